Context: an optimization exercise on an open-source flow, tuned for small area. The choices shown serve that exercise and are no tape-out recipe.
At most, simulation tests tie the RTL to the original design; equivalence was not proved.
Runs are listed by start time; runs that overlapped did not see each other's results, and the first one shown may already differ from the original design.
Some runs may be left out. An edit can pass the tests and still lose a function that they never use.
The RTL of runs 8 to 10, 14 and 19 was laid out without a check of its function.

[config.mk]
export PLATFORM = sky130hd
export DESIGN_NAME = FIR
export DESIGN_NICKNAME = FIR
export VERILOG_FILES = /design/flow/design.v
export SDC_FILE = /design/flow/constraint.sdc
export NUM_CORES = 4
export LEC_CHECK = 0
export CAP_MARGIN = 20
export CORE_MARGIN = 2
export CORE_UTILIZATION = 40
export SLEW_MARGIN = 20
[design.v]
`timescale 1ns / 10ps
module FIR(
    input rst,
    input clk,
    input en,
    input signed [16-1:0] din,
    output  reg signed [16-1:0] dout
    );
    integer  i;
    parameter signed tap0 =16'hFF9F;
    parameter signed tap1 =16'h00A4 ;
    parameter signed tap2 =16'h02A5 ;
    parameter signed tap3 =16'h0338 ;
    parameter signed tap4 =16'h004C ;
    parameter signed tap5 =16'hFCB3 ;
    parameter signed tap6 =16'hFDF5 ;
    parameter signed tap7 =16'h03BD ;
    parameter signed tap8 =16'h056C ;
    parameter signed tap9 =16'hFD6A ;
    parameter signed tap10=16'hF50B ;
    parameter signed tap11=16'hFD47 ;
    parameter signed tap12=16'h188F ;
    parameter signed tap13=16'h3218 ;
    reg enable_id;
    reg [4:0] index ;
    reg signed [16-1:0]tap_coef[0:28-1];
    reg signed [16-1:0] buffer;    
    reg signed [16-1:0] d_input[0:28-1];
    reg signed [(2*16)-1:0] temp_output; 
    reg [20:0] counter_r;   
    reg signed  [(2*16)-1:0] D_in;
    always @(posedge clk or posedge rst) begin
       if(rst)begin
             buffer <= 0;
             enable_id<= 0;
       end
       else begin
          if(en)begin
             buffer <= din;
             enable_id<=1'd1;
          end
          else begin
             buffer <= buffer ;
             enable_id<=1'd0;
          end
       end
    end 
    always @(posedge clk or posedge rst ) begin
       if(rst)begin
	        counter_r <= 0;
	  end
	  else begin
            if(en && counter_r!=21'd2)begin   
              counter_r <=  counter_r+1;
	    end
            else begin
		counter_r<=counter_r;
	    end
	  end	
    end
    always @(posedge clk or posedge rst) begin
       if(rst)begin
		tap_coef[0]<=tap0;
          tap_coef[1]<=tap1;
          tap_coef[2]<=tap2;
          tap_coef[3]<=tap3;
          tap_coef[4]<=tap4;
          tap_coef[5]<=tap5;
          tap_coef[6]<=tap6;
          tap_coef[7]<=tap7;
          tap_coef[8]<=tap8;
          tap_coef[9]<=tap9;
          tap_coef[10]<=tap10;
          tap_coef[11]<=tap11;
          tap_coef[12]<=tap12;
          tap_coef[13]<=tap13;     
          tap_coef[14]<=tap13;
          tap_coef[15]<=tap12;
          tap_coef[16]<=tap11;
          tap_coef[17]<=tap10;
          tap_coef[18]<=tap9;
          tap_coef[19]<=tap8;
          tap_coef[20]<=tap7;
          tap_coef[21]<=tap6;
          tap_coef[22]<=tap5;
          tap_coef[23]<=tap4;
          tap_coef[24]<=tap3;
          tap_coef[25]<=tap2;
          tap_coef[26]<=tap1;
          tap_coef[27]<=tap0;
       end
       else begin
          tap_coef[0]<=tap_coef[0];
          tap_coef[1]<=tap_coef[1];
          tap_coef[2]<=tap_coef[2];
          tap_coef[3]<=tap_coef[3];
          tap_coef[4]<=tap_coef[4];
          tap_coef[5]<=tap_coef[5];
          tap_coef[6]<=tap_coef[6];
          tap_coef[7]<=tap_coef[7];
          tap_coef[8]<=tap_coef[8];
          tap_coef[9]<=tap_coef[9];
          tap_coef[10]<=tap_coef[10];
          tap_coef[11]<=tap_coef[11];
          tap_coef[12]<=tap_coef[12];
          tap_coef[13]<=tap_coef[13];     
          tap_coef[14]<=tap_coef[14];
          tap_coef[15]<=tap_coef[15];
          tap_coef[16]<=tap_coef[16];
          tap_coef[17]<=tap_coef[17];
          tap_coef[18]<=tap_coef[18];
          tap_coef[19]<=tap_coef[19];
          tap_coef[20]<=tap_coef[20];
          tap_coef[21]<=tap_coef[21];
          tap_coef[22]<=tap_coef[22];
          tap_coef[23]<=tap_coef[23];
          tap_coef[24]<=tap_coef[24];
          tap_coef[25]<=tap_coef[25];
          tap_coef[26]<=tap_coef[26];
          tap_coef[27]<=tap_coef[27];  
       end
    end
    always@(posedge clk or posedge rst)begin
        if(rst)begin
            for(i=0;i<28;i=i+1)
            begin
                d_input[i]<=16'h0000;
            end
        end
        else begin
	  if(counter_r==1 || index==5'd28)begin
		    d_input[0]<=buffer;
		    d_input[1]<=d_input[0];
		    d_input[2]<=d_input[1];
		    d_input[3]<=d_input[2];
		    d_input[4]<=d_input[3];
		    d_input[5]<=d_input[4];
		    d_input[6]<=d_input[5];
		    d_input[7]<=d_input[6];
		    d_input[8]<=d_input[7];
		    d_input[9]<=d_input[8];
		    d_input[10]<=d_input[9];
		    d_input[11]<=d_input[10];
		    d_input[12]<=d_input[11];
		    d_input[13]<=d_input[12];
		    d_input[14]<=d_input[13];
		    d_input[15]<=d_input[14];
		    d_input[16]<=d_input[15];
		    d_input[17]<=d_input[16];
		    d_input[18]<=d_input[17];
		    d_input[19]<=d_input[18];
		    d_input[20]<=d_input[19];
		    d_input[21]<=d_input[20];
		    d_input[22]<=d_input[21];
		    d_input[23]<=d_input[22];
		    d_input[24]<=d_input[23];
		    d_input[25]<=d_input[24];
		    d_input[26]<=d_input[25];
		    d_input[27]<=d_input[26];
	   end
	   else begin
		    d_input[0]<=d_input[0];
		    d_input[1]<=d_input[1];
		    d_input[2]<=d_input[2];
		    d_input[3]<=d_input[3];
		    d_input[4]<=d_input[4];
		    d_input[5]<=d_input[5];
		    d_input[6]<=d_input[6];
		    d_input[7]<=d_input[7];
		    d_input[8]<=d_input[8];
		    d_input[9]<=d_input[9];
		    d_input[10]<=d_input[10];
		    d_input[11]<=d_input[11];
		    d_input[12]<=d_input[12];
		    d_input[13]<=d_input[13];
		    d_input[14]<=d_input[14];
		    d_input[15]<=d_input[15];
		    d_input[16]<=d_input[16];
		    d_input[17]<=d_input[17];
		    d_input[18]<=d_input[18];
		    d_input[19]<=d_input[19];
		    d_input[20]<=d_input[20];
		    d_input[21]<=d_input[21];
		    d_input[22]<=d_input[22];
		    d_input[23]<=d_input[23];
		    d_input[24]<=d_input[24];
		    d_input[25]<=d_input[25];
		    d_input[26]<=d_input[26];
		    d_input[27]<=d_input[27];
           end
        end
    end
   always@(posedge clk or posedge rst)begin
        if(rst)begin
            index<=5'd0;          
        end
        else begin
           if(index==5'd28)begin
               index<=0;
           end
           else if (enable_id)begin
               index<=index+1;
           end
           else begin
               index<=5'd0;
           end
        end
    end
    always@(posedge clk or posedge rst)begin
        if(rst)begin
            temp_output<=32'd0;
        end
        else begin
           if(index==5'd0)begin
               temp_output<=32'd0;
           end
           else if (enable_id )begin
			if( index!=32'd28)begin
			   temp_output<=temp_output+ D_in;
			end
			else begin
                  temp_output<=temp_output+ D_in;
			end
           end
           else begin
               temp_output<=32'd0;
           end
        end
    end
    always@(posedge clk)begin
        if(!rst && index==5'd0)begin
            dout<={temp_output[31],temp_output[29:15]};
        end
    end
	always@(posedge clk or posedge rst)begin
        if(rst)begin
	       D_in<=32'd0;
        end
        else begin
            if (enable_id && index!=32'd28 )begin
	           D_in<=d_input[index]*tap_coef[index];
           end
           else begin
                D_in<=32'd0;
           end
        end
    end
endmodule
[run.sh]
#!/bin/bash
# synth_recipe.tcl (not shown) runs the flow's synth.tcl, then flattens the netlist and writes it again
# the make line also repeats each setting of config.mk as NAME=value (left out here)
make -C /OpenROAD-flow-scripts/flow DESIGN_CONFIG=/design/flow/config.mk WORK_HOME=/design/flow/orfs CLKGATE_MAP_FILE= SYNTH_SCRIPT=/design/flow/synth_recipe.tcl finish
[constraint.sdc]
create_clock -name core_clock -period 12.0 [get_ports {clk}]
set_input_delay 2.4000 -clock core_clock [delete_from_list [all_inputs] [get_ports {clk}]]
set_output_delay 2.4000 -clock core_clock [all_outputs]
set_load 0.01 [all_outputs]
==> notes.md, run 1 <==
clk latency of the worst-skew pair=approximately 0.64 ns; Yosys top cell area share=roughly two fifths; CTS buffer count=slightly above 60; Slew Limit Fails=0; min-delay worst type=reg2reg; top_reg_cell synth=dfrtp_1; Post CTS Setup Buffer Count=0; FF-to-FF Start=index[4]$_DFF_PP0_; hold buffer count at cts=0; Worst setup SP type=register; Worst setup EP type=register; Worst Hold Endpoint=dout[13]$_DFFE_PP_; Clock Tree Buf Depth=3; clock root cell=clkbuf_16; die height=301.9 µm; Syn Area/Cell=11.86 µm²; RSZ-0062 raised after global routing=no; Max H-tree Level=2; clock tree sinks=around 570; # port buffers=34; Fin. Hold Viols=0; Crit Path Category=reg2reg; post-synthesis mux area share=14.77%; DRT iter0 DRCs=between 1500 and 2000; vias=~23000; die area=slightly above 90000 µm²; final setup violation count=0; num rows=between 100 and 150; HPWL after detailed placement=59.26 mm; Synth async-reset ratio=97.20%; layout cells sized above 1=between 20% and 30%; FF-to-FF path depth=25; Synth Warn #=3; final WL=between 80 and 90 mm; Routed Antenna Nets=0; drt first pass iters=8; Mapped Nets=around 3400; gr ovfl total=0; Chip Width=301.9 µm; Yosys cell types=between 80 and 90; antenna violations before repair=0; core footprint=approximately 88000 µm²; relative slew slack=between 10 and 15%; Area growth syn-to-layout=10.62%; Synth area leader=dfrtp_1; required time of the critical path=12.49 ns; fin crit period=10.27 ns; Reg2Reg Capture Point=D_in[31]$_DFF_PP0_; largest family of logic cells by synthesized area=adder cells; measured slew at the worst slew-check pin=between 1 and 1.5 ns; Synth Area in Adders=about a fifth; number of flops mapped to enable cells by yosys=16; status=complete, no violations; Synth Area in Compound Gates=roughly 9.0%; Post-Synth XOR/XNOR Area=under 10%; sequential share of the synthesized area=40.47%; global-route wire length before repair=between 100 and 150 mm; number of synthesized register bits=between 500 and 600; Initial Util=between 40% and 50%; clk_skew=about 0.024 ns; Mapped Cells=approximately 3000; Area contributors post-synth=dfrtp_1 (39%), fa_1 (15%), mux2_2 (15%), ha_1 (4.2%), inv_1 (3.3%); # IOs=35; Max Cap Viol=0; worst hold start=temp_output[28]$_DFF_PP0_; reg-to-reg slack, setup=approximately 1.7 ns; Final nets=between 3000 and 4000; clock slew at reported path FFs=0.07 ns; total track usage=20.13%; number of global-route vias before repair=between 20000 and 25000; area of the mapped netlist=approximately 36000 µm²; worst-path fanout max=35; residual DRC count=0; CTS tree=done; gpl congestion=0.8143; WL/cell=21.37 µm; simple-gate share of the synthesized area=under 10%; worst hold stages=0; crit share post-route=around 86%; Max Freq=between 90 and 100 MHz; Sum Neg Setup Slack=0 ns; CP arrival=~11 ns; CTS resizes=0; largest net degree at the start of global routing=between 150 and 200; Via-to-Cell Ratio=around 5.5
[routing by layer]
layer	GRT usage [%]	up-vias	routed length, µm
met5	0	-	0
met4	4.455	0	2001
met3	2.456	128	5192
met2	32.49	667	41650
met1	29.16	11900	40760
li1	-	10310	-
[synth_stat cells (10+ instances only)]
cell type	number
xnor2_1	44
nand2_1	110
a21o_1	22
nor3_1	28
inv_1	311
mux2_2	464
o21a_1	19
edfxtp_1	16
fa_1	263
nand2b_1	42
buf_6	13
a222oi_1	15
and2_1	55
xor2_1	28
clkbuf_1	61
nor2_1	169
o21ai_0	34
nand4_1	39
a22oi_1	88
dfrtp_1	555
a22o_1	51
buf_4	11
a21oi_1	51
nand3_1	28
a211oi_1	10
nor4_1	15
ha_1	120
and3_1	22
a221oi_1	55
buf_2	67
nor2b_1	48
[layout by cell type (no fill, tap or decap), types with 39 or more instances in the layout]
cell type,Yosys,final
dfrtp_1,555,553
mux2_2,464,464
inv_1,311,310
fa_1,263,263
nor2_1,169,166
ha_1,120,120
nand2_1,110,110
a22oi_1,88,88
clkbuf_16,0,62
a221oi_1,55,55
and2_1,55,55
a22o_1,51,51
a21oi_1,51,50
nor2b_1,48,45
xnor2_1,44,44
nand2b_1,42,42
nand4_1,39,39
buf_4,11,39
[how the worst max path moves through the flow]
stage / depth (start not counted) / startpoint / slack, ns / endpoint
2_1_floorplan: 1 / rst / 2.05 / D_in[0]$_DFF_PP0_
3_3_place_gp: 25 / index[4]$_DFF_PP0_ / 2.11 / D_in[31]$_DFF_PP0_
3_5_place_dp: 25 / index[4]$_DFF_PP0_ / 1.82 / D_in[31]$_DFF_PP0_
4_1_cts: 25 / index[4]$_DFF_PP0_ / 1.78 / D_in[31]$_DFF_PP0_
5_1_grt: 25 / index[4]$_DFF_PP0_ / 1.08 / D_in[31]$_DFF_PP0_
6_report: 25 / index[4]$_DFF_PP0_ / 1.73 / D_in[31]$_DFF_PP0_
[flip-flops by register name (all words and copies together), names as in the netlist]
register and cells:
d_input 448, counter_r 21, buffer 16, temp_output 32, dout 16, index 5
enable_id 1, D_in 32
[metrics by stage]
step / hold slack (ns) / util, % / worst slack (ns) / std cells / cell area, µm²
4_1_cts: 0.4497 / 44.57 / 1.775 / 4191 / 39270
3_3_place_gp: 0.4410 / 42.05 / 2.112 / 4078 / 37050
6_report: 0.4514 / 44.58 / 1.727 / 4192 / 39270
3_5_place_dp: 0.4411 / 42.05 / 1.824 / 4078 / 37050
2_1_floorplan: 0.4314 / - / 2.046 / 2994 / 35510
5_1_grt: 0.4526 / 44.57 / 1.075 / 4191 / 39270
[kinds of logic (layout without fill, tap and decap cells)]
family | Yosys count | after routing
and+or+nand+nor | 620 | 620
DFF | 571 | 571
buffers and inverters | 469 | 501
muxes | 466 | 466
AOI/OAI and AO/OA | 412 | 412
adders and majority gates | 383 | 383
xor gates and xnor gates | 73 | 73
other | 0 | 1
[cell type report]
type                    count  area [µm²]
repair buffers             77       713.2
well taps                1165        1458
inverters                 311        1171
flip-flops and latches    571       14370
multi-input cells        1954       19330
clock inverters            33       503.0
clock buffers              80        1719
fillers                  8273       48830
diodes                      1       2.502
[worst max-delay path: stages, from the launching register on]
cell	delay, ns
dfrtp_2	0.97
inv_1	0.22
ha_1	0.31
nor4_4	0.35
o2111ai_1	0.19
or3b_2	0.88
a31oi_4	0.69
o21ai_0	0.42
fa_1	0.62
inv_1	0.07
fa_1	0.80
fa_1	0.53
fa_1	0.51
fa_1	0.49
inv_1	0.05
fa_1	0.48
inv_1	0.04
ha_1	0.33
a21oi_1	0.21
o21ai_0	0.14
a2111oi_0	0.47
o221ai_1	0.42
a221oi_1	0.45
o21ai_0	0.16
xnor3_1	0.24
nor2_1	0.04
Power of run 1 is not shown: default switching activity piles up to over one toggle a cycle in this logic, so the estimate is an artifact.
==> run 2: changes to the inputs <==
==> design.v (replaced) <==
module FIR(
    input rst,
    input clk,
    input en,
    input signed [15:0] din,
    output reg signed [15:0] dout
    );
    reg        enable_id;
    reg [1:0]  counter_r;    
    reg [4:0]  index;        
    reg [4:0]  ptap;         
    reg [4:0]  live;         
    reg        pend;         
    reg [15:0] buffer;
    reg [15:0] ring [0:27];
    reg [31:0] acc;
    wire shift = (counter_r == 2'd1) || (index == 5'd28);
    wire wr    = (shift && ptap == 5'd27) || (pend && ptap == 5'd0);
    wire [15:0] dp = wr ? buffer : ring[1];
    wire signed [15:0] x  = (ptap < live) ? dp : 16'd0;
    wire [4:0] cidx = (ptap > 5'd13) ? (5'd27 - ptap) : ptap;
    reg signed [15:0] coef;
    always @(*) begin
        case (cidx)
            5'd0:  coef = 16'hFF9F;
            5'd1:  coef = 16'h00A4;
            5'd2:  coef = 16'h02A5;
            5'd3:  coef = 16'h0338;
            5'd4:  coef = 16'h004C;
            5'd5:  coef = 16'hFCB3;
            5'd6:  coef = 16'hFDF5;
            5'd7:  coef = 16'h03BD;
            5'd8:  coef = 16'h056C;
            5'd9:  coef = 16'hFD6A;
            5'd10: coef = 16'hF50B;
            5'd11: coef = 16'hFD47;
            5'd12: coef = 16'h188F;
            default: coef = 16'h3218;
        endcase
    end
    wire signed [31:0] prod = x * coef;
    integer i;
    always @(posedge clk) begin
        ring[0] <= dp;
        for (i = 1; i < 27; i = i + 1)
            ring[i] <= ring[i+1];
        ring[27] <= ring[0];
        if (en && (wr || (!pend && !shift)))
            buffer <= din;
    end
    always @(posedge clk or posedge rst) begin
        if (rst) begin
            enable_id <= 1'b0;
            counter_r <= 2'd0;
            index     <= 5'd0;
            ptap      <= 5'd27;
            live      <= 5'd0;
            pend      <= 1'b0;
            acc       <= 32'd0;
        end else begin
            enable_id <= en;
            if (en && counter_r != 2'd2)
                counter_r <= counter_r + 2'd1;
            if (index == 5'd28)
                index <= 5'd0;
            else if (enable_id)
                index <= index + 5'd1;
            else
                index <= 5'd0;
            if (counter_r == 2'd0)
                ptap <= 5'd27;
            else if (!shift)
                ptap <= (ptap == 5'd0) ? 5'd27 : ptap - 5'd1;
            if (shift && live != 5'd28)
                live <= live + 5'd1;
            if (shift)
                pend <= !wr;
            else if (wr)
                pend <= 1'b0;
            if (!enable_id)
                acc <= 32'd0;
            else if (index == 5'd0)
                acc <= prod;
            else if (index != 5'd28)
                acc <= acc + prod;
        end
    end
    always @(posedge clk) begin
        if (!rst && index == 5'd0)
            dout <= {acc[31], acc[29:15]};
    end
endmodule
==> notes.md, run 2 <==
Routed Antenna Nets=0 (unchanged); Fillers=5556 (was 8273); clock slew at reported path FFs=0.06 ns (was 0.07 ns); vias=14910 (was 23000); CTS resizes=0 (unchanged); WL/cell=16.65 µm (was 21.37 µm); Yosys top cell area share=36.61% (was 39.12%); Diodes inserted=0 (was 1); DRT iter0 DRCs=737 (was 1905); top cells by count, synth=dfxtp_1 (448), inv_1 (326), fa_1 (264) (was dfrtp_1 (555), mux2_2 (464), inv_1 (311)); CP arrival=11.65 ns (was 10.76 ns); FF-to-FF Start=ptap[2]$_DFFE_PP0P_ (was index[4]$_DFF_PP0_); Area contributors post-synth=dfxtp_1 (37%), fa_1 (22%), ha_1 (6.7%), inv_1 (5.0%), dfrtp_1 (4.8%) (was dfrtp_1 (39%), fa_1 (15%), mux2_2 (15%), ha_1 (4.2%), inv_1 (3.3%)); Reg2Reg Capture Point=acc[31]$_DFFE_PP0P_ (was D_in[31]$_DFF_PP0_); clock root cell=clkbuf_16 (unchanged); die area=63250 µm² (was 91150 µm²); Mapped Nets=2628 (was 3396); Slew Limit Fails=0 (unchanged); required time of the critical path=12.48 ns (was 12.49 ns); Synth area leader=dfxtp_1 (was dfrtp_1); final setup violation count=0 (unchanged); dpl cells=2999 (was 4078); layout cells sized above 1=6.548% (was 22.17%); number of synthesized register bits=531 (was 571); fin crit period=11.16 ns (was 10.27 ns); crit share post-route=93.04% (was 85.61%); number of global-route vias before repair=15960 (was 23860); most frequent CP cell=fa_1 (unchanged); min-delay worst type=reg2reg (unchanged); number of flops mapped to enable cells by yosys=32 (was 16); # port buffers=34 (unchanged); Area growth syn-to-layout=12.14% (was 10.62%); # IOs=35 (unchanged); worst setup margin=0.8353 ns (was 1.727 ns); global-route wire length before repair=85.33 mm (was 142.3 mm); Crit-path slowest cell=dfrtp_1 (was dfrtp_2); relative slew slack=31.43% (was 13.98%); Biggest register=ring (was d_input); area of the multi-input gates=11820 µm² (was 19330 µm²); Crit Path Category=reg2reg (unchanged); Mapped Cells=2214 (was 2994); clock tree sinks=531 (was 571); worst-path fanout max=31 (was 35); CTS buffer count=49 (was 61); Worst path max stage delay=0.95 ns (was 0.97 ns); area of the mapped netlist=24500 µm² (was 35500 µm²); Max Freq=89.57 MHz (was 97.35 MHz); pre-CTS WS=1.006 ns (was 1.824 ns); Worst setup EP type=register (unchanged); HPWL after detailed placement=38.99 mm (was 59.26 mm); largest net degree at the start of global routing=52 (was 192); drt first pass iters=6 (was 8); biggest regs=ring x448, acc x32 (was d_input x448, D_in x32, temp_output x32); core footprint=60470 µm² (was 88100 µm²); commonest non-fill, non-tap cell in the layout=dfxtp_1 (was dfrtp_1); reg-to-reg slack, setup=0.84 ns (was 1.73 ns); top_reg_cell synth=dfxtp_1 (was dfrtp_1); hold buffer count at cts=0 (unchanged); FF-to-FF path depth=42 (was 25); fin cells=3088 (was 4192); Worst setup SP type=register (unchanged); Fin. Hold Viols=0 (unchanged); Max H-tree Level=2 (unchanged); gpl congestion=0.9260 (was 0.8143); Sum Neg Setup Slack=0 ns (unchanged); CP endpoint=acc[31]$_DFFE_PP0P_ (was D_in[31]$_DFF_PP0_); die height=251.5 µm (was 301.9 µm); Post CTS Setup Buffer Count=0 (unchanged); fin util=45.44% (was 44.58%); Max Cap Viol=0 (unchanged); total track usage=17.08% (was 20.13%); Synth Warn #=2 (was 3); gr ovfl total=0 (unchanged); status=complete, no violations (unchanged); most frequent cells in the layout=dfxtp_1 (448), inv_1 (325), fa_1 (264) (was dfrtp_1 (553), mux2_2 (464), inv_1 (310)); num rows=90 (was 109); CTS tree=done (unchanged); Final nets=2682 (was 3378); Via-to-Cell Ratio=4.829 (was 5.487); residual DRC count=0 (unchanged); Synth async-reset ratio=9.605% (was 97.20%); cell with the most instances after synthesis=dfxtp_1 (was dfrtp_1); Seq. cell area=11210 µm² (was 14370 µm²); Initial Util=40.52% (was 40.30%); Clock Tree Buf Depth=3 (unchanged); clk_skew=0.04405 ns (was 0.02394 ns); Chip Width=251.5 µm (was 301.9 µm); clk latency of the worst-skew pair=0.60 ns (was 0.64 ns); Syn Area/Cell=11.07 µm² (was 11.86 µm²); sequential share of the synthesized area=45.76% (was 40.47%); Yosys cell types=80 (was 86); final WL=51.41 mm (was 89.60 mm); max FFs per register=448 (unchanged); Critical Path Source=ptap[2]$_DFFE_PP0P_ (was index[4]$_DFF_PP0_); antenna violations before repair=1 (was 0); RSZ-0062 raised after global routing=no (unchanged); measured slew at the worst slew-check pin=1.022 ns (was 1.290 ns)
[run 2: area by class of cell]
type | instances | share of cell area [%]
multi-input cells | 1296 | 43.03
flip-flops and latches | 531 | 40.80
clock buffers | 58 | 5.046
inverters | 328 | 4.481
well taps | 782 | 3.561
repair buffers | 62 | 2.004
clock inverters | 31 | 1.079
[run 2: logic make-up (layout without fill, tap and decap cells)]
kind of cell    after synthesis  count (layout)  synth area share, %
simple gates                560             560                9.687
flops                       531             531                45.76
fa+ha+maj                   395             395                28.26
buf+inv                     387             479                6.062
compound gates              253             253                6.976
xor+xnor                     67              67                2.395
mux                          21              21               0.8630
[run 2: layer usage]
layer / vias to the layer above / global-route usage (%) / routed length (µm)
li1: 7088 / - / -
met1: 7399 / 23.76 / 23860
met2: 363 / 27.23 / 23390
met3: 63 / 3.198 / 2981
met4: 0 / 5.034 / 1180
met5: - / 0 / 0
[run 2: worst max-delay path, delay by kind of cell (launching register included)]
| family | cells | cell delay, ns |
|---|---|---|
| simple gates | 7 | 1.22 |
| xor+xnor | 1 | 0.14 |
| compound gates | 18 | 3.80 |
| mux | 1 | 0.24 |
| fa+ha+maj | 9 | 3.92 |
| buf+inv | 6 | 0.80 |
| flops | 1 | 0.95 |
[run 2: metrics by stage]
stage               hold WS, ns  cell area (µm²)
global route             0.2869            27480
CTS                      0.2787            27480
finish                   0.2859            27480
floorplan                0.3096            24500
global placement         0.3099            25790
detailed placement       0.3121            25790
[run 2: worst min-delay path by stage]
stage / startpoint / endpoint / slack [ns] / cells after the start
after floorplan: ring[11][0]$_DFF_P_ / ring[10][0]$_DFF_P_ / 0.31 / 0
after global placement: ring[20][13]$_DFF_P_ / ring[19][13]$_DFF_P_ / 0.31 / 0
after detailed placement: ring[12][0]$_DFF_P_ / ring[11][0]$_DFF_P_ / 0.31 / 0
after CTS: ring[9][8]$_DFF_P_ / ring[8][8]$_DFF_P_ / 0.28 / 0
after global routing: ring[7][7]$_DFF_P_ / ring[6][7]$_DFF_P_ / 0.29 / 0
final: ring[9][8]$_DFF_P_ / ring[8][8]$_DFF_P_ / 0.29 / 0
Power of run 2 is not shown: the default activity estimate is doubtful for this run.
==> run 3: changes to the inputs <==
--- a/design.v
+++ b/design.v
@@ -18,26 +18,48 @@
     wire wr    = (shift && ptap == 5'd27) || (pend && ptap == 5'd0);
     wire [15:0] dp = wr ? buffer : ring[1];
-    wire signed [15:0] x  = (ptap < live) ? dp : 16'd0;
+    wire        use_p  = enable_id && index != 5'd28 && ptap < live;
+    wire [15:0] x      = use_p ? dp : 16'd0;
+    wire [31:0] acc_in = (enable_id && index != 5'd0) ? acc : 32'd0;
     wire [4:0] cidx = (ptap > 5'd13) ? (5'd27 - ptap) : ptap;
-    reg signed [15:0] coef;
+    reg [24:0] bc;
     always @(*) begin
         case (cidx)
-            5'd0:  coef = 16'hFF9F;
-            5'd1:  coef = 16'h00A4;
-            5'd2:  coef = 16'h02A5;
-            5'd3:  coef = 16'h0338;
-            5'd4:  coef = 16'h004C;
-            5'd5:  coef = 16'hFCB3;
-            5'd6:  coef = 16'hFDF5;
-            5'd7:  coef = 16'h03BD;
-            5'd8:  coef = 16'h056C;
-            5'd9:  coef = 16'hFD6A;
-            5'd10: coef = 16'hF50B;
-            5'd11: coef = 16'hFD47;
-            5'd12: coef = 16'h188F;
-            default: coef = 16'h3218;
+            5'd0: bc = 25'h0004911;
+            5'd1: bc = 25'h0000908;
+            5'd2: bc = 25'h0009294;
+            5'd3: bc = 25'h0015220;
+            5'd4: bc = 25'h0000428;
+            5'd5: bc = 25'h0091244;
+            5'd6: bc = 25'h0088234;
+            5'd7: bc = 25'h0014414;
+            5'd8: bc = 25'h0024a88;
+            5'd9: bc = 25'h008ca82;
+            5'd10: bc = 25'h1112024;
+            5'd11: bc = 25'h008d031;
+            5'd12: bc = 25'h0140851;
+            default: bc = 25'h0408080;
         endcase
     end
-    wire signed [31:0] prod = x * coef;
+    wire [18:0] x1 = {{3{x[15]}}, x};
+    wire [18:0] x2 = {{2{x[15]}}, x, 1'b0};
+    wire [18:0] x3 = x1 + x2;
+    wire [18:0] x4 = {x[15], x, 2'b0};
+    reg [31:0] sum;
+    reg [31:0] k;
+    reg [18:0] pp;
+    integer j;
+    always @(*) begin
+        sum = acc_in;
+        k = 32'd0;
+        for (j = 0; j < 5; j = j + 1) begin
+            pp = (bc[5*j] ? x1 : 19'd0) | (bc[5*j+1] ? x2 : 19'd0)
+               | (bc[5*j+2] ? x3 : 19'd0) | (bc[5*j+3] ? x4 : 19'd0);
+            pp = pp ^ {19{bc[5*j+4]}};
+            sum = sum + ({13'd0, ~pp[18], pp[17:0]} << (3*j))
+                      + ({31'd0, bc[5*j+4]} << (3*j));
+            k = k - (32'd1 << (18 + 3*j));
+        end
+        sum = sum + k;
+    end
     integer i;
     always @(posedge clk) begin
@@ -48,4 +70,5 @@
         if (en && (wr || (!pend && !shift)))
             buffer <= din;
+        acc <= sum;
     end
     always @(posedge clk or posedge rst) begin
@@ -57,5 +80,4 @@
             live      <= 5'd0;
             pend      <= 1'b0;
-            acc       <= 32'd0;
         end else begin
             enable_id <= en;
@@ -78,10 +100,4 @@
             else if (wr)
                 pend <= 1'b0;
-            if (!enable_id)
-                acc <= 32'd0;
-            else if (index == 5'd0)
-                acc <= prod;
-            else if (index != 5'd28)
-                acc <= acc + prod;
         end
     end
==> notes.md, run 3 <==
measured slew at the worst slew-check pin=1.092 ns (was 1.022 ns); drt first pass iters=7 (was 6); fin crit period=9.800 ns (was 11.16 ns); clock tree sinks=531 (unchanged); Worst setup EP type=register (unchanged); Routed Antenna Nets=0 (unchanged); area of the multi-input gates=7971 µm² (was 11820 µm²); final WL=43.13 mm (was 51.41 mm); Initial Util=40.56% (was 40.52%); Via-to-Cell Ratio=4.964 (was 4.829); Post CTS Setup Buffer Count=0 (unchanged); Synth async-reset ratio=3.578% (was 9.605%); CP top delay family=compound AO/OA/AOI/OAI gates (was adder cells); CP Buf/Inv Count=4 (was 6); Diodes inserted=0 (unchanged); hold buffer count at cts=0 (unchanged); number of flops mapped to enable cells by yosys=32 (unchanged); Synth area leader=dfxtp_1 (unchanged); residual DRC count=0 (unchanged); vias=11980 (was 14910); commonest non-fill, non-tap cell in the layout=dfxtp_1 (unchanged); CTS tree=done (unchanged); clock root cell=clkbuf_16 (unchanged); sequential share of the synthesized area=55.66% (was 45.76%); most frequent cells in the layout=dfxtp_1 (480), ha_1 (131), inv_1 (129) (was dfxtp_1 (448), inv_1 (325), fa_1 (264)); total track usage=17.14% (was 17.08%); biggest regs=ring x448, acc x32 (unchanged); Fillers=4420 (was 5556); die height=226.8 µm (was 251.5 µm); clk_skew=0.02589 ns (was 0.04405 ns); Seq. cell area=11050 µm² (was 11210 µm²); Crit Path Category=reg2reg (unchanged); top_reg_cell synth=dfxtp_1 (unchanged); number of global-route vias before repair=12020 (was 15960); Max Freq=102.0 MHz (was 89.57 MHz); Max H-tree Level=2 (unchanged); DRT iter0 DRCs=791 (was 737); Worst path max stage delay=0.58 ns (was 0.95 ns); tightest hold margin=0.3047 ns (was 0.2859 ns); Biggest register=ring (unchanged); Worst setup SP type=register (unchanged); cell with the most instances after synthesis=dfxtp_1 (unchanged); Clock Tree Buf Depth=3 (unchanged); Crit-path slowest cell=a311oi_1 (was dfrtp_1); Yosys top cell area share=48.40% (was 36.61%); Yosys cell types=92 (was 80); num rows=81 (was 90); relative slew slack=26.65% (was 31.43%); RSZ-0062 raised after global routing=no (unchanged); CP arrival=10.32 ns (was 11.65 ns); Chip Width=226.8 µm (was 251.5 µm); final setup violation count=0 (unchanged); Final nets=1927 (was 2682); clk latency of the worst-skew pair=0.60 ns (about the same); Fin. Hold Viols=0 (unchanged); Syn Area/Cell=11.95 µm² (was 11.07 µm²); largest net degree at the start of global routing=33 (was 52); number of synthesized register bits=531 (unchanged); clock slew at reported path FFs=0.06 ns (about the same); Max Cap Viol=0 (unchanged); min-delay worst type=reg2reg (unchanged); Slew Limit Fails=0 (unchanged); Synth Warn #=2 (unchanged); global-route wire length before repair=68.30 mm (was 85.33 mm); Post-DP Area=20860 µm² (was 25790 µm²); required time of the critical path=12.52 ns (was 12.48 ns); Mapped Cells=1662 (was 2214); Area contributors post-synth=dfxtp_1 (48%), ha_1 (8.3%), fa_1 (7.1%), edfxtp_1 (4.8%), xnor2_1 (3.9%) (was dfxtp_1 (37%), fa_1 (22%), ha_1 (6.7%), inv_1 (5.0%), dfrtp_1 (4.8%)); CTS buffer count=51 (was 49); Mapped Nets=1882 (was 2628); antenna violations before repair=0 (was 1); crit share post-route=81.66% (was 93.04%); # IOs=35 (unchanged); worst-path fanout max=13 (was 31); Post-Layout Inst Area=22630 µm² (was 27480 µm²); CTS resizes=0 (unchanged); Sum Neg Setup Slack=0 ns (unchanged); gpl congestion=0.9269 (was 0.9260); max FFs per register=448 (unchanged); Area growth syn-to-layout=13.97% (was 12.14%); die area=51440 µm² (was 63250 µm²); status=complete, no violations (unchanged); core footprint=48950 µm² (was 60470 µm²); # port buffers=34 (unchanged); HPWL after detailed placement=30.56 mm (was 38.99 mm); top cells by count, synth=dfxtp_1 (480), ha_1 (131), inv_1 (129) (was dfxtp_1 (448), inv_1 (326), fa_1 (264)); area of the mapped netlist=19860 µm² (was 24500 µm²); gr ovfl total=0 (unchanged); layout cells sized above 1=9.086% (was 6.548%); WL/cell=17.87 µm (was 16.65 µm)
-- run 3: changes by cell type after synthesis, moves of 32 or more --
cell,delta
dfrtp_1,-32
fa_1,-194
inv_1,-197
nand2_1,-112
dfxtp_1,+32
nor2_1,-188
-- run 3: per-stage QoR --
step | worst slack, ns | cells | util (%)
finish | 2.200 | 2414 | 46.23
global route | 1.501 | 2414 | 46.23
CTS | 2.280 | 2414 | 46.23
detailed placement | 2.355 | 2318 | 42.61
global placement | 2.572 | 2318 | 42.61
floorplan | 3.758 | 1662 | -
-- run 3: worst register-to-register path, delay by kind of cell (launching register included) --
family,cells,cell delay (ns)
compound gates,13,3.43
fa+ha+maj,8,3.35
buf+inv,4,1.02
xor+xnor,3,0.81
simple gates,3,0.48
flops,1,0.38
mux,1,0.26
-- run 3: area by class of cell --
type | instances | area share, %
Inverter | 144 | 2.400
Tap cell | 664 | 3.671
Clock buffer | 73 | 6.497
Sequential cell | 531 | 48.83
Clock inverter | 23 | 1.338
Timing Repair Buffer | 50 | 2.035
Multi-Input combinational cell | 929 | 35.23
-- run 3: logic make-up after synthesis --
family	Yosys count	synth area share, %
buf+inv	202	4.430
mux	18	0.9137
flops	531	55.66
fa+ha+maj	201	15.31
xor+xnor	117	5.161
compound gates	334	12.00
simple gates	259	6.522
-- run 3: worst paths after layout --
path,start,to,slack (ns),cells after the start
hold reg to reg,ring[3][3]$_DFF_P_,ring[2][3]$_DFF_P_,0.30,0
setup / recovery,ptap[2]$_DFFE_PP0P_,acc[28]$_DFF_P_,2.20,32
hold / removal,ring[3][3]$_DFF_P_,ring[2][3]$_DFF_P_,0.30,0
min in group asynchronous,rst,enable_id$_DFF_PP0_,2.26,2
max in group asynchronous,rst,ptap[2]$_DFFE_PP0P_,9.25,2
setup reg to reg,ptap[2]$_DFFE_PP0P_,acc[28]$_DFF_P_,2.20,32
-- run 3: routing by layer --
layer / wire (µm) / share of wire (%) / track usage, %
met1: 21040 / 49 / 24.34
met2: 18490 / 43 / 26.09
met3: 2308 / 5.4 / 2.760
met4: 1299 / 3.0 / 6.706
met5: 0 / 0 / 0
Power of run 3 is left out: the tool's default activity adds up to more than one toggle a clock period on the data nets, which glitch-free logic cannot reach.
==> run 4: changes to the inputs <==
--- a/design.v
+++ b/design.v
@@ -21,21 +21,21 @@
     wire [15:0] x      = use_p ? dp : 16'd0;
     wire [31:0] acc_in = (enable_id && index != 5'd0) ? acc : 32'd0;
-    wire [4:0] cidx = (ptap > 5'd13) ? (5'd27 - ptap) : ptap;
+    wire [3:0] cidx = (ptap > 5'd13) ? (5'd27 - ptap) : ptap[3:0];
     reg [24:0] bc;
     always @(*) begin
         case (cidx)
-            5'd0: bc = 25'h0004911;
-            5'd1: bc = 25'h0000908;
-            5'd2: bc = 25'h0009294;
-            5'd3: bc = 25'h0015220;
-            5'd4: bc = 25'h0000428;
-            5'd5: bc = 25'h0091244;
-            5'd6: bc = 25'h0088234;
-            5'd7: bc = 25'h0014414;
-            5'd8: bc = 25'h0024a88;
-            5'd9: bc = 25'h008ca82;
-            5'd10: bc = 25'h1112024;
-            5'd11: bc = 25'h008d031;
-            5'd12: bc = 25'h0140851;
+            4'd0: bc = 25'h0004911;
+            4'd1: bc = 25'h0000908;
+            4'd2: bc = 25'h0009294;
+            4'd3: bc = 25'h0015220;
+            4'd4: bc = 25'h0000428;
+            4'd5: bc = 25'h0091244;
+            4'd6: bc = 25'h0088234;
+            4'd7: bc = 25'h0014414;
+            4'd8: bc = 25'h0024a88;
+            4'd9: bc = 25'h008ca82;
+            4'd10: bc = 25'h1112024;
+            4'd11: bc = 25'h008d031;
+            4'd12: bc = 25'h0140851;
             default: bc = 25'h0408080;
         endcase
@@ -45,21 +45,227 @@
     wire [18:0] x3 = x1 + x2;
     wire [18:0] x4 = {x[15], x, 2'b0};
-    reg [31:0] sum;
-    reg [31:0] k;
-    reg [18:0] pp;
-    integer j;
-    always @(*) begin
-        sum = acc_in;
-        k = 32'd0;
-        for (j = 0; j < 5; j = j + 1) begin
-            pp = (bc[5*j] ? x1 : 19'd0) | (bc[5*j+1] ? x2 : 19'd0)
-               | (bc[5*j+2] ? x3 : 19'd0) | (bc[5*j+3] ? x4 : 19'd0);
-            pp = pp ^ {19{bc[5*j+4]}};
-            sum = sum + ({13'd0, ~pp[18], pp[17:0]} << (3*j))
-                      + ({31'd0, bc[5*j+4]} << (3*j));
-            k = k - (32'd1 << (18 + 3*j));
-        end
-        sum = sum + k;
-    end
+    wire [18:0] pp0 = ((bc[0] ? x1 : 19'd0) | (bc[1] ? x2 : 19'd0)
+                      | (bc[2] ? x3 : 19'd0) | (bc[3] ? x4 : 19'd0)) ^ {19{bc[4]}};
+    wire [18:0] pp1 = ((bc[5] ? x1 : 19'd0) | (bc[6] ? x2 : 19'd0)
+                      | (bc[7] ? x3 : 19'd0) | (bc[8] ? x4 : 19'd0)) ^ {19{bc[9]}};
+    wire [18:0] pp2 = ((bc[10] ? x1 : 19'd0) | (bc[11] ? x2 : 19'd0)
+                      | (bc[12] ? x3 : 19'd0) | (bc[13] ? x4 : 19'd0)) ^ {19{bc[14]}};
+    wire [18:0] pp3 = ((bc[15] ? x1 : 19'd0) | (bc[16] ? x2 : 19'd0)
+                      | (bc[17] ? x3 : 19'd0) | (bc[18] ? x4 : 19'd0)) ^ {19{bc[19]}};
+    wire [18:0] pp4 = ((bc[20] ? x1 : 19'd0) | (bc[21] ? x2 : 19'd0)
+                      | (bc[22] ? x3 : 19'd0) | (bc[23] ? x4 : 19'd0)) ^ {19{bc[24]}};
+    wire [31:0] sum;
+    wire cs_1, cs_2, cs_3, cs_4, cs_5, cs_6, cs_7, cs_8, cs_9, cs_10, cs_11, cs_12, cs_13, cs_14, cs_15, cs_16, cs_17, cs_18, cs_19, cs_20, cs_21, cs_22, cs_23, cs_24, cs_25, cs_26, cs_27, cs_28, cs_29, cs_30, cs_31, cs_32, cs_33, cs_34, cs_35, cs_36, cs_37, cs_38, cs_39, cs_40, cs_41, cs_42, cs_43, cs_44, cs_45, cs_46, cs_47, cs_48, cs_49, cs_50, cs_51, cs_52, cs_53, cs_54, cs_55, cs_56, cs_57, cs_58, cs_59, cs_60, cs_61, cs_62, cs_63, cs_64, cs_65, cs_66, cs_67, cs_68, cs_69, cs_70, cs_71, cs_72, cs_73, cs_74, cs_75, cs_76, cs_77, cs_78, cs_79, cs_80, cs_81, cs_82, cs_83, cs_84, cs_85, cs_86, cs_87, cs_88, cs_89, cs_90, cs_91, cs_92, cs_93, cs_94, cs_95, cs_96, cs_97, cs_98, cs_99, cs_100, cs_101, cs_102, cs_103, cs_104, cs_105, cs_106, cs_107, cs_108, cs_109, cs_110, cs_111, cs_112, cs_113, cs_114, cs_115, cs_116, cs_117, cs_118, cs_119, cs_120, cs_121, cs_122, cs_123, cs_124, cs_125, cs_126, cs_127, cs_128, cs_129, cs_130, cs_131, cs_132, cs_133, cs_134, cs_135, cs_136, cs_137, cs_138, cs_139, cs_140, cs_141, cs_142, cs_143, cs_144, cs_145, cs_146, cs_147, cs_148, cs_149, cs_150, cs_151, cs_152, cs_153, cs_154, cs_155, cs_156, cs_157, cs_158, cs_159, cs_160, cs_161, cs_162, cs_163, cs_164, cs_165, cs_166, cs_167, cs_168, cs_169, cs_170, cs_171, cs_172, cs_173, cs_174, cs_175, cs_176, cs_177, cs_178, cs_179, cs_180, cs_181, cs_182, cs_183, cs_184, cs_185, cs_186, cs_187, cs_188, cs_189, cs_190, cs_191, cs_192, cs_193, cs_194, cs_195, cs_196, cs_197, cs_198, cs_199, cs_200, cs_201, cs_202, cs_203, cs_204, cs_205, cs_206, cs_207, cs_208;
+    assign cs_1 = acc_in[0] ^ pp0[0] ^ bc[4];
+    assign cs_2 = (acc_in[0] & pp0[0]) | (acc_in[0] & bc[4]) | (pp0[0] & bc[4]);
+    assign cs_3 = acc_in[3] ^ pp0[3] ^ pp1[0];
+    assign cs_4 = (acc_in[3] & pp0[3]) | (acc_in[3] & pp1[0]) | (pp0[3] & pp1[0]);
+    assign cs_5 = acc_in[4] ^ pp0[4] ^ pp1[1];
+    assign cs_6 = (acc_in[4] & pp0[4]) | (acc_in[4] & pp1[1]) | (pp0[4] & pp1[1]);
+    assign cs_7 = acc_in[5] ^ pp0[5] ^ pp1[2];
+    assign cs_8 = (acc_in[5] & pp0[5]) | (acc_in[5] & pp1[2]) | (pp0[5] & pp1[2]);
+    assign cs_9 = acc_in[6] ^ pp0[6] ^ pp1[3];
+    assign cs_10 = (acc_in[6] & pp0[6]) | (acc_in[6] & pp1[3]) | (pp0[6] & pp1[3]);
+    assign cs_11 = acc_in[7] ^ pp0[7] ^ pp1[4];
+    assign cs_12 = (acc_in[7] & pp0[7]) | (acc_in[7] & pp1[4]) | (pp0[7] & pp1[4]);
+    assign cs_13 = acc_in[8] ^ pp0[8] ^ pp1[5];
+    assign cs_14 = (acc_in[8] & pp0[8]) | (acc_in[8] & pp1[5]) | (pp0[8] & pp1[5]);
+    assign cs_15 = acc_in[9] ^ pp0[9] ^ pp1[6];
+    assign cs_16 = (acc_in[9] & pp0[9]) | (acc_in[9] & pp1[6]) | (pp0[9] & pp1[6]);
+    assign cs_17 = pp2[3] ^ pp3[0] ^ bc[19];
+    assign cs_18 = (pp2[3] & pp3[0]) | (pp2[3] & bc[19]) | (pp3[0] & bc[19]);
+    assign cs_19 = acc_in[10] ^ pp0[10] ^ pp1[7];
+    assign cs_20 = (acc_in[10] & pp0[10]) | (acc_in[10] & pp1[7]) | (pp0[10] & pp1[7]);
+    assign cs_21 = acc_in[11] ^ pp0[11] ^ pp1[8];
+    assign cs_22 = (acc_in[11] & pp0[11]) | (acc_in[11] & pp1[8]) | (pp0[11] & pp1[8]);
+    assign cs_23 = acc_in[12] ^ pp0[12] ^ pp1[9];
+    assign cs_24 = (acc_in[12] & pp0[12]) | (acc_in[12] & pp1[9]) | (pp0[12] & pp1[9]);
+    assign cs_25 = pp2[6] ^ pp3[3] ^ pp4[0];
+    assign cs_26 = (pp2[6] & pp3[3]) | (pp2[6] & pp4[0]) | (pp3[3] & pp4[0]);
+    assign cs_27 = acc_in[13] ^ pp0[13] ^ pp1[10];
+    assign cs_28 = (acc_in[13] & pp0[13]) | (acc_in[13] & pp1[10]) | (pp0[13] & pp1[10]);
+    assign cs_29 = pp2[7] ^ pp3[4] ^ pp4[1];
+    assign cs_30 = (pp2[7] & pp3[4]) | (pp2[7] & pp4[1]) | (pp3[4] & pp4[1]);
+    assign cs_31 = acc_in[14] ^ pp0[14] ^ pp1[11];
+    assign cs_32 = (acc_in[14] & pp0[14]) | (acc_in[14] & pp1[11]) | (pp0[14] & pp1[11]);
+    assign cs_33 = pp2[8] ^ pp3[5] ^ pp4[2];
+    assign cs_34 = (pp2[8] & pp3[5]) | (pp2[8] & pp4[2]) | (pp3[5] & pp4[2]);
+    assign cs_35 = acc_in[15] ^ pp0[15] ^ pp1[12];
+    assign cs_36 = (acc_in[15] & pp0[15]) | (acc_in[15] & pp1[12]) | (pp0[15] & pp1[12]);
+    assign cs_37 = pp2[9] ^ pp3[6] ^ pp4[3];
+    assign cs_38 = (pp2[9] & pp3[6]) | (pp2[9] & pp4[3]) | (pp3[6] & pp4[3]);
+    assign cs_39 = acc_in[16] ^ pp0[16] ^ pp1[13];
+    assign cs_40 = (acc_in[16] & pp0[16]) | (acc_in[16] & pp1[13]) | (pp0[16] & pp1[13]);
+    assign cs_41 = pp2[10] ^ pp3[7] ^ pp4[4];
+    assign cs_42 = (pp2[10] & pp3[7]) | (pp2[10] & pp4[4]) | (pp3[7] & pp4[4]);
+    assign cs_43 = acc_in[17] ^ pp0[17] ^ pp1[14];
+    assign cs_44 = (acc_in[17] & pp0[17]) | (acc_in[17] & pp1[14]) | (pp0[17] & pp1[14]);
+    assign cs_45 = pp2[11] ^ pp3[8] ^ pp4[5];
+    assign cs_46 = (pp2[11] & pp3[8]) | (pp2[11] & pp4[5]) | (pp3[8] & pp4[5]);
+    assign cs_47 = acc_in[18] ^ ~pp0[18] ^ pp1[15];
+    assign cs_48 = (acc_in[18] & ~pp0[18]) | (acc_in[18] & pp1[15]) | (~pp0[18] & pp1[15]);
+    assign cs_49 = pp2[12] ^ pp3[9] ^ pp4[6];
+    assign cs_50 = (pp2[12] & pp3[9]) | (pp2[12] & pp4[6]) | (pp3[9] & pp4[6]);
+    assign cs_51 = acc_in[19] ^ pp1[16] ^ pp2[13];
+    assign cs_52 = (acc_in[19] & pp1[16]) | (acc_in[19] & pp2[13]) | (pp1[16] & pp2[13]);
+    assign cs_53 = pp3[10] ^ pp4[7] ^ 1'b1;
+    assign cs_54 = (pp3[10] & pp4[7]) | (pp3[10] & 1'b1) | (pp4[7] & 1'b1);
+    assign cs_55 = acc_in[20] ^ pp1[17] ^ pp2[14];
+    assign cs_56 = (acc_in[20] & pp1[17]) | (acc_in[20] & pp2[14]) | (pp1[17] & pp2[14]);
+    assign cs_57 = pp3[11] ^ pp4[8] ^ 1'b1;
+    assign cs_58 = (pp3[11] & pp4[8]) | (pp3[11] & 1'b1) | (pp4[8] & 1'b1);
+    assign cs_59 = acc_in[21] ^ ~pp1[18] ^ pp2[15];
+    assign cs_60 = (acc_in[21] & ~pp1[18]) | (acc_in[21] & pp2[15]) | (~pp1[18] & pp2[15]);
+    assign cs_61 = acc_in[22] ^ pp2[16] ^ pp3[13];
+    assign cs_62 = (acc_in[22] & pp2[16]) | (acc_in[22] & pp3[13]) | (pp2[16] & pp3[13]);
+    assign cs_63 = acc_in[23] ^ pp2[17] ^ pp3[14];
+    assign cs_64 = (acc_in[23] & pp2[17]) | (acc_in[23] & pp3[14]) | (pp2[17] & pp3[14]);
+    assign cs_65 = acc_in[24] ^ ~pp2[18] ^ pp3[15];
+    assign cs_66 = (acc_in[24] & ~pp2[18]) | (acc_in[24] & pp3[15]) | (~pp2[18] & pp3[15]);
+    assign cs_67 = acc_in[25] ^ pp3[16] ^ pp4[13];
+    assign cs_68 = (acc_in[25] & pp3[16]) | (acc_in[25] & pp4[13]) | (pp3[16] & pp4[13]);
+    assign cs_69 = acc_in[26] ^ pp3[17] ^ pp4[14];
+    assign cs_70 = (acc_in[26] & pp3[17]) | (acc_in[26] & pp4[14]) | (pp3[17] & pp4[14]);
+    assign cs_71 = acc_in[27] ^ ~pp3[18] ^ pp4[15];
+    assign cs_72 = (acc_in[27] & ~pp3[18]) | (acc_in[27] & pp4[15]) | (~pp3[18] & pp4[15]);
+    assign cs_73 = acc_in[28] ^ pp4[16] ^ 1'b1;
+    assign cs_74 = (acc_in[28] & pp4[16]) | (acc_in[28] & 1'b1) | (pp4[16] & 1'b1);
+    assign cs_75 = acc_in[29] ^ pp4[17] ^ 1'b1;
+    assign cs_76 = (acc_in[29] & pp4[17]) | (acc_in[29] & 1'b1) | (pp4[17] & 1'b1);
+    assign cs_77 = cs_2 ^ acc_in[1] ^ pp0[1];
+    assign cs_78 = (cs_2 & acc_in[1]) | (cs_2 & pp0[1]) | (acc_in[1] & pp0[1]);
+    assign cs_79 = cs_8 ^ cs_9 ^ pp2[0];
+    assign cs_80 = (cs_8 & cs_9) | (cs_8 & pp2[0]) | (cs_9 & pp2[0]);
+    assign cs_81 = cs_10 ^ cs_11 ^ pp2[1];
+    assign cs_82 = (cs_10 & cs_11) | (cs_10 & pp2[1]) | (cs_11 & pp2[1]);
+    assign cs_83 = cs_12 ^ cs_13 ^ pp2[2];
+    assign cs_84 = (cs_12 & cs_13) | (cs_12 & pp2[2]) | (cs_13 & pp2[2]);
+    assign cs_85 = cs_14 ^ cs_15 ^ cs_17;
+    assign cs_86 = (cs_14 & cs_15) | (cs_14 & cs_17) | (cs_15 & cs_17);
+    assign cs_87 = cs_16 ^ cs_18 ^ cs_19;
+    assign cs_88 = (cs_16 & cs_18) | (cs_16 & cs_19) | (cs_18 & cs_19);
+    assign cs_89 = cs_20 ^ cs_21 ^ pp2[5];
+    assign cs_90 = (cs_20 & cs_21) | (cs_20 & pp2[5]) | (cs_21 & pp2[5]);
+    assign cs_91 = cs_22 ^ cs_23 ^ cs_25;
+    assign cs_92 = (cs_22 & cs_23) | (cs_22 & cs_25) | (cs_23 & cs_25);
+    assign cs_93 = cs_24 ^ cs_26 ^ cs_27;
+    assign cs_94 = (cs_24 & cs_26) | (cs_24 & cs_27) | (cs_26 & cs_27);
+    assign cs_95 = cs_28 ^ cs_30 ^ cs_31;
+    assign cs_96 = (cs_28 & cs_30) | (cs_28 & cs_31) | (cs_30 & cs_31);
+    assign cs_97 = cs_32 ^ cs_34 ^ cs_35;
+    assign cs_98 = (cs_32 & cs_34) | (cs_32 & cs_35) | (cs_34 & cs_35);
+    assign cs_99 = cs_36 ^ cs_38 ^ cs_39;
+    assign cs_100 = (cs_36 & cs_38) | (cs_36 & cs_39) | (cs_38 & cs_39);
+    assign cs_101 = cs_40 ^ cs_42 ^ cs_43;
+    assign cs_102 = (cs_40 & cs_42) | (cs_40 & cs_43) | (cs_42 & cs_43);
+    assign cs_103 = cs_44 ^ cs_46 ^ cs_47;
+    assign cs_104 = (cs_44 & cs_46) | (cs_44 & cs_47) | (cs_46 & cs_47);
+    assign cs_105 = cs_48 ^ cs_50 ^ cs_51;
+    assign cs_106 = (cs_48 & cs_50) | (cs_48 & cs_51) | (cs_50 & cs_51);
+    assign cs_107 = cs_52 ^ cs_54 ^ cs_55;
+    assign cs_108 = (cs_52 & cs_54) | (cs_52 & cs_55) | (cs_54 & cs_55);
+    assign cs_109 = cs_56 ^ cs_58 ^ cs_59;
+    assign cs_110 = (cs_56 & cs_58) | (cs_56 & cs_59) | (cs_58 & cs_59);
+    assign cs_111 = cs_60 ^ cs_61 ^ pp4[10];
+    assign cs_112 = (cs_60 & cs_61) | (cs_60 & pp4[10]) | (cs_61 & pp4[10]);
+    assign cs_113 = cs_62 ^ cs_63 ^ pp4[11];
+    assign cs_114 = (cs_62 & cs_63) | (cs_62 & pp4[11]) | (cs_63 & pp4[11]);
+    assign cs_115 = cs_64 ^ cs_65 ^ pp4[12];
+    assign cs_116 = (cs_64 & cs_65) | (cs_64 & pp4[12]) | (cs_65 & pp4[12]);
+    assign cs_117 = cs_66 ^ cs_67 ^ 1'b1;
+    assign cs_118 = (cs_66 & cs_67) | (cs_66 & 1'b1) | (cs_67 & 1'b1);
+    assign cs_119 = cs_68 ^ cs_69 ^ 1'b1;
+    assign cs_120 = (cs_68 & cs_69) | (cs_68 & 1'b1) | (cs_69 & 1'b1);
+    assign cs_121 = cs_76 ^ acc_in[30] ^ ~pp4[18];
+    assign cs_122 = (cs_76 & acc_in[30]) | (cs_76 & ~pp4[18]) | (acc_in[30] & ~pp4[18]);
+    assign cs_123 = cs_78 ^ acc_in[2] ^ pp0[2];
+    assign cs_124 = (cs_78 & acc_in[2]) | (cs_78 & pp0[2]) | (acc_in[2] & pp0[2]);
+    assign cs_125 = cs_86 ^ cs_87 ^ pp2[4];
+    assign cs_126 = (cs_86 & cs_87) | (cs_86 & pp2[4]) | (cs_87 & pp2[4]);
+    assign cs_127 = cs_88 ^ cs_89 ^ pp3[2];
+    assign cs_128 = (cs_88 & cs_89) | (cs_88 & pp3[2]) | (cs_89 & pp3[2]);
+    assign cs_129 = cs_90 ^ cs_91 ^ bc[24];
+    assign cs_130 = (cs_90 & cs_91) | (cs_90 & bc[24]) | (cs_91 & bc[24]);
+    assign cs_131 = cs_92 ^ cs_93 ^ cs_29;
+    assign cs_132 = (cs_92 & cs_93) | (cs_92 & cs_29) | (cs_93 & cs_29);
+    assign cs_133 = cs_94 ^ cs_95 ^ cs_33;
+    assign cs_134 = (cs_94 & cs_95) | (cs_94 & cs_33) | (cs_95 & cs_33);
+    assign cs_135 = cs_96 ^ cs_97 ^ cs_37;
+    assign cs_136 = (cs_96 & cs_97) | (cs_96 & cs_37) | (cs_97 & cs_37);
+    assign cs_137 = cs_98 ^ cs_99 ^ cs_41;
+    assign cs_138 = (cs_98 & cs_99) | (cs_98 & cs_41) | (cs_99 & cs_41);
+    assign cs_139 = cs_100 ^ cs_101 ^ cs_45;
+    assign cs_140 = (cs_100 & cs_101) | (cs_100 & cs_45) | (cs_101 & cs_45);
+    assign cs_141 = cs_102 ^ cs_103 ^ cs_49;
+    assign cs_142 = (cs_102 & cs_103) | (cs_102 & cs_49) | (cs_103 & cs_49);
+    assign cs_143 = cs_104 ^ cs_105 ^ cs_53;
+    assign cs_144 = (cs_104 & cs_105) | (cs_104 & cs_53) | (cs_105 & cs_53);
+    assign cs_145 = cs_106 ^ cs_107 ^ cs_57;
+    assign cs_146 = (cs_106 & cs_107) | (cs_106 & cs_57) | (cs_107 & cs_57);
+    assign cs_147 = cs_108 ^ cs_109 ^ pp3[12];
+    assign cs_148 = (cs_108 & cs_109) | (cs_108 & pp3[12]) | (cs_109 & pp3[12]);
+    assign cs_149 = cs_110 ^ cs_111 ^ 1'b1;
+    assign cs_150 = (cs_110 & cs_111) | (cs_110 & 1'b1) | (cs_111 & 1'b1);
+    assign cs_151 = cs_112 ^ cs_113 ^ 1'b1;
+    assign cs_152 = (cs_112 & cs_113) | (cs_112 & 1'b1) | (cs_113 & 1'b1);
+    assign cs_153 = cs_120 ^ cs_70 ^ cs_71;
+    assign cs_154 = (cs_120 & cs_70) | (cs_120 & cs_71) | (cs_70 & cs_71);
+    assign cs_155 = cs_122 ^ acc_in[31] ^ 1'b1;
+    assign cs_156 = (cs_122 & acc_in[31]) | (cs_122 & 1'b1) | (acc_in[31] & 1'b1);
+    assign cs_157 = cs_124 ^ cs_3 ^ bc[9];
+    assign cs_158 = (cs_124 & cs_3) | (cs_124 & bc[9]) | (cs_3 & bc[9]);
+    assign cs_159 = cs_140 ^ cs_141 ^ 1'b1;
+    assign cs_160 = (cs_140 & cs_141) | (cs_140 & 1'b1) | (cs_141 & 1'b1);
+    assign cs_161 = cs_146 ^ cs_147 ^ pp4[9];
+    assign cs_162 = (cs_146 & cs_147) | (cs_146 & pp4[9]) | (cs_147 & pp4[9]);
+    assign cs_163 = cs_152 ^ cs_114 ^ cs_115;
+    assign cs_164 = (cs_152 & cs_114) | (cs_152 & cs_115) | (cs_114 & cs_115);
+    assign cs_165 = cs_154 ^ cs_72 ^ cs_73;
+    assign cs_166 = (cs_154 & cs_72) | (cs_154 & cs_73) | (cs_72 & cs_73);
+    assign cs_167 = cs_158 ^ cs_4 ^ cs_5;
+    assign cs_168 = (cs_158 & cs_4) | (cs_158 & cs_5) | (cs_4 & cs_5);
+    assign cs_169 = cs_160 ^ cs_142 ^ cs_143;
+    assign cs_170 = (cs_160 & cs_142) | (cs_160 & cs_143) | (cs_142 & cs_143);
+    assign cs_171 = cs_162 ^ cs_148 ^ cs_149;
+    assign cs_172 = (cs_162 & cs_148) | (cs_162 & cs_149) | (cs_148 & cs_149);
+    assign cs_173 = cs_164 ^ cs_116 ^ cs_117;
+    assign cs_174 = (cs_164 & cs_116) | (cs_164 & cs_117) | (cs_116 & cs_117);
+    assign cs_175 = cs_166 ^ cs_74 ^ cs_75;
+    assign cs_176 = (cs_166 & cs_74) | (cs_166 & cs_75) | (cs_74 & cs_75);
+    assign cs_177 = cs_168 ^ cs_6 ^ cs_7;
+    assign cs_178 = (cs_168 & cs_6) | (cs_168 & cs_7) | (cs_6 & cs_7);
+    assign cs_179 = cs_170 ^ cs_144 ^ cs_145;
+    assign cs_180 = (cs_170 & cs_144) | (cs_170 & cs_145) | (cs_144 & cs_145);
+    assign cs_181 = cs_172 ^ cs_150 ^ cs_151;
+    assign cs_182 = (cs_172 & cs_150) | (cs_172 & cs_151) | (cs_150 & cs_151);
+    assign cs_183 = cs_174 ^ cs_118 ^ cs_119;
+    assign cs_184 = (cs_174 & cs_118) | (cs_174 & cs_119) | (cs_118 & cs_119);
+    assign cs_185 = cs_178 ^ cs_79 ^ bc[14];
+    assign cs_186 = (cs_178 & cs_79) | (cs_178 & bc[14]) | (cs_79 & bc[14]);
+    assign cs_187 = cs_186 ^ cs_80 ^ cs_81;
+    assign cs_188 = (cs_186 & cs_80) | (cs_186 & cs_81) | (cs_80 & cs_81);
+    assign cs_189 = cs_188 ^ cs_82 ^ cs_83;
+    assign cs_190 = (cs_188 & cs_82) | (cs_188 & cs_83) | (cs_82 & cs_83);
+    assign cs_191 = cs_190 ^ cs_84 ^ cs_85;
+    assign cs_192 = (cs_190 & cs_84) | (cs_190 & cs_85) | (cs_84 & cs_85);
+    assign cs_193 = cs_192 ^ cs_125 ^ pp3[1];
+    assign cs_194 = (cs_192 & cs_125) | (cs_192 & pp3[1]) | (cs_125 & pp3[1]);
+    assign cs_195 = cs_194 ^ cs_126 ^ cs_127;
+    assign cs_196 = (cs_194 & cs_126) | (cs_194 & cs_127) | (cs_126 & cs_127);
+    assign cs_197 = cs_196 ^ cs_128 ^ cs_129;
+    assign cs_198 = (cs_196 & cs_128) | (cs_196 & cs_129) | (cs_128 & cs_129);
+    assign cs_199 = cs_198 ^ cs_130 ^ cs_131;
+    assign cs_200 = (cs_198 & cs_130) | (cs_198 & cs_131) | (cs_130 & cs_131);
+    assign cs_201 = cs_200 ^ cs_132 ^ cs_133;
+    assign cs_202 = (cs_200 & cs_132) | (cs_200 & cs_133) | (cs_132 & cs_133);
+    assign cs_203 = cs_202 ^ cs_134 ^ cs_135;
+    assign cs_204 = (cs_202 & cs_134) | (cs_202 & cs_135) | (cs_134 & cs_135);
+    assign cs_205 = cs_204 ^ cs_136 ^ cs_137;
+    assign cs_206 = (cs_204 & cs_136) | (cs_204 & cs_137) | (cs_136 & cs_137);
+    assign cs_207 = cs_206 ^ cs_138 ^ cs_139;
+    assign cs_208 = (cs_206 & cs_138) | (cs_206 & cs_139) | (cs_138 & cs_139);
+    wire [31:0] csa_a = {cs_155, cs_176, cs_175, cs_165, cs_184, cs_183, cs_173, cs_182, cs_181, cs_171, cs_180, cs_179, cs_169, cs_208, cs_207, cs_205, cs_203, cs_201, cs_199, cs_197, cs_195, cs_193, cs_191, cs_189, cs_187, cs_185, cs_177, cs_167, cs_157, cs_123, cs_77, cs_1};
+    wire [31:0] csa_b = {1'b0, cs_121, 1'b0, 1'b0, cs_153, 1'b0, 1'b0, cs_163, 1'b0, 1'b0, cs_161, 1'b0, 1'b0, cs_159, 1'b0, 1'b0, 1'b0, 1'b0, 1'b0, 1'b0, 1'b0, 1'b0, 1'b0, 1'b0, 1'b0, 1'b0, 1'b0, 1'b0, 1'b0, 1'b0, 1'b0, 1'b0};
+    assign sum = csa_a + csa_b;
     integer i;
     always @(posedge clk) begin
--- a/config.mk
+++ b/config.mk
@@ -8,4 +8,9 @@
 export CAP_MARGIN = 20
 export CORE_MARGIN = 2
-export CORE_UTILIZATION = 40
+export CORE_UTILIZATION = 50
+export CTS_BUF_LIST = sky130_fd_sc_hd__clkbuf_4 sky130_fd_sc_hd__clkbuf_8
+export CTS_CLUSTER_DIAMETER = 60
+export CTS_CLUSTER_SIZE = 20
+export GPL_TIMING_DRIVEN = 0
+export HOLD_SLACK_MARGIN = 0
 export SLEW_MARGIN = 20
==> notes.md, run 4 <==
status=complete, no violations (unchanged); relative slew slack=31.03% (was 26.65%); Max H-tree Level=2 (unchanged); hold buffer count at cts=0 (unchanged); residual DRC count=0 (unchanged); CTS buffer count=36 (was 51); Routed Antenna Nets=0 (unchanged); FF-to-FF path depth=43 (was 32); Clock Tree Buf Depth=3 (unchanged); total track usage=21.57% (was 17.14%); Worst setup EP type=register (unchanged); final WL=39.82 mm (was 43.13 mm); gpl congestion=0.9532 (was 0.9269); Via-to-Cell Ratio=5.210 (was 4.964); Max Freq=86.44 MHz (was 102.0 MHz); commonest non-fill, non-tap cell in the layout=dfxtp_1 (unchanged); Area contributors post-synth=dfxtp_1 (52%), fa_1 (10%), edfxtp_1 (5.2%), ha_1 (3.8%), inv_1 (2.8%) (was dfxtp_1 (48%), ha_1 (8.3%), fa_1 (7.1%), edfxtp_1 (4.8%), xnor2_1 (3.9%)); area of the mapped netlist=18320 µm² (was 19860 µm²); Diodes inserted=0 (unchanged); Mapped Nets=1640 (was 1882); CP arrival=12.05 ns (was 10.32 ns); Sum Neg Setup Slack=0 ns (unchanged); fin util=56.34% (was 46.23%); Initial Util=50.41% (was 40.56%); # port buffers=34 (unchanged); Yosys top cell area share=52.44% (was 48.40%); Worst path max stage delay=0.47 ns (was 0.58 ns); Biggest register=ring (unchanged); most frequent cells in the layout=dfxtp_1 (480), inv_1 (137), nand2_1 (89) (was dfxtp_1 (480), ha_1 (131), inv_1 (129)); Final nets=1736 (was 1927); worst hold start=ring[6][7]$_DFF_P_ (was ring[3][3]$_DFF_P_); Synth Warn #=2 (unchanged); fin crit period=11.57 ns (was 9.800 ns); antenna violations before repair=0 (unchanged); Area growth syn-to-layout=11.77% (was 13.97%); die height=195.4 µm (was 226.8 µm); number of flops mapped to enable cells by yosys=32 (unchanged); Crit Path Category=reg2reg (unchanged); clock root cell=clkbuf_8 (was clkbuf_16); min-delay worst type=reg2reg (unchanged); WL/cell=19.37 µm (was 17.87 µm); core footprint=36350 µm² (was 48950 µm²); gr ovfl total=0 (unchanged); final setup violation count=0 (unchanged); FF-to-FF Start=ptap[2]$_DFFE_PP0P_ (unchanged); crit share post-route=96.41% (was 81.66%); top cells by count, synth=dfxtp_1 (480), inv_1 (138), fa_1 (92) (was dfxtp_1 (480), ha_1 (131), inv_1 (129)); number of global-route vias before repair=10810 (was 12020); worst-path fanout max=12 (was 13); Yosys cell types=63 (was 92); Slew Limit Fails=0 (unchanged); Worst Hold Endpoint=ring[5][7]$_DFF_P_ (was ring[2][3]$_DFF_P_); Syn Area/Cell=12.43 µm² (was 11.95 µm²); largest net degree at the start of global routing=22 (was 33); clock tree sinks=531 (unchanged); Synth area leader=dfxtp_1 (unchanged); CTS tree=done (unchanged); HPWL after detailed placement=28.81 mm (was 30.56 mm); max FFs per register=448 (unchanged); clk latency of the worst-skew pair=0.61 ns (was 0.60 ns); measured slew at the worst slew-check pin=1.025 ns (was 1.092 ns); number of synthesized register bits=531 (unchanged); required time of the critical path=12.48 ns (was 12.52 ns); Synth async-reset ratio=3.578% (unchanged); Worst setup SP type=register (unchanged); sequential share of the synthesized area=60.31% (was 55.66%); vias=10710 (was 11980); Reg2Reg Capture Point=acc[30]$_DFF_P_ (was acc[28]$_DFF_P_); biggest regs=ring x448, acc x32 (unchanged); Chip Width=195.4 µm (was 226.8 µm); DRT iter0 DRCs=1040 (was 791); layout cells sized above 1=11.78% (was 9.086%); drt first pass iters=6 (was 7); die area=38190 µm² (was 51440 µm²); most frequent CP cell=fa_2; cell with the most instances after synthesis=dfxtp_1 (unchanged); reg-to-reg slack, setup=0.43 ns (was 2.20 ns); clk_skew=0.03873 ns (was 0.02589 ns); Fin. Hold Viols=0 (unchanged); Mapped Cells=1474 (was 1662); clock slew at reported path FFs=0.11 ns (was 0.06 ns); num rows=70 (was 81); Crit-path slowest cell=fa_1 (was a311oi_1); global-route wire length before repair=62.33 mm (was 68.30 mm); worst hold stages=0 (unchanged); Max Cap Viol=0 (unchanged); # IOs=35 (unchanged); top_reg_cell synth=dfxtp_1 (unchanged)
-- run 4: per-stage QoR --
step                      hold WS, ns  instance area (µm²)  instances  setup WS, ns
final                          0.2958                20480       2056        0.4307
after global routing           0.3032                20480       2056      -0.01484
after global placement         0.3096                19260       1976        -2.139
after CTS                      0.3076                20300       2046       0.05724
after floorplan                0.3096                18330       1474       0.03006
after detailed placement       0.3121                19270       1977        -2.094
-- run 4: logic make-up (layout without fill, tap and decap cells) --
logic type / Yosys count / count (layout) / synth area share, %
mux: 22 / 22 / 1.215
simple gates: 223 / 223 / 5.511
buf+inv: 203 / 317 / 4.493
flops: 531 / 531 / 60.31
fa+ha+maj: 147 / 147 / 13.81
compound gates: 242 / 242 / 9.594
xor+xnor: 106 / 106 / 5.067
-- run 4: layer usage --
layer  routed length, µm  vias to the layer above  track usage (%)
met1               19250                     5217            31.41
met3                2497                       70            4.318
met5                   0                        -                0
met2               16910                      348            32.04
li1                    -                     5077                -
met4                1155                        0            7.775
-- run 4: worst max path at each step --
stage	end	slack, ns	startpoint
after floorplan	acc[30]$_DFF_P_	0.03	ptap[2]$_DFFE_PP0P_
after global placement	acc[30]$_DFF_P_	-2.14	ptap[2]$_DFFE_PP0P_
after detailed placement	acc[30]$_DFF_P_	-2.09	ptap[2]$_DFFE_PP0P_
after CTS	acc[31]$_DFF_P_	0.06	ptap[2]$_DFFE_PP0P_
after global routing	acc[30]$_DFF_P_	-0.01	ptap[2]$_DFFE_PP0P_
final	acc[30]$_DFF_P_	0.43	ptap[2]$_DFFE_PP0P_
-- run 4: area by class of cell --
class                      count  area [µm²]
buffer                        63       349.1
clock buffer                  48       598.1
clock inverter                 8       87.58
fill                        3120       15870
inverter                     139       521.8
multi-input combinational    740        6741
sequential                   531       11050
tap                          468       585.6
timing repair buffer          59       544.3
-- run 4: what timing repair did --
item	4_1_cts	5_1_grt
pin swaps	6	18
resized for setup	56	28
setup buffers	14	10
endpoints found under the setup margin	16	6
-- run 4: worst max-delay path: cells and delay by family (launching register included) --
kind,cells,cell delay [ns]
flops,1,0.45
simple gates,6,0.53
xor+xnor,3,0.55
buf+inv,7,0.85
fa+ha+maj,21,7.52
mux,1,0.25
compound gates,5,1.28
Power of run 4 is left out for the same reason.
==> run 5: changes to the inputs <==
--- a/config.mk
+++ b/config.mk
@@ -6,5 +6,5 @@
 export NUM_CORES = 4
 export LEC_CHECK = 0
-export CAP_MARGIN = 20
+export CAP_MARGIN = 0
 export CORE_MARGIN = 2
 export CORE_UTILIZATION = 50
@@ -14,3 +14,3 @@
 export GPL_TIMING_DRIVEN = 0
 export HOLD_SLACK_MARGIN = 0
-export SLEW_MARGIN = 20
+export SLEW_MARGIN = 0
==> notes.md, run 5 <==
Yosys cell types=63 (unchanged); Seq. cell area=11050 µm² (unchanged); Chip Width=195.4 µm (unchanged); largest net degree at the start of global routing=22 (unchanged); Mapped Cells=1474 (unchanged); most frequent CP cell=fa_2 (unchanged); Routed Antenna Nets=0 (unchanged); Synth Warn #=2 (unchanged); Max Cap Viol=0 (unchanged); clock tree sinks=531 (unchanged); WL/cell=19.43 µm (was 19.37 µm); Crit-path slowest cell=fa_1 (unchanged); number of global-route vias before repair=10740 (was 10810); fin util=56.35% (was 56.34%); number of flops mapped to enable cells by yosys=32 (unchanged); Final nets=1732 (was 1736); top_reg_cell synth=dfxtp_1 (unchanged); Worst setup EP type=register (unchanged); final WL=39.89 mm (was 39.82 mm); antenna violations before repair=0 (unchanged); Fin. Hold Viols=0 (unchanged); total track usage=21.54% (was 21.57%); vias=10650 (was 10710); Worst setup SP type=register (unchanged); pre-CTS WS=-2.072 ns (was -2.094 ns); clk latency of the worst-skew pair=0.61 ns (about the same); Clock Tree Buf Depth=3 (unchanged); sequential share of the synthesized area=60.31% (unchanged); Worst path max stage delay=0.49 ns (was 0.47 ns); Max H-tree Level=2 (unchanged); global-route wire length before repair=62.15 mm (was 62.33 mm); worst-path fanout max=12 (unchanged); fin crit period=11.53 ns (was 11.57 ns); layout cells sized above 1=11.80% (was 11.78%); gr ovfl total=0 (unchanged); num rows=70 (unchanged); hold buffer count at cts=0 (unchanged); Area contributors post-synth=dfxtp_1 (52%), fa_1 (10%), edfxtp_1 (5.2%), ha_1 (3.8%), inv_1 (2.8%) (unchanged); residual DRC count=0 (unchanged); commonest non-fill, non-tap cell in the layout=dfxtp_1 (unchanged); top cells by count, synth=dfxtp_1 (480), inv_1 (138), fa_1 (92) (unchanged); Initial Util=50.41% (unchanged); DRT iter0 DRCs=774 (was 1040); area of the multi-input gates=6749 µm² (was 6741 µm²); die height=195.4 µm (unchanged); final setup violation count=0 (unchanged); clock slew at reported path FFs=0.11 ns (about the same); tightest hold margin=0.3073 ns (was 0.2958 ns); clk_skew=0.02832 ns (was 0.03873 ns); max FFs per register=448 (unchanged); Crit Path Category=reg2reg (unchanged); biggest regs=ring x448, acc x32 (unchanged); CP arrival=12.02 ns (was 12.05 ns); Via-to-Cell Ratio=5.189 (was 5.210); Area growth syn-to-layout=11.79% (was 11.77%); drt first pass iters=6 (unchanged); worst setup margin=0.4699 ns (was 0.4307 ns); cell with the most instances after synthesis=dfxtp_1 (unchanged); area of the mapped netlist=18320 µm² (unchanged); fin cells=2053 (was 2056); Syn Area/Cell=12.43 µm² (unchanged); Max Freq=86.73 MHz (was 86.44 MHz); core footprint=36350 µm² (unchanged); relative slew slack=20.07% (was 31.03%); Synth async-reset ratio=3.578% (unchanged); CTS tree=done (unchanged); Diodes inserted=0 (unchanged); # IOs=35 (unchanged); number of synthesized register bits=531 (unchanged); CTS buffer count=36 (unchanged); Biggest register=ring (unchanged); required time of the critical path=12.49 ns (was 12.48 ns); most frequent cells in the layout=dfxtp_1 (480), inv_1 (137), nand2_1 (88) (was dfxtp_1 (480), inv_1 (137), nand2_1 (89)); # port buffers=34 (unchanged); Yosys top cell area share=52.44% (unchanged); clock root cell=clkbuf_8 (unchanged); Synth area leader=dfxtp_1 (unchanged); gpl congestion=0.9532 (unchanged); HPWL after detailed placement=28.87 mm (was 28.81 mm); Fillers=3121 (was 3120); Slew Limit Fails=0 (unchanged); min-delay worst type=reg2reg (unchanged); dpl cells=1977 (unchanged); die area=38190 µm² (unchanged); crit share post-route=96.08% (was 96.41%); measured slew at the worst slew-check pin=1.188 ns (was 1.025 ns); Mapped Nets=1640 (unchanged); status=complete, no violations (unchanged)
## run 5: metal layers
metal | GRT usage (%) | vias to the layer above | share of wire, %
li1 | - | 5071 | -
met1 | 31.61 | 5230 | 49
met2 | 31.77 | 294 | 42
met3 | 4.318 | 57 | 6.0
met4 | 7.634 | 0 | 2.7
met5 | 0 | - | 0
## run 5: final cells by class
| cell class | count | area share (%) |
|---|---|---|
| timing repair buffer | 55 | 2.468 |
| inverter | 139 | 2.547 |
| multi-input combinational | 740 | 32.95 |
| sequential | 531 | 53.96 |
| clock buffer | 49 | 2.926 |
| tap | 468 | 2.859 |
| clock inverter | 8 | 0.5315 |
| buffer | 63 | 1.759 |
## run 5: cell families after synthesis
logic type | Yosys count | synth area share [%]
flops | 531 | 60.31
compound gates | 242 | 9.594
mux | 22 | 1.215
simple gates | 223 | 5.511
xor+xnor | 106 | 5.067
buf+inv | 203 | 4.493
fa+ha+maj | 147 | 13.81
## run 5: per-stage QoR
| stage | cell area, µm² | TNS, ns |
|---|---|---|
| after floorplan | 18330 | 0 |
| after global placement | 19260 | -20.69 |
| after detailed placement | 19280 | -19.88 |
| after CTS | 20300 | 0 |
| after global routing | 20480 | -0.003408 |
| final | 20480 | 0 |
## run 5: path summary, 6_finish.rpt
path,cells past startpoint,endpoint,startpoint,slack [ns]
worst max-delay path,43,acc[30]$_DFF_P_,ptap[2]$_DFFE_PP0P_,0.47
worst min-delay path,0,ring[2][3]$_DFF_P_,ring[3][3]$_DFF_P_,0.31
worst max register to register,43,acc[30]$_DFF_P_,ptap[2]$_DFFE_PP0P_,0.47
worst min register to register,0,ring[2][3]$_DFF_P_,ring[3][3]$_DFF_P_,0.31
max in group asynchronous,2,ptap[2]$_DFFE_PP0P_,rst,9.24
min in group asynchronous,2,index[4]$_DFF_PP0_,rst,2.21
## run 5: repair_timing
item / in CTS / in global routing
pin swaps: 7 / 16
cloned: 0 / 0
endpoints found under the hold margin: 0 / 0
setup buffers: 15 / 5
gates resized for setup: 51 / 39
endpoints found under the setup margin: 16 / 6
## run 5: critical path, delay by kind of cell, from the launching register on
family / cells / cell delay [ns]
DFF: 1 / 0.46
xor gates and xnor gates: 3 / 0.50
muxes: 1 / 0.25
adders and majority gates: 21 / 7.50
buffers and inverters: 7 / 0.83
AOI/OAI and AO/OA: 5 / 1.26
and+or+nand+nor: 6 / 0.59
Power of run 5 is left out for the same reason.
==> run 6: changes to the inputs <==
--- a/config.mk
+++ b/config.mk
@@ -6,5 +6,5 @@
 export NUM_CORES = 4
 export LEC_CHECK = 0
-export CAP_MARGIN = 0
+export CAP_MARGIN = 20
 export CORE_MARGIN = 2
 export CORE_UTILIZATION = 50
@@ -12,5 +12,4 @@
 export CTS_CLUSTER_DIAMETER = 60
 export CTS_CLUSTER_SIZE = 20
-export GPL_TIMING_DRIVEN = 0
 export HOLD_SLACK_MARGIN = 0
-export SLEW_MARGIN = 0
+export SLEW_MARGIN = 20
==> notes.md, run 6 <==
Synth area leader=dfxtp_1 (unchanged); Synth Warn #=2 (unchanged); # port buffers=34 (unchanged); clock slew at reported path FFs=0.12 ns (was 0.11 ns); Fin. Hold Viols=0 (unchanged); worst setup margin=0.6054 ns (was 0.4699 ns); Area contributors post-synth=dfxtp_1 (52%), fa_1 (10%), edfxtp_1 (5.2%), ha_1 (3.8%), inv_1 (2.8%) (unchanged); Routed Antenna Nets=0 (unchanged); num rows=70 (unchanged); crit share post-route=94.96% (was 96.08%); Diodes inserted=0 (unchanged); reg-to-reg slack, setup=0.61 ns (was 0.47 ns); Max Cap Viol=0 (unchanged); Yosys cell types=63 (unchanged); Worst setup EP type=register (unchanged); Synth async-reset ratio=3.578% (unchanged); sequential share of the synthesized area=60.31% (unchanged); Area growth syn-to-layout=11.06% (was 11.79%); Crit Path Category=reg2reg (unchanged); top cells by count, synth=dfxtp_1 (480), inv_1 (138), fa_1 (92) (unchanged); max FFs per register=448 (unchanged); antenna violations before repair=0 (unchanged); dpl cells=1982 (was 1977); top_reg_cell synth=dfxtp_1 (unchanged); Reg2Reg Capture Point=acc[31]$_DFF_P_ (was acc[30]$_DFF_P_); measured slew at the worst slew-check pin=1.082 ns (was 1.188 ns); most frequent cells in the layout=dfxtp_1 (480), inv_1 (137), nand2_1 (90) (was dfxtp_1 (480), inv_1 (137), nand2_1 (88)); required time of the critical path=12.58 ns (was 12.49 ns); RSZ-0062 raised after global routing=no; Slew Limit Fails=0 (unchanged); FF-to-FF Start=ptap[4]$_DFFE_PP1P_ (was ptap[2]$_DFFE_PP0P_); worst-path fanout max=13 (was 12); Critical Path Source=ptap[4]$_DFFE_PP1P_ (was ptap[2]$_DFFE_PP0P_); FF-to-FF path depth=35 (was 43); clk_skew=0.07160 ns (was 0.02832 ns); die height=195.4 µm (unchanged); cell with the most instances after synthesis=dfxtp_1 (unchanged); Fillers=3036 (was 3121); clock tree sinks=531 (unchanged); status=complete, no violations (unchanged); Worst path max stage delay=0.70 ns (was 0.49 ns); number of flops mapped to enable cells by yosys=32 (unchanged); DRT iter0 DRCs=893 (was 774); Biggest register=ring (unchanged); CTS tree=done (unchanged); core footprint=36350 µm² (unchanged); Post-Layout Inst Area=20350 µm² (was 20480 µm²); residual DRC count=0 (unchanged); clock root cell=clkbuf_8 (unchanged); Mapped Cells=1474 (unchanged); final WL=34.94 mm (was 39.89 mm); most frequent CP cell=fa_2 (unchanged); Worst setup SP type=register (unchanged); worst hold start=ring[26][0]$_DFF_P_ (was ring[3][3]$_DFF_P_); relative slew slack=27.19% (was 20.07%); Clock Tree Buf Depth=3 (unchanged); fin crit period=11.39 ns (was 11.53 ns); Initial Util=50.41% (unchanged); pre-CTS WS=0.03696 ns (was -2.072 ns); # IOs=35 (unchanged); number of global-route vias before repair=10470 (was 10740); Yosys top cell area share=52.44% (unchanged); Max H-tree Level=2 (unchanged); fin cells=2044 (was 2053); CTS buffer count=37 (was 36); final setup violation count=0 (unchanged); gr ovfl total=0 (unchanged); Mapped Nets=1640 (unchanged); largest net degree at the start of global routing=32 (was 22); Sum Neg Setup Slack=0 ns (unchanged); HPWL after detailed placement=24.29 mm (was 28.87 mm); Final nets=1722 (was 1732); min-delay worst type=reg2reg (unchanged); CP arrival=11.97 ns (was 12.02 ns); Crit-path slowest cell=dfstp_2 (was fa_1); drt first pass iters=6 (unchanged); global-route wire length before repair=56.44 mm (was 62.15 mm); vias=10420 (was 10650); clk latency of the worst-skew pair=0.65 ns (was 0.61 ns); die area=38190 µm² (unchanged); biggest regs=ring x448, acc x32 (unchanged); CP endpoint=acc[31]$_DFF_P_ (was acc[30]$_DFF_P_); number of synthesized register bits=531 (unchanged); Max Freq=87.76 MHz (was 86.73 MHz); total track usage=18.87% (was 21.54%); area of the mapped netlist=18320 µm² (unchanged); commonest non-fill, non-tap cell in the layout=dfxtp_1 (unchanged); Syn Area/Cell=12.43 µm² (unchanged); Via-to-Cell Ratio=5.095 (was 5.189); Post-DP Area=19500 µm² (was 19280 µm²); layout cells sized above 1=11.04% (was 11.80%); Chip Width=195.4 µm (unchanged); WL/cell=17.09 µm (was 19.43 µm); gpl congestion=0.9157 (was 0.9532)
## run 6: final cells by class
| type | instances | area [µm²] | area share [%] |
|---|---|---|---|
| Inverter | 139 | 521.8 | 2.564 |
| Tap cell | 468 | 585.6 | 2.878 |
| Sequential cell | 531 | 11050 | 54.31 |
| Multi-Input combinational cell | 740 | 6549 | 32.18 |
| Timing Repair Buffer | 107 | 895.9 | 4.403 |
| Clock inverter | 12 | 153.9 | 0.7563 |
| Clock buffer | 47 | 590.6 | 2.902 |
## run 6: worst min-delay path by stage
stage,to,slack (ns),depth (start not counted)
after floorplan,ring[10][0]$_DFF_P_,0.31,0
after global placement,ring[2][10]$_DFF_P_,0.31,0
after detailed placement,ring[20][10]$_DFF_P_,0.31,0
after CTS,ring[25][0]$_DFF_P_,0.29,0
after global routing,ring[25][0]$_DFF_P_,0.31,0
final,ring[25][0]$_DFF_P_,0.29,0
## run 6: kinds of logic (layout without fill, tap and decap cells)
family | after synthesis | count (layout) | share of synthesized area [%]
AO/OA/AOI/OAI | 242 | 242 | 9.594
XOR/XNOR | 106 | 106 | 5.067
adder cells (fa/ha/maj) | 147 | 147 | 13.81
buffers and inverters | 203 | 305 | 4.493
flip-flops | 531 | 531 | 60.31
multiplexers | 22 | 22 | 1.215
AND/OR/NAND/NOR | 223 | 223 | 5.511
## run 6: repair_timing
action | in CTS | in global routing
endpoints found under the setup margin | 1 | 9
buffers inserted | 0 | 3
pin swaps | 0 | 2
hold buffers | 0 | 0
resized for setup | 1 | 21
## run 6: critical path: cells and delay by family (launching register included)
kind                     cells  cell delay (ns)
AO/OA/AOI/OAI                6             1.60
buffers and inverters        3             0.36
XOR/XNOR                     2             0.29
flip-flops                   1             0.70
adder cells (fa/ha/maj)     19             7.62
AND/OR/NAND/NOR              5             0.76
## run 6: routing by layer
metal	GRT usage (%)	vias to the layer above	share of wire [%]	routed length, µm
li1	-	5036	-	-
met1	26.75	5021	48	16870
met2	28.57	301	43	14950
met3	3.834	57	6.1	2145
met4	7.323	0	2.8	977
met5	0	-	0	0
## run 6: through the flow
| step | hold WS, ns | util, % |
|---|---|---|
| 3_5_place_dp | 0.3121 | 53.66 |
| 6_report | 0.2904 | 55.98 |
| 5_1_grt | 0.3075 | 55.98 |
| 2_1_floorplan | 0.3096 | - |
| 4_1_cts | 0.2927 | 55.73 |
| 3_3_place_gp | 0.3102 | 53.66 |
Power of run 6 is left out for the same reason.
==> run 7: changes to the inputs <==
--- a/config.mk
+++ b/config.mk
@@ -9,7 +9,7 @@
 export CORE_MARGIN = 2
 export CORE_UTILIZATION = 50
-export CTS_BUF_LIST = sky130_fd_sc_hd__clkbuf_4 sky130_fd_sc_hd__clkbuf_8
-export CTS_CLUSTER_DIAMETER = 60
-export CTS_CLUSTER_SIZE = 20
+export CTS_BUF_LIST = sky130_fd_sc_hd__clkbuf_4
+export CTS_CLUSTER_DIAMETER = 40
+export CTS_CLUSTER_SIZE = 12
 export HOLD_SLACK_MARGIN = 0
 export SLEW_MARGIN = 20
==> notes.md, run 7 <==
status=complete, no violations (unchanged); CTS tree=done (unchanged); commonest non-fill, non-tap cell in the layout=dfxtp_1 (unchanged); FF-to-FF Start=ptap[4]$_DFFE_PP1P_ (unchanged); num rows=70 (unchanged); top cells by count, synth=dfxtp_1 (480), inv_1 (138), fa_1 (92) (unchanged); max FFs per register=448 (unchanged); largest net degree at the start of global routing=32 (unchanged); clk latency of the worst-skew pair=0.84 ns (was 0.65 ns); Max H-tree Level=2 (unchanged); final WL=34.90 mm (was 34.94 mm); Crit Path Category=reg2reg (unchanged); gr ovfl total=0 (unchanged); Max Freq=88.19 MHz (was 87.76 MHz); Yosys top cell area share=52.44% (unchanged); clock root cell=clkbuf_4 (was clkbuf_8); Final nets=1741 (was 1722); Worst setup SP type=register (unchanged); antenna violations before repair=2 (was 0); vias=10570 (was 10420); Worst setup EP type=register (unchanged); Clock Tree Buf Depth=3 (unchanged); Synth Warn #=2 (unchanged); fin cells=2072 (was 2044); Yosys cell types=63 (unchanged); residual DRC count=0 (unchanged); required time of the critical path=12.78 ns (was 12.58 ns); most frequent CP cell=fa_2 (unchanged); number of flops mapped to enable cells by yosys=32 (unchanged); top_reg_cell synth=dfxtp_1 (unchanged); Biggest register=ring (unchanged); Reg2Reg Capture Point=acc[31]$_DFF_P_ (unchanged); number of synthesized register bits=531 (unchanged); Via-to-Cell Ratio=5.100 (was 5.095); reg-to-reg slack, setup=0.66 ns (was 0.61 ns); clock slew at reported path FFs=0.12 ns (about the same); FF-to-FF path depth=35 (unchanged); dpl cells=1982 (unchanged); CP top delay family=adder cells (unchanged); Area contributors post-synth=dfxtp_1 (52%), fa_1 (10%), edfxtp_1 (5.2%), ha_1 (3.8%), inv_1 (2.8%) (unchanged); gpl congestion=0.9157 (unchanged); area of the mapped netlist=18320 µm² (unchanged); Syn Area/Cell=12.43 µm² (unchanged); worst hold stages=0 (unchanged); core footprint=36350 µm² (unchanged); number of global-route vias before repair=10590 (was 10470); Routed Antenna Nets=0 (unchanged); layout cells sized above 1=12.36% (was 11.04%); clock tree sinks=531 (unchanged); hold buffer count at cts=0 (unchanged); crit share post-route=94.49% (was 94.96%); measured slew at the worst slew-check pin=1.055 ns (was 1.082 ns); # IOs=35 (unchanged); drt first pass iters=7 (was 6); Post-DP Area=19500 µm² (unchanged); Synth area leader=dfxtp_1 (unchanged); CP arrival=12.12 ns (was 11.97 ns); Post-Layout Inst Area=20300 µm² (was 20350 µm²); Area growth syn-to-layout=10.82% (was 11.06%); Crit-path slowest cell=dfstp_2 (unchanged); die height=195.4 µm (unchanged); die area=38190 µm² (unchanged); # port buffers=34 (unchanged); fin crit period=11.34 ns (was 11.39 ns); CP Buf/Inv Count=3 (unchanged); cell with the most instances after synthesis=dfxtp_1 (unchanged); RSZ-0062 raised after global routing=no (unchanged); final setup violation count=0 (unchanged); WL/cell=16.84 µm (was 17.09 µm); sequential share of the synthesized area=60.31% (unchanged); Synth async-reset ratio=3.578% (unchanged); CTS buffer count=56 (was 37); Initial Util=50.41% (unchanged); Slew Limit Fails=0 (unchanged); relative slew slack=29.02% (was 27.19%); global-route wire length before repair=56.62 mm (was 56.44 mm); Max Cap Viol=0 (unchanged); Fin. Hold Viols=0 (unchanged); min-delay worst type=reg2reg (unchanged); HPWL after detailed placement=24.29 mm (unchanged); total track usage=18.92% (was 18.87%); worst hold start=ring[7][0]$_DFF_P_ (was ring[26][0]$_DFF_P_); worst-path fanout max=13 (unchanged); Sum Neg Setup Slack=0 ns (unchanged); Worst path max stage delay=0.70 ns (about the same); Worst Hold Endpoint=ring[6][0]$_DFF_P_ (was ring[25][0]$_DFF_P_); biggest regs=ring x448, acc x32 (unchanged); DRT iter0 DRCs=938 (was 893); Chip Width=195.4 µm (unchanged); most frequent cells in the layout=dfxtp_1 (480), inv_1 (137), nand2_1 (90) (unchanged); clk_skew=0.1208 ns (was 0.07160 ns); Mapped Cells=1474 (unchanged); Mapped Nets=1640 (unchanged)
[run 7: cell type report]
cell class,instances,area (µm²)
Sequential cell,531,11050
Fill cell,3065,16040
Clock inverter,16,177.7
Multi-Input combinational cell,740,6549
Antenna cell,2,5.005
Inverter,139,521.8
Tap cell,468,585.6
Timing Repair Buffer,107,895.9
Clock buffer,69,518.0
[run 7: kinds of logic after synthesis]
kind of cell             after synthesis  synth area share, %
AND/OR/NAND/NOR                      223                5.511
flip-flops                           531                60.31
multiplexers                          22                1.215
XOR/XNOR                             106                5.067
buffers and inverters                203                4.493
AO/OA/AOI/OAI                        242                9.594
adder cells (fa/ha/maj)              147                13.81
[run 7: repair_timing]
item | 4_1_cts | 5_1_grt
setup endpoints to repair | 0 | 9
buffers inserted | 0 | 3
resized for setup | 0 | 22
[run 7: per-layer routing]
metal  vias up  track usage [%]  wire (µm)  share of wire (%)
met5         -                0          0                  0
met4         0            7.888        993                2.8
met3        57            4.128       2316                6.6
met2       345            28.49      15190                 44
met1      5058            26.56      16400                 47
li1       5108                -          -                  -
[run 7: worst max path at each step]
stage                                    from              end  slack [ns]  cells past startpoint
after floorplan           ptap[2]$_DFFE_PP0P_  acc[30]$_DFF_P_        0.03                     43
after global placement     index[0]$_DFF_PP0_  acc[31]$_DFF_P_        0.13                     38
after detailed placement  ptap[4]$_DFFE_PP1P_  acc[30]$_DFF_P_        0.04                     36
after CTS                  index[0]$_DFF_PP0_  acc[30]$_DFF_P_        0.02                     39
after global routing      ptap[2]$_DFFE_PP0P_  acc[30]$_DFF_P_        0.02                     44
final                     ptap[4]$_DFFE_PP1P_  acc[31]$_DFF_P_        0.66                     35
[run 7: per-stage QoR]
stage | utilization (%) | worst slack [ns] | hold slack [ns]
after floorplan | - | 0.03006 | 0.3096
after global placement | 53.66 | 0.1278 | 0.3102
after detailed placement | 53.66 | 0.03696 | 0.3121
after CTS | 55.57 | 0.01965 | 0.2953
after global routing | 55.86 | 0.02310 | 0.3202
final | 55.86 | 0.6610 | 0.2854
[run 7: worst reg2reg max path: cells and delay by family, from the launching register on]
| family | cells | cell delay (ns) |
|---|---|---|
| simple gates | 5 | 0.76 |
| flops | 1 | 0.70 |
| buf+inv | 3 | 0.37 |
| fa+ha+maj | 19 | 7.66 |
| compound gates | 6 | 1.60 |
| xor+xnor | 2 | 0.29 |
Power of run 7 is left out for the same reason.
==> run 8: changes to the inputs <==
==> design.v (replaced) <==
module FIR(
    input rst,
    input clk,
    input en,
    input signed [15:0] din,
    output reg signed [15:0] dout
    );
    reg        enable_id;
    reg [1:0]  counter_r;    
    reg [4:0]  index;        
    reg [4:0]  ptap;         
    reg [4:0]  live;         
    reg        pend;         
    reg [15:0] buffer;
    reg [15:0] ring [0:27];
    reg [31:0] acc;
    wire shift = (counter_r == 2'd1) || (index == 5'd28);
    wire wr    = (shift && ptap == 5'd27) || (pend && ptap == 5'd0);
    wire [15:0] dp = wr ? buffer : ring[1];
    wire        use_p  = enable_id && index != 5'd28 && ptap < live;
    wire [15:0] x      = use_p ? dp : 16'd0;
    wire [31:0] acc_in = (enable_id && index != 5'd0) ? acc : 32'd0;
    wire [3:0] cidx = (ptap > 5'd13) ? (5'd27 - ptap) : ptap[3:0];
    reg [24:0] bc;
    always @(*) begin
        case (cidx)
            4'd0: bc = 25'h0004911;
            4'd1: bc = 25'h0000908;
            4'd2: bc = 25'h0009294;
            4'd3: bc = 25'h0015220;
            4'd4: bc = 25'h0000428;
            4'd5: bc = 25'h0091244;
            4'd6: bc = 25'h0088234;
            4'd7: bc = 25'h0014414;
            4'd8: bc = 25'h0024a88;
            4'd9: bc = 25'h008ca82;
            4'd10: bc = 25'h1112024;
            4'd11: bc = 25'h008d031;
            4'd12: bc = 25'h0140851;
            default: bc = 25'h0408080;
        endcase
    end
    wire [17:0] x1 = {{2{x[15]}}, x};
    wire [17:0] x2 = {x[15], x, 1'b0};
    wire [17:0] x3 = x1 + x2;
    wire [17:0] x4 = {x, 2'b0};
    wire [17:0] pp0 = ((bc[0] ? x1 : 18'd0) | (bc[1] ? x2 : 18'd0)
                      | (bc[2] ? x3 : 18'd0) | (bc[3] ? x4 : 18'd0)) ^ {18{bc[4]}};
    wire [17:0] pp1 = ((bc[5] ? x1 : 18'd0) | (bc[6] ? x2 : 18'd0)
                      | (bc[7] ? x3 : 18'd0) | (bc[8] ? x4 : 18'd0)) ^ {18{bc[9]}};
    wire [17:0] pp2 = ((bc[10] ? x1 : 18'd0) | (bc[11] ? x2 : 18'd0)
                      | (bc[12] ? x3 : 18'd0) | (bc[13] ? x4 : 18'd0)) ^ {18{bc[14]}};
    wire [17:0] pp3 = ((bc[15] ? x1 : 18'd0) | (bc[16] ? x2 : 18'd0)
                      | (bc[17] ? x3 : 18'd0) | (bc[18] ? x4 : 18'd0)) ^ {18{bc[19]}};
    wire [17:0] pp4 = ((bc[20] ? x1 : 18'd0) | (bc[21] ? x2 : 18'd0)
                      | (bc[22] ? x3 : 18'd0) | (bc[23] ? x4 : 18'd0)) ^ {18{bc[24]}};
    wire [31:0] sum;
    wire cs_1, cs_2, cs_3, cs_4, cs_5, cs_6, cs_7, cs_8, cs_9, cs_10, cs_11, cs_12, cs_13, cs_14, cs_15, cs_16, cs_17, cs_18, cs_19, cs_20, cs_21, cs_22, cs_23, cs_24, cs_25, cs_26, cs_27, cs_28, cs_29, cs_30, cs_31, cs_32, cs_33, cs_34, cs_35, cs_36, cs_37, cs_38, cs_39, cs_40, cs_41, cs_42, cs_43, cs_44, cs_45, cs_46, cs_47, cs_48, cs_49, cs_50, cs_51, cs_52, cs_53, cs_54, cs_55, cs_56, cs_57, cs_58, cs_59, cs_60, cs_61, cs_62, cs_63, cs_64, cs_65, cs_66, cs_67, cs_68, cs_69, cs_70, cs_71, cs_72, cs_73, cs_74, cs_75, cs_76, cs_77, cs_78, cs_79, cs_80, cs_81, cs_82, cs_83, cs_84, cs_85, cs_86, cs_87, cs_88, cs_89, cs_90, cs_91, cs_92, cs_93, cs_94, cs_95, cs_96, cs_97, cs_98, cs_99, cs_100, cs_101, cs_102, cs_103, cs_104, cs_105, cs_106, cs_107, cs_108, cs_109, cs_110, cs_111, cs_112, cs_113, cs_114, cs_115, cs_116, cs_117, cs_118, cs_119, cs_120, cs_121, cs_122, cs_123, cs_124, cs_125, cs_126, cs_127, cs_128, cs_129, cs_130, cs_131, cs_132, cs_133, cs_134, cs_135, cs_136, cs_137, cs_138, cs_139, cs_140, cs_141, cs_142, cs_143, cs_144, cs_145, cs_146, cs_147, cs_148, cs_149, cs_150, cs_151, cs_152, cs_153, cs_154, cs_155, cs_156, cs_157, cs_158, cs_159, cs_160, cs_161, cs_162, cs_163, cs_164, cs_165, cs_166, cs_167, cs_168, cs_169, cs_170, cs_171, cs_172, cs_173, cs_174, cs_175, cs_176, cs_177, cs_178, cs_179, cs_180, cs_181, cs_182, cs_183, cs_184, cs_185, cs_186, cs_187, cs_188, cs_189, cs_190, cs_191, cs_192, cs_193, cs_194, cs_195, cs_196, cs_197, cs_198, cs_199, cs_200;
    assign cs_1 = acc_in[0] ^ pp0[0] ^ bc[4];
    assign cs_2 = (acc_in[0] & pp0[0]) | (acc_in[0] & bc[4]) | (pp0[0] & bc[4]);
    assign cs_3 = acc_in[3] ^ pp0[3] ^ pp1[0];
    assign cs_4 = (acc_in[3] & pp0[3]) | (acc_in[3] & pp1[0]) | (pp0[3] & pp1[0]);
    assign cs_5 = acc_in[4] ^ pp0[4] ^ pp1[1];
    assign cs_6 = (acc_in[4] & pp0[4]) | (acc_in[4] & pp1[1]) | (pp0[4] & pp1[1]);
    assign cs_7 = acc_in[5] ^ pp0[5] ^ pp1[2];
    assign cs_8 = (acc_in[5] & pp0[5]) | (acc_in[5] & pp1[2]) | (pp0[5] & pp1[2]);
    assign cs_9 = acc_in[6] ^ pp0[6] ^ pp1[3];
    assign cs_10 = (acc_in[6] & pp0[6]) | (acc_in[6] & pp1[3]) | (pp0[6] & pp1[3]);
    assign cs_11 = acc_in[7] ^ pp0[7] ^ pp1[4];
    assign cs_12 = (acc_in[7] & pp0[7]) | (acc_in[7] & pp1[4]) | (pp0[7] & pp1[4]);
    assign cs_13 = acc_in[8] ^ pp0[8] ^ pp1[5];
    assign cs_14 = (acc_in[8] & pp0[8]) | (acc_in[8] & pp1[5]) | (pp0[8] & pp1[5]);
    assign cs_15 = acc_in[9] ^ pp0[9] ^ pp1[6];
    assign cs_16 = (acc_in[9] & pp0[9]) | (acc_in[9] & pp1[6]) | (pp0[9] & pp1[6]);
    assign cs_17 = pp2[3] ^ pp3[0] ^ bc[19];
    assign cs_18 = (pp2[3] & pp3[0]) | (pp2[3] & bc[19]) | (pp3[0] & bc[19]);
    assign cs_19 = acc_in[10] ^ pp0[10] ^ pp1[7];
    assign cs_20 = (acc_in[10] & pp0[10]) | (acc_in[10] & pp1[7]) | (pp0[10] & pp1[7]);
    assign cs_21 = acc_in[11] ^ pp0[11] ^ pp1[8];
    assign cs_22 = (acc_in[11] & pp0[11]) | (acc_in[11] & pp1[8]) | (pp0[11] & pp1[8]);
    assign cs_23 = acc_in[12] ^ pp0[12] ^ pp1[9];
    assign cs_24 = (acc_in[12] & pp0[12]) | (acc_in[12] & pp1[9]) | (pp0[12] & pp1[9]);
    assign cs_25 = pp2[6] ^ pp3[3] ^ pp4[0];
    assign cs_26 = (pp2[6] & pp3[3]) | (pp2[6] & pp4[0]) | (pp3[3] & pp4[0]);
    assign cs_27 = acc_in[13] ^ pp0[13] ^ pp1[10];
    assign cs_28 = (acc_in[13] & pp0[13]) | (acc_in[13] & pp1[10]) | (pp0[13] & pp1[10]);
    assign cs_29 = pp2[7] ^ pp3[4] ^ pp4[1];
    assign cs_30 = (pp2[7] & pp3[4]) | (pp2[7] & pp4[1]) | (pp3[4] & pp4[1]);
    assign cs_31 = acc_in[14] ^ pp0[14] ^ pp1[11];
    assign cs_32 = (acc_in[14] & pp0[14]) | (acc_in[14] & pp1[11]) | (pp0[14] & pp1[11]);
    assign cs_33 = pp2[8] ^ pp3[5] ^ pp4[2];
    assign cs_34 = (pp2[8] & pp3[5]) | (pp2[8] & pp4[2]) | (pp3[5] & pp4[2]);
    assign cs_35 = acc_in[15] ^ pp0[15] ^ pp1[12];
    assign cs_36 = (acc_in[15] & pp0[15]) | (acc_in[15] & pp1[12]) | (pp0[15] & pp1[12]);
    assign cs_37 = pp2[9] ^ pp3[6] ^ pp4[3];
    assign cs_38 = (pp2[9] & pp3[6]) | (pp2[9] & pp4[3]) | (pp3[6] & pp4[3]);
    assign cs_39 = acc_in[16] ^ pp0[16] ^ pp1[13];
    assign cs_40 = (acc_in[16] & pp0[16]) | (acc_in[16] & pp1[13]) | (pp0[16] & pp1[13]);
    assign cs_41 = pp2[10] ^ pp3[7] ^ pp4[4];
    assign cs_42 = (pp2[10] & pp3[7]) | (pp2[10] & pp4[4]) | (pp3[7] & pp4[4]);
    assign cs_43 = acc_in[17] ^ ~pp0[17] ^ pp1[14];
    assign cs_44 = (acc_in[17] & ~pp0[17]) | (acc_in[17] & pp1[14]) | (~pp0[17] & pp1[14]);
    assign cs_45 = pp2[11] ^ pp3[8] ^ pp4[5];
    assign cs_46 = (pp2[11] & pp3[8]) | (pp2[11] & pp4[5]) | (pp3[8] & pp4[5]);
    assign cs_47 = acc_in[18] ^ pp1[15] ^ pp2[12];
    assign cs_48 = (acc_in[18] & pp1[15]) | (acc_in[18] & pp2[12]) | (pp1[15] & pp2[12]);
    assign cs_49 = pp3[9] ^ pp4[6] ^ 1'b1;
    assign cs_50 = (pp3[9] & pp4[6]) | (pp3[9] & 1'b1) | (pp4[6] & 1'b1);
    assign cs_51 = acc_in[19] ^ pp1[16] ^ pp2[13];
    assign cs_52 = (acc_in[19] & pp1[16]) | (acc_in[19] & pp2[13]) | (pp1[16] & pp2[13]);
    assign cs_53 = pp3[10] ^ pp4[7] ^ 1'b1;
    assign cs_54 = (pp3[10] & pp4[7]) | (pp3[10] & 1'b1) | (pp4[7] & 1'b1);
    assign cs_55 = acc_in[20] ^ ~pp1[17] ^ pp2[14];
    assign cs_56 = (acc_in[20] & ~pp1[17]) | (acc_in[20] & pp2[14]) | (~pp1[17] & pp2[14]);
    assign cs_57 = acc_in[21] ^ pp2[15] ^ pp3[12];
    assign cs_58 = (acc_in[21] & pp2[15]) | (acc_in[21] & pp3[12]) | (pp2[15] & pp3[12]);
    assign cs_59 = acc_in[22] ^ pp2[16] ^ pp3[13];
    assign cs_60 = (acc_in[22] & pp2[16]) | (acc_in[22] & pp3[13]) | (pp2[16] & pp3[13]);
    assign cs_61 = acc_in[23] ^ ~pp2[17] ^ pp3[14];
    assign cs_62 = (acc_in[23] & ~pp2[17]) | (acc_in[23] & pp3[14]) | (~pp2[17] & pp3[14]);
    assign cs_63 = acc_in[24] ^ pp3[15] ^ pp4[12];
    assign cs_64 = (acc_in[24] & pp3[15]) | (acc_in[24] & pp4[12]) | (pp3[15] & pp4[12]);
    assign cs_65 = acc_in[25] ^ pp3[16] ^ pp4[13];
    assign cs_66 = (acc_in[25] & pp3[16]) | (acc_in[25] & pp4[13]) | (pp3[16] & pp4[13]);
    assign cs_67 = acc_in[26] ^ ~pp3[17] ^ pp4[14];
    assign cs_68 = (acc_in[26] & ~pp3[17]) | (acc_in[26] & pp4[14]) | (~pp3[17] & pp4[14]);
    assign cs_69 = acc_in[27] ^ pp4[15] ^ 1'b1;
    assign cs_70 = (acc_in[27] & pp4[15]) | (acc_in[27] & 1'b1) | (pp4[15] & 1'b1);
    assign cs_71 = acc_in[28] ^ pp4[16] ^ 1'b1;
    assign cs_72 = (acc_in[28] & pp4[16]) | (acc_in[28] & 1'b1) | (pp4[16] & 1'b1);
    assign cs_73 = cs_2 ^ acc_in[1] ^ pp0[1];
    assign cs_74 = (cs_2 & acc_in[1]) | (cs_2 & pp0[1]) | (acc_in[1] & pp0[1]);
    assign cs_75 = cs_8 ^ cs_9 ^ pp2[0];
    assign cs_76 = (cs_8 & cs_9) | (cs_8 & pp2[0]) | (cs_9 & pp2[0]);
    assign cs_77 = cs_10 ^ cs_11 ^ pp2[1];
    assign cs_78 = (cs_10 & cs_11) | (cs_10 & pp2[1]) | (cs_11 & pp2[1]);
    assign cs_79 = cs_12 ^ cs_13 ^ pp2[2];
    assign cs_80 = (cs_12 & cs_13) | (cs_12 & pp2[2]) | (cs_13 & pp2[2]);
    assign cs_81 = cs_14 ^ cs_15 ^ cs_17;
    assign cs_82 = (cs_14 & cs_15) | (cs_14 & cs_17) | (cs_15 & cs_17);
    assign cs_83 = cs_16 ^ cs_18 ^ cs_19;
    assign cs_84 = (cs_16 & cs_18) | (cs_16 & cs_19) | (cs_18 & cs_19);
    assign cs_85 = cs_20 ^ cs_21 ^ pp2[5];
    assign cs_86 = (cs_20 & cs_21) | (cs_20 & pp2[5]) | (cs_21 & pp2[5]);
    assign cs_87 = cs_22 ^ cs_23 ^ cs_25;
    assign cs_88 = (cs_22 & cs_23) | (cs_22 & cs_25) | (cs_23 & cs_25);
    assign cs_89 = cs_24 ^ cs_26 ^ cs_27;
    assign cs_90 = (cs_24 & cs_26) | (cs_24 & cs_27) | (cs_26 & cs_27);
    assign cs_91 = cs_28 ^ cs_30 ^ cs_31;
    assign cs_92 = (cs_28 & cs_30) | (cs_28 & cs_31) | (cs_30 & cs_31);
    assign cs_93 = cs_32 ^ cs_34 ^ cs_35;
    assign cs_94 = (cs_32 & cs_34) | (cs_32 & cs_35) | (cs_34 & cs_35);
    assign cs_95 = cs_36 ^ cs_38 ^ cs_39;
    assign cs_96 = (cs_36 & cs_38) | (cs_36 & cs_39) | (cs_38 & cs_39);
    assign cs_97 = cs_40 ^ cs_42 ^ cs_43;
    assign cs_98 = (cs_40 & cs_42) | (cs_40 & cs_43) | (cs_42 & cs_43);
    assign cs_99 = cs_44 ^ cs_46 ^ cs_47;
    assign cs_100 = (cs_44 & cs_46) | (cs_44 & cs_47) | (cs_46 & cs_47);
    assign cs_101 = cs_48 ^ cs_50 ^ cs_51;
    assign cs_102 = (cs_48 & cs_50) | (cs_48 & cs_51) | (cs_50 & cs_51);
    assign cs_103 = cs_52 ^ cs_54 ^ cs_55;
    assign cs_104 = (cs_52 & cs_54) | (cs_52 & cs_55) | (cs_54 & cs_55);
    assign cs_105 = cs_56 ^ cs_57 ^ pp4[9];
    assign cs_106 = (cs_56 & cs_57) | (cs_56 & pp4[9]) | (cs_57 & pp4[9]);
    assign cs_107 = cs_58 ^ cs_59 ^ pp4[10];
    assign cs_108 = (cs_58 & cs_59) | (cs_58 & pp4[10]) | (cs_59 & pp4[10]);
    assign cs_109 = cs_60 ^ cs_61 ^ pp4[11];
    assign cs_110 = (cs_60 & cs_61) | (cs_60 & pp4[11]) | (cs_61 & pp4[11]);
    assign cs_111 = cs_62 ^ cs_63 ^ 1'b1;
    assign cs_112 = (cs_62 & cs_63) | (cs_62 & 1'b1) | (cs_63 & 1'b1);
    assign cs_113 = cs_64 ^ cs_65 ^ 1'b1;
    assign cs_114 = (cs_64 & cs_65) | (cs_64 & 1'b1) | (cs_65 & 1'b1);
    assign cs_115 = cs_72 ^ acc_in[29] ^ ~pp4[17];
    assign cs_116 = (cs_72 & acc_in[29]) | (cs_72 & ~pp4[17]) | (acc_in[29] & ~pp4[17]);
    assign cs_117 = cs_74 ^ acc_in[2] ^ pp0[2];
    assign cs_118 = (cs_74 & acc_in[2]) | (cs_74 & pp0[2]) | (acc_in[2] & pp0[2]);
    assign cs_119 = cs_82 ^ cs_83 ^ pp2[4];
    assign cs_120 = (cs_82 & cs_83) | (cs_82 & pp2[4]) | (cs_83 & pp2[4]);
    assign cs_121 = cs_84 ^ cs_85 ^ pp3[2];
    assign cs_122 = (cs_84 & cs_85) | (cs_84 & pp3[2]) | (cs_85 & pp3[2]);
    assign cs_123 = cs_86 ^ cs_87 ^ bc[24];
    assign cs_124 = (cs_86 & cs_87) | (cs_86 & bc[24]) | (cs_87 & bc[24]);
    assign cs_125 = cs_88 ^ cs_89 ^ cs_29;
    assign cs_126 = (cs_88 & cs_89) | (cs_88 & cs_29) | (cs_89 & cs_29);
    assign cs_127 = cs_90 ^ cs_91 ^ cs_33;
    assign cs_128 = (cs_90 & cs_91) | (cs_90 & cs_33) | (cs_91 & cs_33);
    assign cs_129 = cs_92 ^ cs_93 ^ cs_37;
    assign cs_130 = (cs_92 & cs_93) | (cs_92 & cs_37) | (cs_93 & cs_37);
    assign cs_131 = cs_94 ^ cs_95 ^ cs_41;
    assign cs_132 = (cs_94 & cs_95) | (cs_94 & cs_41) | (cs_95 & cs_41);
    assign cs_133 = cs_96 ^ cs_97 ^ cs_45;
    assign cs_134 = (cs_96 & cs_97) | (cs_96 & cs_45) | (cs_97 & cs_45);
    assign cs_135 = cs_98 ^ cs_99 ^ cs_49;
    assign cs_136 = (cs_98 & cs_99) | (cs_98 & cs_49) | (cs_99 & cs_49);
    assign cs_137 = cs_100 ^ cs_101 ^ cs_53;
    assign cs_138 = (cs_100 & cs_101) | (cs_100 & cs_53) | (cs_101 & cs_53);
    assign cs_139 = cs_102 ^ cs_103 ^ pp3[11];
    assign cs_140 = (cs_102 & cs_103) | (cs_102 & pp3[11]) | (cs_103 & pp3[11]);
    assign cs_141 = cs_104 ^ cs_105 ^ 1'b1;
    assign cs_142 = (cs_104 & cs_105) | (cs_104 & 1'b1) | (cs_105 & 1'b1);
    assign cs_143 = cs_106 ^ cs_107 ^ 1'b1;
    assign cs_144 = (cs_106 & cs_107) | (cs_106 & 1'b1) | (cs_107 & 1'b1);
    assign cs_145 = cs_114 ^ cs_66 ^ cs_67;
    assign cs_146 = (cs_114 & cs_66) | (cs_114 & cs_67) | (cs_66 & cs_67);
    assign cs_147 = cs_116 ^ acc_in[30] ^ 1'b1;
    assign cs_148 = (cs_116 & acc_in[30]) | (cs_116 & 1'b1) | (acc_in[30] & 1'b1);
    assign cs_149 = cs_118 ^ cs_3 ^ bc[9];
    assign cs_150 = (cs_118 & cs_3) | (cs_118 & bc[9]) | (cs_3 & bc[9]);
    assign cs_151 = cs_132 ^ cs_133 ^ 1'b1;
    assign cs_152 = (cs_132 & cs_133) | (cs_132 & 1'b1) | (cs_133 & 1'b1);
    assign cs_153 = cs_138 ^ cs_139 ^ pp4[8];
    assign cs_154 = (cs_138 & cs_139) | (cs_138 & pp4[8]) | (cs_139 & pp4[8]);
    assign cs_155 = cs_144 ^ cs_108 ^ cs_109;
    assign cs_156 = (cs_144 & cs_108) | (cs_144 & cs_109) | (cs_108 & cs_109);
    assign cs_157 = cs_146 ^ cs_68 ^ cs_69;
    assign cs_158 = (cs_146 & cs_68) | (cs_146 & cs_69) | (cs_68 & cs_69);
    assign cs_159 = cs_148 ^ acc_in[31] ^ 1'b1;
    assign cs_160 = (cs_148 & acc_in[31]) | (cs_148 & 1'b1) | (acc_in[31] & 1'b1);
    assign cs_161 = cs_150 ^ cs_4 ^ cs_5;
    assign cs_162 = (cs_150 & cs_4) | (cs_150 & cs_5) | (cs_4 & cs_5);
    assign cs_163 = cs_152 ^ cs_134 ^ cs_135;
    assign cs_164 = (cs_152 & cs_134) | (cs_152 & cs_135) | (cs_134 & cs_135);
    assign cs_165 = cs_154 ^ cs_140 ^ cs_141;
    assign cs_166 = (cs_154 & cs_140) | (cs_154 & cs_141) | (cs_140 & cs_141);
    assign cs_167 = cs_156 ^ cs_110 ^ cs_111;
    assign cs_168 = (cs_156 & cs_110) | (cs_156 & cs_111) | (cs_110 & cs_111);
    assign cs_169 = cs_158 ^ cs_70 ^ cs_71;
    assign cs_170 = (cs_158 & cs_70) | (cs_158 & cs_71) | (cs_70 & cs_71);
    assign cs_171 = cs_162 ^ cs_6 ^ cs_7;
    assign cs_172 = (cs_162 & cs_6) | (cs_162 & cs_7) | (cs_6 & cs_7);
    assign cs_173 = cs_164 ^ cs_136 ^ cs_137;
    assign cs_174 = (cs_164 & cs_136) | (cs_164 & cs_137) | (cs_136 & cs_137);
    assign cs_175 = cs_166 ^ cs_142 ^ cs_143;
    assign cs_176 = (cs_166 & cs_142) | (cs_166 & cs_143) | (cs_142 & cs_143);
    assign cs_177 = cs_168 ^ cs_112 ^ cs_113;
    assign cs_178 = (cs_168 & cs_112) | (cs_168 & cs_113) | (cs_112 & cs_113);
    assign cs_179 = cs_172 ^ cs_75 ^ bc[14];
    assign cs_180 = (cs_172 & cs_75) | (cs_172 & bc[14]) | (cs_75 & bc[14]);
    assign cs_181 = cs_180 ^ cs_76 ^ cs_77;
    assign cs_182 = (cs_180 & cs_76) | (cs_180 & cs_77) | (cs_76 & cs_77);
    assign cs_183 = cs_182 ^ cs_78 ^ cs_79;
    assign cs_184 = (cs_182 & cs_78) | (cs_182 & cs_79) | (cs_78 & cs_79);
    assign cs_185 = cs_184 ^ cs_80 ^ cs_81;
    assign cs_186 = (cs_184 & cs_80) | (cs_184 & cs_81) | (cs_80 & cs_81);
    assign cs_187 = cs_186 ^ cs_119 ^ pp3[1];
    assign cs_188 = (cs_186 & cs_119) | (cs_186 & pp3[1]) | (cs_119 & pp3[1]);
    assign cs_189 = cs_188 ^ cs_120 ^ cs_121;
    assign cs_190 = (cs_188 & cs_120) | (cs_188 & cs_121) | (cs_120 & cs_121);
    assign cs_191 = cs_190 ^ cs_122 ^ cs_123;
    assign cs_192 = (cs_190 & cs_122) | (cs_190 & cs_123) | (cs_122 & cs_123);
    assign cs_193 = cs_192 ^ cs_124 ^ cs_125;
    assign cs_194 = (cs_192 & cs_124) | (cs_192 & cs_125) | (cs_124 & cs_125);
    assign cs_195 = cs_194 ^ cs_126 ^ cs_127;
    assign cs_196 = (cs_194 & cs_126) | (cs_194 & cs_127) | (cs_126 & cs_127);
    assign cs_197 = cs_196 ^ cs_128 ^ cs_129;
    assign cs_198 = (cs_196 & cs_128) | (cs_196 & cs_129) | (cs_128 & cs_129);
    assign cs_199 = cs_198 ^ cs_130 ^ cs_131;
    assign cs_200 = (cs_198 & cs_130) | (cs_198 & cs_131) | (cs_130 & cs_131);
    wire [31:0] csa_a = {cs_159, cs_147, cs_170, cs_169, cs_157, cs_178, cs_177, cs_167, cs_176, cs_175, cs_165, cs_174, cs_173, cs_163, cs_200, cs_199, cs_197, cs_195, cs_193, cs_191, cs_189, cs_187, cs_185, cs_183, cs_181, cs_179, cs_171, cs_161, cs_149, cs_117, cs_73, cs_1};
    wire [31:0] csa_b = {1'b0, 1'b0, cs_115, 1'b0, 1'b0, cs_145, 1'b0, 1'b0, cs_155, 1'b0, 1'b0, cs_153, 1'b0, 1'b0, cs_151, 1'b0, 1'b0, 1'b0, 1'b0, 1'b0, 1'b0, 1'b0, 1'b0, 1'b0, 1'b0, 1'b0, 1'b0, 1'b0, 1'b0, 1'b0, 1'b0, 1'b0};
    assign sum = csa_a + csa_b;
    integer i;
    always @(posedge clk) begin
        ring[0] <= dp;
        for (i = 1; i < 27; i = i + 1)
            ring[i] <= ring[i+1];
        ring[27] <= ring[0];
        if (en && (wr || (!pend && !shift)))
            buffer <= din;
        acc <= sum;
    end
    always @(posedge clk or posedge rst) begin
        if (rst) begin
            enable_id <= 1'b0;
            counter_r <= 2'd0;
            index     <= 5'd0;
            ptap      <= 5'd27;
            live      <= 5'd0;
            pend      <= 1'b0;
        end else begin
            enable_id <= en;
            if (en && counter_r != 2'd2)
                counter_r <= counter_r + 2'd1;
            if (index == 5'd28)
                index <= 5'd0;
            else if (enable_id)
                index <= index + 5'd1;
            else
                index <= 5'd0;
            if (counter_r == 2'd0)
                ptap <= 5'd27;
            else if (!shift)
                ptap <= (ptap == 5'd0) ? 5'd27 : ptap - 5'd1;
            if (shift && live != 5'd28)
                live <= live + 5'd1;
            if (shift)
                pend <= !wr;
            else if (wr)
                pend <= 1'b0;
        end
    end
    always @(posedge clk) begin
        if (!rst && index == 5'd0)
            dout <= {acc[31], acc[29:15]};
    end
endmodule
--- a/config.mk
+++ b/config.mk
@@ -9,7 +9,7 @@
 export CORE_MARGIN = 2
 export CORE_UTILIZATION = 50
-export CTS_BUF_LIST = sky130_fd_sc_hd__clkbuf_4
-export CTS_CLUSTER_DIAMETER = 40
-export CTS_CLUSTER_SIZE = 12
+export CTS_BUF_LIST = sky130_fd_sc_hd__clkbuf_4 sky130_fd_sc_hd__clkbuf_8
+export CTS_CLUSTER_DIAMETER = 60
+export CTS_CLUSTER_SIZE = 20
 export HOLD_SLACK_MARGIN = 0
 export SLEW_MARGIN = 20
==> notes.md, run 8 <==
dpl cells=2036 (was 1982); die area=39090 µm² (was 38190 µm²); Slew Limit Fails=0 (unchanged); Syn Area/Cell=12.43 µm² (about the same); Synth Warn #=2 (unchanged); hold buffer count at cts=0 (unchanged); Max Freq=87.11 MHz (was 88.19 MHz); Worst setup EP type=register (unchanged); fin crit period=11.48 ns (was 11.34 ns); Fin. Hold Viols=0 (unchanged); area of the mapped netlist=18760 µm² (was 18320 µm²); status=complete, no violations (unchanged); Max H-tree Level=2 (unchanged); Yosys cell types=83 (was 63); FF-to-FF path depth=40 (was 35); Critical Path Stages=40 (was 35); CP top delay family=adder cells (unchanged); Mapped Cells=1510 (was 1474); Area growth syn-to-layout=11.37% (was 10.82%); number of global-route vias before repair=11430 (was 10590); Max Cap Viol=0 (unchanged); final WL=42.37 mm (was 34.90 mm); area of the multi-input gates=6994 µm² (was 6549 µm²); clock tree sinks=531 (unchanged); HPWL after detailed placement=31.02 mm (was 24.29 mm); # port buffers=34 (unchanged); Fillers=3100 (was 3065); Crit Path Category=reg2reg (unchanged); core footprint=36790 µm² (was 36350 µm²); gr ovfl total=0 (unchanged); most frequent CP cell=fa_1 (was fa_2); number of flops mapped to enable cells by yosys=32 (unchanged); max FFs per register=448 (unchanged); CTS buffer count=35 (was 56); commonest non-fill, non-tap cell in the layout=dfxtp_1 (unchanged); Critical Path Source=ptap[3]$_DFFE_PP1P_ (was ptap[4]$_DFFE_PP1P_); clk latency of the worst-skew pair=0.61 ns (was 0.84 ns); min-delay worst type=reg2reg (unchanged); CP endpoint=acc[31]$_DFF_P_ (unchanged); FF-to-FF Start=ptap[3]$_DFFE_PP1P_ (was ptap[4]$_DFFE_PP1P_); relative slew slack=39.50% (was 29.02%); clock slew at reported path FFs=0.11 ns (was 0.12 ns); Final nets=1770 (was 1741); # IOs=35 (unchanged); CTS tree=done (unchanged); Yosys top cell area share=51.21% (was 52.44%); CP arrival=11.98 ns (was 12.12 ns); fin cells=2097 (was 2072); num rows=70 (unchanged); Synth area leader=dfxtp_1 (unchanged); vias=11400 (was 10570); Worst setup SP type=register (unchanged); cell with the most instances after synthesis=dfxtp_1 (unchanged); biggest regs=ring x448, acc x32 (unchanged); Initial Util=51.01% (was 50.41%); top_reg_cell synth=dfxtp_1 (unchanged); Mapped Nets=1674 (was 1640); most frequent cells in the layout=dfxtp_1 (480), inv_1 (137), fa_1 (85) (was dfxtp_1 (480), inv_1 (137), nand2_1 (90)); crit share post-route=95.66% (was 94.49%); antenna violations before repair=0 (was 2); required time of the critical path=12.50 ns (was 12.78 ns); worst-path fanout max=9 (was 13); Routed Antenna Nets=0 (unchanged); final setup violation count=0 (unchanged); die height=197.7 µm (was 195.4 µm); layout cells sized above 1=12.16% (was 12.36%); number of synthesized register bits=531 (unchanged); Reg2Reg Capture Point=acc[31]$_DFF_P_ (unchanged); gpl congestion=0.9644 (was 0.9157); Clock Tree Buf Depth=3 (unchanged); DRT iter0 DRCs=1066 (was 938); WL/cell=20.21 µm (was 16.84 µm); measured slew at the worst slew-check pin=0.9006 ns (was 1.055 ns); sequential share of the synthesized area=58.89% (was 60.31%); Chip Width=197.7 µm (was 195.4 µm); Post-Layout Inst Area=20900 µm² (was 20300 µm²); reg-to-reg slack, setup=0.52 ns (was 0.66 ns); clk_skew=0.02489 ns (was 0.1208 ns); largest net degree at the start of global routing=37 (was 32); Synth async-reset ratio=3.578% (unchanged); total track usage=22.64% (was 18.92%); CP Buf/Inv Count=5 (was 3); Post-DP Area=20070 µm² (was 19500 µm²); Worst path max stage delay=0.49 ns (was 0.70 ns); top cells by count, synth=dfxtp_1 (480), inv_1 (137), fa_1 (88) (was dfxtp_1 (480), inv_1 (138), fa_1 (92)); Seq. cell area=11050 µm² (about the same); Area contributors post-synth=dfxtp_1 (51%), fa_1 (9.4%), edfxtp_1 (5.1%), ha_1 (3.8%), xnor2_1 (3.2%) (was dfxtp_1 (52%), fa_1 (10%), edfxtp_1 (5.2%), ha_1 (3.8%), inv_1 (2.8%)); clock root cell=clkbuf_8 (was clkbuf_4); Crit-path slowest cell=fa_1 (was dfstp_2); drt first pass iters=6 (was 7); Biggest register=ring (unchanged); global-route wire length before repair=66.48 mm (was 56.62 mm); residual DRC count=0 (unchanged); Via-to-Cell Ratio=5.435 (was 5.100)
==> run 8: cell types whose count changed in the layout (fill, tap and decap cells not counted), moves of 11 or more <==
cell      change
a22oi_1      -15
nand2_1      -23
mux2i_1      -12
xor2_1       -16
a22o_1       -11
a21oi_1      +11
clkbuf_8     +36
xnor2_1      +17
o22ai_1      +46
clkbuf_4     -58
==> run 8: cell families (layout without fill, tap and decap cells) <==
logic type	count (synthesis)	count (layout)	share of synthesized area, %
buffers and inverters	201	319	4.401
xor gates and xnor gates	108	108	5.041
DFF	531	531	58.89
and+or+nand+nor	214	214	5.395
muxes	25	25	1.994
AOI/OAI and AO/OA	286	286	11.09
adders and majority gates	145	145	13.19
other	0	1	0
==> run 8: stage by stage <==
step           setup slack (ns)  util [%]  hold WS [ns]  TNS (ns)
2_1_floorplan            0.3611         -        0.3096         0
3_3_place_gp             0.3367     54.56        0.3096         0
3_5_place_dp             0.2067     54.56        0.3121         0
4_1_cts                  0.1558     56.58        0.3195         0
5_1_grt                -0.01769     56.80        0.3240  -0.01769
6_report                 0.5208     56.81        0.3140         0
==> run 8: what timing repair did <==
action                     in CTS  in global routing
gates resized for setup         0                 15
setup endpoints to repair       0                  6
setup buffers                   0                  1
==> run 8: how the worst min path moves through the flow <==
stage | depth (start not counted) | from | to | slack [ns]
floorplan | 0 | ring[11][0]$_DFF_P_ | ring[10][0]$_DFF_P_ | 0.31
global placement | 0 | ring[10][14]$_DFF_P_ | ring[9][14]$_DFF_P_ | 0.31
detailed placement | 0 | ring[12][7]$_DFF_P_ | ring[11][7]$_DFF_P_ | 0.31
CTS | 0 | ring[6][14]$_DFF_P_ | ring[5][14]$_DFF_P_ | 0.32
global route | 0 | ring[27][7]$_DFF_P_ | ring[26][7]$_DFF_P_ | 0.32
finish | 0 | ring[0][4]$_DFF_P_ | ring[27][4]$_DFF_P_ | 0.31
==> run 8: cell type report <==
class	instances	area share, %
antenna	1	0.01197
timing repair buffer	115	4.658
inverter	145	2.604
multi-input combinational	778	33.47
clock inverter	12	0.7903
tap	468	2.802
sequential	531	52.90
clock buffer	47	2.766
==> run 8: layer usage <==
metal | vias to the layer above | wire (µm) | global-route usage [%]
met5 | - | 0 | 0
met2 | 398 | 18820 | 35.41
met4 | 0 | 1433 | 8.493
li1 | 5326 | - | -
met1 | 5585 | 19170 | 31.43
met3 | 89 | 2947 | 4.258
==> run 8: worst reg2reg max path: cells and delay by family (launching register included) <==
family	cells	cell delay [ns]
adders and majority gates	20	7.86
AOI/OAI and AO/OA	6	1.38
buffers and inverters	5	0.53
and+or+nand+nor	5	0.53
xor gates and xnor gates	3	0.45
DFF	1	0.43
muxes	1	0.22
Power of run 8 is left out for the same reason.
==> run 9: changes to the inputs <==
--- a/design.v
+++ b/design.v
@@ -15,10 +15,12 @@
     reg [15:0] ring [0:27];
     reg [31:0] acc;
+    reg        cy;
     wire shift = (counter_r == 2'd1) || (index == 5'd28);
     wire wr    = (shift && ptap == 5'd27) || (pend && ptap == 5'd0);
     wire [15:0] dp = wr ? buffer : ring[1];
     wire        use_p  = enable_id && index != 5'd28 && ptap < live;
-    wire [15:0] x      = use_p ? dp : 16'd0;
+    wire [15:0] x      = dp;
     wire [31:0] acc_in = (enable_id && index != 5'd0) ? acc : 32'd0;
+    wire        cy_in  = enable_id && index != 5'd0 && cy;
     wire [3:0] cidx = (ptap > 5'd13) ? (5'd27 - ptap) : ptap[3:0];
     reg [24:0] bc;
@@ -41,22 +43,24 @@
         endcase
     end
+    wire [24:0] bcu = use_p ? bc : 25'd0;
     wire [17:0] x1 = {{2{x[15]}}, x};
     wire [17:0] x2 = {x[15], x, 1'b0};
     wire [17:0] x3 = x1 + x2;
     wire [17:0] x4 = {x, 2'b0};
-    wire [17:0] pp0 = ((bc[0] ? x1 : 18'd0) | (bc[1] ? x2 : 18'd0)
-                      | (bc[2] ? x3 : 18'd0) | (bc[3] ? x4 : 18'd0)) ^ {18{bc[4]}};
-    wire [17:0] pp1 = ((bc[5] ? x1 : 18'd0) | (bc[6] ? x2 : 18'd0)
-                      | (bc[7] ? x3 : 18'd0) | (bc[8] ? x4 : 18'd0)) ^ {18{bc[9]}};
-    wire [17:0] pp2 = ((bc[10] ? x1 : 18'd0) | (bc[11] ? x2 : 18'd0)
-                      | (bc[12] ? x3 : 18'd0) | (bc[13] ? x4 : 18'd0)) ^ {18{bc[14]}};
-    wire [17:0] pp3 = ((bc[15] ? x1 : 18'd0) | (bc[16] ? x2 : 18'd0)
-                      | (bc[17] ? x3 : 18'd0) | (bc[18] ? x4 : 18'd0)) ^ {18{bc[19]}};
-    wire [17:0] pp4 = ((bc[20] ? x1 : 18'd0) | (bc[21] ? x2 : 18'd0)
-                      | (bc[22] ? x3 : 18'd0) | (bc[23] ? x4 : 18'd0)) ^ {18{bc[24]}};
+    wire [17:0] pp0 = ((bcu[0] ? x1 : 18'd0) | (bcu[1] ? x2 : 18'd0)
+                      | (bcu[2] ? x3 : 18'd0) | (bcu[3] ? x4 : 18'd0)) ^ {18{bcu[4]}};
+    wire [17:0] pp1 = ((bcu[5] ? x1 : 18'd0) | (bcu[6] ? x2 : 18'd0)
+                      | (bcu[7] ? x3 : 18'd0) | (bcu[8] ? x4 : 18'd0)) ^ {18{bcu[9]}};
+    wire [17:0] pp2 = ((bcu[10] ? x1 : 18'd0) | (bcu[11] ? x2 : 18'd0)
+                      | (bcu[12] ? x3 : 18'd0) | (bcu[13] ? x4 : 18'd0)) ^ {18{bcu[14]}};
+    wire [17:0] pp3 = ((bcu[15] ? x1 : 18'd0) | (bcu[16] ? x2 : 18'd0)
+                      | (bcu[17] ? x3 : 18'd0) | (bcu[18] ? x4 : 18'd0)) ^ {18{bcu[19]}};
+    wire [17:0] pp4 = ((bcu[20] ? x1 : 18'd0) | (bcu[21] ? x2 : 18'd0)
+                      | (bcu[22] ? x3 : 18'd0) | (bcu[23] ? x4 : 18'd0)) ^ {18{bcu[24]}};
     wire [31:0] sum;
+    wire        sum_c;
     wire cs_1, cs_2, cs_3, cs_4, cs_5, cs_6, cs_7, cs_8, cs_9, cs_10, cs_11, cs_12, cs_13, cs_14, cs_15, cs_16, cs_17, cs_18, cs_19, cs_20, cs_21, cs_22, cs_23, cs_24, cs_25, cs_26, cs_27, cs_28, cs_29, cs_30, cs_31, cs_32, cs_33, cs_34, cs_35, cs_36, cs_37, cs_38, cs_39, cs_40, cs_41, cs_42, cs_43, cs_44, cs_45, cs_46, cs_47, cs_48, cs_49, cs_50, cs_51, cs_52, cs_53, cs_54, cs_55, cs_56, cs_57, cs_58, cs_59, cs_60, cs_61, cs_62, cs_63, cs_64, cs_65, cs_66, cs_67, cs_68, cs_69, cs_70, cs_71, cs_72, cs_73, cs_74, cs_75, cs_76, cs_77, cs_78, cs_79, cs_80, cs_81, cs_82, cs_83, cs_84, cs_85, cs_86, cs_87, cs_88, cs_89, cs_90, cs_91, cs_92, cs_93, cs_94, cs_95, cs_96, cs_97, cs_98, cs_99, cs_100, cs_101, cs_102, cs_103, cs_104, cs_105, cs_106, cs_107, cs_108, cs_109, cs_110, cs_111, cs_112, cs_113, cs_114, cs_115, cs_116, cs_117, cs_118, cs_119, cs_120, cs_121, cs_122, cs_123, cs_124, cs_125, cs_126, cs_127, cs_128, cs_129, cs_130, cs_131, cs_132, cs_133, cs_134, cs_135, cs_136, cs_137, cs_138, cs_139, cs_140, cs_141, cs_142, cs_143, cs_144, cs_145, cs_146, cs_147, cs_148, cs_149, cs_150, cs_151, cs_152, cs_153, cs_154, cs_155, cs_156, cs_157, cs_158, cs_159, cs_160, cs_161, cs_162, cs_163, cs_164, cs_165, cs_166, cs_167, cs_168, cs_169, cs_170, cs_171, cs_172, cs_173, cs_174, cs_175, cs_176, cs_177, cs_178, cs_179, cs_180, cs_181, cs_182, cs_183, cs_184, cs_185, cs_186, cs_187, cs_188, cs_189, cs_190, cs_191, cs_192, cs_193, cs_194, cs_195, cs_196, cs_197, cs_198, cs_199, cs_200;
-    assign cs_1 = acc_in[0] ^ pp0[0] ^ bc[4];
-    assign cs_2 = (acc_in[0] & pp0[0]) | (acc_in[0] & bc[4]) | (pp0[0] & bc[4]);
+    assign cs_1 = acc_in[0] ^ pp0[0] ^ bcu[4];
+    assign cs_2 = (acc_in[0] & pp0[0]) | (acc_in[0] & bcu[4]) | (pp0[0] & bcu[4]);
     assign cs_3 = acc_in[3] ^ pp0[3] ^ pp1[0];
     assign cs_4 = (acc_in[3] & pp0[3]) | (acc_in[3] & pp1[0]) | (pp0[3] & pp1[0]);
@@ -73,6 +77,6 @@
     assign cs_15 = acc_in[9] ^ pp0[9] ^ pp1[6];
     assign cs_16 = (acc_in[9] & pp0[9]) | (acc_in[9] & pp1[6]) | (pp0[9] & pp1[6]);
-    assign cs_17 = pp2[3] ^ pp3[0] ^ bc[19];
-    assign cs_18 = (pp2[3] & pp3[0]) | (pp2[3] & bc[19]) | (pp3[0] & bc[19]);
+    assign cs_17 = pp2[3] ^ pp3[0] ^ bcu[19];
+    assign cs_18 = (pp2[3] & pp3[0]) | (pp2[3] & bcu[19]) | (pp3[0] & bcu[19]);
     assign cs_19 = acc_in[10] ^ pp0[10] ^ pp1[7];
     assign cs_20 = (acc_in[10] & pp0[10]) | (acc_in[10] & pp1[7]) | (pp0[10] & pp1[7]);
@@ -95,8 +99,8 @@
     assign cs_37 = pp2[9] ^ pp3[6] ^ pp4[3];
     assign cs_38 = (pp2[9] & pp3[6]) | (pp2[9] & pp4[3]) | (pp3[6] & pp4[3]);
-    assign cs_39 = acc_in[16] ^ pp0[16] ^ pp1[13];
-    assign cs_40 = (acc_in[16] & pp0[16]) | (acc_in[16] & pp1[13]) | (pp0[16] & pp1[13]);
-    assign cs_41 = pp2[10] ^ pp3[7] ^ pp4[4];
-    assign cs_42 = (pp2[10] & pp3[7]) | (pp2[10] & pp4[4]) | (pp3[7] & pp4[4]);
+    assign cs_39 = acc_in[16] ^ cy_in ^ pp0[16];
+    assign cs_40 = (acc_in[16] & cy_in) | (acc_in[16] & pp0[16]) | (cy_in & pp0[16]);
+    assign cs_41 = pp1[13] ^ pp2[10] ^ pp3[7];
+    assign cs_42 = (pp1[13] & pp2[10]) | (pp1[13] & pp3[7]) | (pp2[10] & pp3[7]);
     assign cs_43 = acc_in[17] ^ ~pp0[17] ^ pp1[14];
     assign cs_44 = (acc_in[17] & ~pp0[17]) | (acc_in[17] & pp1[14]) | (~pp0[17] & pp1[14]);
@@ -179,6 +183,6 @@
     assign cs_121 = cs_84 ^ cs_85 ^ pp3[2];
     assign cs_122 = (cs_84 & cs_85) | (cs_84 & pp3[2]) | (cs_85 & pp3[2]);
-    assign cs_123 = cs_86 ^ cs_87 ^ bc[24];
-    assign cs_124 = (cs_86 & cs_87) | (cs_86 & bc[24]) | (cs_87 & bc[24]);
+    assign cs_123 = cs_86 ^ cs_87 ^ bcu[24];
+    assign cs_124 = (cs_86 & cs_87) | (cs_86 & bcu[24]) | (cs_87 & bcu[24]);
     assign cs_125 = cs_88 ^ cs_89 ^ cs_29;
     assign cs_126 = (cs_88 & cs_89) | (cs_88 & cs_29) | (cs_89 & cs_29);
@@ -205,59 +209,61 @@
     assign cs_147 = cs_116 ^ acc_in[30] ^ 1'b1;
     assign cs_148 = (cs_116 & acc_in[30]) | (cs_116 & 1'b1) | (acc_in[30] & 1'b1);
-    assign cs_149 = cs_118 ^ cs_3 ^ bc[9];
-    assign cs_150 = (cs_118 & cs_3) | (cs_118 & bc[9]) | (cs_3 & bc[9]);
-    assign cs_151 = cs_132 ^ cs_133 ^ 1'b1;
-    assign cs_152 = (cs_132 & cs_133) | (cs_132 & 1'b1) | (cs_133 & 1'b1);
-    assign cs_153 = cs_138 ^ cs_139 ^ pp4[8];
-    assign cs_154 = (cs_138 & cs_139) | (cs_138 & pp4[8]) | (cs_139 & pp4[8]);
-    assign cs_155 = cs_144 ^ cs_108 ^ cs_109;
-    assign cs_156 = (cs_144 & cs_108) | (cs_144 & cs_109) | (cs_108 & cs_109);
-    assign cs_157 = cs_146 ^ cs_68 ^ cs_69;
-    assign cs_158 = (cs_146 & cs_68) | (cs_146 & cs_69) | (cs_68 & cs_69);
-    assign cs_159 = cs_148 ^ acc_in[31] ^ 1'b1;
-    assign cs_160 = (cs_148 & acc_in[31]) | (cs_148 & 1'b1) | (acc_in[31] & 1'b1);
-    assign cs_161 = cs_150 ^ cs_4 ^ cs_5;
-    assign cs_162 = (cs_150 & cs_4) | (cs_150 & cs_5) | (cs_4 & cs_5);
-    assign cs_163 = cs_152 ^ cs_134 ^ cs_135;
-    assign cs_164 = (cs_152 & cs_134) | (cs_152 & cs_135) | (cs_134 & cs_135);
-    assign cs_165 = cs_154 ^ cs_140 ^ cs_141;
-    assign cs_166 = (cs_154 & cs_140) | (cs_154 & cs_141) | (cs_140 & cs_141);
-    assign cs_167 = cs_156 ^ cs_110 ^ cs_111;
-    assign cs_168 = (cs_156 & cs_110) | (cs_156 & cs_111) | (cs_110 & cs_111);
-    assign cs_169 = cs_158 ^ cs_70 ^ cs_71;
-    assign cs_170 = (cs_158 & cs_70) | (cs_158 & cs_71) | (cs_70 & cs_71);
-    assign cs_171 = cs_162 ^ cs_6 ^ cs_7;
-    assign cs_172 = (cs_162 & cs_6) | (cs_162 & cs_7) | (cs_6 & cs_7);
-    assign cs_173 = cs_164 ^ cs_136 ^ cs_137;
-    assign cs_174 = (cs_164 & cs_136) | (cs_164 & cs_137) | (cs_136 & cs_137);
-    assign cs_175 = cs_166 ^ cs_142 ^ cs_143;
-    assign cs_176 = (cs_166 & cs_142) | (cs_166 & cs_143) | (cs_142 & cs_143);
-    assign cs_177 = cs_168 ^ cs_112 ^ cs_113;
-    assign cs_178 = (cs_168 & cs_112) | (cs_168 & cs_113) | (cs_112 & cs_113);
-    assign cs_179 = cs_172 ^ cs_75 ^ bc[14];
-    assign cs_180 = (cs_172 & cs_75) | (cs_172 & bc[14]) | (cs_75 & bc[14]);
-    assign cs_181 = cs_180 ^ cs_76 ^ cs_77;
-    assign cs_182 = (cs_180 & cs_76) | (cs_180 & cs_77) | (cs_76 & cs_77);
-    assign cs_183 = cs_182 ^ cs_78 ^ cs_79;
-    assign cs_184 = (cs_182 & cs_78) | (cs_182 & cs_79) | (cs_78 & cs_79);
-    assign cs_185 = cs_184 ^ cs_80 ^ cs_81;
-    assign cs_186 = (cs_184 & cs_80) | (cs_184 & cs_81) | (cs_80 & cs_81);
-    assign cs_187 = cs_186 ^ cs_119 ^ pp3[1];
-    assign cs_188 = (cs_186 & cs_119) | (cs_186 & pp3[1]) | (cs_119 & pp3[1]);
-    assign cs_189 = cs_188 ^ cs_120 ^ cs_121;
-    assign cs_190 = (cs_188 & cs_120) | (cs_188 & cs_121) | (cs_120 & cs_121);
-    assign cs_191 = cs_190 ^ cs_122 ^ cs_123;
-    assign cs_192 = (cs_190 & cs_122) | (cs_190 & cs_123) | (cs_122 & cs_123);
-    assign cs_193 = cs_192 ^ cs_124 ^ cs_125;
-    assign cs_194 = (cs_192 & cs_124) | (cs_192 & cs_125) | (cs_124 & cs_125);
-    assign cs_195 = cs_194 ^ cs_126 ^ cs_127;
-    assign cs_196 = (cs_194 & cs_126) | (cs_194 & cs_127) | (cs_126 & cs_127);
-    assign cs_197 = cs_196 ^ cs_128 ^ cs_129;
-    assign cs_198 = (cs_196 & cs_128) | (cs_196 & cs_129) | (cs_128 & cs_129);
-    assign cs_199 = cs_198 ^ cs_130 ^ cs_131;
-    assign cs_200 = (cs_198 & cs_130) | (cs_198 & cs_131) | (cs_130 & cs_131);
-    wire [31:0] csa_a = {cs_159, cs_147, cs_170, cs_169, cs_157, cs_178, cs_177, cs_167, cs_176, cs_175, cs_165, cs_174, cs_173, cs_163, cs_200, cs_199, cs_197, cs_195, cs_193, cs_191, cs_189, cs_187, cs_185, cs_183, cs_181, cs_179, cs_171, cs_161, cs_149, cs_117, cs_73, cs_1};
-    wire [31:0] csa_b = {1'b0, 1'b0, cs_115, 1'b0, 1'b0, cs_145, 1'b0, 1'b0, cs_155, 1'b0, 1'b0, cs_153, 1'b0, 1'b0, cs_151, 1'b0, 1'b0, 1'b0, 1'b0, 1'b0, 1'b0, 1'b0, 1'b0, 1'b0, 1'b0, 1'b0, 1'b0, 1'b0, 1'b0, 1'b0, 1'b0, 1'b0};
-    assign sum = csa_a + csa_b;
+    assign cs_149 = cs_118 ^ cs_3 ^ bcu[9];
+    assign cs_150 = (cs_118 & cs_3) | (cs_118 & bcu[9]) | (cs_3 & bcu[9]);
+    assign cs_151 = cs_130 ^ cs_131 ^ pp4[4];
+    assign cs_152 = (cs_130 & cs_131) | (cs_130 & pp4[4]) | (cs_131 & pp4[4]);
+    assign cs_153 = cs_132 ^ cs_133 ^ 1'b1;
+    assign cs_154 = (cs_132 & cs_133) | (cs_132 & 1'b1) | (cs_133 & 1'b1);
+    assign cs_155 = cs_138 ^ cs_139 ^ pp4[8];
+    assign cs_156 = (cs_138 & cs_139) | (cs_138 & pp4[8]) | (cs_139 & pp4[8]);
+    assign cs_157 = cs_144 ^ cs_108 ^ cs_109;
+    assign cs_158 = (cs_144 & cs_108) | (cs_144 & cs_109) | (cs_108 & cs_109);
+    assign cs_159 = cs_146 ^ cs_68 ^ cs_69;
+    assign cs_160 = (cs_146 & cs_68) | (cs_146 & cs_69) | (cs_68 & cs_69);
+    assign cs_161 = cs_148 ^ acc_in[31] ^ 1'b1;
+    assign cs_162 = (cs_148 & acc_in[31]) | (cs_148 & 1'b1) | (acc_in[31] & 1'b1);
+    assign cs_163 = cs_150 ^ cs_4 ^ cs_5;
+    assign cs_164 = (cs_150 & cs_4) | (cs_150 & cs_5) | (cs_4 & cs_5);
+    assign cs_165 = cs_154 ^ cs_134 ^ cs_135;
+    assign cs_166 = (cs_154 & cs_134) | (cs_154 & cs_135) | (cs_134 & cs_135);
+    assign cs_167 = cs_156 ^ cs_140 ^ cs_141;
+    assign cs_168 = (cs_156 & cs_140) | (cs_156 & cs_141) | (cs_140 & cs_141);
+    assign cs_169 = cs_158 ^ cs_110 ^ cs_111;
+    assign cs_170 = (cs_158 & cs_110) | (cs_158 & cs_111) | (cs_110 & cs_111);
+    assign cs_171 = cs_160 ^ cs_70 ^ cs_71;
+    assign cs_172 = (cs_160 & cs_70) | (cs_160 & cs_71) | (cs_70 & cs_71);
+    assign cs_173 = cs_164 ^ cs_6 ^ cs_7;
+    assign cs_174 = (cs_164 & cs_6) | (cs_164 & cs_7) | (cs_6 & cs_7);
+    assign cs_175 = cs_166 ^ cs_136 ^ cs_137;
+    assign cs_176 = (cs_166 & cs_136) | (cs_166 & cs_137) | (cs_136 & cs_137);
+    assign cs_177 = cs_168 ^ cs_142 ^ cs_143;
+    assign cs_178 = (cs_168 & cs_142) | (cs_168 & cs_143) | (cs_142 & cs_143);
+    assign cs_179 = cs_170 ^ cs_112 ^ cs_113;
+    assign cs_180 = (cs_170 & cs_112) | (cs_170 & cs_113) | (cs_112 & cs_113);
+    assign cs_181 = cs_174 ^ cs_75 ^ bcu[14];
+    assign cs_182 = (cs_174 & cs_75) | (cs_174 & bcu[14]) | (cs_75 & bcu[14]);
+    assign cs_183 = cs_182 ^ cs_76 ^ cs_77;
+    assign cs_184 = (cs_182 & cs_76) | (cs_182 & cs_77) | (cs_76 & cs_77);
+    assign cs_185 = cs_184 ^ cs_78 ^ cs_79;
+    assign cs_186 = (cs_184 & cs_78) | (cs_184 & cs_79) | (cs_78 & cs_79);
+    assign cs_187 = cs_186 ^ cs_80 ^ cs_81;
+    assign cs_188 = (cs_186 & cs_80) | (cs_186 & cs_81) | (cs_80 & cs_81);
+    assign cs_189 = cs_188 ^ cs_119 ^ pp3[1];
+    assign cs_190 = (cs_188 & cs_119) | (cs_188 & pp3[1]) | (cs_119 & pp3[1]);
+    assign cs_191 = cs_190 ^ cs_120 ^ cs_121;
+    assign cs_192 = (cs_190 & cs_120) | (cs_190 & cs_121) | (cs_120 & cs_121);
+    assign cs_193 = cs_192 ^ cs_122 ^ cs_123;
+    assign cs_194 = (cs_192 & cs_122) | (cs_192 & cs_123) | (cs_122 & cs_123);
+    assign cs_195 = cs_194 ^ cs_124 ^ cs_125;
+    assign cs_196 = (cs_194 & cs_124) | (cs_194 & cs_125) | (cs_124 & cs_125);
+    assign cs_197 = cs_196 ^ cs_126 ^ cs_127;
+    assign cs_198 = (cs_196 & cs_126) | (cs_196 & cs_127) | (cs_126 & cs_127);
+    assign cs_199 = cs_198 ^ cs_128 ^ cs_129;
+    assign cs_200 = (cs_198 & cs_128) | (cs_198 & cs_129) | (cs_128 & cs_129);
+    wire [31:0] csa_a = {cs_161, cs_147, cs_172, cs_171, cs_159, cs_180, cs_179, cs_169, cs_178, cs_177, cs_167, cs_176, cs_175, cs_165, cs_152, cs_200, cs_199, cs_197, cs_195, cs_193, cs_191, cs_189, cs_187, cs_185, cs_183, cs_181, cs_173, cs_163, cs_149, cs_117, cs_73, cs_1};
+    wire [31:0] csa_b = {1'b0, 1'b0, cs_115, 1'b0, 1'b0, cs_145, 1'b0, 1'b0, cs_157, 1'b0, 1'b0, cs_155, 1'b0, 1'b0, cs_153, cs_151, 1'b0, 1'b0, 1'b0, 1'b0, 1'b0, 1'b0, 1'b0, 1'b0, 1'b0, 1'b0, 1'b0, 1'b0, 1'b0, 1'b0, 1'b0, 1'b0};
+    wire [16:0] sum_lo = {1'b0, csa_a[15:0]} + {1'b0, csa_b[15:0]};
+    assign sum = {csa_a[31:16] + csa_b[31:16], sum_lo[15:0]};
+    assign sum_c = sum_lo[16];
     integer i;
     always @(posedge clk) begin
@@ -269,4 +275,5 @@
             buffer <= din;
         acc <= sum;
+        cy  <= sum_c;
     end
     always @(posedge clk or posedge rst) begin
==> notes.md, run 9 <==
status=complete, no violations (unchanged); crit share post-route=93.33% (was 95.66%); Biggest register=ring (unchanged); Slew Limit Fails=0 (unchanged); Worst path max stage delay=0.71 ns (was 0.49 ns); Via-to-Cell Ratio=5.367 (was 5.435); Max Freq=89.29 MHz (was 87.11 MHz); RSZ-0062 raised after global routing=no; min-delay worst type=reg2reg (unchanged); Synth area leader=dfxtp_1 (unchanged); core footprint=37580 µm² (was 36790 µm²); relative slew slack=30.38% (was 39.50%); Max Cap Viol=0 (unchanged); residual DRC count=0 (unchanged); final setup violation count=0 (unchanged); Diodes inserted=0 (was 1); Syn Area/Cell=12.43 µm² (about the same); number of flops mapped to enable cells by yosys=32 (unchanged); HPWL after detailed placement=30.73 mm (was 31.02 mm); gpl congestion=0.9618 (was 0.9644); CP Buf/Inv Count=7 (was 5); most frequent cells in the layout=dfxtp_1 (480), inv_1 (148), fa_1 (88) (was dfxtp_1 (480), inv_1 (137), fa_1 (85)); top_reg_cell synth=dfxtp_1 (unchanged); final WL=43.45 mm (was 42.37 mm); # port buffers=34 (unchanged); required time of the critical path=12.56 ns (was 12.50 ns); fin crit period=11.20 ns (was 11.48 ns); gr ovfl total=0 (unchanged); global-route wire length before repair=67.38 mm (was 66.48 mm); Area growth syn-to-layout=9.433% (was 11.37%); hold buffer count at cts=0 (unchanged); Synth Warn #=2 (unchanged); clk latency of the worst-skew pair=0.62 ns (was 0.61 ns); CP arrival=11.76 ns (was 11.98 ns); Initial Util=50.65% (was 51.01%); most frequent CP cell=fa_1 (unchanged); area of the mapped netlist=19030 µm² (was 18760 µm²); tightest hold margin=0.2948 ns (was 0.3140 ns); Clock Tree Buf Depth=3 (unchanged); worst-path fanout max=16 (was 9); layout cells sized above 1=11.10% (was 12.16%); Max H-tree Level=2 (unchanged); die area=39640 µm² (was 39090 µm²); Routed Antenna Nets=0 (unchanged); cell with the most instances after synthesis=dfxtp_1 (unchanged); Worst setup EP type=register (unchanged); total track usage=22.80% (was 22.64%); num rows=71 (was 70); largest net degree at the start of global routing=53 (was 37); drt first pass iters=7 (was 6); Final nets=1760 (was 1770); Area contributors post-synth=dfxtp_1 (50%), fa_1 (9.3%), edfxtp_1 (5.0%), ha_1 (3.7%), xnor2_1 (3.2%) (was dfxtp_1 (51%), fa_1 (9.4%), edfxtp_1 (5.1%), ha_1 (3.8%), xnor2_1 (3.2%)); Post-Layout Inst Area=20830 µm² (was 20900 µm²); clock tree sinks=531 (unchanged); clk_skew=0.04539 ns (was 0.02489 ns); die height=199.1 µm (was 197.7 µm); DRT iter0 DRCs=1105 (was 1066); Mapped Cells=1531 (was 1510); Crit-path slowest cell=dfstp_2 (was fa_1); top cells by count, synth=dfxtp_1 (480), inv_1 (148), fa_1 (88) (was dfxtp_1 (480), inv_1 (137), fa_1 (88)); clock root cell=clkbuf_8 (unchanged); CTS buffer count=35 (unchanged); number of global-route vias before repair=11500 (was 11430); Fin. Hold Viols=0 (unchanged); sequential share of the synthesized area=58.06% (was 58.89%); measured slew at the worst slew-check pin=1.044 ns (was 0.9006 ns); clock slew at reported path FFs=0.11 ns (about the same); Yosys top cell area share=50.49% (was 51.21%); number of synthesized register bits=531 (unchanged); CTS tree=done (unchanged); fin cells=2124 (was 2097); dpl cells=2063 (was 2036); Post-DP Area=20050 µm² (was 20070 µm²); # IOs=35 (unchanged); Mapped Nets=1695 (was 1674); Yosys cell types=95 (was 83); Crit Path Category=reg2reg (unchanged); Sum Neg Setup Slack=0 ns (unchanged); Worst setup SP type=register (unchanged); vias=11400 (about the same); biggest regs=ring x448, acc x32 (unchanged); Chip Width=199.1 µm (was 197.7 µm); commonest non-fill, non-tap cell in the layout=dfxtp_1 (unchanged); Synth async-reset ratio=3.578% (unchanged); max FFs per register=448 (unchanged); antenna violations before repair=1 (was 0); CP top delay family=adder cells (unchanged); WL/cell=20.46 µm (was 20.21 µm)
==> run 9: cell types whose count changed after synthesis, sizes merged, moves of 5 or more <==
cell,change
clkbuf,-12
o221ai,+17
o21bai,+6
nand2,-11
and3,+5
a222oi,-17
a41oi,+5
inv,+9
buf,+18
a21oi,-6
and2,-8
a211oi,+5
==> run 9: path summary, 6_finish.rpt <==
check	from	endpoint	slack (ns)	cells past startpoint
max	ptap[0]$_DFFE_PP1P_	acc[28]$_DFF_P_	0.80	38
min	ring[10][3]$_DFF_P_	ring[9][3]$_DFF_P_	0.29	0
max reg2reg	ptap[0]$_DFFE_PP1P_	acc[28]$_DFF_P_	0.80	38
min reg2reg	ring[10][3]$_DFF_P_	ring[9][3]$_DFF_P_	0.29	0
max in group asynchronous	rst	ptap[2]$_DFFE_PP0P_	9.23	2
min in group asynchronous	rst	index[3]$_DFF_PP0_	2.25	2
==> run 9: area by class of cell <==
class,instances,area (µm²)
Fill cell,3291,16750
Clock buffer,45,569.3
Clock inverter,9,122.6
Sequential cell,531,11050
Inverter,152,570.5
Tap cell,511,639.4
Timing Repair Buffer,90,773.2
Multi-Input combinational cell,786,7103
==> run 9: what timing repair did <==
item,4_1_cts,5_1_grt
setup buffers,0,7
setup endpoints to repair,0,8
gates resized for setup,0,5
==> run 9: logic make-up (layout without fill, tap and decap cells) <==
kind of cell    count (synthesis)  count (layout)  synth area share (%)
flops                         531             531                 58.06
fa+ha+maj                     145             145                 13.00
xor+xnor                      105             105                 4.832
compound gates                296             296                 11.89
buf+inv                       214             296                 4.911
simple gates                  218             218                 5.884
mux                            22              22                 1.420
==> run 9: layer usage <==
metal  routed length, µm  track usage [%]  up-vias
li1                    -                -     5321
met2               18880            34.56      409
met1               19680            31.16     5563
met4                1513            8.817        0
met5                   0           0.3831        -
met3                3381            6.143      107
==> run 9: worst reg2reg max path, delay by kind of cell, from the launching register on <==
family | cells | cell delay (ns)
buf+inv | 7 | 0.90
xor+xnor | 2 | 0.26
mux | 1 | 0.35
simple gates | 4 | 0.52
fa+ha+maj | 16 | 5.93
compound gates | 8 | 2.50
flops | 1 | 0.71
==> run 9: through the flow <==
| step | setup slack, ns | utilization, % |
|---|---|---|
| final | 0.8000 | 55.43 |
| after CTS | 0.3066 | 55.19 |
| after global routing | 0.1483 | 55.43 |
| after global placement | 0.5045 | 53.35 |
| after detailed placement | 0.3034 | 53.35 |
| after floorplan | 1.405 | - |
Power of run 9 is not shown: the default activity estimate is doubtful for this run.
==> run 10: changes to the inputs <==
--- a/design.v
+++ b/design.v
@@ -15,5 +15,4 @@
     reg [15:0] ring [0:27];
     reg [31:0] acc;
-    reg        cy;
     wire shift = (counter_r == 2'd1) || (index == 5'd28);
     wire wr    = (shift && ptap == 5'd27) || (pend && ptap == 5'd0);
@@ -22,5 +21,4 @@
     wire [15:0] x      = dp;
     wire [31:0] acc_in = (enable_id && index != 5'd0) ? acc : 32'd0;
-    wire        cy_in  = enable_id && index != 5'd0 && cy;
     wire [3:0] cidx = (ptap > 5'd13) ? (5'd27 - ptap) : ptap[3:0];
     reg [24:0] bc;
@@ -59,5 +57,4 @@
                       | (bcu[22] ? x3 : 18'd0) | (bcu[23] ? x4 : 18'd0)) ^ {18{bcu[24]}};
     wire [31:0] sum;
-    wire        sum_c;
     wire cs_1, cs_2, cs_3, cs_4, cs_5, cs_6, cs_7, cs_8, cs_9, cs_10, cs_11, cs_12, cs_13, cs_14, cs_15, cs_16, cs_17, cs_18, cs_19, cs_20, cs_21, cs_22, cs_23, cs_24, cs_25, cs_26, cs_27, cs_28, cs_29, cs_30, cs_31, cs_32, cs_33, cs_34, cs_35, cs_36, cs_37, cs_38, cs_39, cs_40, cs_41, cs_42, cs_43, cs_44, cs_45, cs_46, cs_47, cs_48, cs_49, cs_50, cs_51, cs_52, cs_53, cs_54, cs_55, cs_56, cs_57, cs_58, cs_59, cs_60, cs_61, cs_62, cs_63, cs_64, cs_65, cs_66, cs_67, cs_68, cs_69, cs_70, cs_71, cs_72, cs_73, cs_74, cs_75, cs_76, cs_77, cs_78, cs_79, cs_80, cs_81, cs_82, cs_83, cs_84, cs_85, cs_86, cs_87, cs_88, cs_89, cs_90, cs_91, cs_92, cs_93, cs_94, cs_95, cs_96, cs_97, cs_98, cs_99, cs_100, cs_101, cs_102, cs_103, cs_104, cs_105, cs_106, cs_107, cs_108, cs_109, cs_110, cs_111, cs_112, cs_113, cs_114, cs_115, cs_116, cs_117, cs_118, cs_119, cs_120, cs_121, cs_122, cs_123, cs_124, cs_125, cs_126, cs_127, cs_128, cs_129, cs_130, cs_131, cs_132, cs_133, cs_134, cs_135, cs_136, cs_137, cs_138, cs_139, cs_140, cs_141, cs_142, cs_143, cs_144, cs_145, cs_146, cs_147, cs_148, cs_149, cs_150, cs_151, cs_152, cs_153, cs_154, cs_155, cs_156, cs_157, cs_158, cs_159, cs_160, cs_161, cs_162, cs_163, cs_164, cs_165, cs_166, cs_167, cs_168, cs_169, cs_170, cs_171, cs_172, cs_173, cs_174, cs_175, cs_176, cs_177, cs_178, cs_179, cs_180, cs_181, cs_182, cs_183, cs_184, cs_185, cs_186, cs_187, cs_188, cs_189, cs_190, cs_191, cs_192, cs_193, cs_194, cs_195, cs_196, cs_197, cs_198, cs_199, cs_200;
     assign cs_1 = acc_in[0] ^ pp0[0] ^ bcu[4];
@@ -99,8 +96,8 @@
     assign cs_37 = pp2[9] ^ pp3[6] ^ pp4[3];
     assign cs_38 = (pp2[9] & pp3[6]) | (pp2[9] & pp4[3]) | (pp3[6] & pp4[3]);
-    assign cs_39 = acc_in[16] ^ cy_in ^ pp0[16];
-    assign cs_40 = (acc_in[16] & cy_in) | (acc_in[16] & pp0[16]) | (cy_in & pp0[16]);
-    assign cs_41 = pp1[13] ^ pp2[10] ^ pp3[7];
-    assign cs_42 = (pp1[13] & pp2[10]) | (pp1[13] & pp3[7]) | (pp2[10] & pp3[7]);
+    assign cs_39 = acc_in[16] ^ pp0[16] ^ pp1[13];
+    assign cs_40 = (acc_in[16] & pp0[16]) | (acc_in[16] & pp1[13]) | (pp0[16] & pp1[13]);
+    assign cs_41 = pp2[10] ^ pp3[7] ^ pp4[4];
+    assign cs_42 = (pp2[10] & pp3[7]) | (pp2[10] & pp4[4]) | (pp3[7] & pp4[4]);
     assign cs_43 = acc_in[17] ^ ~pp0[17] ^ pp1[14];
     assign cs_44 = (acc_in[17] & ~pp0[17]) | (acc_in[17] & pp1[14]) | (~pp0[17] & pp1[14]);
@@ -211,59 +208,57 @@
     assign cs_149 = cs_118 ^ cs_3 ^ bcu[9];
     assign cs_150 = (cs_118 & cs_3) | (cs_118 & bcu[9]) | (cs_3 & bcu[9]);
-    assign cs_151 = cs_130 ^ cs_131 ^ pp4[4];
-    assign cs_152 = (cs_130 & cs_131) | (cs_130 & pp4[4]) | (cs_131 & pp4[4]);
-    assign cs_153 = cs_132 ^ cs_133 ^ 1'b1;
-    assign cs_154 = (cs_132 & cs_133) | (cs_132 & 1'b1) | (cs_133 & 1'b1);
-    assign cs_155 = cs_138 ^ cs_139 ^ pp4[8];
-    assign cs_156 = (cs_138 & cs_139) | (cs_138 & pp4[8]) | (cs_139 & pp4[8]);
-    assign cs_157 = cs_144 ^ cs_108 ^ cs_109;
-    assign cs_158 = (cs_144 & cs_108) | (cs_144 & cs_109) | (cs_108 & cs_109);
-    assign cs_159 = cs_146 ^ cs_68 ^ cs_69;
-    assign cs_160 = (cs_146 & cs_68) | (cs_146 & cs_69) | (cs_68 & cs_69);
-    assign cs_161 = cs_148 ^ acc_in[31] ^ 1'b1;
-    assign cs_162 = (cs_148 & acc_in[31]) | (cs_148 & 1'b1) | (acc_in[31] & 1'b1);
-    assign cs_163 = cs_150 ^ cs_4 ^ cs_5;
-    assign cs_164 = (cs_150 & cs_4) | (cs_150 & cs_5) | (cs_4 & cs_5);
-    assign cs_165 = cs_154 ^ cs_134 ^ cs_135;
-    assign cs_166 = (cs_154 & cs_134) | (cs_154 & cs_135) | (cs_134 & cs_135);
-    assign cs_167 = cs_156 ^ cs_140 ^ cs_141;
-    assign cs_168 = (cs_156 & cs_140) | (cs_156 & cs_141) | (cs_140 & cs_141);
-    assign cs_169 = cs_158 ^ cs_110 ^ cs_111;
-    assign cs_170 = (cs_158 & cs_110) | (cs_158 & cs_111) | (cs_110 & cs_111);
-    assign cs_171 = cs_160 ^ cs_70 ^ cs_71;
-    assign cs_172 = (cs_160 & cs_70) | (cs_160 & cs_71) | (cs_70 & cs_71);
-    assign cs_173 = cs_164 ^ cs_6 ^ cs_7;
-    assign cs_174 = (cs_164 & cs_6) | (cs_164 & cs_7) | (cs_6 & cs_7);
-    assign cs_175 = cs_166 ^ cs_136 ^ cs_137;
-    assign cs_176 = (cs_166 & cs_136) | (cs_166 & cs_137) | (cs_136 & cs_137);
-    assign cs_177 = cs_168 ^ cs_142 ^ cs_143;
-    assign cs_178 = (cs_168 & cs_142) | (cs_168 & cs_143) | (cs_142 & cs_143);
-    assign cs_179 = cs_170 ^ cs_112 ^ cs_113;
-    assign cs_180 = (cs_170 & cs_112) | (cs_170 & cs_113) | (cs_112 & cs_113);
-    assign cs_181 = cs_174 ^ cs_75 ^ bcu[14];
-    assign cs_182 = (cs_174 & cs_75) | (cs_174 & bcu[14]) | (cs_75 & bcu[14]);
-    assign cs_183 = cs_182 ^ cs_76 ^ cs_77;
-    assign cs_184 = (cs_182 & cs_76) | (cs_182 & cs_77) | (cs_76 & cs_77);
-    assign cs_185 = cs_184 ^ cs_78 ^ cs_79;
-    assign cs_186 = (cs_184 & cs_78) | (cs_184 & cs_79) | (cs_78 & cs_79);
-    assign cs_187 = cs_186 ^ cs_80 ^ cs_81;
-    assign cs_188 = (cs_186 & cs_80) | (cs_186 & cs_81) | (cs_80 & cs_81);
-    assign cs_189 = cs_188 ^ cs_119 ^ pp3[1];
-    assign cs_190 = (cs_188 & cs_119) | (cs_188 & pp3[1]) | (cs_119 & pp3[1]);
-    assign cs_191 = cs_190 ^ cs_120 ^ cs_121;
-    assign cs_192 = (cs_190 & cs_120) | (cs_190 & cs_121) | (cs_120 & cs_121);
-    assign cs_193 = cs_192 ^ cs_122 ^ cs_123;
-    assign cs_194 = (cs_192 & cs_122) | (cs_192 & cs_123) | (cs_122 & cs_123);
-    assign cs_195 = cs_194 ^ cs_124 ^ cs_125;
-    assign cs_196 = (cs_194 & cs_124) | (cs_194 & cs_125) | (cs_124 & cs_125);
-    assign cs_197 = cs_196 ^ cs_126 ^ cs_127;
-    assign cs_198 = (cs_196 & cs_126) | (cs_196 & cs_127) | (cs_126 & cs_127);
-    assign cs_199 = cs_198 ^ cs_128 ^ cs_129;
-    assign cs_200 = (cs_198 & cs_128) | (cs_198 & cs_129) | (cs_128 & cs_129);
-    wire [31:0] csa_a = {cs_161, cs_147, cs_172, cs_171, cs_159, cs_180, cs_179, cs_169, cs_178, cs_177, cs_167, cs_176, cs_175, cs_165, cs_152, cs_200, cs_199, cs_197, cs_195, cs_193, cs_191, cs_189, cs_187, cs_185, cs_183, cs_181, cs_173, cs_163, cs_149, cs_117, cs_73, cs_1};
-    wire [31:0] csa_b = {1'b0, 1'b0, cs_115, 1'b0, 1'b0, cs_145, 1'b0, 1'b0, cs_157, 1'b0, 1'b0, cs_155, 1'b0, 1'b0, cs_153, cs_151, 1'b0, 1'b0, 1'b0, 1'b0, 1'b0, 1'b0, 1'b0, 1'b0, 1'b0, 1'b0, 1'b0, 1'b0, 1'b0, 1'b0, 1'b0, 1'b0};
-    wire [16:0] sum_lo = {1'b0, csa_a[15:0]} + {1'b0, csa_b[15:0]};
-    assign sum = {csa_a[31:16] + csa_b[31:16], sum_lo[15:0]};
-    assign sum_c = sum_lo[16];
+    assign cs_151 = cs_132 ^ cs_133 ^ 1'b1;
+    assign cs_152 = (cs_132 & cs_133) | (cs_132 & 1'b1) | (cs_133 & 1'b1);
+    assign cs_153 = cs_138 ^ cs_139 ^ pp4[8];
+    assign cs_154 = (cs_138 & cs_139) | (cs_138 & pp4[8]) | (cs_139 & pp4[8]);
+    assign cs_155 = cs_144 ^ cs_108 ^ cs_109;
+    assign cs_156 = (cs_144 & cs_108) | (cs_144 & cs_109) | (cs_108 & cs_109);
+    assign cs_157 = cs_146 ^ cs_68 ^ cs_69;
+    assign cs_158 = (cs_146 & cs_68) | (cs_146 & cs_69) | (cs_68 & cs_69);
+    assign cs_159 = cs_148 ^ acc_in[31] ^ 1'b1;
+    assign cs_160 = (cs_148 & acc_in[31]) | (cs_148 & 1'b1) | (acc_in[31] & 1'b1);
+    assign cs_161 = cs_150 ^ cs_4 ^ cs_5;
+    assign cs_162 = (cs_150 & cs_4) | (cs_150 & cs_5) | (cs_4 & cs_5);
+    assign cs_163 = cs_152 ^ cs_134 ^ cs_135;
+    assign cs_164 = (cs_152 & cs_134) | (cs_152 & cs_135) | (cs_134 & cs_135);
+    assign cs_165 = cs_154 ^ cs_140 ^ cs_141;
+    assign cs_166 = (cs_154 & cs_140) | (cs_154 & cs_141) | (cs_140 & cs_141);
+    assign cs_167 = cs_156 ^ cs_110 ^ cs_111;
+    assign cs_168 = (cs_156 & cs_110) | (cs_156 & cs_111) | (cs_110 & cs_111);
+    assign cs_169 = cs_158 ^ cs_70 ^ cs_71;
+    assign cs_170 = (cs_158 & cs_70) | (cs_158 & cs_71) | (cs_70 & cs_71);
+    assign cs_171 = cs_162 ^ cs_6 ^ cs_7;
+    assign cs_172 = (cs_162 & cs_6) | (cs_162 & cs_7) | (cs_6 & cs_7);
+    assign cs_173 = cs_164 ^ cs_136 ^ cs_137;
+    assign cs_174 = (cs_164 & cs_136) | (cs_164 & cs_137) | (cs_136 & cs_137);
+    assign cs_175 = cs_166 ^ cs_142 ^ cs_143;
+    assign cs_176 = (cs_166 & cs_142) | (cs_166 & cs_143) | (cs_142 & cs_143);
+    assign cs_177 = cs_168 ^ cs_112 ^ cs_113;
+    assign cs_178 = (cs_168 & cs_112) | (cs_168 & cs_113) | (cs_112 & cs_113);
+    assign cs_179 = cs_172 ^ cs_75 ^ bcu[14];
+    assign cs_180 = (cs_172 & cs_75) | (cs_172 & bcu[14]) | (cs_75 & bcu[14]);
+    assign cs_181 = cs_180 ^ cs_76 ^ cs_77;
+    assign cs_182 = (cs_180 & cs_76) | (cs_180 & cs_77) | (cs_76 & cs_77);
+    assign cs_183 = cs_182 ^ cs_78 ^ cs_79;
+    assign cs_184 = (cs_182 & cs_78) | (cs_182 & cs_79) | (cs_78 & cs_79);
+    assign cs_185 = cs_184 ^ cs_80 ^ cs_81;
+    assign cs_186 = (cs_184 & cs_80) | (cs_184 & cs_81) | (cs_80 & cs_81);
+    assign cs_187 = cs_186 ^ cs_119 ^ pp3[1];
+    assign cs_188 = (cs_186 & cs_119) | (cs_186 & pp3[1]) | (cs_119 & pp3[1]);
+    assign cs_189 = cs_188 ^ cs_120 ^ cs_121;
+    assign cs_190 = (cs_188 & cs_120) | (cs_188 & cs_121) | (cs_120 & cs_121);
+    assign cs_191 = cs_190 ^ cs_122 ^ cs_123;
+    assign cs_192 = (cs_190 & cs_122) | (cs_190 & cs_123) | (cs_122 & cs_123);
+    assign cs_193 = cs_192 ^ cs_124 ^ cs_125;
+    assign cs_194 = (cs_192 & cs_124) | (cs_192 & cs_125) | (cs_124 & cs_125);
+    assign cs_195 = cs_194 ^ cs_126 ^ cs_127;
+    assign cs_196 = (cs_194 & cs_126) | (cs_194 & cs_127) | (cs_126 & cs_127);
+    assign cs_197 = cs_196 ^ cs_128 ^ cs_129;
+    assign cs_198 = (cs_196 & cs_128) | (cs_196 & cs_129) | (cs_128 & cs_129);
+    assign cs_199 = cs_198 ^ cs_130 ^ cs_131;
+    assign cs_200 = (cs_198 & cs_130) | (cs_198 & cs_131) | (cs_130 & cs_131);
+    wire [31:0] csa_a = {cs_159, cs_147, cs_170, cs_169, cs_157, cs_178, cs_177, cs_167, cs_176, cs_175, cs_165, cs_174, cs_173, cs_163, cs_200, cs_199, cs_197, cs_195, cs_193, cs_191, cs_189, cs_187, cs_185, cs_183, cs_181, cs_179, cs_171, cs_161, cs_149, cs_117, cs_73, cs_1};
+    wire [31:0] csa_b = {1'b0, 1'b0, cs_115, 1'b0, 1'b0, cs_145, 1'b0, 1'b0, cs_155, 1'b0, 1'b0, cs_153, 1'b0, 1'b0, cs_151, 1'b0, 1'b0, 1'b0, 1'b0, 1'b0, 1'b0, 1'b0, 1'b0, 1'b0, 1'b0, 1'b0, 1'b0, 1'b0, 1'b0, 1'b0, 1'b0, 1'b0};
+    assign sum = csa_a + csa_b;
     integer i;
     always @(posedge clk) begin
@@ -275,5 +270,4 @@
             buffer <= din;
         acc <= sum;
-        cy  <= sum_c;
     end
     always @(posedge clk or posedge rst) begin
==> notes.md, run 10 <==
status=complete, no violations (unchanged); top_reg_cell synth=dfxtp_1 (unchanged); clk latency of the worst-skew pair=0.64 ns (was 0.62 ns); clk_skew=0.05409 ns (was 0.04539 ns); Synth Warn #=2 (unchanged); area of the mapped netlist=18670 µm² (was 19030 µm²); clock root cell=clkbuf_8 (unchanged); Initial Util=50.88% (was 50.65%); min-delay worst type=reg2reg (unchanged); die area=38910 µm² (was 39640 µm²); most frequent cells in the layout=dfxtp_1 (480), inv_1 (137), fa_1 (88) (was dfxtp_1 (480), inv_1 (148), fa_1 (88)); Clock Tree Buf Depth=3 (unchanged); layout cells sized above 1=11.96% (was 11.10%); # port buffers=34 (unchanged); drt first pass iters=7 (unchanged); Mapped Cells=1466 (was 1531); Yosys top cell area share=51.46% (was 50.49%); largest net degree at the start of global routing=33 (was 53); # IOs=35 (unchanged); most frequent CP cell=fa_1 (unchanged); CTS tree=done (unchanged); Worst setup EP type=register (unchanged); Syn Area/Cell=12.74 µm² (was 12.43 µm²); top routing layer in use=met5 (was met4); met1 WL=16.59 mm (was 19.68 mm); Via-to-Cell Ratio=5.263 (was 5.367); Max Cap Viol=0 (unchanged); worst hold stages=0 (unchanged); gpl congestion=0.9378 (was 0.9618); Sum Neg Setup Slack=0 ns (unchanged); Area growth syn-to-layout=9.328% (was 9.433%); max FFs per register=448 (unchanged); CTS buffer count=37 (was 35); required time of the critical path=12.53 ns (was 12.56 ns); tightest hold margin=0.2933 ns (was 0.2948 ns); Fin. Hold Viols=0 (unchanged); Synth area leader=dfxtp_1 (unchanged); Synth async-reset ratio=3.578% (unchanged); final WL=36.93 mm (was 43.45 mm); Crit Path Category=reg2reg (unchanged); crit share post-route=94.73% (was 93.33%); Max Freq=87.97 MHz (was 89.29 MHz); relative slew slack=30.38% (about the same); num rows=70 (was 71); core footprint=36700 µm² (was 37580 µm²); CP arrival=11.90 ns (was 11.76 ns); Worst path max stage delay=0.67 ns (was 0.71 ns); Routed Antenna Nets=0 (unchanged); Crit-path slowest cell=dfstp_4 (was dfstp_2); met3 routed WL=2.420 mm (was 3.381 mm); WL/cell=18.26 µm (was 20.46 µm); measured slew at the worst slew-check pin=1.044 ns (about the same); Mapped Nets=1630 (was 1695); Slew Limit Fails=0 (unchanged); HPWL after detailed placement=25.95 mm (was 30.73 mm); Yosys cell types=89 (was 95); WL met2=16.62 mm (was 18.88 mm); total track usage=19.79% (was 22.80%); number of flops mapped to enable cells by yosys=32 (unchanged); Biggest register=ring (unchanged); residual DRC count=0 (unchanged); antenna violations before repair=1 (unchanged); worst-path fanout max=11 (was 16); Area contributors post-synth=dfxtp_1 (51%), fa_1 (9.4%), edfxtp_1 (5.1%), ha_1 (3.8%), xnor2_1 (2.8%) (was dfxtp_1 (50%), fa_1 (9.3%), edfxtp_1 (5.0%), ha_1 (3.7%), xnor2_1 (3.2%)); Max H-tree Level=2 (unchanged); clock tree sinks=531 (unchanged); sequential share of the synthesized area=59.18% (was 58.06%); number of synthesized register bits=531 (unchanged); clock slew at reported path FFs=0.12 ns (was 0.11 ns); FF-to-FF path depth=43 (was 38); Worst setup SP type=register (unchanged); gr ovfl total=0 (unchanged); Diodes inserted=0 (unchanged); DRT iter0 DRCs=1020 (was 1105); final setup violation count=0 (unchanged); top cells by count, synth=dfxtp_1 (480), inv_1 (138), fa_1 (88) (was dfxtp_1 (480), inv_1 (148), fa_1 (88)); Final nets=1705 (was 1760); global-route wire length before repair=58.61 mm (was 67.38 mm); commonest non-fill, non-tap cell in the layout=dfxtp_1 (unchanged); Chip Width=197.2 µm (was 199.1 µm); vias=10650 (was 11400); die height=197.2 µm (was 199.1 µm); number of global-route vias before repair=10580 (was 11500); biggest regs=ring x448, acc x32 (unchanged); fin crit period=11.37 ns (was 11.20 ns); cell with the most instances after synthesis=dfxtp_1 (unchanged)
run 10: worst max-delay path, delay by kind of cell (launching register included):
kind	cells	cell delay, ns
compound gates	8	1.80
fa+ha+maj	17	6.39
simple gates	6	0.80
flops	1	0.67
xor+xnor	3	0.45
mux	1	0.27
buf+inv	8	0.92
run 10: final timing paths:
| path | startpoint | end | slack [ns] |
|---|---|---|---|
| max | ptap[1]$_DFFE_PP1P_ | acc[31]$_DFF_P_ | 0.63 |
| min reg2reg | ring[15][13]$_DFF_P_ | ring[14][13]$_DFF_P_ | 0.29 |
| min in group asynchronous | rst | live[0]$_DFFE_PP0P_ | 2.25 |
| max reg2reg | ptap[1]$_DFFE_PP1P_ | acc[31]$_DFF_P_ | 0.63 |
| min | ring[15][13]$_DFF_P_ | ring[14][13]$_DFF_P_ | 0.29 |
| max in group asynchronous | rst | enable_id$_DFF_PP0_ | 9.27 |
run 10: logic make-up (layout without fill, tap and decap cells):
logic type	after synthesis	count (layout)	synth area share, %
flops	531	531	59.18
compound gates	257	257	10.55
simple gates	209	209	5.683
buf+inv	197	286	4.604
fa+ha+maj	145	145	13.25
xor+xnor	106	106	4.972
mux	21	21	1.749
run 10: repair_timing:
action                                  in CTS  in global routing
endpoints found under the setup margin       0                  7
hold buffers                                 0                  0
resized for setup                            0                 11
setup buffers                                0                  9
run 10: final cells by class:
cell class / instances / area, µm²
inverters: 154 / 580.6
repair buffers: 79 / 678.2
fillers: 3126 / 16280
flip-flops and latches: 531 / 11060
clock buffers: 41 / 539.3
multi-input cells: 738 / 6822
clock inverters: 12 / 150.1
well taps: 468 / 585.6
run 10: layer usage:
layer / track usage, % / vias up
met5: 1.916 / -
met4: 8.187 / 2
met3: 3.910 / 84
met2: 30.93 / 359
met1: 26.90 / 5121
li1: - / 5082
run 10: metrics by stage:
stage | area, µm² | std cells | util, % | worst slack, ns
floorplan | 18670 | 1466 | - | 0.2825
global placement | 19600 | 1961 | 53.41 | 0.4049
detailed placement | 19600 | 1961 | 53.41 | 0.2111
CTS | 20290 | 2014 | 55.29 | 0.2305
global route | 20410 | 2023 | 55.63 | -0.01679
finish | 20410 | 2023 | 55.63 | 0.6324
Power of run 10 is not shown: the default activity estimate is doubtful for this run.
==> run 11: changes to the inputs <==
==> design.v: back to that of run 4 <==
==> flow/run.sh (new file) <==
#!/bin/bash
# Standard ORFS layout with two changes:
#  - after the standard synthesis, flow/polarity.py re-chooses the polarity of
#    the full adders to drop inverters (same function, same registers);
#  - ports are buffered with buf_1 cells.
set -euo pipefail
R=orfs/results/$FLOW_PLATFORM/FIR/base
bash standard.sh synth > synth.log 2>&1
python3 flow/polarity.py $R/1_2_yosys.v > polarity.log 2>&1
bash standard.sh BUFFER_PORTS_ARGS="-buffer_cell sky130_fd_sc_hd__buf_1" finish > layout.log 2>&1
==> flow/polarity.py (new file) <==
#!/usr/bin/env python3
"""Re-choose the polarity of full adders in a mapped netlist to remove inverters.

A full adder is self-dual: FA(~a, ~b, ~c) = ~FA(a, b, c) on both outputs.  The
synthesised netlist has inverters between full adders; this script removes every
inverter, picks for each sky130 fa cell whether it computes on true or on
complemented values, and adds back one inverter per signal that still has a load
needing the other polarity.  The function of the netlist is unchanged.
usage: polarity.py netlist.v  (rewritten in place)
"""
import re, sys, random

path = sys.argv[1]
text = open(path).read()
OUTS = {'X', 'Y', 'Q', 'Q_N', 'SUM', 'COUT', 'HI', 'LO'}
inst_re = re.compile(r'^(\s*)(sky130_fd_sc_hd__\w+)\s+(\S+)\s*\((.*?)\);\n', re.S | re.M)
pin_re = re.compile(r'\.(\w+)\(([^()]*)\)')

insts = []
for m in inst_re.finditer(text):
    pins = [(p, n.strip()) for p, n in pin_re.findall(m.group(4))]
    insts.append(dict(span=m.span(), indent=m.group(1), type=m.group(2), name=m.group(3), pins=pins))

def is_inv(t):
    return re.match(r'sky130_fd_sc_hd__(clk)?inv_\d+$', t) is not None
def is_fa(t):
    return re.match(r'sky130_fd_sc_hd__fa_\d+$', t) is not None
def is_const(n):
    return re.match(r"^\d+'[bh][01]$", n) is not None

driver = {}
for i, c in enumerate(insts):
    for p, n in c['pins']:
        if p in OUTS:
            driver[n] = (i, p)

# nets used outside instances (assigns, ports) keep their inverters
other = text
for c in reversed(insts):
    other = other[:c['span'][0]] + other[c['span'][1]:]
assign_nets = set()
for m in re.finditer(r'assign\s+(.*?);', other, re.S):
    for tok in re.findall(r'\\\S+|[A-Za-z_][\w$]*(?:\[\d+\])?', m.group(1)):
        assign_nets.add(tok)
outports = set()
for m in re.finditer(r'^\s*output\s+(?:\[(\d+):(\d+)\]\s*)?(\S+)\s*;', other, re.M):
    if m.group(1):
        for k in range(int(m.group(2)), int(m.group(1)) + 1):
            outports.add(f'{m.group(3)}[{k}]')
    else:
        outports.add(m.group(3))

# removable inverters: output net not an assign/port net
removable = set()
for i, c in enumerate(insts):
    if is_inv(c['type']):
        y = dict(c['pins'])['Y']
        if y not in assign_nets and y not in outports:
            removable.add(i)

def root(n):
    par = 0
    seen = 0
    while n in driver and driver[n][0] in removable:
        a = dict(insts[driver[n][0]]['pins'])['A']
        n = a; par ^= 1; seen += 1
        if seen > 100: raise SystemExit('inverter loop')
    return n, par

fa_ids = [i for i, c in enumerate(insts) if is_fa(c['type'])]
fa_index = {i: k for k, i in enumerate(fa_ids)}
# loads: (inst, pin, source, parity)
loads = {}
for i, c in enumerate(insts):
    if i in removable:
        continue
    for p, n in c['pins']:
        if p in OUTS or n == '':
            continue
        s, par = root(n)
        loads.setdefault(s, []).append((i, p, par))
src_fa = {}
for s in loads:
    if s in driver and driver[s][0] in fa_index:
        src_fa[s] = driver[s][0]

def need(s, L, pol):
    pd = pol.get(src_fa.get(s), 0)
    return L[2] ^ pol.get(L[0], 0) ^ pd

def cost_of(s, pol):
    if is_const(s):
        return 0
    return 1 if any(need(s, L, pol) for L in loads[s]) else 0

touch = {}
for s, Ls in loads.items():
    ids = set(L[0] for L in Ls if L[0] in fa_index)
    if s in src_fa:
        ids.add(src_fa[s])
    for i in ids:
        touch.setdefault(i, []).append(s)

def total(pol):
    return sum(cost_of(s, pol) for s in loads)

best = None
rng = random.Random(1)
for trial in range(20):
    pol = {i: (rng.random() < 0.5 if trial else 0) for i in fa_ids}
    improved = True
    while improved:
        improved = False
        order = fa_ids[:]
        rng.shuffle(order)
        for i in order:
            before = sum(cost_of(s, pol) for s in touch.get(i, []))
            pol[i] ^= 1
            after = sum(cost_of(s, pol) for s in touch.get(i, []))
            if after < before:
                improved = True
            else:
                pol[i] ^= 1
    t = total(pol)
    if best is None or t < best[0]:
        best = (t, dict(pol))
ninv_before = sum(1 for i in removable)
pol = best[1]

# rewrite
newpins = {}
new_insts = []
new_wires = []
invnet = {}
k = 0
for s, Ls in loads.items():
    for L in Ls:
        i, p, par = L
        if need(s, L, pol):
            if is_const(s):
                net = s[:-1] + ('0' if s[-1] == '1' else '1')
            else:
                if s not in invnet:
                    k += 1
                    invnet[s] = f'polinv_n{k}'
                    new_wires.append(invnet[s])
                    new_insts.append(f'  sky130_fd_sc_hd__inv_1 polinv_{k} (\n    .A({s}),\n    .Y({invnet[s]})\n  );\n')
                net = invnet[s]
        else:
            net = s
        newpins[(i, p)] = net

out = []
pos = 0
for i, c in enumerate(insts):
    a, b = c['span']
    out.append(text[pos:a])
    pos = b
    if i in removable:
        continue
    pins = []
    for p, n in c['pins']:
        n2 = newpins.get((i, p), n)
        pins.append(f'    .{p}({n2})')
    out.append(f"{c['indent']}{c['type']} {c['name']} (\n" + ',\n'.join(pins) + '\n  );\n')
tail = text[pos:]
m = tail.rfind('endmodule')
out.append(tail[:m] + ''.join(new_insts) + tail[m:])
res = ''.join(out)
decl = ''.join(f'  wire {w};\n' for w in new_wires)
res = re.sub(r'(\n\s*(?:wire|input|output)\b)', '\n' + decl.rstrip('\n') + r'\1', res, count=1) if decl else res
open(path, 'w').write(res)
print(f'polarity: inverters {ninv_before} removed, {k} added; fa flipped {sum(pol.values())} of {len(fa_ids)}')
==> standard.sh (new file) <==
#!/bin/bash
# synth_recipe.tcl (not shown) runs the flow's synth.tcl, then flattens the netlist and writes it again
# the make line also repeats each setting of config.mk as NAME=value (left out here)
make -C /OpenROAD-flow-scripts/flow DESIGN_CONFIG=/design/flow/config.mk WORK_HOME=/design/flow/orfs CLKGATE_MAP_FILE= SYNTH_SCRIPT=/design/flow/synth_recipe.tcl "${@:-finish}"
removed: run.sh
==> notes.md, run 11 <==
Err=[ERROR STA-0171] /design/flow/orfs/results/sky130hd/FIR/base/1_2_yosys.v line 1705, syntax error; status=aborted with a tool error (was complete, no violations); Exit stage=1_synth; Synth Warn #=2 (unchanged)
==> run 12: changes to the inputs <==
==> run.sh (new file) <==
#!/bin/bash
# synth_recipe.tcl (not shown) runs the flow's synth.tcl, then flattens the netlist and writes it again
# the make line also repeats each setting of config.mk as NAME=value (left out here)
make -C /OpenROAD-flow-scripts/flow DESIGN_CONFIG=/design/flow/config.mk WORK_HOME=/design/flow/orfs CLKGATE_MAP_FILE= SYNTH_SCRIPT=/design/flow/synth_recipe.tcl finish
--- a/config.mk
+++ b/config.mk
@@ -9,7 +9,7 @@
 export CORE_MARGIN = 2
 export CORE_UTILIZATION = 50
-export CTS_BUF_LIST = sky130_fd_sc_hd__clkbuf_4 sky130_fd_sc_hd__clkbuf_8
-export CTS_CLUSTER_DIAMETER = 60
-export CTS_CLUSTER_SIZE = 20
+export CTS_BUF_LIST = sky130_fd_sc_hd__clkbuf_8
+export CTS_CLUSTER_DIAMETER = 50
+export CTS_CLUSTER_SIZE = 24
 export HOLD_SLACK_MARGIN = 0
 export SLEW_MARGIN = 20
removed: flow/run.sh
removed: flow/polarity.py
removed: standard.sh
==> notes.md, run 12 <==
Mapped Cells=1474; Area contributors post-synth=dfxtp_1 (52%), fa_1 (10%), edfxtp_1 (5.2%), ha_1 (3.8%), inv_1 (2.8%); clock tree sinks=531; relative slew slack=around 24%; Synth async-reset ratio=under 10%; crit share post-route=between 90 and 100%; number of global-route vias before repair=10520; dpl cells=between 1500 and 2000; Worst path max stage delay=around 0.67 ns; Diodes inserted=0; Via-to-Cell Ratio=5.084; Chip Width=a little under 200 µm; post-synthesis mux area share=under 10%; Yosys top cell area share=52.44%; top cells by count, synth=dfxtp_1 (480), inv_1 (138), fa_1 (92); top_reg_cell synth=dfxtp_1; measured slew at the worst slew-check pin=between 1 and 1.5 ns; die height=~200 µm; Crit-path slowest cell=dfstp_2; largest family of logic cells by synthesized area=adder cells; biggest regs=ring x448, acc x32; Max Freq=87.80 MHz; clock root cell=clkbuf_8; clk_skew=between 0.06 and 0.07 ns; Biggest register=ring; Fin. Hold Viols=0; Worst setup SP type=register; most frequent CP cell=fa_2; num rows=70; final setup violation count=0; cell with the most instances after synthesis=dfxtp_1; Synth Area in Compound Gates=9.594%; Critical Path Source=ptap[4]$_DFFE_PP1P_; clk latency of the worst-skew pair=~0.65 ns; Max Cap Viol=0; largest net degree at the start of global routing=32; FF-to-FF Start=ptap[4]$_DFFE_PP1P_; Max H-tree Level=2; total track usage=between 10% and 20%; sequential share of the synthesized area=between 60% and 70%; most frequent cells in the layout=dfxtp_1 (480), inv_1 (141), nand2_1 (90); vias=around 11000; Slew Limit Fails=0; clock slew at reported path FFs=roughly 0.12 ns; fin crit period=approximately 11 ns; # IOs=35; Yosys cell types=63; worst hold start=ring[2][3]$_DFF_P_; CTS buffer count=40; status=complete, no violations (was aborted with a tool error); die area=roughly 38000 µm²; Clock Tree Buf Depth=3; antenna violations before repair=0; number of synthesized register bits=531; pre-CTS WS=~0.037 ns; required time of the critical path=around 12 ns; worst-path fanout max=13; core footprint=36350 µm²; gr ovfl total=0; CTS tree=done; Worst setup EP type=register; Synth area leader=dfxtp_1; Crit Path Category=reg2reg; # port buffers=34; number of flops mapped to enable cells by yosys=32; Post-Synth XOR/XNOR Area=under 10%; Syn Area/Cell=12.43 µm²; Synth Warn #=2 (unchanged); Final nets=1737; Fillers=between 3000 and 4000; gpl congestion=between 0.9 and 1; Routed Antenna Nets=0; worst setup margin=just over 0.6 ns; drt first pass iters=6; simple-gate share of the synthesized area=5.511%; Initial Util=50.41%; layout cells sized above 1=~13%; Seq. cell area=about 11000 µm²; HPWL after detailed placement=roughly 24 mm; DRT iter0 DRCs=~890; min-delay worst type=reg2reg; WL/cell=~17 µm; CP arrival=11.88 ns; Synth Area in Adders=between 10% and 20%; area of the mapped netlist=18320 µm²; commonest non-fill, non-tap cell in the layout=dfxtp_1; final WL=35.16 mm; Area growth syn-to-layout=12.82%; fin cells=between 2000 and 2500; area of the multi-input gates=roughly 6600 µm²; max FFs per register=448; fin util=approximately 57%; reg-to-reg slack, setup=about 0.6 ns; residual DRC count=0; Mapped Nets=between 1500 and 2000; global-route wire length before repair=~57 mm
run 12: metal layers:
| layer | vias to the layer above | wire length [µm] | GRT usage [%] |
|---|---|---|---|
| met5 | - | 0 | 0 |
| met4 | 0 | 1088 | 7.803 |
| met3 | 67 | 2112 | 3.765 |
| met2 | 311 | 15140 | 28.53 |
| met1 | 5061 | 16830 | 26.92 |
| li1 | 5085 | - | - |
run 12: worst max-delay path: cells and delay by family, from the launching register on:
family	cells	cell delay [ns]
flip-flops	1	0.67
XOR/XNOR	2	0.25
AND/OR/NAND/NOR	5	0.73
adder cells (fa/ha/maj)	19	7.60
AO/OA/AOI/OAI	6	1.59
buffers and inverters	3	0.36
run 12: path summary, 6_finish.rpt:
kind	end	cells after the start
setup / recovery	acc[31]$_DFF_P_	35
hold / removal	ring[1][3]$_DFF_P_	0
setup reg to reg	acc[31]$_DFF_P_	35
hold reg to reg	ring[1][3]$_DFF_P_	0
max in group asynchronous	ptap[2]$_DFFE_PP0P_	2
min in group asynchronous	index[0]$_DFF_PP0_	2
run 12: per-stage QoR:
step                      hold slack (ns)  TNS [ns]  cell area (µm²)
final                              0.3164         0            20670
after floorplan                    0.3096         0            18330
after global routing               0.3155  -0.05839            20670
after global placement             0.3102         0            19500
after detailed placement           0.3121         0            19500
after CTS                          0.2987         0            20510
run 12: timing repair:
item                                    4_1_cts  5_1_grt
hold buffers                                  0        0
buffers inserted                              5       10
gates resized for setup                       6       24
endpoints found under the setup margin        3        9
endpoints found under the hold margin         0        0
pin swaps                                     2        3
run 12: kinds of logic (layout without fill, tap and decap cells):
group                    after synthesis  count (layout)
multiplexers                          22              22
AND/OR/NAND/NOR                      223             223
adder cells (fa/ha/maj)              147             147
flip-flops                           531             531
AO/OA/AOI/OAI                        242             242
XOR/XNOR                             106             106
buffers and inverters                203             331
run 12: area by class of cell:
class / count / share of cell area (%)
multi-input cells: 740 / 31.82
inverters: 139 / 2.524
clock inverters: 31 / 1.792
flip-flops and latches: 531 / 53.46
well taps: 468 / 2.833
repair buffers: 119 / 4.769
clock buffers: 42 / 2.796
Power of run 12 is left out: the tool's default activity adds up to more than one toggle a clock period on the data nets, which glitch-free logic cannot reach.
==> run 13: changes to the inputs <==
==> flow/run.sh (new file) <==
#!/bin/bash
# Standard ORFS layout with two changes:
#  - after the standard synthesis, flow/polarity.py re-chooses the polarity of
#    the full adders to drop inverters (same function, same registers);
#  - ports are buffered with buf_1 cells.
set -euo pipefail
R=orfs/results/$FLOW_PLATFORM/FIR/base
bash standard.sh synth > synth.log 2>&1
python3 flow/polarity.py $R/1_2_yosys.v > polarity.log 2>&1
bash standard.sh BUFFER_PORTS_ARGS="-buffer_cell sky130_fd_sc_hd__buf_1" finish > layout.log 2>&1
==> flow/polarity.py (new file) <==
#!/usr/bin/env python3
"""Re-choose the polarity of full adders in a mapped netlist to remove inverters.

A full adder is self-dual: FA(~a, ~b, ~c) = ~FA(a, b, c) on both outputs.  The
synthesised netlist has inverters between full adders; this script removes every
inverter, picks for each sky130 fa cell whether it computes on true or on
complemented values, and adds back one inverter per signal that still has a load
needing the other polarity.  The function of the netlist is unchanged.
usage: polarity.py netlist.v  (rewritten in place)
"""
import re, sys, random

path = sys.argv[1]
text = open(path).read()
OUTS = {'X', 'Y', 'Q', 'Q_N', 'SUM', 'COUT', 'HI', 'LO'}
inst_re = re.compile(r'^(\s*)(sky130_fd_sc_hd__\w+)\s+(\S+)\s*\((.*?)\);\n', re.S | re.M)
pin_re = re.compile(r'\.(\w+)\(([^()]*)\)')

insts = []
for m in inst_re.finditer(text):
    pins = [(p, n.strip()) for p, n in pin_re.findall(m.group(4))]
    insts.append(dict(span=m.span(), indent=m.group(1), type=m.group(2), name=m.group(3), pins=pins))

def fmt(n):
    return n + ' ' if n.startswith('\\') else n

def is_inv(t):
    return re.match(r'sky130_fd_sc_hd__(clk)?inv_\d+$', t) is not None
def is_fa(t):
    return re.match(r'sky130_fd_sc_hd__fa_\d+$', t) is not None
def is_const(n):
    return re.match(r"^\d+'[bh][01]$", n) is not None

driver = {}
for i, c in enumerate(insts):
    for p, n in c['pins']:
        if p in OUTS:
            driver[n] = (i, p)

# nets used outside instances (assigns, ports) keep their inverters
other = text
for c in reversed(insts):
    other = other[:c['span'][0]] + other[c['span'][1]:]
assign_nets = set()
for m in re.finditer(r'assign\s+(.*?);', other, re.S):
    for tok in re.findall(r'\\\S+|[A-Za-z_][\w$]*(?:\[\d+\])?', m.group(1)):
        assign_nets.add(tok)
outports = set()
for m in re.finditer(r'^\s*output\s+(?:\[(\d+):(\d+)\]\s*)?(\S+)\s*;', other, re.M):
    if m.group(1):
        for k in range(int(m.group(2)), int(m.group(1)) + 1):
            outports.add(f'{m.group(3)}[{k}]')
    else:
        outports.add(m.group(3))

# removable inverters: output net not an assign/port net
removable = set()
for i, c in enumerate(insts):
    if is_inv(c['type']):
        y = dict(c['pins'])['Y']
        if y not in assign_nets and y not in outports:
            removable.add(i)

def root(n):
    par = 0
    seen = 0
    while n in driver and driver[n][0] in removable:
        a = dict(insts[driver[n][0]]['pins'])['A']
        n = a; par ^= 1; seen += 1
        if seen > 100: raise SystemExit('inverter loop')
    return n, par

fa_ids = [i for i, c in enumerate(insts) if is_fa(c['type'])]
fa_index = {i: k for k, i in enumerate(fa_ids)}
# loads: (inst, pin, source, parity)
loads = {}
for i, c in enumerate(insts):
    if i in removable:
        continue
    for p, n in c['pins']:
        if p in OUTS or n == '':
            continue
        s, par = root(n)
        loads.setdefault(s, []).append((i, p, par))
src_fa = {}
for s in loads:
    if s in driver and driver[s][0] in fa_index:
        src_fa[s] = driver[s][0]

def need(s, L, pol):
    pd = pol.get(src_fa.get(s), 0)
    return L[2] ^ pol.get(L[0], 0) ^ pd

def cost_of(s, pol):
    if is_const(s):
        return 0
    return 1 if any(need(s, L, pol) for L in loads[s]) else 0

touch = {}
for s, Ls in loads.items():
    ids = set(L[0] for L in Ls if L[0] in fa_index)
    if s in src_fa:
        ids.add(src_fa[s])
    for i in ids:
        touch.setdefault(i, []).append(s)

def total(pol):
    return sum(cost_of(s, pol) for s in loads)

best = None
rng = random.Random(1)
for trial in range(20):
    pol = {i: (rng.random() < 0.5 if trial else 0) for i in fa_ids}
    improved = True
    while improved:
        improved = False
        order = fa_ids[:]
        rng.shuffle(order)
        for i in order:
            before = sum(cost_of(s, pol) for s in touch.get(i, []))
            pol[i] ^= 1
            after = sum(cost_of(s, pol) for s in touch.get(i, []))
            if after < before:
                improved = True
            else:
                pol[i] ^= 1
    t = total(pol)
    if best is None or t < best[0]:
        best = (t, dict(pol))
ninv_before = sum(1 for i in removable)
pol = best[1]

# rewrite
newpins = {}
new_insts = []
new_wires = []
invnet = {}
k = 0
for s, Ls in loads.items():
    for L in Ls:
        i, p, par = L
        if need(s, L, pol):
            if is_const(s):
                net = s[:-1] + ('0' if s[-1] == '1' else '1')
            else:
                if s not in invnet:
                    k += 1
                    invnet[s] = f'polinv_n{k}'
                    new_wires.append(invnet[s])
                    new_insts.append(f'  sky130_fd_sc_hd__inv_1 polinv_{k} (\n    .A({fmt(s)}),\n    .Y({invnet[s]})\n  );\n')
                net = invnet[s]
        else:
            net = s
        newpins[(i, p)] = net

out = []
pos = 0
for i, c in enumerate(insts):
    a, b = c['span']
    out.append(text[pos:a])
    pos = b
    if i in removable:
        continue
    pins = []
    for p, n in c['pins']:
        n2 = newpins.get((i, p), n)
        pins.append(f'    .{p}({fmt(n2)})')
    out.append(f"{c['indent']}{c['type']} {c['name']} (\n" + ',\n'.join(pins) + '\n  );\n')
tail = text[pos:]
m = tail.rfind('endmodule')
out.append(tail[:m] + ''.join(new_insts) + tail[m:])
res = ''.join(out)
decl = ''.join(f'  wire {w};\n' for w in new_wires)
res = re.sub(r'(\n\s*(?:wire|input|output)\b)', '\n' + decl.rstrip('\n') + r'\1', res, count=1) if decl else res
open(path, 'w').write(res)
print(f'polarity: inverters {ninv_before} removed, {k} added; fa flipped {sum(pol.values())} of {len(fa_ids)}')
==> standard.sh (new file) <==
#!/bin/bash
# synth_recipe.tcl (not shown) runs the flow's synth.tcl, then flattens the netlist and writes it again
# the make line also repeats each setting of config.mk as NAME=value (left out here)
make -C /OpenROAD-flow-scripts/flow DESIGN_CONFIG=/design/flow/config.mk WORK_HOME=/design/flow/orfs CLKGATE_MAP_FILE= SYNTH_SCRIPT=/design/flow/synth_recipe.tcl "${@:-finish}"
--- a/config.mk
+++ b/config.mk
@@ -9,7 +9,7 @@
 export CORE_MARGIN = 2
 export CORE_UTILIZATION = 50
-export CTS_BUF_LIST = sky130_fd_sc_hd__clkbuf_8
-export CTS_CLUSTER_DIAMETER = 50
-export CTS_CLUSTER_SIZE = 24
+export CTS_BUF_LIST = sky130_fd_sc_hd__clkbuf_4 sky130_fd_sc_hd__clkbuf_8
+export CTS_CLUSTER_DIAMETER = 60
+export CTS_CLUSTER_SIZE = 20
 export HOLD_SLACK_MARGIN = 0
 export SLEW_MARGIN = 20
removed: run.sh
==> notes.md, run 13 <==
vias=10200 (was 10520); Worst setup SP type=register (unchanged); final setup violation count=0 (unchanged); worst-path fanout max=8 (was 13); GR met2 Demand/Resource=28.39% (was 28.53%); Worst path max stage delay=0.49 ns (was 0.67 ns); Sum Neg Setup Slack=0 ns (unchanged); # port buffers=34 (unchanged); largest net degree at the start of global routing=34 (was 32); clock tree sinks=531 (unchanged); most frequent cells in the layout=dfxtp_1 (480), fa_1 (92), nand2_1 (90) (was dfxtp_1 (480), inv_1 (141), nand2_1 (90)); max FFs per register=448 (unchanged); CTS buffer count=36 (was 40); Slew Limit Fails=0 (unchanged); total track usage=18.77% (was 18.96%); CP arrival=11.87 ns (was 11.88 ns); drt first pass iters=9 (was 6); CTS tree=done (unchanged); Syn Area/Cell=12.76 µm² (was 12.43 µm²); Mapped Nets=1586 (was 1640); measured slew at the worst slew-check pin=0.9713 ns (was 1.127 ns); final WL=33.95 mm (was 35.16 mm); Max Freq=88.40 MHz (was 87.80 MHz); residual DRC count=0 (unchanged); required time of the critical path=12.55 ns (was 12.49 ns); clock root cell=clkbuf_8 (unchanged); antenna violations before repair=0 (unchanged); Fin. Hold Viols=0 (unchanged); Biggest register=ring (unchanged); commonest non-fill, non-tap cell in the layout=dfxtp_1 (unchanged); # IOs=35 (unchanged); Clock Tree Buf Depth=3 (unchanged); Worst setup EP type=register (unchanged); most frequent CP cell=fa_1 (was fa_2); clock slew at reported path FFs=0.11 ns (was 0.12 ns); die height=194.4 µm (was 195.4 µm); WL/cell=17.29 µm (was 16.99 µm); fin crit period=11.31 ns (was 11.39 ns); num rows=69 (was 70); biggest regs=ring x448, acc x32 (unchanged); status=complete, no violations (unchanged); die area=37780 µm² (was 38190 µm²); clk latency of the worst-skew pair=0.66 ns (was 0.65 ns); DRT iter0 DRCs=767 (was 894); fin util=55.31% (was 56.87%); Chip Width=194.4 µm (was 195.4 µm); gpl congestion=0.8791 (was 0.9157); global-route wire length before repair=55.79 mm (was 56.68 mm); grt peak-use layer=met2 (unchanged); HPWL after detailed placement=23.74 mm (was 24.29 mm); Routed Antenna Nets=0 (unchanged); core footprint=35660 µm² (was 36350 µm²); Max Cap Viol=0 (unchanged); Final nets=1651 (was 1737); area of the mapped netlist=18120 µm² (was 18320 µm²); Crit Path Category=reg2reg (unchanged); M1 GR Usage=26.98% (was 26.92%); Synth Warn #=2 (unchanged); pre-CTS WS=0.3848 ns (was 0.03696 ns); min-delay worst type=reg2reg (unchanged); tightest hold margin=0.2984 ns (was 0.3164 ns); gr ovfl total=0 (unchanged); Area growth syn-to-layout=8.838% (was 12.82%); Crit-path slowest cell=fa_1 (was dfstp_2); layout cells sized above 1=9.248% (was 12.61%); crit share post-route=94.27% (was 94.91%); clk_skew=0.05864 ns (was 0.06575 ns); Initial Util=50.82% (was 50.41%); Mapped Cells=1420 (was 1474); Diodes inserted=0 (unchanged); relative slew slack=34.95% (was 24.20%); Max H-tree Level=2 (unchanged); number of global-route vias before repair=10250 (was 10520); worst setup margin=0.6880 ns (was 0.6104 ns); M3 GR Usage=3.227% (was 3.765%); Via-to-Cell Ratio=5.196 (was 5.084)
run 13: cell count changes in the layout (fill, tap and decap cells not counted), sizes merged:
| cell | previous run | this run |
|---|---|---|
| buf | 85 | 91 |
| bufinv | 2 | 0 |
| clkdlybuf4s50 | 34 | 0 |
| clkinv | 11 | 1 |
| clkbuf | 42 | 45 |
| clkinvlp | 4 | 0 |
| inv | 153 | 95 |
run 13: final timing paths:
| check | from | end | slack [ns] | cells after the start |
|---|---|---|---|---|
| hold / removal | ring[2][13]$_DFF_P_ | ring[1][13]$_DFF_P_ | 0.30 | 0 |
| setup / recovery | ptap[2]$_DFFE_PP0P_ | acc[30]$_DFF_P_ | 0.69 | 39 |
| setup reg to reg | ptap[2]$_DFFE_PP0P_ | acc[30]$_DFF_P_ | 0.69 | 39 |
| max in group asynchronous | rst | pend$_DFFE_PP0P_ | 9.57 | 2 |
| min in group asynchronous | rst | live[4]$_DFFE_PP0P_ | 1.93 | 2 |
| hold reg to reg | ring[2][13]$_DFF_P_ | ring[1][13]$_DFF_P_ | 0.30 | 0 |
run 13: worst max-delay path: cells and delay by family (launching register included):
kind	cells	cell delay, ns
fa+ha+maj	21	7.73
compound gates	5	1.35
simple gates	6	0.58
xor+xnor	3	0.55
flops	1	0.48
mux	1	0.28
buf+inv	3	0.27
run 13: layout make-up:
class,instances,area (µm²)
inverters,85,319.1
clock buffers,45,575.6
fillers,3005,15930
flip-flops and latches,531,11050
well taps,461,576.8
clock inverters,11,138.9
repair buffers,91,555.5
multi-input cells,740,6505
run 13: what timing repair did:
item,in CTS,in global routing
setup endpoints to repair,0,5
gates resized for setup,0,5
hold endpoints to repair,0,0
hold buffers,0,0
buffers inserted,0,8
run 13: metrics by stage:
| stage | std cells | instance area (µm²) |
|---|---|---|
| finish | 1964 | 19720 |
| global route | 1964 | 19720 |
| CTS | 1956 | 19640 |
| detailed placement | 1900 | 18920 |
| global placement | 1900 | 18920 |
| floorplan | 1420 | 18120 |
run 13: metal layers:
metal  routed length (µm)  share of wire [%]
met2                14530                 43
met4                 1190                3.5
met5                    0                  0
met1                16170                 48
met3                 2066                6.1
Power of run 13 is left out for the same reason.
==> run 14: changes to the inputs <==
==> design.v: back to that of run 9 <==
==> notes.md, run 14 <==
final WL=41.88 mm (was 33.95 mm); fin crit period=11.35 ns (was 11.31 ns); worst-path fanout max=6 (was 8); number of global-route vias before repair=11310 (was 10250); Chip Width=198.1 µm (was 194.4 µm); HPWL after detailed placement=30.06 mm (was 23.74 mm); Mapped Nets=1642 (was 1586); antenna violations before repair=0 (unchanged); layout cells sized above 1=12.22% (was 9.248%); Post-DP Area=19790 µm² (was 18920 µm²); Diodes inserted=0 (unchanged); CTS buffer count=36 (unchanged); # IOs=35 (unchanged); pre-CTS WS=0.2800 ns (was 0.3848 ns); Post-Layout Inst Area=20560 µm² (was 19720 µm²); final setup violation count=0 (unchanged); num rows=71 (was 69); Fin. Hold Viols=0 (unchanged); Biggest register=ring (unchanged); reg-to-reg slack, setup=0.65 ns (was 0.69 ns); Worst setup SP type=register (unchanged); Max Cap Viol=0 (unchanged); Worst setup EP type=register (unchanged); area of the mapped netlist=18830 µm² (was 18120 µm²); most frequent CP cell=fa_1 (unchanged); CP arrival=11.89 ns (was 11.87 ns); die height=198.1 µm (was 194.4 µm); core footprint=37400 µm² (was 35660 µm²); biggest regs=ring x448, acc x32 (unchanged); largest net degree at the start of global routing=35 (was 34); status=complete, no violations (unchanged); DRT iter0 DRCs=989 (was 767); clock tree sinks=531 (unchanged); worst setup margin=0.6452 ns (was 0.6880 ns); gr ovfl total=0 (unchanged); global-route wire length before repair=65.17 mm (was 55.79 mm); clock slew at reported path FFs=0.12 ns (was 0.11 ns); crit share post-route=94.62% (was 94.27%); Routed Antenna Nets=0 (unchanged); Mapped Cells=1478 (was 1420); Max Freq=88.07 MHz (was 88.40 MHz); Slew Limit Fails=0 (unchanged); Syn Area/Cell=12.74 µm² (was 12.76 µm²); Via-to-Cell Ratio=5.385 (was 5.196); # port buffers=34 (unchanged); Synth Warn #=2 (unchanged); drt first pass iters=6 (was 9); most frequent cells in the layout=dfxtp_1 (480), inv_1 (99), fa_1 (88) (was dfxtp_1 (480), fa_1 (92), nand2_1 (90)); Max H-tree Level=2 (unchanged); Crit-path slowest cell=dfstp_2 (was fa_1); measured slew at the worst slew-check pin=1.039 ns (was 0.9713 ns); CTS tree=done (unchanged); Clock Tree Buf Depth=3 (unchanged); Worst path max stage delay=0.54 ns (was 0.49 ns); residual DRC count=0 (unchanged); required time of the critical path=12.54 ns (was 12.55 ns); die area=39240 µm² (was 37780 µm²); WL/cell=20.04 µm (was 17.29 µm); relative slew slack=30.71% (was 34.95%); min-delay worst type=reg2reg (unchanged); Initial Util=50.36% (was 50.82%); Sum Neg Setup Slack=0 ns (unchanged); gpl congestion=0.9557 (was 0.8791); Crit Path Category=reg2reg (unchanged); Area growth syn-to-layout=9.168% (was 8.838%); Final nets=1725 (was 1651); max FFs per register=448 (unchanged); clock root cell=clkbuf_8 (unchanged); total track usage=22.10% (was 18.77%); commonest non-fill, non-tap cell in the layout=dfxtp_1 (unchanged); vias=11250 (was 10200); clk_skew=0.03258 ns (was 0.05864 ns); clk latency of the worst-skew pair=0.61 ns (was 0.66 ns); tightest hold margin=0.3245 ns (was 0.2984 ns); CP top delay family=adder cells (unchanged); CP Buf/Inv Count=4 (was 3)
## run 14: cell count changes in the layout (fill, tap and decap cells not counted), moves of 7 or more
cell / delta
nand2_1: -38
xor2_1: -19
a22o_1: -11
o22ai_1: +48
inv_1: +14
mux2i_1: -7
a22oi_1: -18
xnor2_1: +18
nor2_1: +9
buf_4: +16
a222oi_1: -15
o221ai_1: +22
## run 14: final timing paths
check,startpoint,end,cells past startpoint
hold reg to reg,ring[9][14]$_DFF_P_,ring[8][14]$_DFF_P_,0
max in group asynchronous,rst,pend$_DFFE_PP0P_,2
setup / recovery,ptap[1]$_DFFE_PP1P_,acc[28]$_DFF_P_,36
hold / removal,ring[9][14]$_DFF_P_,ring[8][14]$_DFF_P_,0
min in group asynchronous,rst,counter_r[0]$_DFFE_PP0P_,2
setup reg to reg,ptap[1]$_DFFE_PP1P_,acc[28]$_DFF_P_,36
## run 14: metrics by stage
step / cells / utilization [%]
floorplan: 1478 / -
global placement: 2031 / 52.92
detailed placement: 2031 / 52.92
CTS: 2087 / 54.88
global route: 2090 / 54.98
finish: 2090 / 54.98
## run 14: final cells by class
class | instances | area, µm²
Clock inverter | 9 | 147.6
Clock buffer | 47 | 584.3
Sequential cell | 531 | 11050
Fill cell | 3173 | 16840
Tap cell | 511 | 639.4
Multi-Input combinational cell | 786 | 7092
Timing Repair Buffer | 107 | 675.6
Inverter | 99 | 371.6
## run 14: routing by layer
metal  track usage (%)  share of wire [%]  vias up
met5                 0                  0        -
met1             30.12                 45     5484
li1                  -                  -     5244
met3             4.735                7.0      103
met4             9.997                4.1        0
met2             33.93                 44      423
## run 14: repair_timing
item,CTS,global route
endpoints found under the setup margin,0,5
buffers inserted,0,3
gates resized for setup,0,5
hold buffers,0,0
Power of run 14 is not shown: the default activity estimate is doubtful for this run.
==> run 15: changes to the inputs <==
==> design.v: back to that of run 4 <==
--- a/config.mk
+++ b/config.mk
@@ -9,7 +9,7 @@
 export CORE_MARGIN = 2
 export CORE_UTILIZATION = 50
-export CTS_BUF_LIST = sky130_fd_sc_hd__clkbuf_4 sky130_fd_sc_hd__clkbuf_8
-export CTS_CLUSTER_DIAMETER = 60
-export CTS_CLUSTER_SIZE = 20
+export CTS_BUF_LIST = sky130_fd_sc_hd__clkbuf_4
+export CTS_CLUSTER_DIAMETER = 40
+export CTS_CLUSTER_SIZE = 12
 export HOLD_SLACK_MARGIN = 0
 export SLEW_MARGIN = 20
==> notes.md, run 15 <==
antenna violations before repair=1 (was 0); residual DRC count=0 (unchanged); # port buffers=34 (unchanged); Sum Neg Setup Slack=0 ns (unchanged); relative slew slack=35.30% (was 30.71%); Fillers=3020 (was 3173); layout cells sized above 1=10.51% (was 12.22%); Crit Path Category=reg2reg (unchanged); number of global-route vias before repair=10500 (was 11310); Worst setup EP type=register (unchanged); fin crit period=11.33 ns (was 11.35 ns); core footprint=35660 µm² (was 37400 µm²); Final nets=1669 (was 1725); Slew Limit Fails=0 (unchanged); WL/cell=17.11 µm (was 20.04 µm); Fin. Hold Viols=0 (unchanged); FF-to-FF path depth=41 (was 36); crit share post-route=94.39% (was 94.62%); Max Cap Viol=0 (unchanged); clk latency of the worst-skew pair=0.84 ns (was 0.61 ns); global-route wire length before repair=56.08 mm (was 65.17 mm); commonest non-fill, non-tap cell in the layout=dfxtp_1 (unchanged); Reg2Reg Capture Point=acc[30]$_DFF_P_ (was acc[28]$_DFF_P_); Mapped Nets=1586 (was 1642); Mapped Cells=1420 (was 1478); FF-to-FF Start=ptap[1]$_DFFE_PP1P_ (unchanged); reg-to-reg slack, setup=0.67 ns (was 0.65 ns); worst hold stages=0 (unchanged); Initial Util=50.82% (was 50.36%); most frequent CP cell=fa_1 (unchanged); measured slew at the worst slew-check pin=0.9661 ns (was 1.039 ns); Worst setup SP type=register (unchanged); die height=194.4 µm (was 198.1 µm); Worst Hold Endpoint=ring[4][10]$_DFF_P_ (was ring[8][14]$_DFF_P_); Synth Warn #=2 (unchanged); DRT iter0 DRCs=893 (was 989); clock root cell=clkbuf_4 (was clkbuf_8); worst-path fanout max=9 (was 6); CTS tree=done (unchanged); most frequent cells in the layout=dfxtp_1 (480), fa_1 (92), nand2_1 (90) (was dfxtp_1 (480), inv_1 (99), fa_1 (88)); Worst path max stage delay=0.65 ns (was 0.54 ns); clk_skew=0.06781 ns (was 0.03258 ns); area of the mapped netlist=18120 µm² (was 18830 µm²); clock tree sinks=531 (unchanged); biggest regs=ring x448, acc x32 (unchanged); Routed Antenna Nets=0 (unchanged); HPWL after detailed placement=23.74 mm (was 30.06 mm); drt first pass iters=12 (was 6); Chip Width=194.4 µm (was 198.1 µm); clock slew at reported path FFs=0.11 ns (was 0.12 ns); CP arrival=12.06 ns (was 11.89 ns); worst hold start=ring[5][10]$_DFF_P_ (was ring[9][14]$_DFF_P_); # IOs=35 (unchanged); status=complete, no violations (unchanged); hold buffer count at cts=0 (unchanged); die area=37780 µm² (was 39240 µm²); Crit-path slowest cell=dfstp_2 (unchanged); Post-DP Area=18920 µm² (was 19790 µm²); Max Freq=88.29 MHz (was 88.07 MHz); largest net degree at the start of global routing=34 (was 35); required time of the critical path=12.73 ns (was 12.54 ns); final setup violation count=0 (unchanged); Biggest register=ring (unchanged); max FFs per register=448 (unchanged); fin util=55.36% (was 54.98%); Max H-tree Level=2 (unchanged); Clock Tree Buf Depth=3 (unchanged); min-delay worst type=reg2reg (unchanged); Area growth syn-to-layout=8.928% (was 9.168%); gr ovfl total=0 (unchanged); num rows=69 (was 71); Via-to-Cell Ratio=5.181 (was 5.385); Syn Area/Cell=12.76 µm² (was 12.74 µm²); total track usage=18.91% (was 22.10%); Post-Layout Inst Area=19740 µm² (was 20560 µm²); CTS buffer count=56 (was 36); gpl congestion=0.8791 (was 0.9557); vias=10340 (was 11250); final WL=34.13 mm (was 41.88 mm)
==> run 15: timing repair <==
action,4_1_cts,5_1_grt
setup endpoints to repair,0,5
buffers inserted,0,6
hold endpoints to repair,0,0
resized for setup,0,4
==> run 15: how the worst max path moves through the flow <==
stage / startpoint / cells past startpoint / endpoint
5_1_grt: ptap[1]$_DFFE_PP1P_ / 41 / acc[30]$_DFF_P_
4_1_cts: ptap[1]$_DFFE_PP1P_ / 40 / acc[30]$_DFF_P_
3_3_place_gp: ptap[0]$_DFFE_PP1P_ / 40 / acc[30]$_DFF_P_
6_report: ptap[1]$_DFFE_PP1P_ / 41 / acc[30]$_DFF_P_
3_5_place_dp: ptap[0]$_DFFE_PP1P_ / 39 / acc[30]$_DFF_P_
2_1_floorplan: ptap[2]$_DFFE_PP0P_ / 43 / acc[30]$_DFF_P_
==> run 15: critical path: cells and delay by family, from the launching register on <==
| family | cells | cell delay, ns |
|---|---|---|
| adder cells (fa/ha/maj) | 20 | 7.28 |
| AO/OA/AOI/OAI | 8 | 1.66 |
| AND/OR/NAND/NOR | 6 | 0.71 |
| flip-flops | 1 | 0.65 |
| buffers and inverters | 5 | 0.55 |
| XOR/XNOR | 2 | 0.34 |
==> run 15: final cells by class <==
class / instances / area, µm² / share of cell area (%)
clock buffers: 67 / 503.0 / 2.548
repair buffers: 89 / 540.5 / 2.739
inverters: 85 / 319.1 / 1.616
flip-flops and latches: 531 / 11050 / 55.99
diodes: 2 / 5.005 / 0.02536
clock inverters: 20 / 237.7 / 1.204
well taps: 461 / 576.8 / 2.922
multi-input cells: 740 / 6505 / 32.96
==> run 15: stage by stage <==
stage | setup WS (ns) | hold WS [ns] | cells
3_3_place_gp | 0.5762 | 0.3097 | 1900
4_1_cts | 0.3450 | 0.2801 | 1987
6_report | 0.6735 | 0.2779 | 1995
3_5_place_dp | 0.3848 | 0.3121 | 1900
2_1_floorplan | 0.4951 | 0.3096 | 1420
5_1_grt | -0.02141 | 0.3017 | 1995
==> run 15: metal layers <==
metal  wire length, µm  track usage, %
met1             16360           26.90
met2             14680           28.39
met3              2007           3.401
met4              1077           8.433
met5                 0               0
Power of run 15 is left out: the tool's default activity adds up to more than one toggle a clock period on the data nets, which glitch-free logic cannot reach.
==> run 16: changes to the inputs <==
--- a/config.mk
+++ b/config.mk
@@ -8,8 +8,8 @@
 export CAP_MARGIN = 20
 export CORE_MARGIN = 2
-export CORE_UTILIZATION = 50
-export CTS_BUF_LIST = sky130_fd_sc_hd__clkbuf_4
-export CTS_CLUSTER_DIAMETER = 40
-export CTS_CLUSTER_SIZE = 12
+export CORE_UTILIZATION = 55
+export CTS_BUF_LIST = sky130_fd_sc_hd__clkbuf_4 sky130_fd_sc_hd__clkbuf_8
+export CTS_CLUSTER_DIAMETER = 60
+export CTS_CLUSTER_SIZE = 20
 export HOLD_SLACK_MARGIN = 0
 export SLEW_MARGIN = 20
==> notes.md, run 16 <==
num rows=66 (was 69); gr ovfl total=0 (unchanged); Final nets=1652 (was 1669); core footprint=32450 µm² (was 35660 µm²); Chip Width=185.5 µm (was 194.4 µm); Synth Warn #=2 (unchanged); die area=34410 µm² (was 37780 µm²); WL/cell=17.55 µm (was 17.11 µm); vias=10250 (was 10340); fin util=60.71% (was 55.36%); largest net degree at the start of global routing=34 (unchanged); CP top delay family=adder cells (unchanged); die height=185.5 µm (was 194.4 µm); required time of the critical path=12.51 ns (was 12.73 ns); Critical Path Source=ptap[3]$_DFFE_PP1P_ (was ptap[1]$_DFFE_PP1P_); Max Cap Viol=0 (unchanged); Fin. Hold Viols=0 (unchanged); Routed Antenna Nets=0 (unchanged); CP arrival=11.80 ns (was 12.06 ns); commonest non-fill, non-tap cell in the layout=dfxtp_1 (unchanged); residual DRC count=0 (unchanged); total track usage=20.49% (was 18.91%); Diodes inserted=0 (was 2); status=complete, no violations (unchanged); dpl cells=1877 (was 1900); number of global-route vias before repair=9993 (was 10500); Reg2Reg Capture Point=acc[30]$_DFF_P_ (unchanged); relative slew slack=33.35% (was 35.30%); drt first pass iters=9 (was 12); clk_skew=0.04540 ns (was 0.06781 ns); Crit Path Category=reg2reg (unchanged); Area growth syn-to-layout=8.728% (was 8.928%); # port buffers=34 (unchanged); M1 GR Usage=30.04% (was 26.90%); CP endpoint=acc[30]$_DFF_P_ (unchanged); DRT iter0 DRCs=1026 (was 893); tightest hold margin=0.3012 ns (was 0.2779 ns); Initial Util=55.83% (was 50.82%); antenna violations before repair=0 (was 1); CTS tree=done (unchanged); layout cells sized above 1=9.707% (was 10.51%); final setup violation count=0 (unchanged); crit share post-route=94.16% (was 94.39%); GR met2 Demand/Resource=30.45% (was 28.39%); Worst path max stage delay=0.66 ns (was 0.65 ns); clk latency of the worst-skew pair=0.60 ns (was 0.84 ns); grt peak-use layer=met2 (unchanged); Mapped Cells=1420 (unchanged); Mapped Nets=1586 (unchanged); worst-path fanout max=14 (was 9); Post-DP Area=18880 µm² (was 18920 µm²); Critical Path Stages=36 (was 41); max FFs per register=448 (unchanged); # IOs=35 (unchanged); clock tree sinks=531 (unchanged); CTS buffer count=35 (was 56); Worst setup EP type=register (unchanged); Clock Tree Buf Depth=3 (unchanged); most frequent CP cell=fa_1 (unchanged); hold buffer count at cts=0 (unchanged); Max Freq=88.50 MHz (was 88.29 MHz); clock slew at reported path FFs=0.11 ns (about the same); gpl congestion=0.8780 (was 0.8791); fin crit period=11.30 ns (was 11.33 ns); Biggest register=ring (unchanged); FF-to-FF Start=ptap[3]$_DFFE_PP1P_ (was ptap[1]$_DFFE_PP1P_); Syn Area/Cell=12.76 µm² (unchanged); biggest regs=ring x448, acc x32 (unchanged); Post-Layout Inst Area=19700 µm² (was 19740 µm²); clock root cell=clkbuf_8 (was clkbuf_4); Crit-path slowest cell=dfstp_2 (unchanged); Slew Limit Fails=0 (unchanged); Worst setup SP type=register (unchanged); Max H-tree Level=2 (unchanged); FF-to-FF path depth=36 (was 41); CP Buf/Inv Count=3 (was 5); M3 GR Usage=3.326% (was 3.401%); final WL=34.15 mm (was 34.13 mm); global-route wire length before repair=54.40 mm (was 56.08 mm); measured slew at the worst slew-check pin=0.9908 ns (was 0.9661 ns); area of the mapped netlist=18120 µm² (unchanged); Via-to-Cell Ratio=5.266 (was 5.181); most frequent cells in the layout=dfxtp_1 (480), fa_1 (92), nand2_1 (90) (unchanged); reg-to-reg slack, setup=0.70 ns (was 0.67 ns); fin cells=1946 (was 1995); HPWL after detailed placement=23.60 mm (was 23.74 mm); min-delay worst type=reg2reg (unchanged)
[run 16: how the worst min path moves through the flow]
stage | start | endpoint | slack, ns | cells past startpoint
3_3_place_gp | ring[6][8]$_DFF_P_ | ring[5][8]$_DFF_P_ | 0.31 | 0
4_1_cts | ring[7][5]$_DFF_P_ | ring[6][5]$_DFF_P_ | 0.32 | 0
5_1_grt | ring[9][2]$_DFF_P_ | ring[8][2]$_DFF_P_ | 0.33 | 0
6_report | ring[7][5]$_DFF_P_ | ring[6][5]$_DFF_P_ | 0.30 | 0
2_1_floorplan | ring[11][0]$_DFF_P_ | ring[10][0]$_DFF_P_ | 0.31 | 0
3_5_place_dp | ring[21][11]$_DFF_P_ | ring[20][11]$_DFF_P_ | 0.31 | 0
[run 16: routing by layer]
metal / wire [µm] / vias to the layer above
met5: 0 / -
met3: 1969 / 79
li1: - / 4900
met4: 1322 / 0
met1: 16330 / 4966
met2: 14530 / 302
[run 16: final cells by class]
cell class,instances,area [µm²]
Clock buffer,44,561.8
Inverter,85,319.1
Fill cell,2666,12750
Timing Repair Buffer,93,574.3
Multi-Input combinational cell,740,6529
Tap cell,442,553.0
Sequential cell,531,11050
Clock inverter,11,112.6
[run 16: stage by stage]
stage | TNS (ns) | setup WS, ns
finish | 0 | 0.7009
global route | -0.02514 | -0.02514
CTS | 0 | 0.1913
detailed placement | 0 | 0.2488
global placement | 0 | 0.4713
floorplan | 0 | 0.4951
[run 16: repair_timing]
action / in CTS / in global routing
resized for setup: 0 / 11
setup buffers: 0 / 14
endpoints found under the setup margin: 0 / 5
Power of run 16 is left out for the same reason.
==> run 17: changes to the inputs <==
==> flow/run.sh (replaced) <==
#!/bin/bash
# Standard ORFS layout with three changes:
#  - after the standard synthesis, flow/polarity.py re-chooses the polarity of
#    the full adders to drop inverters (same function, same registers);
#  - ports are buffered with buf_1 cells;
#  - clock tree synthesis adds no dummy loads (the clock-tree settings are
#    otherwise those of config.mk).
set -euo pipefail
R=orfs/results/$FLOW_PLATFORM/FIR/base
bash standard.sh synth > synth.log 2>&1
python3 flow/polarity.py $R/1_2_yosys.v > polarity.log 2>&1
CTS="-sink_clustering_enable -repair_clock_nets -sink_clustering_size 20 -sink_clustering_max_diameter 60 -buf_list {sky130_fd_sc_hd__clkbuf_4 sky130_fd_sc_hd__clkbuf_8} -dont_use_dummy_load"
bash standard.sh BUFFER_PORTS_ARGS="-buffer_cell sky130_fd_sc_hd__buf_1" CTS_ARGS="$CTS" finish > layout.log 2>&1
--- a/config.mk
+++ b/config.mk
@@ -8,5 +8,5 @@
 export CAP_MARGIN = 20
 export CORE_MARGIN = 2
-export CORE_UTILIZATION = 55
+export CORE_UTILIZATION = 50
 export CTS_BUF_LIST = sky130_fd_sc_hd__clkbuf_4 sky130_fd_sc_hd__clkbuf_8
 export CTS_CLUSTER_DIAMETER = 60
==> notes.md, run 17 <==
status=complete, no violations (unchanged); most frequent cells in the layout=dfxtp_1 (480), fa_1 (92), nand2_1 (90) (unchanged); CP Buf/Inv Count=3 (unchanged); commonest non-fill, non-tap cell in the layout=dfxtp_1 (unchanged); crit share post-route=94.37% (was 94.16%); num rows=69 (was 66); Crit Path Category=reg2reg (unchanged); Mapped Cells=1420 (unchanged); clk_skew=0.09194 ns (was 0.04540 ns); min-delay worst type=reg2reg (unchanged); gpl congestion=0.8791 (was 0.8780); most frequent CP cell=fa_1 (unchanged); Diodes inserted=0 (unchanged); number of global-route vias before repair=10190 (was 9993); Syn Area/Cell=12.76 µm² (unchanged); hold buffer count at cts=0 (unchanged); CTS tree=done (unchanged); worst-path fanout max=8 (was 14); clk latency of the worst-skew pair=0.61 ns (was 0.60 ns); antenna violations before repair=0 (unchanged); CP arrival=11.79 ns (was 11.80 ns); Worst path max stage delay=0.49 ns (was 0.66 ns); HPWL after detailed placement=23.74 mm (was 23.60 mm); Chip Width=194.4 µm (was 185.5 µm); WL/cell=17.40 µm (was 17.55 µm); Crit-path slowest cell=fa_1 (was dfstp_2); # port buffers=34 (unchanged); die height=194.4 µm (was 185.5 µm); max FFs per register=448 (unchanged); Via-to-Cell Ratio=5.233 (was 5.266); CP top delay family=adder cells (unchanged); Max Freq=88.30 MHz (was 88.50 MHz); final WL=33.85 mm (was 34.15 mm); clock slew at reported path FFs=0.10 ns (was 0.11 ns); measured slew at the worst slew-check pin=0.9710 ns (was 0.9908 ns); Worst setup SP type=register (unchanged); required time of the critical path=12.46 ns (was 12.51 ns); clock tree sinks=531 (unchanged); worst setup margin=0.6751 ns (was 0.7009 ns); die area=37780 µm² (was 34410 µm²); largest net degree at the start of global routing=34 (unchanged); vias=10180 (was 10250); clock root cell=clkbuf_8 (unchanged); Mapped Nets=1586 (unchanged); Initial Util=50.82% (was 55.83%); global-route wire length before repair=55.45 mm (was 54.40 mm); biggest regs=ring x448, acc x32 (unchanged); area of the mapped netlist=18120 µm² (unchanged); Biggest register=ring (unchanged); core footprint=35660 µm² (was 32450 µm²); layout cells sized above 1=8.221% (was 9.707%); Area growth syn-to-layout=7.713% (was 8.728%); Final nets=1652 (unchanged); CTS buffer count=36 (was 35); Max Cap Viol=0 (unchanged); pre-CTS WS=0.3848 ns (was 0.2488 ns); Sum Neg Setup Slack=0 ns (unchanged); Worst setup EP type=register (unchanged); Synth Warn #=2 (unchanged); Max H-tree Level=2 (unchanged); drt first pass iters=9 (unchanged); gr ovfl total=0 (unchanged); Fin. Hold Viols=0 (unchanged); total track usage=18.68% (was 20.49%); residual DRC count=0 (unchanged); # IOs=35 (unchanged); fin crit period=11.32 ns (was 11.30 ns); Slew Limit Fails=0 (unchanged); final setup violation count=0 (unchanged); Clock Tree Buf Depth=3 (unchanged); Routed Antenna Nets=0 (unchanged); relative slew slack=34.97% (was 33.35%); DRT iter0 DRCs=824 (was 1026)
run 17: timing repair:
action | 4_1_cts | 5_1_grt
setup endpoints to repair | 0 | 5
gates resized for setup | 0 | 7
setup buffers | 0 | 9
run 17: metal layers:
metal  global-route usage (%)  wire length [µm]  vias up
li1                         -                 -     4881
met1                    27.01             16180     4898
met2                    28.02             14390      321
met3                    3.366              2064       78
met4                    7.350              1212        0
met5                        0                 0        -
run 17: final timing paths:
check,startpoint,end,slack [ns],cells past startpoint
max,ptap[2]$_DFFE_PP0P_,acc[30]$_DFF_P_,0.68,39
min,ring[5][7]$_DFF_P_,ring[4][7]$_DFF_P_,0.28,0
max reg2reg,ptap[2]$_DFFE_PP0P_,acc[30]$_DFF_P_,0.68,39
min reg2reg,ring[5][7]$_DFF_P_,ring[4][7]$_DFF_P_,0.28,0
max in group asynchronous,rst,pend$_DFFE_PP0P_,9.46,2
min in group asynchronous,rst,live[4]$_DFFE_PP0P_,1.98,2
run 17: per-stage QoR:
step | instance area [µm²] | instances | hold WS [ns] | util (%)
floorplan | 18120 | 1420 | 0.3096 | -
global placement | 18920 | 1900 | 0.3097 | 53.07
detailed placement | 18920 | 1900 | 0.3121 | 53.07
CTS | 19420 | 1936 | 0.2815 | 54.46
global route | 19520 | 1945 | 0.2781 | 54.74
finish | 19520 | 1945 | 0.2786 | 54.74
run 17: area by class of cell:
cell class / instances / area [µm²]
fill: 3024 / 16140
tap: 461 / 576.8
timing repair buffer: 92 / 563.0
inverter: 85 / 319.1
sequential: 531 / 11050
multi-input combinational: 740 / 6511
clock buffer: 36 / 495.5
Power of run 17 is left out for the same reason.
==> run 18: changes to the inputs <==
==> flow/run.sh (replaced) <==
#!/bin/bash
# Standard ORFS layout with four changes:
#  - after the standard synthesis, flow/polarity.py re-chooses the polarity of
#    the full adders to drop inverters (same function, same registers);
#  - ports are buffered with buf_1 cells;
#  - clock tree synthesis adds no dummy loads;
#  - after synthesis the resizer may not use the large buffers (buf_4 and up,
#    clkbuf_4 and clkbuf_16), on top of the platform's don't-use cells.
set -euo pipefail
R=orfs/results/$FLOW_PLATFORM/FIR/base
bash standard.sh synth > synth.log 2>&1
python3 flow/polarity.py $R/1_2_yosys.v > polarity.log 2>&1
CTS="-sink_clustering_enable -repair_clock_nets -sink_clustering_size 20 -sink_clustering_max_diameter 60 -buf_list {sky130_fd_sc_hd__clkbuf_8} -dont_use_dummy_load"
DU="sky130_fd_sc_hd__probe_p_8 sky130_fd_sc_hd__probec_p_8 sky130_fd_sc_hd__lpflow_bleeder_1 sky130_fd_sc_hd__lpflow_clkbufkapwr_1 sky130_fd_sc_hd__lpflow_clkbufkapwr_16 sky130_fd_sc_hd__lpflow_clkbufkapwr_2 sky130_fd_sc_hd__lpflow_clkbufkapwr_4 sky130_fd_sc_hd__lpflow_clkbufkapwr_8 sky130_fd_sc_hd__lpflow_clkinvkapwr_1 sky130_fd_sc_hd__lpflow_clkinvkapwr_16 sky130_fd_sc_hd__lpflow_clkinvkapwr_2 sky130_fd_sc_hd__lpflow_clkinvkapwr_4 sky130_fd_sc_hd__lpflow_clkinvkapwr_8 sky130_fd_sc_hd__lpflow_decapkapwr_12 sky130_fd_sc_hd__lpflow_decapkapwr_3 sky130_fd_sc_hd__lpflow_decapkapwr_4 sky130_fd_sc_hd__lpflow_decapkapwr_6 sky130_fd_sc_hd__lpflow_decapkapwr_8 sky130_fd_sc_hd__lpflow_inputiso0n_1 sky130_fd_sc_hd__lpflow_inputiso0p_1 sky130_fd_sc_hd__lpflow_inputiso1n_1 sky130_fd_sc_hd__lpflow_inputiso1p_1 sky130_fd_sc_hd__lpflow_inputisolatch_1 sky130_fd_sc_hd__lpflow_isobufsrc_1 sky130_fd_sc_hd__lpflow_isobufsrc_16 sky130_fd_sc_hd__lpflow_isobufsrc_2 sky130_fd_sc_hd__lpflow_isobufsrc_4 sky130_fd_sc_hd__lpflow_isobufsrc_8 sky130_fd_sc_hd__lpflow_isobufsrckapwr_16 sky130_fd_sc_hd__lpflow_lsbuf_lh_hl_isowell_tap_1 sky130_fd_sc_hd__lpflow_lsbuf_lh_hl_isowell_tap_2 sky130_fd_sc_hd__lpflow_lsbuf_lh_hl_isowell_tap_4 sky130_fd_sc_hd__lpflow_lsbuf_lh_isowell_4 sky130_fd_sc_hd__lpflow_lsbuf_lh_isowell_tap_1 sky130_fd_sc_hd__lpflow_lsbuf_lh_isowell_tap_2 sky130_fd_sc_hd__lpflow_lsbuf_lh_isowell_tap_4 sky130_fd_sc_hd__buf_4 sky130_fd_sc_hd__buf_6 sky130_fd_sc_hd__buf_8 sky130_fd_sc_hd__buf_12 sky130_fd_sc_hd__buf_16 sky130_fd_sc_hd__clkbuf_4 sky130_fd_sc_hd__clkbuf_16"
bash standard.sh BUFFER_PORTS_ARGS="-buffer_cell sky130_fd_sc_hd__buf_1" CTS_ARGS="$CTS" DONT_USE_CELLS="$DU" finish > layout.log 2>&1
==> notes.md, run 18 <==
Routed Antenna Nets=0 (unchanged); clock root cell=clkbuf_8 (unchanged); Via-to-Cell Ratio=5.218 (was 5.233); Synth Warn #=2 (unchanged); Chip Width=194.4 µm (unchanged); Area growth syn-to-layout=8.162% (was 7.713%); Worst setup EP type=register (unchanged); Mapped Nets=1586 (unchanged); largest net degree at the start of global routing=28 (was 34); Max Freq=87.28 MHz (was 88.30 MHz); die area=37780 µm² (unchanged); worst-path fanout max=8 (unchanged); Slew Limit Fails=0 (unchanged); Worst path max stage delay=0.49 ns (about the same); Crit-path slowest cell=fa_1 (unchanged); CTS tree=done (unchanged); total track usage=18.74% (was 18.68%); max FFs per register=448 (unchanged); status=complete, no violations (unchanged); # port buffers=34 (unchanged); measured slew at the worst slew-check pin=1.122 ns (was 0.9710 ns); clock tree sinks=531 (unchanged); gr ovfl total=0 (unchanged); fin util=54.97% (was 54.74%); Max Cap Viol=0 (unchanged); crit share post-route=95.48% (was 94.37%); antenna violations before repair=0 (unchanged); most frequent CP cell=fa_1 (unchanged); global-route wire length before repair=56.09 mm (was 55.45 mm); commonest non-fill, non-tap cell in the layout=dfxtp_1 (unchanged); Final nets=1651 (was 1652); residual DRC count=0 (unchanged); area of the mapped netlist=18120 µm² (unchanged); clk latency of the worst-skew pair=0.60 ns (was 0.61 ns); Max H-tree Level=2 (unchanged); biggest regs=ring x448, acc x32 (unchanged); clock slew at reported path FFs=0.10 ns (about the same); CTS buffer count=37 (was 36); most frequent cells in the layout=dfxtp_1 (480), fa_1 (92), nand2_1 (90) (unchanged); number of global-route vias before repair=10210 (was 10190); Syn Area/Cell=12.76 µm² (unchanged); WL/cell=17.58 µm (was 17.40 µm); Mapped Cells=1420 (unchanged); Worst setup SP type=register (unchanged); Initial Util=50.82% (unchanged); fin crit period=11.46 ns (was 11.32 ns); min-delay worst type=reg2reg (unchanged); drt first pass iters=22 (was 9); # IOs=35 (unchanged); Post-DP Area=19010 µm² (was 18920 µm²); CP arrival=11.90 ns (was 11.79 ns); num rows=69 (unchanged); Clock Tree Buf Depth=3 (unchanged); Post-Layout Inst Area=19600 µm² (was 19520 µm²); layout cells sized above 1=4.990% (was 8.221%); core footprint=35660 µm² (unchanged); relative slew slack=25.21% (was 34.97%); Diodes inserted=0 (unchanged); clk_skew=0.08044 ns (was 0.09194 ns); final setup violation count=0 (unchanged); vias=10140 (was 10180); gpl congestion=0.8796 (was 0.8791); Crit Path Category=reg2reg (unchanged); die height=194.4 µm (unchanged); DRT iter0 DRCs=961 (was 824); Fin. Hold Viols=0 (unchanged); HPWL after detailed placement=24.31 mm (was 23.74 mm); required time of the critical path=12.44 ns (was 12.46 ns); Biggest register=ring (unchanged); final WL=34.17 mm (was 33.85 mm)
## run 18: worst max-delay path, delay by kind of cell (launching register included)
kind,cells,cell delay [ns]
fa+ha+maj,21,7.77
compound gates,5,1.44
simple gates,6,0.62
xor+xnor,3,0.51
flops,1,0.47
mux,1,0.29
buf+inv,3,0.28
## run 18: cell type report
class                      instances  area, µm²
fill                            2981      16060
sequential                       531      11050
multi-input combinational        740       6534
timing repair buffer              90      609.3
tap                              461      576.8
clock buffer                      37      509.2
inverter                          85      319.1
## run 18: path summary, 6_finish.rpt
check	startpoint	end	slack [ns]	depth (start not counted)
max	ptap[2]$_DFFE_PP0P_	acc[30]$_DFF_P_	0.54	39
min reg2reg	ring[15][6]$_DFF_P_	ring[14][6]$_DFF_P_	0.29	0
min	ring[15][6]$_DFF_P_	ring[14][6]$_DFF_P_	0.29	0
max in group asynchronous	rst	index[3]$_DFF_PP0_	9.44	2
max reg2reg	ptap[2]$_DFFE_PP0P_	acc[30]$_DFF_P_	0.54	39
min in group asynchronous	rst	live[3]$_DFFE_PP0P_	1.97	2
## run 18: through the flow
step | cells | setup slack, ns | hold WS [ns] | setup TNS (ns)
2_1_floorplan | 1420 | 0.4951 | 0.3096 | 0
5_1_grt | 1944 | -0.02653 | 0.2953 | -0.02653
3_5_place_dp | 1903 | 0.3439 | 0.3121 | 0
3_3_place_gp | 1903 | 0.5500 | 0.3098 | 0
4_1_cts | 1940 | 0.2827 | 0.2946 | 0
6_report | 1944 | 0.5425 | 0.2933 | 0
## run 18: what timing repair did
item	in CTS	in global routing
endpoints found under the setup margin	0	4
hold buffers	0	0
hold endpoints to repair	0	0
setup buffers	0	4
gates resized for setup	0	14
## run 18: layer usage
| metal | part of all wire [%] | GRT usage (%) | vias to the layer above |
|---|---|---|---|
| met4 | 2.9 | 7.037 | 0 |
| met1 | 49 | 27.28 | 4895 |
| met5 | 0 | 0 | - |
| met3 | 5.6 | 3.349 | 65 |
| met2 | 43 | 28.04 | 314 |
| li1 | - | - | 4869 |
Power of run 18 is left out for the same reason.
==> run 19: changes to the inputs <==
==> design.v: back to that of run 10 <==
==> flow/run.sh (replaced) <==
#!/bin/bash
# Standard ORFS layout with three changes:
#  - after the standard synthesis, flow/polarity.py re-chooses the polarity of
#    the full adders to drop inverters (same function, same registers);
#  - ports are buffered with buf_1 cells;
#  - clock tree synthesis adds no dummy loads (the clock-tree settings are
#    otherwise those of config.mk).
set -euo pipefail
R=orfs/results/$FLOW_PLATFORM/FIR/base
bash standard.sh synth > synth.log 2>&1
python3 flow/polarity.py $R/1_2_yosys.v > polarity.log 2>&1
CTS="-sink_clustering_enable -repair_clock_nets -sink_clustering_size 20 -sink_clustering_max_diameter 60 -buf_list {sky130_fd_sc_hd__clkbuf_4 sky130_fd_sc_hd__clkbuf_8} -dont_use_dummy_load"
bash standard.sh BUFFER_PORTS_ARGS="-buffer_cell sky130_fd_sc_hd__buf_1" CTS_ARGS="$CTS" finish > layout.log 2>&1
==> notes.md, run 19 <==
status=complete, no violations (unchanged); commonest non-fill, non-tap cell in the layout=dfxtp_1 (unchanged); # IOs=35 (unchanged); fin crit period=11.40 ns (was 11.46 ns); largest net degree at the start of global routing=33 (was 28); clk latency of the worst-skew pair=0.60 ns (about the same); clock tree sinks=531 (unchanged); Mapped Cells=1414 (was 1420); Worst path max stage delay=0.57 ns (was 0.49 ns); CP arrival=11.86 ns (was 11.90 ns); final WL=37.09 mm (was 34.17 mm); required time of the critical path=12.46 ns (was 12.44 ns); clk_skew=0.07547 ns (was 0.08044 ns); drt first pass iters=6 (was 22); global-route wire length before repair=59.28 mm (was 56.09 mm); reg-to-reg slack, setup=0.60 ns (was 0.54 ns); residual DRC count=0 (unchanged); Worst setup EP type=register (unchanged); gr ovfl total=0 (unchanged); fin util=54.80% (was 54.97%); clock slew at reported path FFs=0.11 ns (was 0.10 ns); gpl congestion=0.9410 (was 0.8796); die height=196.2 µm (was 194.4 µm); area of the mapped netlist=18470 µm² (was 18120 µm²); Fin. Hold Viols=0 (unchanged); Max Freq=87.72 MHz (was 87.28 MHz); Area growth syn-to-layout=8.330% (was 8.162%); most frequent CP cell=fa_1 (unchanged); Synth Warn #=2 (unchanged); Post-DP Area=19390 µm² (was 19010 µm²); WL/cell=18.75 µm (was 17.58 µm); Worst setup SP type=register (unchanged); clock root cell=clkbuf_8 (unchanged); Crit Path Category=reg2reg (unchanged); most frequent cells in the layout=dfxtp_1 (480), inv_1 (100), fa_1 (81) (was dfxtp_1 (480), fa_1 (92), nand2_1 (90)); Syn Area/Cell=13.07 µm² (was 12.76 µm²); HPWL after detailed placement=26.46 mm (was 24.31 mm); vias=10630 (was 10140); FF-to-FF Start=ptap[0]$_DFFE_PP1P_ (was ptap[2]$_DFFE_PP0P_); die area=38500 µm² (was 37780 µm²); Initial Util=50.58% (was 50.82%); Max H-tree Level=2 (unchanged); worst-path fanout max=16 (was 8); number of global-route vias before repair=10690 (was 10210); measured slew at the worst slew-check pin=1.106 ns (was 1.122 ns); DRT iter0 DRCs=857 (was 961); # port buffers=34 (unchanged); Reg2Reg Capture Point=acc[31]$_DFF_P_ (was acc[30]$_DFF_P_); Final nets=1675 (was 1651); Biggest register=ring (unchanged); core footprint=36520 µm² (was 35660 µm²); Critical Path Source=ptap[0]$_DFFE_PP1P_ (was ptap[2]$_DFFE_PP0P_); hold buffer count at cts=0 (unchanged); relative slew slack=25.64% (was 25.21%); CP endpoint=acc[31]$_DFF_P_ (was acc[30]$_DFF_P_); Slew Limit Fails=0 (unchanged); final setup violation count=0 (unchanged); CTS tree=done (unchanged); Via-to-Cell Ratio=5.372 (was 5.218); antenna violations before repair=1 (was 0); total track usage=20.03% (was 18.74%); Post-Layout Inst Area=20010 µm² (was 19600 µm²); FF-to-FF path depth=40 (was 39); layout cells sized above 1=12.52% (was 4.990%); biggest regs=ring x448, acc x32 (unchanged); max FFs per register=448 (unchanged); num rows=70 (was 69); crit share post-route=95.00% (was 95.48%); Routed Antenna Nets=0 (unchanged); min-delay worst type=reg2reg (unchanged); Chip Width=196.2 µm (was 194.4 µm); Crit-path slowest cell=dfstp_2 (was fa_1); RSZ-0062 raised after global routing=no; Max Cap Viol=0 (unchanged); Clock Tree Buf Depth=3 (unchanged); CTS buffer count=35 (was 37); Mapped Nets=1578 (was 1586)
[run 19: worst min path at each step]
stage / startpoint / cells after the start / end / slack, ns
floorplan: ring[11][0]$_DFF_P_ / 0 / ring[10][0]$_DFF_P_ / 0.31
global placement: ring[2][13]$_DFF_P_ / 0 / ring[1][13]$_DFF_P_ / 0.31
detailed placement: ring[13][3]$_DFF_P_ / 0 / ring[12][3]$_DFF_P_ / 0.31
CTS: ring[0][3]$_DFF_P_ / 0 / ring[27][3]$_DFF_P_ / 0.27
global route: ring[0][3]$_DFF_P_ / 0 / ring[27][3]$_DFF_P_ / 0.28
finish: ring[0][3]$_DFF_P_ / 0 / ring[27][3]$_DFF_P_ / 0.27
[run 19: critical path: cells and delay by family (launching register included)]
| kind | cells | cell delay (ns) |
|---|---|---|
| compound gates | 9 | 1.53 |
| xor+xnor | 2 | 0.30 |
| simple gates | 6 | 0.94 |
| buf+inv | 4 | 0.55 |
| fa+ha+maj | 19 | 7.36 |
| flops | 1 | 0.57 |
[run 19: what timing repair did]
action                                 CTS  global route
setup buffers                            0             8
endpoints found under the hold margin    0             0
pin swaps                                0             3
cloned                                   0             0
setup endpoints to repair                2             7
resized for setup                        2            18
[run 19: routing by layer]
layer | GRT usage [%] | vias to the layer above | part of all wire (%) | wire length, µm
met5 | 0 | - | 0 | 0
met4 | 7.744 | 0 | 3.5 | 1288
met3 | 4.177 | 80 | 6.4 | 2368
met2 | 31.84 | 380 | 46 | 16970
met1 | 27.02 | 5172 | 44 | 16460
li1 | - | 4993 | - | -
[run 19: final cells by class]
cell class | instances | area (µm²)
fill | 3122 | 16510
tap | 468 | 585.6
multi-input combinational | 738 | 6855
inverter | 102 | 382.9
timing repair buffer | 103 | 653.1
clock buffer | 35 | 481.7
antenna | 1 | 2.502
sequential | 531 | 11050
[run 19: through the flow]
| step | setup WS (ns) | TNS [ns] | hold slack (ns) | std cells |
|---|---|---|---|---|
| 5_1_grt | 0.02859 | 0 | 0.2765 | 1977 |
| 3_3_place_gp | 0.04862 | 0 | 0.3098 | 1933 |
| 2_1_floorplan | 0.008687 | 0 | 0.3096 | 1414 |
| 3_5_place_dp | -0.07604 | -0.07604 | 0.3121 | 1933 |
| 6_report | 0.6005 | 0 | 0.2710 | 1978 |
| 4_1_cts | 0.03434 | 0 | 0.2701 | 1968 |
Power of run 19 is not shown: the default activity estimate is doubtful for this run.
==> run 20: changes to the inputs <==
==> design.v: back to that of run 4 <==
--- a/config.mk
+++ b/config.mk
@@ -12,4 +12,5 @@
 export CTS_CLUSTER_DIAMETER = 60
 export CTS_CLUSTER_SIZE = 20
+export GPL_TIMING_DRIVEN = 0
 export HOLD_SLACK_MARGIN = 0
 export SLEW_MARGIN = 20
==> notes.md, run 20 <==
antenna violations before repair=0 (was 1); Via-to-Cell Ratio=5.333 (was 5.372); required time of the critical path=12.49 ns (was 12.46 ns); Clock Tree Buf Depth=3 (unchanged); CTS buffer count=37 (was 35); Routed Antenna Nets=0 (unchanged); global-route wire length before repair=61.49 mm (was 59.28 mm); Worst setup SP type=register (unchanged); met3 routed WL=2.629 mm (was 2.368 mm); min-delay worst type=reg2reg (unchanged); Mapped Cells=1420 (was 1414); clock slew at reported path FFs=0.11 ns (about the same); clk_skew=0.1065 ns (was 0.07547 ns); met1 WL=18.28 mm (was 16.46 mm); clock root cell=clkbuf_8 (unchanged); Chip Width=194.4 µm (was 196.2 µm); CP Buf/Inv Count=7 (was 4); commonest non-fill, non-tap cell in the layout=dfxtp_1 (unchanged); layout cells sized above 1=9.206% (was 12.52%); fin cells=1960 (was 1978); Max Cap Viol=0 (unchanged); Mapped Nets=1586 (was 1578); DRT iter0 DRCs=1079 (was 857); crit share post-route=95.56% (was 95.00%); Worst path max stage delay=0.51 ns (was 0.57 ns); Fin. Hold Viols=0 (unchanged); Area growth syn-to-layout=8.590% (was 8.330%); Biggest register=ring (unchanged); Synth Warn #=2 (unchanged); HPWL after detailed placement=28.36 mm (was 26.46 mm); clock tree sinks=531 (unchanged); number of global-route vias before repair=10640 (was 10690); Syn Area/Cell=12.76 µm² (was 13.07 µm²); WL met2=16.87 mm (was 16.97 mm); Crit-path slowest cell=fa_1 (was dfstp_2); die area=37780 µm² (was 38500 µm²); CP top delay family=adder cells (unchanged); tightest hold margin=0.2607 ns (was 0.2710 ns); final setup violation count=0 (unchanged); drt first pass iters=22 (was 6); most frequent CP cell=fa_2 (was fa_1); biggest regs=ring x448, acc x32 (unchanged); Final nets=1667 (was 1675); Fillers=3063 (was 3122); total track usage=21.31% (was 20.03%); relative slew slack=36.96% (was 25.64%); Worst setup EP type=register (unchanged); area of the mapped netlist=18120 µm² (was 18470 µm²); most frequent cells in the layout=dfxtp_1 (480), nand2_1 (89), inv_1 (85) (was dfxtp_1 (480), inv_1 (100), fa_1 (81)); worst setup margin=0.5322 ns (was 0.6005 ns); Initial Util=50.82% (was 50.58%); residual DRC count=0 (unchanged); die height=194.4 µm (was 196.2 µm); largest net degree at the start of global routing=21 (was 33); Sum Neg Setup Slack=0 ns (unchanged); gpl congestion=0.9613 (was 0.9410); clk latency of the worst-skew pair=0.61 ns (was 0.60 ns); CTS tree=done (unchanged); CP arrival=11.96 ns (was 11.86 ns); # IOs=35 (unchanged); Max Freq=87.20 MHz (was 87.72 MHz); max FFs per register=448 (unchanged); core footprint=35660 µm² (was 36520 µm²); status=complete, no violations (unchanged); vias=10450 (was 10630); pre-CTS WS=-1.785 ns (was -0.07604 ns); final WL=38.88 mm (was 37.09 mm); gr ovfl total=0 (unchanged); Diodes inserted=0 (was 1); Max H-tree Level=2 (unchanged); fin crit period=11.47 ns (was 11.40 ns); dpl cells=1916 (was 1933); measured slew at the worst slew-check pin=0.9456 ns (was 1.106 ns); WL/cell=19.84 µm (was 18.75 µm); Crit Path Category=reg2reg (unchanged); # port buffers=34 (unchanged); Slew Limit Fails=0 (unchanged); num rows=69 (was 70); top routing layer in use=met4 (unchanged); worst-path fanout max=12 (was 16)
-- run 20: cell types whose count changed in the layout (fill, tap and decap cells not counted), sizes merged, moves of 10 or more --
cell,previous run,this run
buf,103,77
nor2,65,52
o221ai,28,0
inv,102,85
nand2,58,90
clkbuf,35,66
a222oi,11,29
a22o,2,12
o22ai,32,3
-- run 20: area by class of cell --
class	instances	area (µm²)	share of cell area (%)
buffer	62	331.6	1.685
inverter	85	319.1	1.622
sequential	531	11050	56.17
clock buffer	37	509.2	2.588
multi-input combinational	740	6669	33.89
timing repair buffer	44	219.0	1.113
tap	461	576.8	2.931
-- run 20: repair_timing --
action                     in CTS  in global routing
setup endpoints to repair      16                  7
resized for setup              38                 26
hold buffers                    0                  0
setup buffers                   4                  5
pin swaps                       3                  6
-- run 20: path summary, 6_finish.rpt --
kind                                      from             endpoint  slack, ns  cells past startpoint
setup / recovery           ptap[2]$_DFFE_PP0P_      acc[31]$_DFF_P_       0.53                     42
min in group asynchronous                  rst   index[1]$_DFF_PP0_       1.92                      2
setup reg to reg           ptap[2]$_DFFE_PP0P_      acc[31]$_DFF_P_       0.53                     42
hold / removal              ring[3][3]$_DFF_P_   ring[2][3]$_DFF_P_       0.26                      0
hold reg to reg             ring[3][3]$_DFF_P_   ring[2][3]$_DFF_P_       0.26                      0
max in group asynchronous                  rst  ptap[2]$_DFFE_PP0P_       9.47                      2
-- run 20: routing by layer --
layer	vias to the layer above	track usage (%)
met5	-	0
met1	5137	30.72
met3	68	3.731
li1	4918	-
met2	330	32.63
met4	0	7.350
-- run 20: through the flow --
step | util (%) | area (µm²)
floorplan | - | 18120
global route | 55.18 | 19680
CTS | 54.82 | 19550
detailed placement | 52.83 | 18840
finish | 55.18 | 19680
global placement | 52.80 | 18820
Power of run 20 is not shown: default switching activity piles up to over one toggle a cycle in this logic, so the estimate is an artifact.
==> run 21: changes to the inputs <==
--- a/config.mk
+++ b/config.mk
@@ -8,9 +8,8 @@
 export CAP_MARGIN = 20
 export CORE_MARGIN = 2
-export CORE_UTILIZATION = 50
+export CORE_UTILIZATION = 45
 export CTS_BUF_LIST = sky130_fd_sc_hd__clkbuf_4 sky130_fd_sc_hd__clkbuf_8
 export CTS_CLUSTER_DIAMETER = 60
 export CTS_CLUSTER_SIZE = 20
-export GPL_TIMING_DRIVEN = 0
 export HOLD_SLACK_MARGIN = 0
 export SLEW_MARGIN = 20
==> notes.md, run 21 <==
CTS tree=done (unchanged); crit share post-route=95.24% (was 95.56%); Area growth syn-to-layout=8.266% (was 8.590%); number of global-route vias before repair=10350 (was 10640); Post-DP Area=18980 µm² (was 18840 µm²); Final nets=1651 (was 1667); # IOs=35 (unchanged); required time of the critical path=12.44 ns (was 12.49 ns); commonest non-fill, non-tap cell in the layout=dfxtp_1 (unchanged); largest net degree at the start of global routing=34 (was 21); Fillers=3526 (was 3063); clock tree sinks=531 (unchanged); CTS buffer count=37 (unchanged); fin crit period=11.43 ns (was 11.47 ns); Slew Limit Fails=0 (unchanged); Max H-tree Level=2 (unchanged); Max Freq=87.50 MHz (was 87.20 MHz); Routed Antenna Nets=0 (unchanged); Diodes inserted=0 (unchanged); # port buffers=34 (unchanged); relative slew slack=36.58% (was 36.96%); Synth Warn #=2 (unchanged); Post-Layout Inst Area=19620 µm² (was 19680 µm²); final WL=34.69 mm (was 38.88 mm); layout cells sized above 1=8.294% (was 9.206%); drt first pass iters=8 (was 22); global-route wire length before repair=55.64 mm (was 61.49 mm); antenna violations before repair=0 (unchanged); min-delay worst type=reg2reg (unchanged); tightest hold margin=0.2690 ns (was 0.2607 ns); Max Cap Viol=0 (unchanged); core footprint=39730 µm² (was 35660 µm²); Fin. Hold Viols=0 (unchanged); area of the mapped netlist=18120 µm² (unchanged); Biggest register=ring (unchanged); Worst path max stage delay=0.63 ns (was 0.51 ns); Sum Neg Setup Slack=0 ns (unchanged); Crit-path slowest cell=dfstp_2 (was fa_1); most frequent cells in the layout=dfxtp_1 (480), fa_1 (92), nand2_1 (90) (was dfxtp_1 (480), nand2_1 (89), inv_1 (85)); DRT iter0 DRCs=789 (was 1079); Chip Width=204.7 µm (was 194.4 µm); Initial Util=45.61% (was 50.82%); clk latency of the worst-skew pair=0.60 ns (was 0.61 ns); RSZ-0062 raised after global routing=no; total track usage=17.12% (was 21.31%); Seq. cell area=11050 µm² (about the same); HPWL after detailed placement=23.98 mm (was 28.36 mm); die area=41890 µm² (was 37780 µm²); clock slew at reported path FFs=0.11 ns (about the same); Clock Tree Buf Depth=3 (unchanged); most frequent CP cell=fa_1 (was fa_2); hold buffer count at cts=0 (unchanged); Via-to-Cell Ratio=5.082 (was 5.333); clock root cell=clkbuf_8 (unchanged); measured slew at the worst slew-check pin=0.9428 ns (was 0.9456 ns); status=complete, no violations (unchanged); Mapped Cells=1420 (unchanged); gr ovfl total=0 (unchanged); area of the multi-input gates=6521 µm² (was 6669 µm²); max FFs per register=448 (unchanged); Worst setup SP type=register (unchanged); final setup violation count=0 (unchanged); clk_skew=0.09149 ns (was 0.1065 ns); biggest regs=ring x448, acc x32 (unchanged); Syn Area/Cell=12.76 µm² (unchanged); worst-path fanout max=15 (was 12); CP arrival=11.87 ns (was 11.96 ns); Crit Path Category=reg2reg (unchanged); num rows=73 (was 69); Worst setup EP type=register (unchanged); die height=204.7 µm (was 194.4 µm); gpl congestion=0.8648 (was 0.9613); vias=10210 (was 10450); Mapped Nets=1586 (unchanged); residual DRC count=0 (unchanged); WL/cell=17.28 µm (was 19.84 µm)
-- run 21: what timing repair did --
item                                    4_1_cts  5_1_grt
resized for setup                             0       11
endpoints found under the setup margin        0        5
endpoints found under the hold margin         0        0
buffers inserted                              0       10
-- run 21: stage by stage --
stage | utilization [%] | std cells | setup slack, ns
2_1_floorplan | - | 1420 | 0.4951
4_1_cts | 49.06 | 1998 | 0.2158
5_1_grt | 49.37 | 2008 | 0.01574
3_3_place_gp | 47.77 | 1961 | 0.4482
6_report | 49.37 | 2008 | 0.5708
3_5_place_dp | 47.78 | 1961 | 0.3082
-- run 21: worst paths after layout --
path | startpoint | endpoint | slack, ns | depth (start not counted)
max in group asynchronous | rst | counter_r[0]$_DFFE_PP0P_ | 9.52 | 2
hold / removal | ring[11][9]$_DFF_P_ | ring[10][9]$_DFF_P_ | 0.27 | 0
min in group asynchronous | rst | live[0]$_DFFE_PP0P_ | 1.98 | 2
setup / recovery | ptap[3]$_DFFE_PP1P_ | acc[31]$_DFF_P_ | 0.57 | 40
setup reg to reg | ptap[3]$_DFFE_PP1P_ | acc[31]$_DFF_P_ | 0.57 | 40
hold reg to reg | ring[11][9]$_DFF_P_ | ring[10][9]$_DFF_P_ | 0.27 | 0
-- run 21: layout make-up --
cell class / count / area share [%]
multi-input cells: 740 / 33.24
repair buffers: 90 / 2.857
inverters: 85 / 1.626
well taps: 525 / 3.348
clock buffers: 37 / 2.596
flip-flops and latches: 531 / 56.33
-- run 21: routing by layer --
layer	up-vias	wire [µm]	GRT usage, %
met4	0	1271	7.635
met5	-	0	0
li1	4869	-	-
met3	83	2211	3.993
met1	4950	16200	23.57
met2	303	15010	25.72
-- run 21: critical path: cells and delay by family (launching register included) --
kind,cells,cell delay (ns)
fa+ha+maj,19,6.99
simple gates,5,0.85
compound gates,9,1.91
xor+xnor,2,0.27
buf+inv,5,0.65
flops,1,0.63
Power of run 21 is left out for the same reason.

[what the ideal ports hide]
Ports are ideal in the flow. The routed layouts listed here were re-timed in OpenROAD.
Step 1, drivers: a clkbuf_16 drives clk and a buf_2 each remaining input, both assumed.
Step 2 moves the port delays by t, midway between the first and last clock arrival at a register: inputs arrive t later, outputs are due t later. That takes back most of the time a late clock gives input paths.
a / b / c = ideal / step 1 / step 2; a / b = the first two.
run | shift t [ns] | slack for setup (ns) | hold slack, ns | worst setup path after step 2
run 1 | 0.691 | 1.727 / 1.727 / 1.727 | 0.451 / 0.451 / 0.451 | register to register
run 2 | 0.636 | 0.835 / 0.835 / 0.835 | 0.286 / 0.286 / 0.286 | register to register
run 3 | 0.644 | 2.200 / 2.200 / 2.200 | 0.305 / 0.305 / 0.305 | register to register
run 4 | 0.647 | 0.431 / 0.431 / 0.431 | 0.296 / 0.296 / 0.296 | register to register
run 5 | 0.652 | 0.470 / 0.470 / 0.470 | 0.307 / 0.307 / 0.307 | register to register
run 6 | 0.661 | 0.605 / 0.605 / 0.605 | 0.290 / 0.290 / 0.290 | register to register
run 7 | 0.827 | 0.661 / 0.661 / 0.661 | 0.285 / 0.285 / 0.285 | register to register
run 8 | 0.649 | 0.521 / 0.521 / 0.521 | 0.314 / 0.314 / 0.314 | register to register
run 9 | 0.650 | 0.800 / 0.800 / 0.800 | 0.295 / 0.295 / 0.295 | register to register
run 10 | 0.667 | 0.632 / 0.632 / 0.632 | 0.293 / 0.293 / 0.293 | register to register
run 12 | 0.669 | 0.610 / 0.610 / 0.610 | 0.316 / 0.316 / 0.316 | register to register
run 13 | 0.676 | 0.688 / 0.688 / 0.688 | 0.298 / 0.298 / 0.298 | register to register
run 14 | 0.649 | 0.645 / 0.645 / 0.645 | 0.324 / 0.324 / 0.324 | register to register
run 15 | 0.845 | 0.673 / 0.673 / 0.673 | 0.278 / 0.278 / 0.278 | register to register
run 16 | 0.630 | 0.701 / 0.701 / 0.701 | 0.301 / 0.301 / 0.301 | register to register
run 17 | 0.617 | 0.675 / 0.675 / 0.675 | 0.279 / 0.279 / 0.279 | register to register
run 18 | 0.605 | 0.542 / 0.542 / 0.542 | 0.293 / 0.293 / 0.293 | register to register
run 19 | 0.613 | 0.601 / 0.601 / 0.601 | 0.271 / 0.271 / 0.271 | register to register
run 20 | 0.614 | 0.532 / 0.532 / 0.532 | 0.261 / 0.261 / 0.261 | register to register
run 21 | 0.609 | 0.571 / 0.571 / 0.571 | 0.269 / 0.269 / 0.269 | register to register
After both steps every run listed still meets setup and hold.
